Context: an optimization exercise on an open-source flow, tuned for small area. The choices shown serve that exercise and are no tape-out recipe. Where RTL was checked, it was by simulation tests only, not by an equivalence proof against the original. Runs are listed by start time; runs that overlapped did not see each other's results, and the first one shown may already differ from the original design. The series may have gaps, and a smaller design here may also do less where the tests do not look. For runs 1 to 4, only the layout was checked, not whether the RTL still works. Power figures rest on the tool's default switching activity, not on a simulated workload.

--- design/flow/config.mk ---
export PLATFORM = sky130hd
export DESIGN_NAME = img_proc_top
export DESIGN_NICKNAME = img_proc_top
export VERILOG_FILES = /design/flow/design.v
export SDC_FILE = /design/flow/constraint.sdc
export NUM_CORES = 4
export LEC_CHECK = 0
export CAP_MARGIN = 20
export CORE_MARGIN = 2
export CORE_UTILIZATION = 40
export SLEW_MARGIN = 20
--- design/flow/constraint.sdc ---
create_clock -name core_clock -period 10.0 [get_ports {i_clk}]
set_input_delay 2.0000 -clock core_clock [delete_from_list [all_inputs] [get_ports {i_clk}]]
set_output_delay 2.0000 -clock core_clock [all_outputs]
set_load 0.01 [all_outputs]
--- design/flow/design.v ---
`timescale 1ns / 1ps
module lineBuffer #(
    parameter W = 640
) (
    input  wire         i_clk,
    input  wire         i_rst,
    input  wire [15:0]  i_data,          
    input  wire         i_data_valid,
    output wire [47:0]  o_data,          
    input  wire         i_rd_data
);
    reg [15:0] buffer [W-1:0];
    reg [9:0] write_ptr;  
    reg [9:0] read_ptr;
    always @(posedge i_clk) begin
        if (i_data_valid) begin
            buffer[write_ptr] <= i_data;
        end
    end
    always @(posedge i_clk) begin
        if (i_rst) begin
            read_ptr <= 10'd0;
        end 
        else if (i_rd_data) begin
            read_ptr <= (read_ptr == W - 1) ? 10'd0 : read_ptr + 10'd1;
        end
    end
    always @(posedge i_clk) begin
        if (i_rst) begin
            write_ptr <= 10'd0;
        end 
        else if (i_data_valid) begin
            write_ptr <= (write_ptr == W - 1) ? 10'd0 : write_ptr + 10'd1;
        end
    end
    wire [9:0] rd_ptr1 = (read_ptr >= W - 1) ? read_ptr + 1 - W : read_ptr + 1;
    wire [9:0] rd_ptr2 = (read_ptr >= W - 2) ? read_ptr + 2 - W : read_ptr + 2;
    assign o_data = {buffer[read_ptr], 
                     buffer[rd_ptr1], 
                     buffer[rd_ptr2]};
endmodule
`timescale 1ns / 1ps
module control #(
    parameter W = 640
) (
    input  wire         i_clk,
    input  wire         i_rst,
    input  wire [15:0]  i_pixel,
    input  wire         i_pixel_valid,
    output reg  [143:0] o_pixel,
    output wire         o_pixel_valid
);
    reg [9:0]   pix_write_cnt;     
    reg [9:0]   pix_read_cnt;      
    reg [1:0]   curr_w_buff;       
    reg [1:0]   curr_r_buff;      
    reg         rd_line_buff_en;   
    reg [3:0]   buff_data_valid;  
    reg [3:0]   buff_rd_en;        
    reg [11:0]  total_pix_cnt;    
    localparam IDLE      = 1'b0,
               RD_BUFFER = 1'b1;
    reg rd_state;                  
    assign o_pixel_valid = rd_line_buff_en;
    always @(posedge i_clk) begin
        if (i_rst) begin
            total_pix_cnt <= 12'd0;
        end
        else begin
            if (i_pixel_valid && !rd_line_buff_en) begin
                total_pix_cnt <= total_pix_cnt + 12'd1;
            end
            else if (!i_pixel_valid && rd_line_buff_en) begin
                total_pix_cnt <= total_pix_cnt - 12'd1;
            end
        end
    end
    always @(posedge i_clk) begin
        if (i_rst) begin
            pix_write_cnt <= 10'd0;
        end
        else begin
            if (i_pixel_valid && (pix_write_cnt != W - 1)) begin
                pix_write_cnt <= pix_write_cnt + 10'd1;
            end
            else if (i_pixel_valid && (pix_write_cnt == W - 1)) begin
                pix_write_cnt <= 10'd0;
            end
        end
    end
    always @(posedge i_clk) begin
        if (i_rst) begin
            curr_w_buff <= 2'd0;
        end
        else begin
            if ((pix_write_cnt == W - 1) && i_pixel_valid) begin
                curr_w_buff <= curr_w_buff + 2'd1;
            end
        end
    end
    always @(*) begin
        buff_data_valid = 4'b0000;
        buff_data_valid[curr_w_buff] = i_pixel_valid;
    end
    always @(posedge i_clk) begin
        if (i_rst) begin
            pix_read_cnt <= 10'd0;
        end
        else begin
            if (rd_line_buff_en && (pix_read_cnt != W - 1)) begin
                pix_read_cnt <= pix_read_cnt + 10'd1;
            end
            else if (rd_line_buff_en && (pix_read_cnt == W - 1)) begin
                pix_read_cnt <= 10'd0;
            end
        end
    end
    always @(posedge i_clk) begin
        if (i_rst) begin
            curr_r_buff <= 2'd0;
        end
        else begin
            if ((pix_read_cnt == W - 1) && rd_line_buff_en) begin
                curr_r_buff <= curr_r_buff + 2'd1;
            end
        end
    end
    wire [47:0] buf0_data;
    wire [47:0] buf1_data;
    wire [47:0] buf2_data;
    wire [47:0] buf3_data;
    always @(*) begin
        case (curr_r_buff)
            2'd0: o_pixel = {buf2_data, buf1_data, buf0_data};
            2'd1: o_pixel = {buf3_data, buf2_data, buf1_data};
            2'd2: o_pixel = {buf0_data, buf3_data, buf2_data};
            2'd3: o_pixel = {buf1_data, buf0_data, buf3_data};
        endcase
    end
    always @(posedge i_clk) begin
        if (i_rst) begin
            rd_state       <= IDLE;
            rd_line_buff_en <= 1'b0;
        end
        else begin
            case (rd_state)
                IDLE: begin
                    if (total_pix_cnt >= 3 * W) begin
                        rd_line_buff_en <= 1'b1;
                        rd_state        <= RD_BUFFER;
                    end
                end
                RD_BUFFER: begin
                    if (pix_read_cnt == W - 1) begin
                        rd_state       <= IDLE;
                        rd_line_buff_en <= 1'b0;
                    end
                end
            endcase
        end
    end
    always @(*) begin
        case (curr_r_buff)
            2'd0: begin
                buff_rd_en[0] = rd_line_buff_en;
                buff_rd_en[1] = rd_line_buff_en;
                buff_rd_en[2] = rd_line_buff_en;
                buff_rd_en[3] = 1'b0;
            end
            2'd1: begin
                buff_rd_en[0] = 1'b0;
                buff_rd_en[1] = rd_line_buff_en;
                buff_rd_en[2] = rd_line_buff_en;
                buff_rd_en[3] = rd_line_buff_en;
            end
            2'd2: begin
                buff_rd_en[0] = rd_line_buff_en;
                buff_rd_en[1] = 1'b0;
                buff_rd_en[2] = rd_line_buff_en;
                buff_rd_en[3] = rd_line_buff_en;
            end
            2'd3: begin
                buff_rd_en[0] = rd_line_buff_en;
                buff_rd_en[1] = rd_line_buff_en;
                buff_rd_en[2] = 1'b0;
                buff_rd_en[3] = rd_line_buff_en;
            end
        endcase
    end
    lineBuffer #(.W(W)) buf0 (
        .i_clk       (i_clk),
        .i_rst       (i_rst),
        .i_data      (i_pixel),
        .i_data_valid(buff_data_valid[0]),
        .o_data      (buf0_data),
        .i_rd_data   (buff_rd_en[0])
    );
    lineBuffer #(.W(W)) buf1 (
        .i_clk       (i_clk),
        .i_rst       (i_rst),
        .i_data      (i_pixel),
        .i_data_valid(buff_data_valid[1]),
        .o_data      (buf1_data),
        .i_rd_data   (buff_rd_en[1])
    );
    lineBuffer #(.W(W)) buf2 (
        .i_clk       (i_clk),
        .i_rst       (i_rst),
        .i_data      (i_pixel),
        .i_data_valid(buff_data_valid[2]),
        .o_data      (buf2_data),
        .i_rd_data   (buff_rd_en[2])
    );
    lineBuffer #(.W(W)) buf3 (
        .i_clk       (i_clk),
        .i_rst       (i_rst),
        .i_data      (i_pixel),
        .i_data_valid(buff_data_valid[3]),
        .o_data      (buf3_data),
        .i_rd_data   (buff_rd_en[3])
    );
endmodule
`timescale 1ns / 1ps
module gaussian #
(
    parameter SUM_ALL_KERNAL = 16,
    parameter IMG_W = 640,
    parameter IMG_H = 480
) (
    input               d_clk,
    input               rst,
    input               valid_in,   
    input [143:0]       RGB_data,
    output [17:0]       bram_addr,
    output reg          valid_out,      
    output reg [15:0]   convolved_rgb   
);
    integer i, out_c, in_c;
    reg multValid, sumValid;
    reg [7:0] base_kernel [8:0];
    wire [7:0] kernel [2:0][8:0];
    reg [15:0] mult [2:0][8:0];
    reg [19:0] sum_out [2:0];
    reg [19:0] r_out;
    reg [19:0] g_out;
    reg [19:0] b_out;
    generate
        genvar k, g;
        for (k = 0; k < 3; k = k + 1) begin : init_kernel
            for (g = 0; g < 9; g = g + 1) begin : init_elements
                assign kernel[k][g] = (g == 4) ? 8'd4 :
                                      (g == 1 || g == 3 || g == 5 || g == 7) ? 8'd2 : 8'd1;
            end
        end
    endgenerate
    always @(posedge d_clk) begin : extract_rgb
        for (in_c = 0; in_c < 3; in_c = in_c + 1) begin
            for (i = 0; i < 9; i = i + 1) begin
                case (in_c)
                    0: mult[in_c][i] <= kernel[in_c][i] * RGB_data[143 - (i*16) -:5];  
                    1: mult[in_c][i] <= kernel[in_c][i] * RGB_data[138 - (i*16) -:6];  
                    2: mult[in_c][i] <= kernel[in_c][i] * RGB_data[132 - (i*16) -:5];  
                endcase
            end
        end
        multValid <= rst ? 1'b0 : valid_in;
    end
    always @(*) begin
        for (out_c = 0; out_c < 3; out_c = out_c + 1) begin
            sum_out[out_c] = 0;
            for (i = 0; i < 9; i = i + 1) begin
                sum_out[out_c] = sum_out[out_c] + mult[out_c][i];
            end
        end
    end
    always @(posedge d_clk) begin
            r_out <= sum_out[0];
            g_out <= sum_out[1];
            b_out <= sum_out[2];
            sumValid <= rst ? 1'b0 : multValid;
    end
    wire [4:0] r_norm = (r_out / SUM_ALL_KERNAL) > 31 ? 8'd31 : (r_out / SUM_ALL_KERNAL);
    wire [5:0] g_norm = (g_out / SUM_ALL_KERNAL) > 63 ? 8'd63 : (g_out / SUM_ALL_KERNAL);
    wire [4:0] b_norm = (b_out / SUM_ALL_KERNAL) > 31 ? 8'd31 : (b_out / SUM_ALL_KERNAL);
    always @(posedge d_clk) begin
        convolved_rgb <= {r_norm, g_norm, b_norm};
        valid_out <= rst ? 1'b0 : sumValid;
    end
    reg [18:0] filter_addr_ctr;
    assign bram_addr = filter_addr_ctr[18:1];
    always @(posedge d_clk) begin
        if (rst || filter_addr_ctr == IMG_W * IMG_H - 1) begin
            filter_addr_ctr <= 19'd0;
        end
        else if (valid_out == 1) begin
            filter_addr_ctr <= filter_addr_ctr + 19'd1;
        end
    end
endmodule
`timescale 1ns / 1ps
module sobel #
(
    parameter SUM_ALL_KERNAL = 0,
    parameter IMG_W = 640,
    parameter IMG_H = 480
) (
    input               d_clk,
    input               rst,
    input               valid_in,   
    input [143:0]       RGB_data,
    output [17:0]       bram_addr,
    output reg          valid_out,      
    output reg [15:0]   convolved_rgb   
);
    integer i, out_c, in_c;
    reg multValid, sumValid;
    reg [7:0] base_kernel [8:0];
    wire signed [7:0] kernel [2:0][8:0];
    wire signed [7:0] kernel1 [2:0][8:0];
    reg signed [15:0] mult [2:0][8:0];
    reg signed [15:0] mult1 [2:0][8:0];
    reg signed [19:0] sum_out [2:0];
    reg signed [19:0] sum_out1 [2:0];
    reg signed [19:0] r_out;
    reg signed [19:0] g_out;
    reg signed [19:0] b_out;
    generate
        genvar k, g;
        for (k = 0; k < 3; k = k + 1) begin : init_kernel
            for (g = 0; g < 9; g = g + 1) begin : init_elements
                assign kernel[k][g]  = (g == 0 || g == 6) ? -8'sd1 : (g == 3) ? -8'sd2 :
                                       (g == 2 || g == 8) ? 8'sd1 : (g == 5) ? 8'sd2 : 8'sd0;
                assign kernel1[k][g] = (g == 0 || g == 2) ? 8'sd1 : (g == 1) ? 8'sd2 :
                                       (g == 6 || g == 8) ? -8'sd1 : (g == 7) ? -8'sd2 : 8'sd0;
            end
        end
    endgenerate
    always @(posedge d_clk) begin : extract_rgb
        for (in_c = 0; in_c < 3; in_c = in_c + 1) begin
            for (i = 0; i < 9; i = i + 1) begin
                case (in_c)
                    0: begin mult[in_c][i] <= kernel[in_c][i] * RGB_data[143 - (i*16) -:5];  
                    mult1[in_c][i] <= kernel1[in_c][i] * RGB_data[143 - (i*16) -:5];
                    end
                    1: begin mult[in_c][i] <= kernel[in_c][i] * RGB_data[138 - (i*16) -:6];  
                    mult1[in_c][i] <= kernel1[in_c][i] * RGB_data[138 - (i*16) -:6];
                    end
                    2: begin mult[in_c][i] <= kernel[in_c][i] * RGB_data[132 - (i*16) -:5];  
                    mult1[in_c][i] <= kernel1[in_c][i] * RGB_data[132 - (i*16) -:5];
                    end
                endcase
            end
        end
        multValid <= rst ? 1'b0 : valid_in;
    end
    always @(*) begin
        for (out_c = 0; out_c < 3; out_c = out_c + 1) begin
            sum_out[out_c] = 0;
            sum_out1[out_c] = 0;
            for (i = 0; i < 9; i = i + 1) begin
                sum_out[out_c] = sum_out[out_c] + mult[out_c][i];
                sum_out1[out_c] = sum_out1[out_c] + mult1[out_c][i];
            end
        end
    end
    always @(posedge d_clk) begin
            r_out <= sum_out[0] + sum_out1[0];
            g_out <= sum_out[1] + sum_out1[1];
            b_out <= sum_out[2] + sum_out1[2];
            sumValid <= rst ? 1'b0 : multValid;
    end
    wire [4:0] r_norm = (r_out) > 10000 ? 8'd31 : 8'd0;
    wire [5:0] g_norm = (g_out) > 10000 ? 8'd63 : 8'd0;
    wire [4:0] b_norm = (b_out) > 10000 ? 8'd31 : 8'd0;
    always @(posedge d_clk) begin
        convolved_rgb <= {r_norm, g_norm, b_norm};
        valid_out <= rst ? 1'b0 : sumValid;
    end
    reg [18:0] filter_addr_ctr;
    assign bram_addr = filter_addr_ctr[18:1];
    always @(posedge d_clk) begin
        if (rst || filter_addr_ctr == IMG_W * IMG_H - 1) begin
            filter_addr_ctr <= 19'd0;
        end
        else if (valid_out == 1) begin
            filter_addr_ctr <= filter_addr_ctr + 19'd1;
        end
    end
endmodule
`timescale 1ns / 1ps
module img_proc_top(
    input           i_clk,
    input           someport, 
    input           i_data_valid,
    input [11:0]    pixel_in,
    output          o_data_valid,
    output [17:0]   o_waddr,
    output [11:0]   o_data,
    input [2:0]     filter_sel
);
    localparam IMG_W = 32;
    localparam IMG_H = 24;
    wire [143:0] pixel_data;
    wire pixel_data_valid;
    wire [15:0] data_out;
    wire [15:0] gaussian_out;
    wire [15:0] sobel_out;
    wire [17:0] gaussian_addr;
    wire [17:0] sobel_addr;
    wire gaussian_we;
    wire sobel_we;   
    wire [3:0]  r_out = data_out[14:11];
    wire [3:0]  g_out = data_out[8:5];
    wire [3:0]  b_out = data_out[3:0];
    assign o_data  = {r_out, g_out, b_out};
    wire [3:0] r_in = pixel_in[11:8];
    wire [3:0] g_in = pixel_in[7:4];
    wire [3:0] b_in = pixel_in[3:0];
    wire [15:0] data_in;
    wire [11:0] pixel_out;
    wire [13:0] weighted_sum;   
    assign weighted_sum = (299 * r_in) + (587 * g_in) + (114 * b_in);
    wire [7:0] gray_8bit = weighted_sum / 1000;
    wire [3:0] gray_4bit;
    assign gray_4bit = (gray_8bit > 8'd15) ? 4'd15 : gray_8bit[3:0];
    assign data_in = (filter_sel == 3'd2) ? {1'b0, r_in, 2'b0,g_in, 1'b0, b_in} :
                      (filter_sel == 3'd3) ? {1'b0, gray_4bit, 2'b0, gray_4bit, 1'b0, gray_4bit} :
                                 15'b0;
    control #(
        .W(IMG_W)
    ) u_control(
        .i_clk(i_clk),
        .i_rst(someport),
        .i_pixel(data_in),
        .i_pixel_valid(i_data_valid),
        .o_pixel(pixel_data),
        .o_pixel_valid(pixel_data_valid)
    );
    gaussian #(
        .SUM_ALL_KERNAL(16),
        .IMG_W(IMG_W),
        .IMG_H(IMG_H)
    ) u_gaussian(
        .d_clk(i_clk),
        .rst(someport),
        .valid_in(pixel_data_valid),
        .RGB_data(pixel_data),
        .bram_addr(gaussian_addr),
        .valid_out(gaussian_we),
        .convolved_rgb(gaussian_out)
    );
    sobel #(
        .SUM_ALL_KERNAL(0),
        .IMG_W(IMG_W),
        .IMG_H(IMG_H)
    ) u_sobel(
        .d_clk(i_clk),
        .rst(someport),
        .valid_in(pixel_data_valid),
        .RGB_data(pixel_data),
        .bram_addr(sobel_addr),
        .valid_out(sobel_we),
        .convolved_rgb(sobel_out)
    );
    assign data_out = (filter_sel == 3'd2) ? gaussian_out :
                      (filter_sel == 3'd3) ? sobel_out :
                                 16'b0;
    assign o_waddr = (filter_sel == 3'd2) ? gaussian_addr :
                     (filter_sel == 3'd3) ? sobel_addr :
                                18'b0; 
    assign o_data_valid = (filter_sel == 3'd2) ? gaussian_we :
                          (filter_sel == 3'd3) ? sobel_we :
                                     1'b0; 
endmodule
--- design/flow/run.sh ---
#!/bin/bash
# synth_recipe.tcl (not shown) runs the flow's synth.tcl, then flattens the netlist and writes it again
# the make line also repeats each setting of config.mk as NAME=value (left out here)
make -C /OpenROAD-flow-scripts/flow DESIGN_CONFIG=/design/flow/config.mk WORK_HOME=/design/flow/orfs CLKGATE_MAP_FILE= SYNTH_SCRIPT=/design/flow/synth_recipe.tcl finish
==> flow_summary.json, run 1 <==
{
  "drive_gt1_share_pct": 28.6,
  "dp_hpwl_mm": 245,
  "register_area_um2": 57000,
  "synth_area_um2": 121000,
  "htreeDepth": 4,
  "crit_end": "u_control.buf0.buffer[3][12]$_DFFE_PP_",
  "tightest_slew_ns": 1.18,
  "drt_drc_violations_left": 0,
  "worstPathRequired_ns": 10.73,
  "dp_cells": 11800,
  "synthArstFlopShare_pct": 0,
  "yosysWarningCount": 10,
  "clock_skew_ns": 0.0405,
  "clkLatencyLatePin_ns": 0.92,
  "run_status": "timing/DRC/antenna clean",
  "viasPerCell": 6.20,
  "port_buffers": 48,
  "synth_edf_count": 1536,
  "synth_top_family_by_area": "multiplexers",
  "cp.arrival_ns": 10.07,
  "grt_pass1_vias": 75400,
  "cts_tree": "yes",
  "die_h_um": 555,
  "rsz0062_at_grt": "no",
  "slew_headroom_pct": 18.8,
  "path_max_fanout": 16,
  "fmax_mhz": 107,
  "cts_sinks": 2075,
  "ant_nets": 0,
  "die_w_um": 555,
  "cpMaxStageDelayCell": "fa_1",
  "crit_type": "in2reg",
  "r2r_start": "u_control.buf2.read_ptr[1]$_SDFFE_PP0P_",
  "cap_violations": 0,
  "cts-root-buf": "clkbuf_16",
  "synth_mux_area_share_pct": 28.1,
  "nets": 8894,
  "ctsResizeCount": 0,
  "finalCriticalPeriod_ns": 9.34,
  "initial_core_util_pct": 40.1,
  "max_stage_delay_ns": 0.63,
  "grt_util_all_layers_pct": 23.6,
  "synthSimpleGateAreaFrac_pct": 4.41,
  "vias": 75600,
  "r2r_slack_ns": 2.21,
  "worstRegToRegCells": 21,
  "fp.coreArea_um2": 302000,
  "die_area_um2": 308000,
  "clkTransAtPathRegs_ns": 0.06,
  "mostFrequentLayoutCells": "1536 x edfxtp_1, 1440 x mux4_2, 606 x inv_1, 557 x nor2_1, 519 x dfxtp_1",
  "cts_setup_buffers": 0,
  "cp_top_family": "adder cells",
  "layout_commonest_cell": "edfxtp_1",
  "wl_per_cell_um": 30.0,
  "wl_mm": 366,
  "syn_inst": 7811,
  "grt_max_degree": 147,
  "synth-seq-cells": 2075,
  "first_pass_iters": 7,
  "hold_slack_ns": 0.325,
  "instances_no_fill": 12200,
  "maxSlewViolCount": 0,
  "path_common_cell": "ha_1",
  "ys_seq_area_share_pct": 46.9,
  "hold_buffers": 0,
  "cts_buffers": 231,
  "yosys.area_share.adder_pct": 11.1,
  "hold_viol_final": 0,
  "area_growth_syn_to_layout_pct": 12.8,
  "first_iter_violations": 9369,
  "worstHoldPathType": "reg2reg",
  "regToRegEndpoint": "u_sobel.mult1[19][12]$_DFF_P_",
  "cp-end-kind": "flop",
  "grt_pass1_wl_mm": 529,
  "grt_antenna_before_repair": 10,
  "multi_input_area_um2": 61100,
  "fin_crit_sh_pct": 93.4,
  "cp.depth": 30,
  "synth_cell_type_count": 94,
  "synth_ff_type": "edfxtp_1",
  "syn_area_per_cell_um2": 15.5,
  "grt-ovfl-total": 0,
  "fillers": 26000,
  "boundaryPins": 49,
  "cp-start-kind": "primary input",
  "finalSetupViolCount": 0,
  "synth_xor_area_share_pct": 2.29,
  "startpoint": "pixel_in[1]",
  "gp_congestion": 0.849,
  "fp-row-count": 202,
  "cp_num_buf_inv": 3,
  "clk_path_buf_depth": 4,
  "synth_compound_area_share_pct": 3.93
}
==> worst min path at each step <==
| stage | start | to | slack, ns | depth (start not counted) |
|---|---|---|---|---|
| after floorplan | u_gaussian.b_out[4]$_DFF_P_ | u_gaussian.convolved_rgb[0]$_DFF_P_ | 0.31 | 0 |
| after global placement | u_gaussian.g_out[4]$_DFF_P_ | u_gaussian.convolved_rgb[5]$_DFF_P_ | 0.31 | 0 |
| after detailed placement | u_gaussian.g_out[6]$_DFF_P_ | u_gaussian.convolved_rgb[7]$_DFF_P_ | 0.31 | 0 |
| after CTS | u_gaussian.g_out[6]$_DFF_P_ | u_gaussian.convolved_rgb[7]$_DFF_P_ | 0.33 | 0 |
| after global routing | u_gaussian.g_out[6]$_DFF_P_ | u_gaussian.convolved_rgb[7]$_DFF_P_ | 0.33 | 0 |
| final | u_gaussian.b_out[7]$_DFF_P_ | u_gaussian.convolved_rgb[3]$_DFF_P_ | 0.32 | 0 |
==> Yosys cell counts (41+ instances only) <==
library cell     n  area share, %
edfxtp_1      1536             38
mux4_2        1440             27
inv_1          608            1.9
nor2_1         588            1.8
dfxtp_1        539            8.9
ha_1           517            5.3
fa_1           348            5.7
clkbuf_1       264           0.82
a21oi_1        248            1.0
nand2_1        189           0.58
xnor2_1        172            1.2
buf_1          160           0.49
mux2i_1        156            1.3
xor2_1         144            1.0
nor3_1          98           0.40
a21o_1          95           0.59
o21ai_0         77           0.32
nand3_1         70           0.29
o22ai_1         70           0.36
nor2b_1         43           0.22
o21bai_1        41           0.25
==> metrics by stage <==
step,cell area [µm²],setup slack (ns),utilization [%],TNS (ns)
after floorplan,121000,-2.63,-,-1008.46
after global placement,129000,-0.154,42.7,-34.32
after detailed placement,129000,-0.224,42.7,-64.59
after CTS,137000,0.671,45.2,0
after global routing,137000,0.210,45.3,0
final,137000,0.662,45.3,0
==> area by class of cell <==
class | count | share of cell area [%]
inverters | 613 | 1.69
well taps | 3978 | 3.64
multi-input cells | 4681 | 44.7
repair buffers | 409 | 2.68
diodes | 7 | 0.0128
flip-flops and latches | 2075 | 41.6
clock buffers | 306 | 4.67
clock inverters | 128 | 1.01
==> logic make-up (layout without fill, tap and decap cells) <==
logic type | count (synthesis) | after routing
simple gates | 1179 | 1179
compound gates | 717 | 717
fa+ha+maj | 865 | 865
flops | 2075 | 2075
xor+xnor | 317 | 317
mux | 1603 | 1603
buf+inv | 1055 | 1456
other cells | 0 | 7
==> metal layers <==
metal	up-vias	track usage, %	routed length (µm)
met5	-	0	0
li1	31000	-	-
met2	4508	37.3	171000
met3	749	6.64	42100
met4	0	8.58	15200
met1	39400	31.1	138000
==> registers in the layout (all words and copies together) (netlist names), 19 cells and up, named ones only <==
| register | cells |
|---|---|
| u_sobel.mult | 121 |
| u_sobel.filter_addr_ctr | 19 |
| u_control.buf0.buffer | 384 |
| u_control.buf1.buffer | 384 |
| u_gaussian.filter_addr_ctr | 19 |
| u_control.buf3.buffer | 384 |
| u_control.buf2.buffer | 384 |
| u_sobel.mult1 | 122 |
| u_gaussian.mult | 39 |
Power of run 1 is not shown: the default activity estimate is doubtful for this run.
==> run 2: changes to the inputs <==
==> design/flow/design.v (replaced) <==
`timescale 1ns / 1ps
module img_proc_top(
    input           i_clk,
    input           someport, 
    input           i_data_valid,
    input [11:0]    pixel_in,
    output          o_data_valid,
    output [17:0]   o_waddr,
    output [11:0]   o_data,
    input [2:0]     filter_sel
);
    wire rst   = someport;
    wire mode2 = (filter_sel == 3'd2);
    wire mode3 = (filter_sel == 3'd3);
    wire [3:0] r_in = pixel_in[11:8];
    wire [3:0] g_in = pixel_in[7:4];
    wire [3:0] b_in = pixel_in[3:0];
    wire [13:0] weighted_sum = (299 * r_in) + (587 * g_in) + (114 * b_in);
    wire [3:0] gray = weighted_sum / 1000;
    wire [11:0] pix_st = {mode3 ? gray : r_in, g_in, b_in};
    reg [4:0] wcol;      
    reg [1:0] wring;     
    reg [1:0] nrows;     
    reg [5:0] ph;        
    reg [9:0] ctr;       
    wire row_done = i_data_valid && (wcol == 5'd31);
    wire trigger  = row_done && (nrows == 2'd2);
    wire burst    = (ph >= 6'd5);
    always @(posedge i_clk) begin
        if (rst) begin
            wcol  <= 5'd0;
            wring <= 2'd0;
            nrows <= 2'd0;
            ph    <= 6'd0;
        end else begin
            if (i_data_valid) wcol <= wcol + 5'd1;
            if (row_done) begin
                wring <= wring + 2'd1;
                if (nrows != 2'd2) nrows <= nrows + 2'd1;
            end
            if (trigger) ph <= 6'd1;
            else if (ph == 6'd36) ph <= 6'd0;
            else if (ph != 6'd0) ph <= ph + 6'd1;
        end
    end
    always @(posedge i_clk) begin
        if (rst || ctr == 10'd767) ctr <= 10'd0;
        else if (burst) ctr <= ctr + 10'd1;
    end
    reg [383:0] ring [0:3];
    genvar k;
    generate
        for (k = 0; k < 4; k = k + 1) begin : g_ring
            wire wr  = (wring == k);
            wire en  = wr ? i_data_valid : burst;
            wire [11:0] tail_in = wr ? pix_st : ring[k][11:0];
            always @(posedge i_clk)
                if (en) ring[k] <= {tail_in, ring[k][383:12]};
        end
    endgenerate
    wire [1:0] ro = wring + 2'd1;
    wire [1:0] rm = wring + 2'd2;
    wire [1:0] rn = wring + 2'd3;
    wire [35:0] O = ring[ro][35:0];
    wire [35:0] M = ring[rm][35:0];
    wire [35:0] N = ring[rn][35:0];
    function [3:0] px(input [35:0] row, input integer j, input integer s);
        px = row[j*12 + (2-s)*4 +: 4];
    endfunction
    wire [3:0] gs [0:2];
    genvar s;
    generate
        for (s = 0; s < 3; s = s + 1) begin : g_gauss
            wire [5:0] hn = px(N,0,s) + 2*px(N,1,s) + px(N,2,s);
            wire [5:0] hm = px(M,0,s) + 2*px(M,1,s) + px(M,2,s);
            wire [5:0] ho = px(O,0,s) + 2*px(O,1,s) + px(O,2,s);
            wire [7:0] sum = hn + 2*hm + ho;
            assign gs[s] = sum[7:4];
        end
    endgenerate
    wire [3:0] p0 = px(N,0,0), p1 = px(N,1,0), p2 = px(N,2,0);
    wire [3:0] p3 = px(M,0,0),                 p5 = px(M,2,0);
    wire [3:0] p6 = px(O,0,0), p7 = px(O,1,0), p8 = px(O,2,0);
    wire [6:0] X  = p0 + p8 + p3 + p7 + 2*p6;
    wire [5:0] A  = p1 + p2 + p5;
    wire [5:0] B  = p3 + p6 + p7;
    wire edge_px = (X >= 7'd40) || ((X == 7'd39) && ({1'b0, A} >= {1'b0, B} + 7'd9));
    assign o_data       = mode3 ? {12{edge_px}} : {gs[0], gs[1], gs[2]};
    assign o_data_valid = (mode2 || mode3) && burst;
    assign o_waddr      = {9'd0, ctr[9:1]};
endmodule
==> flow_summary.json, run 2 <==
{
  "run_status": "timing/DRC/antenna clean",
  "hold_viol_final": 0,
  "cap_violations": 0,
  "fillers": 11600,
  "nets": 3182,
  "ys_seq_area_share_pct": 81.6,
  "crit_path_cell_trace": "inv_1 -> ha_2 -> a222oi_1 -> nor2b_1 -> a21oi_1 -> fa_1 -> fa_1 -> fa_1 -> ha_1 -> fa_1 -> xor2_1 -> nor2_1 -> o31ai_1 -> a221o_1 -> a221oi_1 -> nor2_1 -> buf_4 -> a21o_1 -> clkdlybuf4s50_1",
  "seq_power_share_pct": 47.0,
  "fp.coreArea_um2": 142000,
  "port_buffers": 39,
  "ant_nets": 0,
  "first_pass_iters": 12,
  "worstPathRequired_ns": 8.00,
  "cp-end-kind": "primary output",
  "synth_top_area_cell": "edfxtp_1",
  "viasPerCell": 5.02,
  "maxSlewViolCount": 0,
  "p_leak_uw": 0.0189,
  "largest_reg_flops": 1536,
  "grt-ovfl-total": 0,
  "cellPowerDensity_nw_per_um2": 237,
  "cpMaxStageDelayCell": "ha_2",
  "die_h_um": 382,
  "holdCritStartpoint": "ring[2][315]$_DFFE_PP_",
  "timing.final.ws_setup_ns": 0.438,
  "synth.most_common_cell": "edfxtp_1",
  "dp_hpwl_mm": 55.0,
  "diodes": 0,
  "cp-start-kind": "flop",
  "synth-seq-cells": 1561,
  "initial_core_util_pct": 40.3,
  "finalCriticalPeriod_ns": 9.56,
  "wl_mm": 96.4,
  "p_switching_uw": 4020,
  "cts_sinks": 1561,
  "clkLatencyLatePin_ns": 0.78,
  "area_growth_syn_to_layout_pct": 14.0,
  "p_sw_share_pct": 26.1,
  "finalSetupViolCount": 0,
  "synth_cell_type_count": 91,
  "hold_depth": 0,
  "boundaryPins": 49,
  "grt_pass1_vias": 25600,
  "die_area_um2": 146000,
  "p_clk_share_pct": 36.1,
  "synth_area_um2": 57100,
  "regToRegEndpoint": "ring[1][102]$_DFFE_PP_",
  "power_uw": 15400,
  "ir_worst_vdd_v": 0.000281,
  "yosysWarningCount": 2,
  "vias": 24700,
  "rsz0062_at_grt": "no",
  "syn_area_per_cell_um2": 20.8,
  "syn_inst": 2745,
  "die_w_um": 382,
  "worstRegToRegCells": 6,
  "crit_type": "reg2out",
  "grt_pass1_wl_mm": 150,
  "worstHoldPathType": "reg2reg",
  "max_stage_delay_ns": 0.62,
  "hold_end": "ring[2][303]$_DFFE_PP_",
  "fin_area_um2": 65100,
  "cts_tree": "yes",
  "mostFrequentLayoutCells": "1536 x edfxtp_1, 155 x inv_1, 153 x clkbuf_16, 134 x ha_1, 113 x fa_1",
  "drive_gt1_share_pct": 12.0,
  "comb_power_share_pct": 16.9,
  "post_dp_cell_area_um2": 60100,
  "cp.arrival_ns": 7.56,
  "grt_util_all_layers_pct": 13.2,
  "grt_antenna_before_repair": 3,
  "tightest_slew_ns": 1.03,
  "place_ws_ns": -0.113,
  "largestRegisters": "ring: 1536 flops, ctr: 10 flops, ph: 6 flops",
  "fp-row-count": 138,
  "fmax_mhz": 105,
  "path_max_fanout": 25,
  "synthTopCellsByCount": "1536 x edfxtp_1, 155 x inv_1, 140 x ha_1, 113 x fa_1, 108 x a222oi_1",
  "cts_buffers": 152,
  "synthArstFlopShare_pct": 0,
  "fin_crit_sh_pct": 95.6,
  "netlist.area_leader.share_pct": 80.7,
  "path_common_cell": "fa_1",
  "r2r_start": "wring[1]$_SDFFE_PP0P_",
  "synthTopCellsByArea": "edfxtp_1 81%, fa_1 4.0%, ha_1 3.1%",
  "layout_commonest_cell": "edfxtp_1",
  "slew_headroom_pct": 31.4,
  "cts-root-buf": "clkbuf_16",
  "htreeDepth": 4,
  "clkTransAtPathRegs_ns": 0.06,
  "clk_path_buf_depth": 3,
  "r2r_slack_ns": 6.34,
  "gp_congestion": 0.820,
  "grt_max_degree": 185,
  "synth_ff_type": "edfxtp_1",
  "wl_per_cell_um": 19.6,
  "internal_power_uw": 11400,
  "synth_edf_count": 1536,
  "first_iter_violations": 2974,
  "largest_register": "ring",
  "drt_drc_violations_left": 0,
  "clock_skew_ns": 0.0490,
  "setup_tns_ns": 0
}
==> run 2: layer usage <==
metal	up-vias	share of wire [%]	global-route usage, %
li1	11100	-	-
met1	12700	47	19.5
met2	719	45	19.5
met3	185	5.7	2.75
met4	2	2.4	4.62
met5	-	0.0083	0
==> run 2: worst max path at each step <==
stage,endpoint,from
final,o_data[10],wring[0]$_SDFFE_PP0P_
after global routing,o_data[10],wring[0]$_SDFFE_PP0P_
after CTS,o_data[7],wring[0]$_SDFFE_PP0P_
after detailed placement,ring[2][380]$_DFFE_PP_,pixel_in[1]
after global placement,ring[2][380]$_DFFE_PP_,pixel_in[1]
after floorplan,ring[2][380]$_DFFE_PP_,pixel_in[1]
==> run 2: stage by stage <==
step / hold slack, ns / std cells / util [%]
after floorplan: 0.400 / 2753 / -
after global placement: 0.400 / 4645 / 42.4
after detailed placement: 0.405 / 4645 / 42.4
after CTS: 0.390 / 4921 / 45.9
after global routing: 0.393 / 4922 / 45.9
final: 0.390 / 4922 / 45.9
==> run 2: layout make-up <==
class	instances	area [µm²]	area share, %
timing repair buffer	98	953	1.46
sequential	1561	46600	71.6
clock inverter	91	983	1.51
tap	1890	2360	3.63
multi-input combinational	943	9620	14.8
inverter	155	582	0.893
clock buffer	184	4000	6.13
==> run 2: cell families after synthesis <==
logic type      count (synthesis)  share of synthesized area (%)
compound gates                301                           4.42
mux                           137                           2.50
xor+xnor                       53                          0.845
buf+inv                       249                           1.84
fa+ha+maj                     253                           7.02
other cells                     1                        0.00656
flops                        1561                           81.6
simple gates                  190                           1.78
==> run 2: repair_timing <==
action                     CTS  global route
resized for setup            0             6
hold buffers                 0             0
setup endpoints to repair    2             4
setup buffers                1             1
==> run 2: critical path, delay by kind of cell (launching register included) <==
family	cells	cell delay (ns)
AO/OA/AOI/OAI	6	2.11
flip-flops	1	0.39
buffers and inverters	3	1.03
XOR/XNOR	1	0.16
AND/OR/NAND/NOR	3	0.36
adder cells (fa/ha/maj)	6	2.74
==> run 2: power groups by stage <==
stage	Clock [µW]	Sequential, µW	Combinational [µW]
floorplan	0	7380	1960
global placement	0	7390	2480
detailed placement	0	7390	2560
CTS	5780	7250	2580
global route	6020	7260	2870
finish	5570	7250	2600
==> run 3: changes to the inputs <==
--- a/design/flow/design.v
+++ b/design/flow/design.v
@@ -21,3 +21,3 @@
     reg [4:0] wcol;      
-    reg [1:0] wring;     
+    reg [2:0] wq;        
     reg [1:0] nrows;     
@@ -27,3 +27,4 @@
     wire trigger  = row_done && (nrows == 2'd2);
-    wire burst    = (ph >= 6'd5);
+    wire pop      = (ph >= 6'd2) && (ph <= 6'd33);   
+    wire outv     = (ph >= 6'd5);                     
     always @(posedge i_clk) begin
@@ -31,3 +32,3 @@
             wcol  <= 5'd0;
-            wring <= 2'd0;
+            wq    <= 3'b001;
             nrows <= 2'd0;
@@ -37,3 +38,3 @@
             if (row_done) begin
-                wring <= wring + 2'd1;
+                wq <= {wq[1:0], wq[2]};
                 if (nrows != 2'd2) nrows <= nrows + 2'd1;
@@ -47,21 +48,40 @@
         if (rst || ctr == 10'd767) ctr <= 10'd0;
-        else if (burst) ctr <= ctr + 10'd1;
+        else if (outv) ctr <= ctr + 10'd1;
     end
-    reg [383:0] ring [0:3];
-    genvar k;
+    wire [35:0] tap [0:2];
+    genvar k, i;
     generate
-        for (k = 0; k < 4; k = k + 1) begin : g_ring
-            wire wr  = (wring == k);
-            wire en  = wr ? i_data_valid : burst;
-            wire [11:0] tail_in = wr ? pix_st : ring[k][11:0];
+        for (k = 0; k < 3; k = k + 1) begin : g_q
+            reg [383:0] d;
+            reg [31:0]  v;
+            wire is_w = wq[k];
+            wire arr  = is_w && i_data_valid;
+            wire [11:0] in31  = is_w ? pix_st : d[11:0];
+            wire        vin31 = is_w ? i_data_valid : 1'b1;
+            wire [30:0] mv = v[31:1] & ~v[30:0];    
+            for (i = 0; i < 31; i = i + 1) begin : g_s
+                always @(posedge i_clk)
+                    if (pop || mv[i]) d[i*12 +: 12] <= d[(i+1)*12 +: 12];
+            end
             always @(posedge i_clk)
-                if (en) ring[k] <= {tail_in, ring[k][383:12]};
+                if (pop || arr) d[383:372] <= in31;
+            always @(posedge i_clk) begin
+                if (rst) v <= 32'd0;
+                else if (pop) v <= {vin31, v[31:1]};
+                else v <= (v & ~{mv, 1'b0}) | {arr, mv};
+            end
+            assign tap[k] = d[35:0];
         end
     endgenerate
-    wire [1:0] ro = wring + 2'd1;
-    wire [1:0] rm = wring + 2'd2;
-    wire [1:0] rn = wring + 2'd3;
-    wire [35:0] O = ring[ro][35:0];
-    wire [35:0] M = ring[rm][35:0];
-    wire [35:0] N = ring[rn][35:0];
+    wire [35:0] Ot = ({36{wq[0]}} & tap[0]) | ({36{wq[1]}} & tap[1]) | ({36{wq[2]}} & tap[2]);
+    wire [35:0] M  = ({36{wq[2]}} & tap[0]) | ({36{wq[0]}} & tap[1]) | ({36{wq[1]}} & tap[2]);
+    wire [35:0] N  = ({36{wq[1]}} & tap[0]) | ({36{wq[2]}} & tap[1]) | ({36{wq[0]}} & tap[2]);
+    reg [23:0] wrap;
+    always @(posedge i_clk)
+        if (ph == 6'd2) wrap <= Ot[23:0];
+    wire last1 = (ph == 6'd32);
+    wire last2 = (ph == 6'd33);
+    wire [35:0] O = {last2 ? wrap[23:12] : (last1 ? wrap[11:0] : Ot[35:24]),
+                     last2 ? wrap[11:0] : Ot[23:12],
+                     Ot[11:0]};
     function [3:0] px(input [35:0] row, input integer j, input integer s);
@@ -87,4 +107,11 @@
     wire edge_px = (X >= 7'd40) || ((X == 7'd39) && ({1'b0, A} >= {1'b0, B} + 7'd9));
-    assign o_data       = mode3 ? {12{edge_px}} : {gs[0], gs[1], gs[2]};
-    assign o_data_valid = (mode2 || mode3) && burst;
+    wire [11:0] res = mode3 ? {12{edge_px}} : {gs[0], gs[1], gs[2]};
+    reg [11:0] r1, r2, r3;
+    always @(posedge i_clk) begin
+        r1 <= res;
+        r2 <= r1;
+        r3 <= r2;
+    end
+    assign o_data       = r3;
+    assign o_data_valid = (mode2 || mode3) && outv;
     assign o_waddr      = {9'd0, ctr[9:1]};
--- a/design/flow/config.mk
+++ b/design/flow/config.mk
@@ -9,3 +9,3 @@
 export CORE_MARGIN = 2
-export CORE_UTILIZATION = 40
+export CORE_UTILIZATION = 80
 export SLEW_MARGIN = 20
==> flow_summary.json, run 3 <==
{
  "grt-ovfl-total": 3,
  "netlist.area_leader.share_pct": 69.2,
  "die_h_um": 257,
  "cts_setup_buffers": 0,
  "ys_seq_area_share_pct": 75.4,
  "grt_max_degree": 111,
  "fp-row-count": 92,
  "syn_area_per_cell_um2": 16.3,
  "firstError": "[ERROR GRT-0232] Routing congestion too high. Check the congestion heatmap in the GUI.",
  "die_w_um": 257,
  "syn_inst": 3129,
  "synth_top_area_cell": "edfxtp_1",
  "synthArstFlopShare_pct": 0,
  "postGrtWorstEndpoint": "g_q[2].d[380]$_DFFE_PP_/D",
  "hold_buffers": 0,
  "yosysWarningCount": 1,
  "post_dp_cell_area_um2": 52900,
  "synthTopCellsByArea": "edfxtp_1 69%, dfxtp_1 6.2%, fa_1 4.4%",
  "synth_cell_type_count": 94,
  "cts-root-buf": "clkbuf_16",
  "port_buffers": 39,
  "haltStage": "global routing (5_1_grt)",
  "worstEndpointType": "sequential cell input",
  "run_status": "aborted with a tool error",
  "grt_antenna_before_repair": 36,
  "clk_path_buf_depth": 3,
  "cts_sinks": 1334,
  "htreeDepth": 3,
  "synthTopCellsByCount": "1176 x edfxtp_1, 309 x inv_1, 254 x nand2_1, 158 x dfxtp_1, 139 x a21oi_1",
  "synth_area_um2": 51000,
  "grt_util_all_layers_pct": 66.0,
  "ctsResizeCount": 0,
  "dp_hpwl_mm": 72.9,
  "gp_congestion": 0.892,
  "initial_core_util_pct": 80.9,
  "synth_ff_type": "edfxtp_1",
  "synth-seq-cells": 1334,
  "synth.most_common_cell": "edfxtp_1",
  "synth_edf_count": 1176,
  "cts_buffers": 118,
  "boundaryPins": 49
}
## run 3: cells by family after synthesis
| family | count (synthesis) | share of synthesized area, % |
|---|---|---|
| DFF | 1334 | 75.4 |
| and+or+nand+nor | 519 | 4.66 |
| AOI/OAI and AO/OA | 491 | 6.60 |
| buffers and inverters | 433 | 3.53 |
| adders and majority gates | 246 | 7.69 |
| muxes | 56 | 1.24 |
| xor gates and xnor gates | 49 | 0.878 |
| other | 1 | 0.00735 |
## run 3: per-layer routing
metal  GRT usage, %  overflow
met1           66.1         0
met5           33.7         0
met2           85.9         1
met4           57.2         1
met3           49.5         1
## run 3: worst max-delay path by stage
stage / slack [ns] / end / depth (start not counted)
CTS: 0.41 / g_q[2].d[380]$_DFFE_PP_ / 32
floorplan: 0.52 / g_q[1].d[380]$_DFFE_PP_ / 32
detailed placement: -0.15 / g_q[1].d[380]$_DFFE_PP_ / 32
global placement: -0.0006 / g_q[1].d[380]$_DFFE_PP_ / 32
## run 3: through the flow
stage	worst slack [ns]	cells
after floorplan	0.525	3137
after global placement	-0.000598	4025
after detailed placement	-0.152	4025
after CTS	0.408	4250
==> run 4: changes to the inputs <==
--- a/design/flow/config.mk
+++ b/design/flow/config.mk
@@ -9,3 +9,3 @@
 export CORE_MARGIN = 2
-export CORE_UTILIZATION = 80
+export CORE_UTILIZATION = 60
 export SLEW_MARGIN = 20
==> flow_summary.json, run 4 <==
{
  "cp.arrival_ns": 9.84,
  "first_pass_iters": 13,
  "cap_violations": 0,
  "rsz0062_at_grt": "no",
  "largest_register": "g_q.d",
  "die_w_um": 296,
  "maxSlewViolCount": 0,
  "htreeDepth": 4,
  "p_leak_uw": 0.0200,
  "die_h_um": 296,
  "p_clk_share_pct": 32.4,
  "comb_power_share_pct": 23.8,
  "fp-row-count": 106,
  "hold_buffers": 0,
  "fp.coreArea_um2": 84000,
  "fin_crit_sh_pct": 94.2,
  "cp-start-kind": "primary input",
  "finalSetupViolCount": 0,
  "largestRegisters": "g_q.d: 1152 flops, g_q.v: 96 flops, wrap: 24 flops",
  "cts_tree": "yes",
  "synthArstFlopShare_pct": 0,
  "initial_core_util_pct": 60.8,
  "grt_util_all_layers_pct": 21.4,
  "syn_area_per_cell_um2": 16.3,
  "r2r_slack_ns": 3.06,
  "ir_worst_vdd_v": 0.000350,
  "synth_cell_type_count": 94,
  "gp_congestion": 0.856,
  "ant_nets": 0,
  "seq_power_share_pct": 43.7,
  "synth_area_um2": 51000,
  "fmax_mhz": 106,
  "drt_drc_violations_left": 0,
  "dp_hpwl_mm": 61.0,
  "layout_commonest_cell": "edfxtp_1",
  "grt_pass1_wl_mm": 142,
  "yosysWarningCount": 1,
  "synthTopCellsByArea": "edfxtp_1 69%, dfxtp_1 6.2%, fa_1 4.4%",
  "netlist.area_leader.share_pct": 69.2,
  "tightest_slew_ns": 1.11,
  "max_stage_delay_ns": 0.61,
  "synthTopCellsByCount": "1176 x edfxtp_1, 309 x inv_1, 254 x nand2_1, 158 x dfxtp_1, 139 x a21oi_1",
  "vias": 25500,
  "cts-root-buf": "clkbuf_16",
  "nets": 3581,
  "grt_pass1_vias": 25200,
  "first_iter_violations": 2476,
  "clk_path_buf_depth": 3,
  "synth_ff_type": "edfxtp_1",
  "grt-ovfl-total": 0,
  "cts_sinks": 1334,
  "cp-end-kind": "flop",
  "synth_edf_count": 1176,
  "ys_seq_area_share_pct": 75.4,
  "syn_inst": 3129,
  "run_status": "timing/DRC/antenna clean",
  "drive_gt1_share_pct": 11.9,
  "grt_max_degree": 96,
  "path_max_fanout": 6,
  "dp_cells": 4315,
  "worstHoldPathType": "reg2reg",
  "synth-seq-cells": 1334,
  "grt_antenna_before_repair": 0,
  "die_area_um2": 87400,
  "clock_skew_ns": 0.0321,
  "clkLatencyLatePin_ns": 0.73,
  "area_growth_syn_to_layout_pct": 12.9,
  "largest_reg_flops": 1152,
  "crit_type": "in2reg",
  "worstPathRequired_ns": 10.43,
  "finalCriticalPeriod_ns": 9.42,
  "hold_viol_final": 0,
  "wl_per_cell_um": 20.1,
  "fillers": 5564,
  "p_sw_share_pct": 28.7,
  "p_switching_uw": 4260,
  "diodes": 0,
  "slew_headroom_pct": 26.2,
  "viasPerCell": 5.59,
  "mostFrequentLayoutCells": "1176 x edfxtp_1, 309 x inv_1, 254 x nand2_1, 155 x dfxtp_1, 139 x a21oi_1",
  "cellPowerDensity_nw_per_um2": 258,
  "cts_setup_buffers": 0,
  "port_buffers": 39,
  "synth_top_area_cell": "edfxtp_1",
  "hold_slack_ns": 0.325,
  "instances_no_fill": 4559,
  "clkTransAtPathRegs_ns": 0.06,
  "cpMaxStageDelayCell": "clkdlybuf4s50_1",
  "cts_buffers": 132,
  "boundaryPins": 49,
  "internal_power_uw": 10600,
  "synth.most_common_cell": "edfxtp_1",
  "wl_mm": 91.6
}
-- run 4: worst max-delay path: cells and delay by family --
kind / cells / cell delay [ns]
adder cells (fa/ha/maj): 9 / 3.33
multiplexers: 2 / 0.62
AO/OA/AOI/OAI: 7 / 1.31
AND/OR/NAND/NOR: 7 / 1.63
buffers and inverters: 6 / 0.90
-- run 4: stage by stage --
stage | util (%) | TNS [ns] | power [µW] | setup slack [ns] | area, µm²
2_1_floorplan | - | 0 | 9060 | 0.525 | 51100
3_3_place_gp | 63.4 | -0.00252 | 10000 | -0.00252 | 53200
3_5_place_dp | 63.4 | -1.06 | 10100 | -0.200 | 53200
4_1_cts | 68.6 | 0 | 14900 | 0.561 | 57600
5_1_grt | 68.6 | 0 | 15600 | 0.0880 | 57600
6_report | 68.6 | 0 | 14900 | 0.583 | 57600
-- run 4: kinds of logic after synthesis --
logic type	count (synthesis)	share of synthesized area [%]
mux	56	1.24
other cells	1	0.00735
buf+inv	433	3.53
xor+xnor	49	0.878
flops	1334	75.4
simple gates	519	4.66
compound gates	491	6.60
fa+ha+maj	246	7.69
-- run 4: area by class of cell --
class                   instances  area (µm²)  area share [%]
clock inverters                77         860            1.49
well taps                    1134        1420            2.46
repair buffers                169        1370            2.38
clock buffers                 165        3470            6.02
multi-input cells            1370       10800            18.8
flip-flops and latches       1334       38500            66.8
inverters                     310        1160            2.02
-- run 4: what timing repair did --
action / in CTS / in global routing
endpoints found under the hold margin: 0 / 0
endpoints found under the setup margin: 0 / 6
resized for setup: 0 / 1
-- run 4: path summary, 6_finish.rpt --
| check | end | depth (start not counted) | startpoint |
|---|---|---|---|
| setup / recovery | g_q[2].d[380]$_DFFE_PP_ | 31 | pixel_in[1] |
| hold / removal | r3[6]$_DFF_P_ | 0 | r2[6]$_DFF_P_ |
| setup reg to reg | r1[3]$_DFF_P_ | 23 | wq[0]$_SDFFE_PP1P_ |
| hold reg to reg | r3[6]$_DFF_P_ | 0 | r2[6]$_DFF_P_ |
-- run 4: power groups by stage --
stage / registers (µW) / logic (µW) / clock network, µW
2_1_floorplan: 6570 / 2490 / 0
3_3_place_gp: 6610 / 3390 / 0
3_5_place_dp: 6610 / 3480 / 0
4_1_cts: 6500 / 3500 / 4940
5_1_grt: 6520 / 3900 / 5170
6_report: 6500 / 3540 / 4820
-- run 4: metal layers --
metal | track usage (%) | vias to the layer above | wire length [µm]
li1 | - | 12000 | -
met1 | 29.8 | 12600 | 39200
met2 | 35.0 | 782 | 44600
met3 | 4.07 | 129 | 5920
met4 | 6.34 | 0 | 1790
met5 | 0 | - | 0
==> run 5: changes to the inputs <==
--- a/design/flow/design.v
+++ b/design/flow/design.v
@@ -17,4 +17,4 @@
     wire [3:0] b_in = pixel_in[3:0];
-    wire [13:0] weighted_sum = (299 * r_in) + (587 * g_in) + (114 * b_in);
-    wire [3:0] gray = weighted_sum / 1000;
+    wire [14:0] weighted_sum = (613 * r_in) + (1202 * g_in) + (233 * b_in);
+    wire [3:0] gray = weighted_sum[14:11];
     wire [11:0] pix_st = {mode3 ? gray : r_in, g_in, b_in};
@@ -50,4 +50,10 @@
     end
+    wire [31:0] low;
+    genvar k, i;
+    generate
+        for (i = 0; i < 32; i = i + 1) begin : g_low
+            assign low[i] = pop && (ph <= 6'd33 - i);
+        end
+    endgenerate
     wire [35:0] tap [0:2];
-    genvar k, i;
     generate
@@ -55,19 +61,12 @@
             reg [383:0] d;
-            reg [31:0]  v;
             wire is_w = wq[k];
             wire arr  = is_w && i_data_valid;
-            wire [11:0] in31  = is_w ? pix_st : d[11:0];
-            wire        vin31 = is_w ? i_data_valid : 1'b1;
-            wire [30:0] mv = v[31:1] & ~v[30:0];    
+            wire [31:0] en = {32{arr}} | (is_w ? low : {32{pop}});
+            wire [11:0] in31 = is_w ? pix_st : d[11:0];
             for (i = 0; i < 31; i = i + 1) begin : g_s
                 always @(posedge i_clk)
-                    if (pop || mv[i]) d[i*12 +: 12] <= d[(i+1)*12 +: 12];
+                    if (en[i]) d[i*12 +: 12] <= d[(i+1)*12 +: 12];
             end
             always @(posedge i_clk)
-                if (pop || arr) d[383:372] <= in31;
-            always @(posedge i_clk) begin
-                if (rst) v <= 32'd0;
-                else if (pop) v <= {vin31, v[31:1]};
-                else v <= (v & ~{mv, 1'b0}) | {arr, mv};
-            end
+                if (en[31]) d[383:372] <= in31;
             assign tap[k] = d[35:0];
--- a/design/flow/config.mk
+++ b/design/flow/config.mk
@@ -9,3 +9,3 @@
 export CORE_MARGIN = 2
-export CORE_UTILIZATION = 60
+export CORE_UTILIZATION = 40
 export SLEW_MARGIN = 20
==> flow_summary.json, run 5 <==
{
  "run_status": "timing/DRC/antenna clean",
  "grt_pass1_wl_mm": 130,
  "cp_num_buf_inv": 5,
  "slew_headroom_pct": 26.2,
  "drive_gt1_share_pct": 8.33,
  "synthTopCellsByArea": "edfxtp_1 76%, fa_1 4.9%, ha_1 3.6%",
  "synthTopCellsByCount": "1176 x edfxtp_1, 226 x inv_1, 151 x nand2_1, 133 x ha_1, 112 x fa_1",
  "cts_buffers": 116,
  "wl_per_cell_um": 20.8,
  "htreeDepth": 3,
  "largest_reg_flops": 1152,
  "dp_cells": 3948,
  "cp-end-kind": "flop",
  "fp.coreArea_um2": 114000,
  "register_area_um2": 36600,
  "fin_crit_sh_pct": 72.6,
  "cellPowerDensity_nw_per_um2": 227,
  "synth_top_area_cell": "edfxtp_1",
  "vias": 21100,
  "met1_usage_pct": 18.8,
  "grt_max_degree": 95,
  "rsz0062_at_grt": "no",
  "first_pass_iters": 15,
  "fmax_mhz": 138,
  "busiest_layer": "met2",
  "clkTransAtPathRegs_ns": 0.06,
  "max_stage_delay_ns": 0.61,
  "cts_sinks": 1238,
  "ir_worst_vdd_v": 0.000157,
  "first_iter_violations": 2928,
  "crit_path_cell_trace": "clkdlybuf4s50_1 -> ha_1 -> inv_1 -> fa_1 -> inv_1 -> ha_1 -> and3b_1 -> o21a_1 -> nor2_1 -> ha_1 -> ha_1 -> inv_1 -> fa_1 -> fa_1 -> inv_1 -> ha_1 -> a21o_1 -> a221oi_1 -> o21ai_1 -> a21oi_2 -> nor4b_1 -> or3_1",
  "hold_viol_final": 0,
  "die_h_um": 344,
  "fin_area_um2": 51900,
  "drt_drc_violations_left": 0,
  "cts-root-buf": "clkbuf_16",
  "instances_no_fill": 4166,
  "finalSetupViolCount": 0,
  "final_core_util_pct": 45.4,
  "synth.most_common_cell": "edfxtp_1",
  "die_w_um": 344,
  "holdCritStartpoint": "r1[5]$_DFF_P_",
  "fp-row-count": 124,
  "startpoint": "pixel_in[6]",
  "initial_core_util_pct": 40.4,
  "path_common_cell": "ha_1",
  "nets": 2817,
  "setup_tns_ns": 0,
  "grt-ovfl-total": 0,
  "yosysWarningCount": 1,
  "grt_pass1_vias": 21700,
  "met2_usage_pct": 24.4,
  "largest_register": "g_q.d",
  "synthArstFlopShare_pct": 0,
  "die_area_um2": 118000,
  "path_max_fanout": 9,
  "ant_nets": 0,
  "clk_path_buf_depth": 3,
  "cts_tree": "yes",
  "netlist.area_leader.share_pct": 76.5,
  "viasPerCell": 5.07,
  "ctsResizeCount": 0,
  "worstHoldPathType": "reg2reg",
  "cp_top_family": "adder cells",
  "multi_input_area_um2": 8330,
  "wl_mm": 86.6,
  "synth_cell_type_count": 67,
  "ys_seq_area_share_pct": 79.2,
  "boundaryPins": 49,
  "r2r_start": "wq[0]$_SDFFE_PP1P_",
  "maxSlewViolCount": 0,
  "cpMaxStageDelayCell": "clkdlybuf4s50_1",
  "worstPathRequired_ns": 10.45,
  "synth_edf_count": 1176,
  "cts_setup_buffers": 0,
  "area_growth_syn_to_layout_pct": 12.4,
  "layout_commonest_cell": "edfxtp_1",
  "largestRegisters": "g_q.d: 1152 flops, wrap: 24 flops",
  "p_leak_uw": 0.0183,
  "port_buffers": 39,
  "grt_antenna_before_repair": 3,
  "post_dp_cell_area_um2": 48100,
  "cp-start-kind": "primary input",
  "synth_area_um2": 46200,
  "syn_inst": 2476,
  "synth-seq-cells": 1238,
  "grt_util_met3_pct": 4.32,
  "clkLatencyLatePin_ns": 0.71,
  "grt_util_all_layers_pct": 14.7,
  "clock_skew_ns": 0.0740,
  "synth_ff_type": "edfxtp_1",
  "cap_violations": 0,
  "crit_type": "in2reg",
  "hold_buffers": 0,
  "mostFrequentLayoutCells": "1176 x edfxtp_1, 226 x inv_1, 151 x nand2_1, 133 x ha_1, 116 x clkbuf_16",
  "gp_congestion": 0.847,
  "cp.arrival_ns": 7.72,
  "syn_area_per_cell_um2": 18.6,
  "dp_hpwl_mm": 60.5,
  "fillers": 9572,
  "tightest_slew_ns": 1.10,
  "finalCriticalPeriod_ns": 7.26
}
## run 5: path summary, 6_finish.rpt
| kind | to | depth (start not counted) | slack (ns) |
|---|---|---|---|
| worst min-delay path | r2[5]$_DFF_P_ | 0 | 0.32 |
| worst min register to register | r2[5]$_DFF_P_ | 0 | 0.32 |
| worst max register to register | r1[7]$_DFF_P_ | 21 | 3.30 |
| worst max-delay path | g_q[0].d[381]$_DFFE_PP_ | 22 | 2.74 |
## run 5: kinds of logic (layout without fill, tap and decap cells)
kind of cell	Yosys count	in the layout	share of synthesized area, %
buffers and inverters	321	489	2.87
AND/OR/NAND/NOR	312	312	3.12
AO/OA/AOI/OAI	285	285	4.79
other	1	11	0.00812
flip-flops	1238	1238	79.2
multiplexers	33	33	0.781
adder cells (fa/ha/maj)	245	245	8.46
XOR/XNOR	41	41	0.778
## run 5: where the power goes
| part | switching (µW) | internal (µW) | leakage (µW) |
|---|---|---|---|
| sequential | 128 | 6040 | 0.0114 |
| combinational | 771 | 538 | 0.00512 |
| clock | 1850 | 2450 | 0.00183 |
| total | 2750 | 9030 | 0.0183 |
## run 5: worst register-to-register path: stages (launching register included)
cell	delay [ns]
dfxtp_4	0.98
buf_4	0.61
a222oi_1	0.22
fa_1	0.57
inv_1	0.04
ha_1	0.24
fa_1	0.46
fa_1	0.49
inv_1	0.05
fa_1	0.47
inv_1	0.05
fa_1	0.47
inv_1	0.05
fa_1	0.53
inv_1	0.04
ha_1	0.20
nor2_1	0.26
o21ai_0	0.17
o21a_1	0.17
a41oi_2	0.21
xnor2_1	0.16
o21ai_1	0.08
## run 5: cell type report
class	instances	area share, %
inverters	226	1.63
clock inverters	79	1.59
clock buffers	137	5.75
flip-flops and latches	1238	70.5
well taps	1512	3.65
diodes	2	0.00964
repair buffers	47	0.868
multi-input cells	925	16.0
## run 5: per-stage QoR
stage	setup WS, ns	hold WS (ns)	power (µW)
after CTS	2.76	0.324	11900
final	2.74	0.322	11800
after global placement	2.12	0.310	7550
after global routing	2.38	0.329	12300
after detailed placement	2.01	0.312	7600
after floorplan	3.22	0.310	7170
## run 5: layer usage
| metal | up-vias | part of all wire (%) |
|---|---|---|
| met5 | - | 0 |
| met4 | 0 | 2.0 |
| met3 | 117 | 9.5 |
| met2 | 768 | 49 |
| li1 | 9519 | - |
| met1 | 10700 | 40 |
==> run 6: changes to the inputs <==
--- a/design/flow/design.v
+++ b/design/flow/design.v
@@ -17,4 +17,90 @@
     wire [3:0] b_in = pixel_in[3:0];
-    wire [14:0] weighted_sum = (613 * r_in) + (1202 * g_in) + (233 * b_in);
-    wire [3:0] gray = weighted_sum[14:11];
+    wire gy_0 = r_in[1] ^ r_in[0] ^ g_in[2];
+    wire gy_1 = (r_in[1] & r_in[0]) | (r_in[1] & g_in[2]) | (r_in[0] & g_in[2]);
+    wire gy_2 = r_in[2] ^ r_in[1] ^ g_in[3];
+    wire gy_3 = (r_in[2] & r_in[1]) | (r_in[2] & g_in[3]) | (r_in[1] & g_in[3]);
+    wire gy_4 = g_in[2] ^ g_in[0] ^ b_in[2];
+    wire gy_5 = (g_in[2] & g_in[0]) | (g_in[2] & b_in[2]) | (g_in[0] & b_in[2]);
+    wire gy_6 = r_in[3] ^ r_in[2] ^ g_in[3];
+    wire gy_7 = (r_in[3] & r_in[2]) | (r_in[3] & g_in[3]) | (r_in[2] & g_in[3]);
+    wire gy_8 = g_in[1] ^ b_in[3] ^ b_in[2];
+    wire gy_9 = (g_in[1] & b_in[3]) | (g_in[1] & b_in[2]) | (b_in[3] & b_in[2]);
+    wire gy_10 = r_in[3] ^ r_in[0] ^ g_in[2];
+    wire gy_11 = (r_in[3] & r_in[0]) | (r_in[3] & g_in[2]) | (r_in[0] & g_in[2]);
+    wire gy_12 = r_in[3] ^ r_in[1] ^ g_in[2];
+    wire gy_13 = (r_in[3] & r_in[1]) | (r_in[3] & g_in[2]) | (r_in[1] & g_in[2]);
+    wire gy_14 = r_in[2] ^ g_in[3] ^ g_in[0];
+    wire gy_15 = (r_in[2] & g_in[3]) | (r_in[2] & g_in[0]) | (g_in[3] & g_in[0]);
+    wire gy_16 = r_in[3] ^ r_in[0] ^ g_in[1];
+    wire gy_17 = (r_in[3] & r_in[0]) | (r_in[3] & g_in[1]) | (r_in[0] & g_in[1]);
+    wire gy_18 = g_in[0] ^ b_in[2] ^ b_in[0];
+    wire gy_19 = (g_in[0] & b_in[2]) | (g_in[0] & b_in[0]) | (b_in[2] & b_in[0]);
+    wire gy_20 = gy_0 ^ g_in[1] ^ b_in[3];
+    wire gy_21 = (gy_0 & g_in[1]) | (gy_0 & b_in[3]) | (g_in[1] & b_in[3]);
+    wire gy_22 = b_in[1] ^ b_in[0];
+    wire gy_23 = b_in[1] & b_in[0];
+    wire gy_24 = gy_1 ^ gy_2 ^ gy_4;
+    wire gy_25 = (gy_1 & gy_2) | (gy_1 & gy_4) | (gy_2 & gy_4);
+    wire gy_26 = b_in[1] ^ b_in[0];
+    wire gy_27 = b_in[1] & b_in[0];
+    wire gy_28 = gy_3 ^ gy_5 ^ gy_6;
+    wire gy_29 = (gy_3 & gy_5) | (gy_3 & gy_6) | (gy_5 & gy_6);
+    wire gy_30 = gy_8 ^ b_in[1];
+    wire gy_31 = gy_8 & b_in[1];
+    wire gy_32 = gy_7 ^ gy_9 ^ gy_10;
+    wire gy_33 = (gy_7 & gy_9) | (gy_7 & gy_10) | (gy_9 & gy_10);
+    wire gy_34 = b_in[3] ^ b_in[2];
+    wire gy_35 = b_in[3] & b_in[2];
+    wire gy_36 = gy_11 ^ r_in[1] ^ g_in[3];
+    wire gy_37 = (gy_11 & r_in[1]) | (gy_11 & g_in[3]) | (r_in[1] & g_in[3]);
+    wire gy_38 = g_in[0] ^ b_in[3];
+    wire gy_39 = g_in[0] & b_in[3];
+    wire gy_40 = r_in[2] ^ r_in[0] ^ g_in[1];
+    wire gy_41 = (r_in[2] & r_in[0]) | (r_in[2] & g_in[1]) | (r_in[0] & g_in[1]);
+    wire gy_42 = gy_12 ^ b_in[3] ^ b_in[0];
+    wire gy_43 = (gy_12 & b_in[3]) | (gy_12 & b_in[0]) | (b_in[3] & b_in[0]);
+    wire gy_44 = gy_13 ^ gy_14 ^ b_in[1];
+    wire gy_45 = (gy_13 & gy_14) | (gy_13 & b_in[1]) | (gy_14 & b_in[1]);
+    wire gy_46 = gy_15 ^ gy_16 ^ gy_18;
+    wire gy_47 = (gy_15 & gy_16) | (gy_15 & gy_18) | (gy_16 & gy_18);
+    wire gy_48 = gy_17 ^ gy_19 ^ gy_20;
+    wire gy_49 = (gy_17 & gy_19) | (gy_17 & gy_20) | (gy_19 & gy_20);
+    wire gy_50 = gy_21 ^ gy_23 ^ gy_24;
+    wire gy_51 = (gy_21 & gy_23) | (gy_21 & gy_24) | (gy_23 & gy_24);
+    wire gy_52 = gy_25 ^ gy_27 ^ gy_28;
+    wire gy_53 = (gy_25 & gy_27) | (gy_25 & gy_28) | (gy_27 & gy_28);
+    wire gy_54 = gy_29 ^ gy_31 ^ gy_32;
+    wire gy_55 = (gy_29 & gy_31) | (gy_29 & gy_32) | (gy_31 & gy_32);
+    wire gy_56 = gy_33 ^ gy_35 ^ gy_36;
+    wire gy_57 = (gy_33 & gy_35) | (gy_33 & gy_36) | (gy_35 & gy_36);
+    wire gy_58 = gy_37 ^ gy_39 ^ r_in[2];
+    wire gy_59 = (gy_37 & gy_39) | (gy_37 & r_in[2]) | (gy_39 & r_in[2]);
+    wire gy_60 = r_in[1] ^ g_in[0] ^ b_in[1];
+    wire gy_61 = (r_in[1] & g_in[0]) | (r_in[1] & b_in[1]) | (g_in[0] & b_in[1]);
+    wire gy_62 = gy_40 ^ b_in[2];
+    wire gy_63 = gy_40 & b_in[2];
+    wire gy_64 = gy_41 ^ gy_42;
+    wire gy_65 = gy_41 & gy_42;
+    wire gy_66 = gy_43 ^ gy_44;
+    wire gy_67 = gy_43 & gy_44;
+    wire gy_68 = gy_45 ^ gy_46;
+    wire gy_69 = gy_45 & gy_46;
+    wire gy_70 = gy_47 ^ gy_48 ^ gy_22;
+    wire gy_71 = (gy_47 & gy_48) | (gy_47 & gy_22) | (gy_48 & gy_22);
+    wire gy_72 = gy_49 ^ gy_50 ^ gy_26;
+    wire gy_73 = (gy_49 & gy_50) | (gy_49 & gy_26) | (gy_50 & gy_26);
+    wire gy_74 = gy_51 ^ gy_52 ^ gy_30;
+    wire gy_75 = (gy_51 & gy_52) | (gy_51 & gy_30) | (gy_52 & gy_30);
+    wire gy_76 = gy_53 ^ gy_54 ^ gy_34;
+    wire gy_77 = (gy_53 & gy_54) | (gy_53 & gy_34) | (gy_54 & gy_34);
+    wire gy_78 = gy_55 ^ gy_56 ^ gy_38;
+    wire gy_79 = (gy_55 & gy_56) | (gy_55 & gy_38) | (gy_56 & gy_38);
+    wire gy_80 = gy_57 ^ gy_58 ^ g_in[1];
+    wire gy_81 = (gy_57 & gy_58) | (gy_57 & g_in[1]) | (gy_58 & g_in[1]);
+    wire gy_82 = gy_59 ^ r_in[3] ^ g_in[2];
+    wire gy_83 = (gy_59 & r_in[3]) | (gy_59 & g_in[2]) | (r_in[3] & g_in[2]);
+    wire [14:0] gy_a = {1'b0, gy_83, gy_81, gy_79, gy_77, gy_75, gy_73, gy_71, gy_69, gy_67, gy_65, gy_63, gy_61, gy_60, r_in[0]};
+    wire [14:0] gy_b = {1'b0, g_in[3], gy_82, gy_80, gy_78, gy_76, gy_74, gy_72, gy_70, gy_68, gy_66, gy_64, gy_62, 1'b0, b_in[0]};
+    wire [14:0] gy_sum = gy_a + gy_b;
+    wire [3:0] gray = gy_sum[14:11];
     wire [11:0] pix_st = {mode3 ? gray : r_in, g_in, b_in};
@@ -85,24 +171,227 @@
                      Ot[11:0]};
-    function [3:0] px(input [35:0] row, input integer j, input integer s);
-        px = row[j*12 + (2-s)*4 +: 4];
-    endfunction
-    wire [3:0] gs [0:2];
-    genvar s;
-    generate
-        for (s = 0; s < 3; s = s + 1) begin : g_gauss
-            wire [5:0] hn = px(N,0,s) + 2*px(N,1,s) + px(N,2,s);
-            wire [5:0] hm = px(M,0,s) + 2*px(M,1,s) + px(M,2,s);
-            wire [5:0] ho = px(O,0,s) + 2*px(O,1,s) + px(O,2,s);
-            wire [7:0] sum = hn + 2*hm + ho;
-            assign gs[s] = sum[7:4];
-        end
-    endgenerate
-    wire [3:0] p0 = px(N,0,0), p1 = px(N,1,0), p2 = px(N,2,0);
-    wire [3:0] p3 = px(M,0,0),                 p5 = px(M,2,0);
-    wire [3:0] p6 = px(O,0,0), p7 = px(O,1,0), p8 = px(O,2,0);
-    wire [6:0] X  = p0 + p8 + p3 + p7 + 2*p6;
-    wire [5:0] A  = p1 + p2 + p5;
-    wire [5:0] B  = p3 + p6 + p7;
-    wire edge_px = (X >= 7'd40) || ((X == 7'd39) && ({1'b0, A} >= {1'b0, B} + 7'd9));
-    wire [11:0] res = mode3 ? {12{edge_px}} : {gs[0], gs[1], gs[2]};
+    wire ga0_0 = N[9] ^ N[20] ^ N[33];
+    wire ga0_1 = (N[9] & N[20]) | (N[9] & N[33]) | (N[20] & N[33]);
+    wire ga0_2 = N[10] ^ N[21] ^ N[34];
+    wire ga0_3 = (N[10] & N[21]) | (N[10] & N[34]) | (N[21] & N[34]);
+    wire ga0_4 = M[9] ^ M[20] ^ M[33];
+    wire ga0_5 = (M[9] & M[20]) | (M[9] & M[33]) | (M[20] & M[33]);
+    wire ga0_6 = N[11] ^ N[22] ^ N[35];
+    wire ga0_7 = (N[11] & N[22]) | (N[11] & N[35]) | (N[22] & N[35]);
+    wire ga0_8 = M[10] ^ M[21] ^ M[34];
+    wire ga0_9 = (M[10] & M[21]) | (M[10] & M[34]) | (M[21] & M[34]);
+    wire ga0_10 = O[11] ^ O[22] ^ O[35];
+    wire ga0_11 = (O[11] & O[22]) | (O[11] & O[35]) | (O[22] & O[35]);
+    wire ga0_12 = N[23] ^ M[11] ^ M[22];
+    wire ga0_13 = (N[23] & M[11]) | (N[23] & M[22]) | (M[11] & M[22]);
+    wire ga0_14 = ga0_0 ^ M[8] ^ M[32];
+    wire ga0_15 = (ga0_0 & M[8]) | (ga0_0 & M[32]) | (M[8] & M[32]);
+    wire ga0_16 = ga0_1 ^ ga0_2 ^ ga0_4;
+    wire ga0_17 = (ga0_1 & ga0_2) | (ga0_1 & ga0_4) | (ga0_2 & ga0_4);
+    wire ga0_18 = O[10] ^ O[21] ^ O[34];
+    wire ga0_19 = (O[10] & O[21]) | (O[10] & O[34]) | (O[21] & O[34]);
+    wire ga0_20 = ga0_3 ^ ga0_5 ^ ga0_6;
+    wire ga0_21 = (ga0_3 & ga0_5) | (ga0_3 & ga0_6) | (ga0_5 & ga0_6);
+    wire ga0_22 = ga0_8 ^ ga0_10;
+    wire ga0_23 = ga0_8 & ga0_10;
+    wire ga0_24 = ga0_7 ^ ga0_9 ^ ga0_11;
+    wire ga0_25 = (ga0_7 & ga0_9) | (ga0_7 & ga0_11) | (ga0_9 & ga0_11);
+    wire ga0_26 = ga0_12 ^ M[35] ^ O[23];
+    wire ga0_27 = (ga0_12 & M[35]) | (ga0_12 & O[23]) | (M[35] & O[23]);
+    wire ga0_28 = N[8] ^ N[32] ^ O[8];
+    wire ga0_29 = (N[8] & N[32]) | (N[8] & O[8]) | (N[32] & O[8]);
+    wire ga0_30 = ga0_14 ^ O[9] ^ O[20];
+    wire ga0_31 = (ga0_14 & O[9]) | (ga0_14 & O[20]) | (O[9] & O[20]);
+    wire ga0_32 = ga0_15 ^ ga0_16 ^ ga0_18;
+    wire ga0_33 = (ga0_15 & ga0_16) | (ga0_15 & ga0_18) | (ga0_16 & ga0_18);
+    wire ga0_34 = ga0_17 ^ ga0_19 ^ ga0_20;
+    wire ga0_35 = (ga0_17 & ga0_19) | (ga0_17 & ga0_20) | (ga0_19 & ga0_20);
+    wire ga0_36 = ga0_21 ^ ga0_23 ^ ga0_24;
+    wire ga0_37 = (ga0_21 & ga0_23) | (ga0_21 & ga0_24) | (ga0_23 & ga0_24);
+    wire ga0_38 = ga0_25 ^ ga0_27 ^ ga0_13;
+    wire ga0_39 = (ga0_25 & ga0_27) | (ga0_25 & ga0_13) | (ga0_27 & ga0_13);
+    wire ga0_40 = ga0_29 ^ ga0_30 ^ O[33];
+    wire ga0_41 = (ga0_29 & ga0_30) | (ga0_29 & O[33]) | (ga0_30 & O[33]);
+    wire ga0_42 = ga0_31 ^ ga0_32;
+    wire ga0_43 = ga0_31 & ga0_32;
+    wire ga0_44 = ga0_33 ^ ga0_34 ^ ga0_22;
+    wire ga0_45 = (ga0_33 & ga0_34) | (ga0_33 & ga0_22) | (ga0_34 & ga0_22);
+    wire ga0_46 = ga0_35 ^ ga0_36 ^ ga0_26;
+    wire ga0_47 = (ga0_35 & ga0_36) | (ga0_35 & ga0_26) | (ga0_36 & ga0_26);
+    wire ga0_48 = ga0_37 ^ ga0_38 ^ M[23];
+    wire ga0_49 = (ga0_37 & ga0_38) | (ga0_37 & M[23]) | (ga0_38 & M[23]);
+    wire [7:0] ga0_a = {1'b0, ga0_49, ga0_47, ga0_45, ga0_43, ga0_41, ga0_40, ga0_28};
+    wire [7:0] ga0_b = {1'b0, ga0_39, ga0_48, ga0_46, ga0_44, ga0_42, 1'b0, O[32]};
+    wire [7:0] ga0_sum = ga0_a + ga0_b;
+    wire [3:0] gs0 = ga0_sum[7:4];
+    wire ga1_0 = N[5] ^ N[16] ^ N[29];
+    wire ga1_1 = (N[5] & N[16]) | (N[5] & N[29]) | (N[16] & N[29]);
+    wire ga1_2 = N[6] ^ N[17] ^ N[30];
+    wire ga1_3 = (N[6] & N[17]) | (N[6] & N[30]) | (N[17] & N[30]);
+    wire ga1_4 = M[5] ^ M[16] ^ M[29];
+    wire ga1_5 = (M[5] & M[16]) | (M[5] & M[29]) | (M[16] & M[29]);
+    wire ga1_6 = N[7] ^ N[18] ^ N[31];
+    wire ga1_7 = (N[7] & N[18]) | (N[7] & N[31]) | (N[18] & N[31]);
+    wire ga1_8 = M[6] ^ M[17] ^ M[30];
+    wire ga1_9 = (M[6] & M[17]) | (M[6] & M[30]) | (M[17] & M[30]);
+    wire ga1_10 = O[7] ^ O[18] ^ O[31];
+    wire ga1_11 = (O[7] & O[18]) | (O[7] & O[31]) | (O[18] & O[31]);
+    wire ga1_12 = N[19] ^ M[7] ^ M[18];
+    wire ga1_13 = (N[19] & M[7]) | (N[19] & M[18]) | (M[7] & M[18]);
+    wire ga1_14 = ga1_0 ^ M[4] ^ M[28];
+    wire ga1_15 = (ga1_0 & M[4]) | (ga1_0 & M[28]) | (M[4] & M[28]);
+    wire ga1_16 = ga1_1 ^ ga1_2 ^ ga1_4;
+    wire ga1_17 = (ga1_1 & ga1_2) | (ga1_1 & ga1_4) | (ga1_2 & ga1_4);
+    wire ga1_18 = O[6] ^ O[17] ^ O[30];
+    wire ga1_19 = (O[6] & O[17]) | (O[6] & O[30]) | (O[17] & O[30]);
+    wire ga1_20 = ga1_3 ^ ga1_5 ^ ga1_6;
+    wire ga1_21 = (ga1_3 & ga1_5) | (ga1_3 & ga1_6) | (ga1_5 & ga1_6);
+    wire ga1_22 = ga1_8 ^ ga1_10;
+    wire ga1_23 = ga1_8 & ga1_10;
+    wire ga1_24 = ga1_7 ^ ga1_9 ^ ga1_11;
+    wire ga1_25 = (ga1_7 & ga1_9) | (ga1_7 & ga1_11) | (ga1_9 & ga1_11);
+    wire ga1_26 = ga1_12 ^ M[31] ^ O[19];
+    wire ga1_27 = (ga1_12 & M[31]) | (ga1_12 & O[19]) | (M[31] & O[19]);
+    wire ga1_28 = N[4] ^ N[28] ^ O[4];
+    wire ga1_29 = (N[4] & N[28]) | (N[4] & O[4]) | (N[28] & O[4]);
+    wire ga1_30 = ga1_14 ^ O[5] ^ O[16];
+    wire ga1_31 = (ga1_14 & O[5]) | (ga1_14 & O[16]) | (O[5] & O[16]);
+    wire ga1_32 = ga1_15 ^ ga1_16 ^ ga1_18;
+    wire ga1_33 = (ga1_15 & ga1_16) | (ga1_15 & ga1_18) | (ga1_16 & ga1_18);
+    wire ga1_34 = ga1_17 ^ ga1_19 ^ ga1_20;
+    wire ga1_35 = (ga1_17 & ga1_19) | (ga1_17 & ga1_20) | (ga1_19 & ga1_20);
+    wire ga1_36 = ga1_21 ^ ga1_23 ^ ga1_24;
+    wire ga1_37 = (ga1_21 & ga1_23) | (ga1_21 & ga1_24) | (ga1_23 & ga1_24);
+    wire ga1_38 = ga1_25 ^ ga1_27 ^ ga1_13;
+    wire ga1_39 = (ga1_25 & ga1_27) | (ga1_25 & ga1_13) | (ga1_27 & ga1_13);
+    wire ga1_40 = ga1_29 ^ ga1_30 ^ O[29];
+    wire ga1_41 = (ga1_29 & ga1_30) | (ga1_29 & O[29]) | (ga1_30 & O[29]);
+    wire ga1_42 = ga1_31 ^ ga1_32;
+    wire ga1_43 = ga1_31 & ga1_32;
+    wire ga1_44 = ga1_33 ^ ga1_34 ^ ga1_22;
+    wire ga1_45 = (ga1_33 & ga1_34) | (ga1_33 & ga1_22) | (ga1_34 & ga1_22);
+    wire ga1_46 = ga1_35 ^ ga1_36 ^ ga1_26;
+    wire ga1_47 = (ga1_35 & ga1_36) | (ga1_35 & ga1_26) | (ga1_36 & ga1_26);
+    wire ga1_48 = ga1_37 ^ ga1_38 ^ M[19];
+    wire ga1_49 = (ga1_37 & ga1_38) | (ga1_37 & M[19]) | (ga1_38 & M[19]);
+    wire [7:0] ga1_a = {1'b0, ga1_49, ga1_47, ga1_45, ga1_43, ga1_41, ga1_40, ga1_28};
+    wire [7:0] ga1_b = {1'b0, ga1_39, ga1_48, ga1_46, ga1_44, ga1_42, 1'b0, O[28]};
+    wire [7:0] ga1_sum = ga1_a + ga1_b;
+    wire [3:0] gs1 = ga1_sum[7:4];
+    wire ga2_0 = N[1] ^ N[12] ^ N[25];
+    wire ga2_1 = (N[1] & N[12]) | (N[1] & N[25]) | (N[12] & N[25]);
+    wire ga2_2 = N[2] ^ N[13] ^ N[26];
+    wire ga2_3 = (N[2] & N[13]) | (N[2] & N[26]) | (N[13] & N[26]);
+    wire ga2_4 = M[1] ^ M[12] ^ M[25];
+    wire ga2_5 = (M[1] & M[12]) | (M[1] & M[25]) | (M[12] & M[25]);
+    wire ga2_6 = N[3] ^ N[14] ^ N[27];
+    wire ga2_7 = (N[3] & N[14]) | (N[3] & N[27]) | (N[14] & N[27]);
+    wire ga2_8 = M[2] ^ M[13] ^ M[26];
+    wire ga2_9 = (M[2] & M[13]) | (M[2] & M[26]) | (M[13] & M[26]);
+    wire ga2_10 = O[3] ^ O[14] ^ O[27];
+    wire ga2_11 = (O[3] & O[14]) | (O[3] & O[27]) | (O[14] & O[27]);
+    wire ga2_12 = N[15] ^ M[3] ^ M[14];
+    wire ga2_13 = (N[15] & M[3]) | (N[15] & M[14]) | (M[3] & M[14]);
+    wire ga2_14 = ga2_0 ^ M[0] ^ M[24];
+    wire ga2_15 = (ga2_0 & M[0]) | (ga2_0 & M[24]) | (M[0] & M[24]);
+    wire ga2_16 = ga2_1 ^ ga2_2 ^ ga2_4;
+    wire ga2_17 = (ga2_1 & ga2_2) | (ga2_1 & ga2_4) | (ga2_2 & ga2_4);
+    wire ga2_18 = O[2] ^ O[13] ^ O[26];
+    wire ga2_19 = (O[2] & O[13]) | (O[2] & O[26]) | (O[13] & O[26]);
+    wire ga2_20 = ga2_3 ^ ga2_5 ^ ga2_6;
+    wire ga2_21 = (ga2_3 & ga2_5) | (ga2_3 & ga2_6) | (ga2_5 & ga2_6);
+    wire ga2_22 = ga2_8 ^ ga2_10;
+    wire ga2_23 = ga2_8 & ga2_10;
+    wire ga2_24 = ga2_7 ^ ga2_9 ^ ga2_11;
+    wire ga2_25 = (ga2_7 & ga2_9) | (ga2_7 & ga2_11) | (ga2_9 & ga2_11);
+    wire ga2_26 = ga2_12 ^ M[27] ^ O[15];
+    wire ga2_27 = (ga2_12 & M[27]) | (ga2_12 & O[15]) | (M[27] & O[15]);
+    wire ga2_28 = N[0] ^ N[24] ^ O[0];
+    wire ga2_29 = (N[0] & N[24]) | (N[0] & O[0]) | (N[24] & O[0]);
+    wire ga2_30 = ga2_14 ^ O[1] ^ O[12];
+    wire ga2_31 = (ga2_14 & O[1]) | (ga2_14 & O[12]) | (O[1] & O[12]);
+    wire ga2_32 = ga2_15 ^ ga2_16 ^ ga2_18;
+    wire ga2_33 = (ga2_15 & ga2_16) | (ga2_15 & ga2_18) | (ga2_16 & ga2_18);
+    wire ga2_34 = ga2_17 ^ ga2_19 ^ ga2_20;
+    wire ga2_35 = (ga2_17 & ga2_19) | (ga2_17 & ga2_20) | (ga2_19 & ga2_20);
+    wire ga2_36 = ga2_21 ^ ga2_23 ^ ga2_24;
+    wire ga2_37 = (ga2_21 & ga2_23) | (ga2_21 & ga2_24) | (ga2_23 & ga2_24);
+    wire ga2_38 = ga2_25 ^ ga2_27 ^ ga2_13;
+    wire ga2_39 = (ga2_25 & ga2_27) | (ga2_25 & ga2_13) | (ga2_27 & ga2_13);
+    wire ga2_40 = ga2_29 ^ ga2_30 ^ O[25];
+    wire ga2_41 = (ga2_29 & ga2_30) | (ga2_29 & O[25]) | (ga2_30 & O[25]);
+    wire ga2_42 = ga2_31 ^ ga2_32;
+    wire ga2_43 = ga2_31 & ga2_32;
+    wire ga2_44 = ga2_33 ^ ga2_34 ^ ga2_22;
+    wire ga2_45 = (ga2_33 & ga2_34) | (ga2_33 & ga2_22) | (ga2_34 & ga2_22);
+    wire ga2_46 = ga2_35 ^ ga2_36 ^ ga2_26;
+    wire ga2_47 = (ga2_35 & ga2_36) | (ga2_35 & ga2_26) | (ga2_36 & ga2_26);
+    wire ga2_48 = ga2_37 ^ ga2_38 ^ M[15];
+    wire ga2_49 = (ga2_37 & ga2_38) | (ga2_37 & M[15]) | (ga2_38 & M[15]);
+    wire [7:0] ga2_a = {1'b0, ga2_49, ga2_47, ga2_45, ga2_43, ga2_41, ga2_40, ga2_28};
+    wire [7:0] ga2_b = {1'b0, ga2_39, ga2_48, ga2_46, ga2_44, ga2_42, 1'b0, O[24]};
+    wire [7:0] ga2_sum = ga2_a + ga2_b;
+    wire [3:0] gs2 = ga2_sum[7:4];
+    wire sb_0 = N[21] ^ N[33] ^ M[33];
+    wire sb_1 = (N[21] & N[33]) | (N[21] & M[33]) | (N[33] & M[33]);
+    wire sb_2 = N[22] ^ N[34] ^ M[34];
+    wire sb_3 = (N[22] & N[34]) | (N[22] & M[34]) | (N[34] & M[34]);
+    wire sb_4 = N[23] ^ N[35] ^ M[35];
+    wire sb_5 = (N[23] & N[35]) | (N[23] & M[35]) | (N[35] & M[35]);
+    wire sb_6 = N[20] ^ N[32] ^ M[32];
+    wire sb_7 = (N[20] & N[32]) | (N[20] & M[32]) | (N[32] & M[32]);
+    wire sb_8 = sb_0 ^ ~M[9] ^ ~O[9];
+    wire sb_9 = (sb_0 & ~M[9]) | (sb_0 & ~O[9]) | (~M[9] & ~O[9]);
+    wire sb_10 = sb_1 ^ sb_2 ^ ~M[10];
+    wire sb_11 = (sb_1 & sb_2) | (sb_1 & ~M[10]) | (sb_2 & ~M[10]);
+    wire sb_12 = sb_3 ^ sb_4 ^ ~M[11];
+    wire sb_13 = (sb_3 & sb_4) | (sb_3 & ~M[11]) | (sb_4 & ~M[11]);
+    wire sb_14 = ~O[11] ^ ~O[23] ^ 1'b1;
+    wire sb_15 = (~O[11] & ~O[23]) | (~O[11] & 1'b1) | (~O[23] & 1'b1);
+    wire sb_16 = N[9] ^ O[33] ^ M[9];
+    wire sb_17 = (N[9] & O[33]) | (N[9] & M[9]) | (O[33] & M[9]);
+    wire sb_18 = N[10] ^ O[34] ^ M[10];
+    wire sb_19 = (N[10] & O[34]) | (N[10] & M[10]) | (O[34] & M[10]);
+    wire sb_20 = N[11] ^ O[35] ^ M[11];
+    wire sb_21 = (N[11] & O[35]) | (N[11] & M[11]) | (O[35] & M[11]);
+    wire sb_22 = O[23] ^ O[10] ^ 1'b1;
+    wire sb_23 = (O[23] & O[10]) | (O[23] & 1'b1) | (O[10] & 1'b1);
+    wire sb_24 = sb_6 ^ ~M[8] ^ ~O[8];
+    wire sb_25 = (sb_6 & ~M[8]) | (sb_6 & ~O[8]) | (~M[8] & ~O[8]);
+    wire sb_26 = sb_7 ^ sb_8 ^ ~O[21];
+    wire sb_27 = (sb_7 & sb_8) | (sb_7 & ~O[21]) | (sb_8 & ~O[21]);
+    wire sb_28 = sb_9 ^ sb_10 ^ ~O[10];
+    wire sb_29 = (sb_9 & sb_10) | (sb_9 & ~O[10]) | (sb_10 & ~O[10]);
+    wire sb_30 = sb_11 ^ sb_12 ^ sb_14;
+    wire sb_31 = (sb_11 & sb_12) | (sb_11 & sb_14) | (sb_12 & sb_14);
+    wire sb_32 = sb_13 ^ sb_15 ^ sb_5;
+    wire sb_33 = (sb_13 & sb_15) | (sb_13 & sb_5) | (sb_15 & sb_5);
+    wire sb_34 = N[8] ^ O[32] ^ M[8];
+    wire sb_35 = (N[8] & O[32]) | (N[8] & M[8]) | (O[32] & M[8]);
+    wire sb_36 = sb_16 ^ O[21] ^ O[8];
+    wire sb_37 = (sb_16 & O[21]) | (sb_16 & O[8]) | (O[21] & O[8]);
+    wire sb_38 = sb_17 ^ sb_18 ^ O[22];
+    wire sb_39 = (sb_17 & sb_18) | (sb_17 & O[22]) | (sb_18 & O[22]);
+    wire sb_40 = sb_19 ^ sb_20 ^ sb_22;
+    wire sb_41 = (sb_19 & sb_20) | (sb_19 & sb_22) | (sb_20 & sb_22);
+    wire sb_42 = sb_21 ^ sb_23 ^ O[11];
+    wire sb_43 = (sb_21 & sb_23) | (sb_21 & O[11]) | (sb_23 & O[11]);
+    wire sb_44 = sb_25 ^ sb_26 ^ 1'b1;
+    wire sb_45 = (sb_25 & sb_26) | (sb_25 & 1'b1) | (sb_26 & 1'b1);
+    wire sb_46 = sb_27 ^ sb_28 ^ ~O[22];
+    wire sb_47 = (sb_27 & sb_28) | (sb_27 & ~O[22]) | (sb_28 & ~O[22]);
+    wire sb_48 = sb_29 ^ sb_30;
+    wire sb_49 = sb_29 & sb_30;
+    wire sb_50 = sb_31 ^ sb_32;
+    wire sb_51 = sb_31 & sb_32;
+    wire sb_52 = sb_37 ^ sb_38 ^ O[9];
+    wire sb_53 = (sb_37 & sb_38) | (sb_37 & O[9]) | (sb_38 & O[9]);
+    wire sb_54 = sb_39 ^ sb_40;
+    wire sb_55 = sb_39 & sb_40;
+    wire sb_56 = sb_41 ^ sb_42 ^ 1'b1;
+    wire sb_57 = (sb_41 & sb_42) | (sb_41 & 1'b1) | (sb_42 & 1'b1);
+    wire [14:0] sb_a = {1'b0, 1'b1, sb_57, sb_55, sb_53, sb_52, sb_35, sb_34, 1'b1, sb_51, sb_49, sb_47, sb_45, sb_44, sb_24};
+    wire [14:0] sb_b = {1'b0, 1'b0, sb_43, sb_56, sb_54, 1'b0, sb_36, O[20], 1'b0, sb_33, sb_50, sb_48, sb_46, 1'b0, ~O[20]};
+    wire [14:0] sb_sum = sb_a + sb_b;
+    wire edge_px = sb_sum[14];
+    wire [11:0] res = mode3 ? {12{edge_px}} : {gs0, gs1, gs2};
     reg [11:0] r1, r2, r3;
--- a/design/flow/config.mk
+++ b/design/flow/config.mk
@@ -9,3 +9,7 @@
 export CORE_MARGIN = 2
-export CORE_UTILIZATION = 40
+export CORE_UTILIZATION = 45
+export CTS_BUF_LIST = sky130_fd_sc_hd__clkbuf_16
+export CTS_CLUSTER_DIAMETER = 60
+export CTS_CLUSTER_SIZE = 30
+export GPL_TIMING_DRIVEN = 0
 export SLEW_MARGIN = 20
==> flow_summary.json, run 6 <==
{
  "drive_gt1_share_pct": 8.11,
  "die_w_um": 320,
  "rsz0062_at_grt": "no",
  "boundaryPins": 49,
  "cp-start-kind": "flop",
  "largest_reg_flops": 1152,
  "hold_end": "r3[5]$_DFF_P_",
  "finalSetupViolCount": 0,
  "grt_max_degree": 31,
  "synth_area_um2": 44900,
  "dp_hpwl_mm": 65.2,
  "crit_type": "reg2reg",
  "cellPowerDensity_nw_per_um2": 206,
  "synth_top_area_cell": "edfxtp_1",
  "htreeDepth": 3,
  "clk_path_buf_depth": 3,
  "grt_antenna_before_repair": 2,
  "fin_area_um2": 50000,
  "ys_seq_area_share_pct": 81.3,
  "cp-end-kind": "flop",
  "synthTopCellsByArea": "edfxtp_1 79%, fa_1 5.3%, dfxtp_1 2.8%",
  "cts-root-buf": "clkbuf_16",
  "synth-seq-cells": 1238,
  "grt_pass1_vias": 20500,
  "post_dp_cell_area_um2": 47000,
  "synth_ff_type": "edfxtp_1",
  "startpoint": "wq[0]$_SDFFE_PP1P_",
  "grt_pass1_wl_mm": 132,
  "fp-row-count": 115,
  "cts_tree": "yes",
  "clock_skew_ns": 0.0419,
  "synth_xor_area_share_pct": 0.604,
  "max_stage_delay_ns": 0.74,
  "cp.arrival_ns": 7.90,
  "cp_top_family": "buffers and inverters",
  "cpMaxStageDelayCell": "clkbuf_1",
  "die_h_um": 320,
  "p_leak_uw": 0.0177,
  "worstHoldPathType": "reg2reg",
  "slew_headroom_pct": 22.9,
  "synth_edf_count": 1176,
  "first_iter_violations": 2751,
  "syn_inst": 2353,
  "wl_mm": 90.7,
  "synth_compound_area_share_pct": 4.40,
  "fp.coreArea_um2": 98700,
  "power_uw": 10300,
  "fmax_mhz": 135,
  "finalCriticalPeriod_ns": 7.39,
  "grt-ovfl-total": 0,
  "regToRegEndpoint": "r1[8]$_DFF_P_",
  "synthArstFlopShare_pct": 0,
  "netlist.area_leader.share_pct": 78.6,
  "largest_register": "g_q.d",
  "mostFrequentLayoutCells": "1176 x edfxtp_1, 233 x inv_1, 166 x nand2_1, 119 x fa_1, 94 x a222oi_1",
  "r2r_slack_ns": 2.61,
  "fillers": 7903,
  "cap_violations": 0,
  "setup_tns_ns": 0,
  "run_status": "timing/DRC/antenna clean",
  "yosys.area_share.adder_pct": 7.21,
  "cp_num_buf_inv": 6,
  "synthTopCellsByCount": "1176 x edfxtp_1, 228 x inv_1, 166 x nand2_1, 119 x fa_1, 94 x a222oi_1",
  "fin_crit_sh_pct": 73.9,
  "first_pass_iters": 12,
  "viasPerCell": 5.31,
  "synth_top_family_by_area": "adder cells",
  "cts_sinks": 1238,
  "path_common_cell": "clkbuf_1",
  "holdCritStartpoint": "r2[5]$_DFF_P_",
  "synthSimpleGateAreaFrac_pct": 2.74,
  "clkLatencyLatePin_ns": 0.67,
  "clkTransAtPathRegs_ns": 0.08,
  "wl_per_cell_um": 23.6,
  "hold_viol_final": 0,
  "gp_congestion": 0.909,
  "die_area_um2": 102000,
  "path_max_fanout": 10,
  "synth_mux_area_share_pct": 0.894,
  "crit_path_cell_trace": "buf_1 -> clkbuf_1 -> clkbuf_1 -> clkbuf_1 -> a222oi_1 -> fa_1 -> inv_1 -> fa_1 -> fa_1 -> ha_1 -> ha_1 -> a21oi_1 -> o21ai_0 -> a21oi_1 -> nor2b_1 -> o21ai_0 -> clkbuf_1 -> o21ai_0",
  "r2r_start": "wq[0]$_SDFFE_PP1P_",
  "tightest_slew_ns": 1.16,
  "vias": 20400,
  "yosysWarningCount": 1,
  "nets": 2690,
  "ant_nets": 0,
  "hold_depth": 0,
  "synth.most_common_cell": "edfxtp_1",
  "maxSlewViolCount": 0,
  "worstRegToRegCells": 18,
  "syn_area_per_cell_um2": 19.1,
  "drt_drc_violations_left": 0,
  "port_buffers": 39,
  "layout_commonest_cell": "edfxtp_1",
  "ir_worst_vdd_v": 0.000133,
  "synth_cell_type_count": 59,
  "hold_buffers": 0,
  "grt_util_all_layers_pct": 17.8,
  "initial_core_util_pct": 45.5,
  "cts_buffers": 79,
  "largestRegisters": "g_q.d: 1152 flops, wrap: 24 flops",
  "cts_setup_buffers": 0,
  "worstPathRequired_ns": 10.51,
  "area_growth_syn_to_layout_pct": 11.2,
  "ctsResizeCount": 0
}
-- run 6: cell types whose count changed after synthesis, sizes merged, moves of 7 or more --
| cell | previous run | this run |
|---|---|---|
| o21ai | 50 | 63 |
| nor2b | 14 | 4 |
| nand2 | 151 | 166 |
| clkbuf | 40 | 52 |
| buf | 54 | 36 |
| a21oi | 52 | 40 |
| ha | 133 | 67 |
| a222oi | 105 | 94 |
| a22oi | 4 | 15 |
| fa | 112 | 119 |
| nor2 | 71 | 56 |
-- run 6: routing by layer --
layer	part of all wire (%)	vias up	global-route usage [%]
met5	0.026	-	0.189
met4	2.1	2	4.55
met3	11	127	5.29
met2	47	757	28.1
met1	40	10400	24.1
li1	-	9112	-
-- run 6: worst max path at each step --
stage / to / slack [ns] / cells past startpoint
global placement: r1[10]$_DFF_P_ / 2.87 / 18
floorplan: g_q[2].d[383]$_DFFE_PP_ / 4.22 / 15
CTS: r1[8]$_DFF_P_ / 2.81 / 18
global route: r1[8]$_DFF_P_ / 2.42 / 18
detailed placement: g_q[1].d[381]$_DFFE_PP_ / 2.79 / 16
finish: r1[8]$_DFF_P_ / 2.61 / 18
-- run 6: final cells by class --
type                       count  area, µm²  share of cell area, %
sequential                  1238      36600                   73.1
multi-input combinational    807       7170                   14.3
inverter                     228        856                   1.71
buffer                        88        408                  0.816
clock inverter                68        960                   1.92
antenna                        2       5.00                 0.0100
tap                         1287       1610                   3.22
timing repair buffer          44        448                  0.896
clock buffer                  79       1980                   3.96
-- run 6: per-stage QoR --
stage               util [%]  worst slack (ns)  hold WS, ns  std cells
detailed placement      47.6              2.79        0.312       3690
global route            50.6              2.42        0.329       3839
global placement        47.6              2.87        0.309       3687
finish                  50.6              2.61        0.328       3841
floorplan                  -              4.22        0.310       2361
CTS                     50.6              2.81        0.329       3837
-- run 6: logic make-up after synthesis --
kind of cell / count (synthesis)
other cells: 1
buf+inv: 316
simple gates: 281
xor+xnor: 31
fa+ha+maj: 188
compound gates: 261
mux: 37
flops: 1238
-- run 6: where the power goes --
part,internal (µW),switching [µW]
sequential,5880,84.8
clock,1730,1880
combinational,289,420
==> run 7: changes to the inputs <==
--- a/design/flow/config.mk
+++ b/design/flow/config.mk
@@ -10,5 +10,5 @@
 export CORE_UTILIZATION = 45
-export CTS_BUF_LIST = sky130_fd_sc_hd__clkbuf_16
-export CTS_CLUSTER_DIAMETER = 60
-export CTS_CLUSTER_SIZE = 30
+export CTS_BUF_LIST = sky130_fd_sc_hd__clkbuf_8
+export CTS_CLUSTER_DIAMETER = 50
+export CTS_CLUSTER_SIZE = 16
 export GPL_TIMING_DRIVEN = 0
==> flow_summary.json, run 7 <==
{
  "run_status": "timing/DRC/antenna clean",
  "cts_tree": "yes",
  "hold_slack_ns": 0.327,
  "synthTopCellsByArea": "edfxtp_1 79%, fa_1 5.3%, dfxtp_1 2.8%",
  "dp_hpwl_mm": 65.2,
  "cp.arrival_ns": 8.01,
  "worstHoldPathType": "reg2reg",
  "clk_path_buf_depth": 3,
  "fp.coreArea_um2": 98700,
  "synth_top_family_by_area": "adder cells",
  "crit_type": "reg2reg",
  "gp_congestion": 0.909,
  "clkLatencyLatePin_ns": 0.78,
  "cellPowerDensity_nw_per_um2": 193,
  "cp-start-kind": "flop",
  "mostFrequentLayoutCells": "1176 x edfxtp_1, 243 x inv_1, 166 x nand2_1, 119 x fa_1, 108 x clkbuf_8",
  "synth_edf_count": 1176,
  "synth_top_area_cell": "edfxtp_1",
  "vias": 20600,
  "synth.most_common_cell": "edfxtp_1",
  "p_sw_share_pct": 22.8,
  "fin_crit_sh_pct": 73.9,
  "nets": 2716,
  "synth_area_um2": 44900,
  "clkTransAtPathRegs_ns": 0.09,
  "grt_util_all_layers_pct": 17.8,
  "grt_antenna_before_repair": 2,
  "area_growth_syn_to_layout_pct": 9.20,
  "cap_violations": 0,
  "initial_core_util_pct": 45.5,
  "syn_inst": 2353,
  "synth-seq-cells": 1238,
  "first_pass_iters": 10,
  "yosys.area_share.adder_pct": 7.21,
  "layout_commonest_cell": "edfxtp_1",
  "yosysWarningCount": 1,
  "register_area_um2": 36600,
  "wl_mm": 91.5,
  "place_ws_ns": 2.79,
  "grt_pass1_wl_mm": 132,
  "ys_seq_area_share_pct": 81.3,
  "hold_viol_final": 0,
  "synth_mux_area_share_pct": 0.894,
  "p_leak_uw": 0.0173,
  "synth_cell_type_count": 59,
  "synthTopCellsByCount": "1176 x edfxtp_1, 228 x inv_1, 166 x nand2_1, 119 x fa_1, 94 x a222oi_1",
  "largest_register": "g_q.d",
  "setup_tns_ns": 0,
  "wl_per_cell_um": 23.7,
  "synthArstFlopShare_pct": 0,
  "seq_power_share_pct": 63.1,
  "htreeDepth": 3,
  "tightest_slew_ns": 1.20,
  "viasPerCell": 5.34,
  "path_max_fanout": 10,
  "p_switching_uw": 2160,
  "cp-end-kind": "flop",
  "ir_worst_vdd_v": 0.000121,
  "multi_input_area_um2": 7170,
  "ctsResizeCount": 0,
  "die_area_um2": 102000,
  "cts_buffers": 105,
  "syn_area_per_cell_um2": 19.1,
  "p_clk_share_pct": 29.4,
  "maxSlewViolCount": 0,
  "boundaryPins": 49,
  "cts-root-buf": "clkbuf_8",
  "netlist.area_leader.share_pct": 78.6,
  "grt_pass1_vias": 20700,
  "largestRegisters": "g_q.d: 1152 flops, wrap: 24 flops",
  "internal_power_uw": 7300,
  "drive_gt1_share_pct": 8.24,
  "grt-ovfl-total": 0,
  "slew_headroom_pct": 20.1,
  "hold_buffers": 0,
  "first_iter_violations": 2779,
  "port_buffers": 39,
  "fmax_mhz": 135,
  "die_h_um": 320,
  "cts_sinks": 1238,
  "synthSimpleGateAreaFrac_pct": 2.74,
  "synth_ff_type": "edfxtp_1",
  "cts_setup_buffers": 0,
  "finalSetupViolCount": 0,
  "finalCriticalPeriod_ns": 7.39,
  "fp-row-count": 115,
  "fillers": 8021,
  "die_w_um": 320,
  "largest_reg_flops": 1152,
  "worstPathRequired_ns": 10.63,
  "rsz0062_at_grt": "no",
  "grt_max_degree": 18,
  "synth_compound_area_share_pct": 4.40,
  "timing.final.ws_setup_ns": 2.61,
  "ant_nets": 0,
  "comb_power_share_pct": 7.5,
  "drt_drc_violations_left": 0,
  "clock_skew_ns": 0.0537,
  "synth_xor_area_share_pct": 0.604
}
[run 7: changes by cell type in the layout (fill, tap and decap cells not counted), moves of 3 or more]
cell / change
clkbuf_8: +108
clkbuf_16: -79
clkinv_8: -10
inv_1: +10
clkinv_1: +7
inv_6: -7
inv_12: -5
inv_16: -5
clkinv_2: +3
clkinvlp_4: +3
[run 7: final timing paths]
check / startpoint / end / slack (ns) / cells after the start
min: r1[2]$_DFF_P_ / r2[2]$_DFF_P_ / 0.33 / 0
max: wq[0]$_SDFFE_PP1P_ / r1[8]$_DFF_P_ / 2.61 / 18
min reg2reg: r1[2]$_DFF_P_ / r2[2]$_DFF_P_ / 0.33 / 0
max reg2reg: wq[0]$_SDFFE_PP1P_ / r1[8]$_DFF_P_ / 2.61 / 18
[run 7: cell families (layout without fill, tap and decap cells)]
family                     after synthesis  after routing
adders and majority gates              188            188
muxes                                   37             37
other                                    1             12
AOI/OAI and AO/OA                      261            261
and+or+nand+nor                        281            281
DFF                                   1238           1238
xor gates and xnor gates                31             31
buffers and inverters                  316            529
[run 7: cell type report]
class | instances | area share [%]
Sequential cell | 1238 | 74.5
Multi-Input combinational cell | 807 | 14.6
Tap cell | 1287 | 3.28
Clock buffer | 108 | 3.03
Inverter | 228 | 1.74
Clock inverter | 61 | 1.11
Timing Repair Buffer | 44 | 0.913
Buffer | 88 | 0.831
Antenna cell | 3 | 0.0153
[run 7: stage by stage]
step / power (µW) / instance area, µm² / util, % / instances
global placement: 6770 / 47000 / 47.6 / 3687
detailed placement: 6800 / 47000 / 47.6 / 3690
global route: 9840 / 49100 / 49.7 / 3864
CTS: 9580 / 49100 / 49.7 / 3859
finish: 9450 / 49100 / 49.7 / 3864
floorplan: 6510 / 45000 / - / 2361
[run 7: power groups by stage]
stage	clock network, µW	registers (µW)	logic [µW]
floorplan	0	6040	469
global placement	0	6070	691
detailed placement	0	6080	712
CTS	2890	5970	721
global route	3050	5980	805
finish	2780	5960	710
[run 7: per-layer routing]
metal | track usage (%) | up-vias | share of wire (%) | wire, µm
li1 | - | 9116 | - | -
met1 | 24.2 | 10400 | 40 | 37000
met2 | 28.4 | 898 | 47 | 42800
met3 | 5.18 | 165 | 10 | 9570
met4 | 4.55 | 0 | 2.3 | 2080
met5 | 0 | - | 0 | 0
[run 7: worst max-delay path: stages (launching register included)]
cell      delay [ns]
dfxtp_1         0.39
buf_1           0.42
clkbuf_1        0.48
clkbuf_1        0.73
clkbuf_1        0.72
a222oi_1        0.37
fa_1            0.63
inv_1           0.06
fa_1            0.51
fa_1            0.44
ha_1            0.30
ha_1            0.32
a21oi_1         0.13
o21ai_0         0.10
a21oi_1         0.15
nor2b_1         0.07
o21ai_0         0.65
clkbuf_1        0.54
o21ai_0         0.20
==> run 8: changes to the inputs <==
--- a/design/flow/config.mk
+++ b/design/flow/config.mk
@@ -11,4 +11,4 @@
 export CTS_BUF_LIST = sky130_fd_sc_hd__clkbuf_8
-export CTS_CLUSTER_DIAMETER = 50
-export CTS_CLUSTER_SIZE = 16
+export CTS_CLUSTER_DIAMETER = 40
+export CTS_CLUSTER_SIZE = 20
 export GPL_TIMING_DRIVEN = 0
==> flow_summary.json, run 8 <==
{
  "run_status": "timing/DRC/antenna clean",
  "place_ws_ns": 2.79,
  "finalSetupViolCount": 0,
  "nets": 2747,
  "synth.most_common_cell": "edfxtp_1",
  "largest_register": "g_q.d",
  "tightest_slew_ns": 1.10,
  "cellPowerDensity_nw_per_um2": 206,
  "slew_headroom_pct": 26.6,
  "synth_top_area_cell": "edfxtp_1",
  "syn_area_per_cell_um2": 19.1,
  "ctsResizeCount": 0,
  "first_pass_iters": 8,
  "ys_seq_area_share_pct": 81.3,
  "grt_pass1_vias": 21000,
  "synth_cell_type_count": 59,
  "cts_setup_buffers": 0,
  "ir_worst_vdd_v": 0.000111,
  "fp-row-count": 115,
  "grt_max_degree": 21,
  "synth_area_um2": 44900,
  "grt_antenna_before_repair": 2,
  "fillers": 7925,
  "synth_edf_count": 1176,
  "die_w_um": 320,
  "die_h_um": 320,
  "multi_input_area_um2": 7170,
  "viasPerCell": 5.31,
  "grt_pass1_wl_mm": 135,
  "wl_mm": 92.5,
  "first_iter_violations": 2977,
  "grt-ovfl-total": 0,
  "vias": 21000,
  "crit_type": "reg2reg",
  "ant_nets": 0,
  "clkLatencyLatePin_ns": 0.83,
  "grt_util_all_layers_pct": 18.2,
  "dp_hpwl_mm": 65.2,
  "setup_tns_ns": 0,
  "synthTopCellsByArea": "edfxtp_1 79%, fa_1 5.3%, dfxtp_1 2.8%",
  "timing.final.ws_setup_ns": 2.61,
  "fin_crit_sh_pct": 73.9,
  "cts-root-buf": "clkbuf_8",
  "port_buffers": 39,
  "boundaryPins": 49,
  "r2r_start": "wq[0]$_SDFFE_PP1P_",
  "largest_reg_flops": 1152,
  "wl_per_cell_um": 23.5,
  "netlist.area_leader.share_pct": 78.6,
  "path_max_fanout": 10,
  "largestRegisters": "g_q.d: 1152 flops, wrap: 24 flops",
  "rsz0062_at_grt": "no",
  "synth-seq-cells": 1238,
  "cts_sinks": 1238,
  "cts_tree": "yes",
  "gp_congestion": 0.909,
  "r2r_slack_ns": 2.61,
  "drive_gt1_share_pct": 11.3,
  "cap_violations": 0,
  "synthTopCellsByCount": "1176 x edfxtp_1, 228 x inv_1, 166 x nand2_1, 119 x fa_1, 94 x a222oi_1",
  "fmax_mhz": 135,
  "instances_no_fill": 3943,
  "die_area_um2": 102000,
  "worstRegToRegCells": 18,
  "synth_ff_type": "edfxtp_1",
  "fp.coreArea_um2": 98700,
  "worstHoldPathType": "reg2reg",
  "clk_path_buf_depth": 3,
  "cp-start-kind": "flop",
  "cp-end-kind": "flop",
  "worstPathRequired_ns": 10.65,
  "hold_buffers": 0,
  "hold_end": "r3[5]$_DFF_P_",
  "initial_core_util_pct": 45.5,
  "regToRegEndpoint": "r1[8]$_DFF_P_",
  "dp_cells": 3690,
  "clock_skew_ns": 0.0524,
  "area_growth_syn_to_layout_pct": 11.5,
  "register_area_um2": 36600,
  "finalCriticalPeriod_ns": 7.39,
  "hold_depth": 0,
  "startpoint": "wq[0]$_SDFFE_PP1P_",
  "htreeDepth": 4,
  "p_leak_uw": 0.0178,
  "syn_inst": 2353,
  "cts_buffers": 136,
  "synthArstFlopShare_pct": 0,
  "holdCritStartpoint": "r2[5]$_DFF_P_",
  "drt_drc_violations_left": 0,
  "layout_commonest_cell": "edfxtp_1",
  "hold_viol_final": 0,
  "yosysWarningCount": 1,
  "clkTransAtPathRegs_ns": 0.07,
  "mostFrequentLayoutCells": "1176 x edfxtp_1, 234 x inv_1, 166 x nand2_1, 138 x clkbuf_8, 119 x fa_1",
  "maxSlewViolCount": 0,
  "cp.arrival_ns": 8.04
}
-- run 8: changes by cell type in the layout (fill, tap and decap cells not counted), sizes merged --
cell and change:
inv +24, clkinv +9, bufinv +9, clkbuf +30, diode -2, clkinvlp +9
-- run 8: power by group --
group | internal [µW] | leakage (µW) | switching (µW)
combinational | 289 | 0.00486 | 420
sequential | 5880 | 0.0114 | 85.8
clock | 1730 | 0.00156 | 1930
total | 7890 | 0.0178 | 2440
-- run 8: layout make-up --
cell class	count	area share (%)
flip-flops and latches	1238	72.9
multi-input cells	807	14.3
plain buffers	88	0.814
clock buffers	138	3.79
well taps	1287	3.21
inverters	228	1.71
repair buffers	44	0.894
clock inverters	112	2.36
diodes	1	0.00499
-- run 8: worst max-delay path, cell delays in order, from the launching register on --
cell and delay, ns:
dfxtp_1 0.38, buf_1 0.43, clkbuf_1 0.49, clkbuf_1 0.76, clkbuf_1 0.71, a222oi_1 0.38, fa_1 0.63, inv_1 0.06
fa_1 0.46, fa_1 0.49, ha_1 0.30, ha_1 0.32, a21oi_1 0.13, o21ai_0 0.10, a21oi_1 0.15, nor2b_1 0.07
o21ai_0 0.66, clkbuf_1 0.51, o21ai_0 0.19
-- run 8: worst max-delay path by stage --
stage / end / slack (ns)
after CTS: r1[8]$_DFF_P_ / 2.84
after global placement: r1[10]$_DFF_P_ / 2.87
final: r1[8]$_DFF_P_ / 2.61
after floorplan: g_q[2].d[383]$_DFFE_PP_ / 4.22
after detailed placement: g_q[1].d[381]$_DFFE_PP_ / 2.79
after global routing: r1[8]$_DFF_P_ / 2.46
-- run 8: kinds of logic after synthesis --
logic type	Yosys count	share of synthesized area, %
xor+xnor	31	0.604
flops	1238	81.3
fa+ha+maj	188	7.21
buf+inv	316	2.81
compound gates	261	4.40
mux	37	0.894
other cells	1	0.00834
simple gates	281	2.74
-- run 8: per-stage QoR --
stage / hold slack, ns / total power, µW / utilization, % / instance area (µm²)
after floorplan: 0.310 / 6510 / - / 45000
after detailed placement: 0.312 / 6800 / 47.6 / 47000
final: 0.317 / 10300 / 50.8 / 50100
after global placement: 0.309 / 6770 / 47.6 / 47000
after global routing: 0.320 / 10800 / 50.8 / 50100
after CTS: 0.320 / 10500 / 50.8 / 50100
-- run 8: per-layer routing --
layer	part of all wire (%)	routed length, µm	track usage [%]	up-vias
met5	0	0	0	-
met2	47	43600	28.8	890
met1	40	36900	24.2	10600
li1	-	-	-	9250
met4	2.0	1840	5.21	0
met3	11	10100	6.03	166
==> run 9: changes to the inputs <==
--- a/design/flow/config.mk
+++ b/design/flow/config.mk
@@ -9,6 +9,6 @@
 export CORE_MARGIN = 2
-export CORE_UTILIZATION = 45
+export CORE_UTILIZATION = 55
 export CTS_BUF_LIST = sky130_fd_sc_hd__clkbuf_8
 export CTS_CLUSTER_DIAMETER = 40
-export CTS_CLUSTER_SIZE = 20
+export CTS_CLUSTER_SIZE = 18
 export GPL_TIMING_DRIVEN = 0
==> flow_summary.json, run 9 <==
{
  "fp.coreArea_um2": 80700,
  "cts_sinks": 1238,
  "area_growth_syn_to_layout_pct": 10.9,
  "grt_pass1_vias": 21100,
  "worstHoldPathType": "reg2reg",
  "mostFrequentLayoutCells": "1176 x edfxtp_1, 237 x inv_1, 166 x nand2_1, 142 x clkbuf_8, 119 x fa_1",
  "synth.most_common_cell": "edfxtp_1",
  "ys_seq_area_share_pct": 81.3,
  "slew_headroom_pct": 22.7,
  "initial_core_util_pct": 55.7,
  "wl_met2_mm": 43.3,
  "synth_top_area_cell": "edfxtp_1",
  "grt_pass1_wl_mm": 134,
  "wl_mm": 91.8,
  "p_sw_share_pct": 23.0,
  "vias": 21100,
  "worstPathRequired_ns": 10.60,
  "internal_power_uw": 7960,
  "layout_commonest_cell": "edfxtp_1",
  "ctsResizeCount": 0,
  "synth_edf_count": 1176,
  "comb_power_share_pct": 6.9,
  "gp_congestion": 0.928,
  "p_switching_uw": 2370,
  "fillers": 5829,
  "grt_util_all_layers_pct": 22.0,
  "clkLatencyLatePin_ns": 0.79,
  "ant_nets": 0,
  "die_w_um": 290,
  "dp_hpwl_mm": 64.4,
  "met3_length_mm": 8.65,
  "clk_path_buf_depth": 3,
  "synth_cell_type_count": 59,
  "synthTopCellsByCount": "1176 x edfxtp_1, 228 x inv_1, 166 x nand2_1, 119 x fa_1, 94 x a222oi_1",
  "cp.arrival_ns": 7.82,
  "cp-end-kind": "flop",
  "cp-start-kind": "flop",
  "seq_power_share_pct": 57.7,
  "cts_tree": "yes",
  "drt_drc_violations_left": 0,
  "viasPerCell": 5.68,
  "grt_antenna_before_repair": 3,
  "fmax_mhz": 139,
  "clkTransAtPathRegs_ns": 0.09,
  "grt_max_degree": 19,
  "path_max_fanout": 10,
  "die_area_um2": 84000,
  "syn_inst": 2353,
  "hold_buffers": 0,
  "largest_register": "g_q.d",
  "nets": 2744,
  "p_clk_share_pct": 35.4,
  "met1_length_mm": 37.6,
  "routed.top_layer": "met4",
  "power_uw": 10300,
  "rsz0062_at_grt": "no",
  "cap_violations": 0,
  "synth-seq-cells": 1238,
  "largestRegisters": "g_q.d: 1152 flops, wrap: 24 flops",
  "grt-ovfl-total": 0,
  "run_status": "timing/DRC/antenna clean",
  "first_pass_iters": 12,
  "fin_crit_sh_pct": 72.2,
  "synth_ff_type": "edfxtp_1",
  "wl_per_cell_um": 24.7,
  "cts_setup_buffers": 0,
  "synthArstFlopShare_pct": 0,
  "maxSlewViolCount": 0,
  "ir_worst_vdd_v": 0.000125,
  "port_buffers": 39,
  "synth_area_um2": 44900,
  "setup_tns_ns": 0,
  "first_iter_violations": 2851,
  "finalSetupViolCount": 0,
  "crit_type": "reg2reg",
  "fp-row-count": 104,
  "syn_area_per_cell_um2": 19.1,
  "clock_skew_ns": 0.0340,
  "largest_reg_flops": 1152,
  "drive_gt1_share_pct": 11.2,
  "hold_viol_final": 0,
  "cts-root-buf": "clkbuf_8",
  "boundaryPins": 49,
  "yosysWarningCount": 1,
  "tightest_slew_ns": 1.15,
  "hold_slack_ns": 0.322,
  "cts_buffers": 135,
  "cellPowerDensity_nw_per_um2": 207,
  "p_leak_uw": 0.0178,
  "htreeDepth": 4,
  "finalCriticalPeriod_ns": 7.22,
  "die_h_um": 290,
  "synthTopCellsByArea": "edfxtp_1 79%, fa_1 5.3%, dfxtp_1 2.8%",
  "netlist.area_leader.share_pct": 78.6
}
## run 9: cell count changes in the layout (fill, tap and decap cells not counted), moves of 2 or more
cell	previous run	this run
buf_4	22	19
bufinv_16	12	14
clkbuf_8	138	142
clkinv_2	11	15
clkinv_8	7	3
inv_1	234	237
inv_4	5	2
inv_6	24	19
## run 9: path summary, 6_finish.rpt
check / from / end / slack, ns / depth (start not counted)
worst max-delay path: wq[0]$_SDFFE_PP1P_ / r1[3]$_DFF_P_ / 2.78 / 18
worst min-delay path: r2[1]$_DFF_P_ / r3[1]$_DFF_P_ / 0.32 / 0
worst max register to register: wq[0]$_SDFFE_PP1P_ / r1[3]$_DFF_P_ / 2.78 / 18
worst min register to register: r2[1]$_DFF_P_ / r3[1]$_DFF_P_ / 0.32 / 0
## run 9: cell families (layout without fill, tap and decap cells)
logic type      after synthesis  after routing  synth area share, %
compound gates              261            261                 4.40
simple gates                281            281                 2.74
other cells                   1             10              0.00834
xor+xnor                     31             31                0.604
mux                          37             37                0.894
buf+inv                     316            607                 2.81
flops                      1238           1238                 81.3
fa+ha+maj                   188            188                 7.21
## run 9: area by class of cell
type	count	area, µm²	area share, %
diodes	1	2.50	0.00502
inverters	228	856	1.72
clock inverters	107	1140	2.28
plain buffers	88	408	0.818
well taps	1060	1330	2.66
clock buffers	142	1950	3.92
multi-input cells	807	7170	14.4
repair buffers	42	437	0.876
flip-flops and latches	1238	36600	73.3
## run 9: routing by layer
layer / vias to the layer above / track usage (%)
li1: 9223 / -
met1: 10800 / 30.3
met2: 908 / 34.0
met3: 163 / 6.46
met4: 0 / 7.74
met5: - / 0
## run 9: power by group through the flow
stage | logic (µW) | clock network, µW | registers (µW)
floorplan | 469 | 0 | 6040
global placement | 690 | 0 | 6070
detailed placement | 709 | 0 | 6080
CTS | 717 | 3770 | 5970
global route | 800 | 3980 | 5980
finish | 711 | 3650 | 5960
## run 9: critical path, stage by stage, from the launching register on
cell	delay [ns]
dfxtp_1	0.41
buf_1	0.42
clkbuf_1	0.52
clkbuf_1	0.66
clkbuf_1	0.72
a222oi_1	0.36
fa_1	0.62
inv_1	0.05
fa_1	0.50
fa_1	0.42
ha_1	0.29
ha_1	0.31
a21oi_1	0.12
o21ai_0	0.11
a21oi_1	0.15
nor2b_1	0.06
o21ai_0	0.55
clkbuf_1	0.54
o21ai_1	0.21
## run 9: per-stage QoR
| stage | worst slack (ns) | area, µm² | std cells | util (%) |
|---|---|---|---|---|
| after floorplan | 4.22 | 45000 | 2361 | - |
| final | 2.78 | 49800 | 3713 | 61.8 |
| after CTS | 2.87 | 49800 | 3712 | 61.8 |
| after detailed placement | 2.86 | 46800 | 3463 | 57.9 |
| after global routing | 2.41 | 49800 | 3713 | 61.8 |
| after global placement | 2.93 | 46700 | 3460 | 57.9 |
==> run 10: changes to the inputs <==
--- a/design/flow/config.mk
+++ b/design/flow/config.mk
@@ -9,6 +9,4 @@
 export CORE_MARGIN = 2
-export CORE_UTILIZATION = 55
+export CORE_UTILIZATION = 45
 export CTS_BUF_LIST = sky130_fd_sc_hd__clkbuf_8
-export CTS_CLUSTER_DIAMETER = 40
-export CTS_CLUSTER_SIZE = 18
 export GPL_TIMING_DRIVEN = 0
==> flow_summary.json, run 10 <==
{
  "run_status": "timing/DRC/antenna clean",
  "finalSetupViolCount": 0,
  "dp_hpwl_mm": 65.2,
  "r2r_start": "wq[0]$_SDFFE_PP1P_",
  "grt_pass1_wl_mm": 136,
  "timing.final.ws_setup_ns": 2.49,
  "syn_inst": 2353,
  "finalCriticalPeriod_ns": 7.51,
  "wl_per_cell_um": 23.2,
  "clkLatencyLatePin_ns": 0.89,
  "area_growth_syn_to_layout_pct": 12.5,
  "cp-start-kind": "flop",
  "layout_commonest_cell": "edfxtp_1",
  "regToRegEndpoint": "r1[8]$_DFF_P_",
  "internal_power_uw": 8120,
  "rsz0062_at_grt": "no",
  "largest_register": "g_q.d",
  "synthTopCellsByArea": "edfxtp_1 79%, fa_1 5.3%, dfxtp_1 2.8%",
  "cap_violations": 0,
  "path_max_fanout": 10,
  "cellPowerDensity_nw_per_um2": 208,
  "hold_slack_ns": 0.319,
  "grt_max_degree": 17,
  "grt_util_all_layers_pct": 18.3,
  "fmax_mhz": 133,
  "comb_power_share_pct": 6.7,
  "vias": 21300,
  "die_area_um2": 102000,
  "place_ws_ns": 2.79,
  "nets": 2799,
  "cts-root-buf": "clkbuf_8",
  "maxSlewViolCount": 0,
  "final_core_util_pct": 51.2,
  "p_sw_share_pct": 22.9,
  "clkTransAtPathRegs_ns": 0.07,
  "synthArstFlopShare_pct": 0,
  "ctsResizeCount": 0,
  "netlist.area_leader.share_pct": 78.6,
  "grt_antenna_before_repair": 2,
  "wl_mm": 93.3,
  "yosysWarningCount": 1,
  "worstRegToRegCells": 18,
  "drt_drc_violations_left": 0,
  "first_iter_violations": 2930,
  "cts_setup_buffers": 0,
  "dp_cells": 3690,
  "synth-seq-cells": 1238,
  "crit_type": "reg2reg",
  "instances_no_fill": 4030,
  "setup_tns_ns": 0,
  "slew_headroom_pct": 24.1,
  "drive_gt1_share_pct": 11.1,
  "cp-end-kind": "flop",
  "p_clk_share_pct": 36.6,
  "synth_cell_type_count": 59,
  "cp.arrival_ns": 8.18,
  "r2r_slack_ns": 2.49,
  "clk_path_buf_depth": 3,
  "p_leak_uw": 0.0183,
  "hold_end": "r3[5]$_DFF_P_",
  "hold_depth": 0,
  "mostFrequentLayoutCells": "1176 x edfxtp_1, 289 x inv_1, 198 x clkbuf_8, 166 x nand2_1, 119 x fa_1",
  "initial_core_util_pct": 45.5,
  "largest_reg_flops": 1152,
  "synth.most_common_cell": "edfxtp_1",
  "holdCritStartpoint": "r2[5]$_DFF_P_",
  "cts_sinks": 1238,
  "cts_buffers": 188,
  "synthTopCellsByCount": "1176 x edfxtp_1, 228 x inv_1, 166 x nand2_1, 119 x fa_1, 94 x a222oi_1",
  "tightest_slew_ns": 1.14,
  "synth_area_um2": 44900,
  "boundaryPins": 49,
  "ys_seq_area_share_pct": 81.3,
  "grt-ovfl-total": 0,
  "gp_congestion": 0.909,
  "p_switching_uw": 2420,
  "startpoint": "wq[0]$_SDFFE_PP1P_",
  "synth_top_area_cell": "edfxtp_1",
  "synth_edf_count": 1176,
  "fin_crit_sh_pct": 75.1,
  "fp.coreArea_um2": 98700,
  "first_pass_iters": 9,
  "seq_power_share_pct": 56.7,
  "die_w_um": 320,
  "htreeDepth": 4,
  "viasPerCell": 5.29,
  "hold_viol_final": 0,
  "port_buffers": 39,
  "clock_skew_ns": 0.0681,
  "grt_pass1_vias": 21700,
  "fp-row-count": 115,
  "cts_tree": "yes",
  "largestRegisters": "g_q.d: 1152 flops, wrap: 24 flops",
  "synth_ff_type": "edfxtp_1",
  "ir_worst_vdd_v": 0.000118,
  "hold_buffers": 0,
  "worstPathRequired_ns": 10.67,
  "syn_area_per_cell_um2": 19.1,
  "worstHoldPathType": "reg2reg",
  "die_h_um": 320,
  "ant_nets": 0
}
[run 10: cell counts after synthesis]
Identical to the previous run, type by type.
[run 10: routing by layer]
layer	GRT usage, %	wire length [µm]	up-vias
li1	-	-	9368
met5	0	0	-
met2	28.7	43900	935
met1	23.9	37800	10900
met4	5.71	1820	0
met3	6.82	9820	157
[run 10: cells by family (layout without fill, tap and decap cells)]
| logic type | Yosys count | count (layout) | share of synthesized area [%] |
|---|---|---|---|
| compound gates | 261 | 261 | 4.40 |
| xor+xnor | 31 | 31 | 0.604 |
| fa+ha+maj | 188 | 188 | 7.21 |
| buf+inv | 316 | 695 | 2.81 |
| flops | 1238 | 1238 | 81.3 |
| mux | 37 | 37 | 0.894 |
| other cells | 1 | 12 | 0.00834 |
| simple gates | 281 | 281 | 2.74 |
[run 10: stage by stage]
step	instance area [µm²]	total power [µW]
after floorplan	45000	6510
after global placement	47000	6770
after detailed placement	47000	6800
after CTS	50600	10700
after global routing	50600	11000
final	50600	10500
[run 10: cell type report]
type                    count  area [µm²]
fillers                  7909       48100
flip-flops and latches   1238       36600
multi-input cells         807        7170
clock buffers             198        2730
well taps                1287        1610
inverters                 228         856
clock inverters           137         805
repair buffers             44         448
plain buffers              88         408
diodes                      3        7.51
[run 10: worst max path at each step]
stage                                    endpoint  slack, ns  cells after the start
final                               r1[8]$_DFF_P_       2.49                     18
after global routing                r1[8]$_DFF_P_       2.42                     18
after CTS                           r1[8]$_DFF_P_       2.78                     18
after detailed placement  g_q[1].d[381]$_DFFE_PP_       2.79                     16
after global placement             r1[10]$_DFF_P_       2.87                     18
after floorplan           g_q[2].d[383]$_DFFE_PP_       4.22                     15
[run 10: power by group through the flow]
stage / clock network, µW / registers, µW / logic [µW]
floorplan: 0 / 6040 / 469
global placement: 0 / 6070 / 691
detailed placement: 0 / 6080 / 712
CTS: 3990 / 5980 / 720
global route: 4210 / 5990 / 805
finish: 3850 / 5970 / 709
[run 10: worst max-delay path, cell delays in order (launching register included)]
cell	delay (ns)
dfxtp_1	0.39
buf_1	0.46
clkbuf_1	0.49
clkbuf_1	0.78
clkbuf_1	0.73
a222oi_1	0.38
fa_1	0.63
inv_1	0.06
fa_1	0.51
fa_1	0.44
ha_1	0.30
ha_1	0.32
a21oi_1	0.13
o21ai_0	0.10
a21oi_1	0.15
nor2b_1	0.07
o21ai_0	0.62
clkbuf_1	0.55
o21ai_0	0.20
==> run 11: changes to the inputs <==
--- a/design/flow/config.mk
+++ b/design/flow/config.mk
@@ -9,4 +9,6 @@
 export CORE_MARGIN = 2
-export CORE_UTILIZATION = 45
+export CORE_UTILIZATION = 55
 export CTS_BUF_LIST = sky130_fd_sc_hd__clkbuf_8
+export CTS_CLUSTER_DIAMETER = 45
+export CTS_CLUSTER_SIZE = 18
 export GPL_TIMING_DRIVEN = 0
==> flow_summary.json, run 11 <==
{
  "crit_path_cell_trace": "buf_1 -> clkbuf_1 -> clkbuf_1 -> clkbuf_1 -> a222oi_1 -> fa_1 -> inv_1 -> fa_1 -> fa_1 -> ha_1 -> ha_1 -> a21oi_1 -> o21ai_0 -> a21oi_1 -> nor2b_1 -> o21ai_0 -> clkbuf_1 -> o21ai_1",
  "synth_top_area_cell": "edfxtp_1",
  "synth_cell_type_count": 59,
  "port_buffers": 39,
  "die_w_um": 290,
  "first_iter_violations": 2938,
  "fin_crit_sh_pct": 73.5,
  "fin_area_um2": 49400,
  "mostFrequentLayoutCells": "1176 x edfxtp_1, 233 x inv_1, 166 x nand2_1, 119 x fa_1, 115 x clkbuf_8",
  "grt-ovfl-total": 0,
  "die_area_um2": 84000,
  "grt_antenna_before_repair": 4,
  "htreeDepth": 3,
  "synth_compound_area_share_pct": 4.40,
  "clk_path_buf_depth": 3,
  "post_dp_cell_area_um2": 46800,
  "synth-seq-cells": 1238,
  "synth_ff_type": "edfxtp_1",
  "setup_tns_ns": 0,
  "synthTopCellsByCount": "1176 x edfxtp_1, 228 x inv_1, 166 x nand2_1, 119 x fa_1, 94 x a222oi_1",
  "cp_num_buf_inv": 6,
  "dp_hpwl_mm": 64.4,
  "fp-row-count": 104,
  "cts_buffers": 115,
  "synthTopCellsByArea": "edfxtp_1 79%, fa_1 5.3%, dfxtp_1 2.8%",
  "clkLatencyLatePin_ns": 0.76,
  "synthArstFlopShare_pct": 0,
  "synth_area_um2": 44900,
  "path_max_fanout": 10,
  "hold_depth": 0,
  "wl_mm": 91.5,
  "largest_register": "g_q.d",
  "synth.most_common_cell": "edfxtp_1",
  "clock_skew_ns": 0.0582,
  "final_core_util_pct": 61.3,
  "largest_reg_flops": 1152,
  "holdCritStartpoint": "r2[1]$_DFF_P_",
  "gp_congestion": 0.928,
  "worstPathRequired_ns": 10.56,
  "finalSetupViolCount": 0,
  "grt_pass1_vias": 21000,
  "cts-root-buf": "clkbuf_8",
  "rsz0062_at_grt": "no",
  "max_stage_delay_ns": 0.75,
  "synth_edf_count": 1176,
  "tightest_slew_ns": 1.17,
  "grt_pass1_wl_mm": 134,
  "cpMaxStageDelayCell": "clkbuf_1",
  "timing.final.ws_setup_ns": 2.65,
  "syn_area_per_cell_um2": 19.1,
  "syn_inst": 2353,
  "ctsResizeCount": 0,
  "fmax_mhz": 136,
  "cap_violations": 0,
  "fp.coreArea_um2": 80700,
  "wl_per_cell_um": 24.9,
  "yosysWarningCount": 1,
  "drive_gt1_share_pct": 10.0,
  "cts_setup_buffers": 0,
  "place_ws_ns": 2.86,
  "cts_tree": "yes",
  "grt_max_degree": 19,
  "vias": 20900,
  "finalCriticalPeriod_ns": 7.35,
  "cp_top_family": "buffers and inverters",
  "synth_mux_area_share_pct": 0.894,
  "boundaryPins": 49,
  "ant_nets": 0,
  "dp_cells": 3463,
  "cellPowerDensity_nw_per_um2": 203,
  "path_common_cell": "clkbuf_1",
  "cts_sinks": 1238,
  "drt_drc_violations_left": 0,
  "instances_no_fill": 3671,
  "viasPerCell": 5.71,
  "first_pass_iters": 15,
  "ys_seq_area_share_pct": 81.3,
  "cp-start-kind": "flop",
  "synth_xor_area_share_pct": 0.604,
  "worstRegToRegCells": 18,
  "yosys.area_share.adder_pct": 7.21,
  "r2r_slack_ns": 2.65,
  "crit_type": "reg2reg",
  "r2r_start": "wq[0]$_SDFFE_PP1P_",
  "worstHoldPathType": "reg2reg",
  "startpoint": "wq[0]$_SDFFE_PP1P_",
  "largestRegisters": "g_q.d: 1152 flops, wrap: 24 flops",
  "synthSimpleGateAreaFrac_pct": 2.74,
  "die_h_um": 290,
  "synth_top_family_by_area": "adder cells",
  "ir_worst_vdd_v": 0.000160,
  "initial_core_util_pct": 55.7,
  "clkTransAtPathRegs_ns": 0.10,
  "maxSlewViolCount": 0,
  "cp.arrival_ns": 7.92,
  "slew_headroom_pct": 21.0,
  "grt_util_all_layers_pct": 21.8,
  "p_leak_uw": 0.0176,
  "hold_buffers": 0,
  "hold_viol_final": 0,
  "hold_end": "r3[1]$_DFF_P_",
  "run_status": "timing/DRC/antenna clean",
  "regToRegEndpoint": "r1[3]$_DFF_P_",
  "layout_commonest_cell": "edfxtp_1",
  "cp-end-kind": "flop",
  "netlist.area_leader.share_pct": 78.6,
  "area_growth_syn_to_layout_pct": 9.99,
  "nets": 2724
}
## run 11: cell counts after synthesis
Identical to the previous run, type by type.
## run 11: logic make-up (layout without fill, tap and decap cells)
family | Yosys count | count (layout)
buffers and inverters | 316 | 563
xor gates and xnor gates | 31 | 31
DFF | 1238 | 1238
muxes | 37 | 37
other | 1 | 12
AOI/OAI and AO/OA | 261 | 261
adders and majority gates | 188 | 188
and+or+nand+nor | 281 | 281
## run 11: worst max-delay path by stage
stage,end,depth (start not counted),slack [ns]
final,r1[3]$_DFF_P_,18,2.65
after global routing,r1[10]$_DFF_P_,18,2.34
after CTS,r1[3]$_DFF_P_,18,2.84
after detailed placement,g_q[1].d[381]$_DFFE_PP_,16,2.86
after global placement,g_q[1].d[381]$_DFFE_PP_,16,2.93
after floorplan,g_q[2].d[383]$_DFFE_PP_,15,4.22
## run 11: power by group
part           switching [µW]  leakage, µW  internal [µW]
logic                     421      0.00485            290
registers                83.5       0.0114           5880
clock network            1810      0.00133           1540
## run 11: layout make-up
type                            instances  area [µm²]
Multi-Input combinational cell        807        7170
Fill cell                            5814       31200
Clock inverter                         90        1090
Clock buffer                          115        1580
Tap cell                             1060        1330
Sequential cell                      1238       36600
Inverter                              228         856
Buffer                                 88         408
Timing Repair Buffer                   42         437
Antenna cell                            3        7.51
## run 11: worst reg2reg max path, stage by stage (launching register included)
cell	delay (ns)
dfxtp_1	0.42
buf_1	0.42
clkbuf_1	0.51
clkbuf_1	0.68
clkbuf_1	0.76
a222oi_1	0.37
fa_1	0.62
inv_1	0.05
fa_1	0.50
fa_1	0.43
ha_1	0.29
ha_1	0.31
a21oi_1	0.12
o21ai_0	0.10
a21oi_1	0.15
nor2b_1	0.06
o21ai_0	0.58
clkbuf_1	0.56
o21ai_1	0.21
## run 11: stage by stage
| stage | power (µW) | hold WS, ns |
|---|---|---|
| 6_report | 10000 | 0.322 |
| 3_5_place_dp | 6790 | 0.312 |
| 2_1_floorplan | 6510 | 0.310 |
| 3_3_place_gp | 6760 | 0.309 |
| 5_1_grt | 10400 | 0.332 |
| 4_1_cts | 10100 | 0.323 |
## run 11: layer usage
| metal | up-vias | global-route usage [%] | wire, µm |
|---|---|---|---|
| met4 | 0 | 6.29 | 2130 |
| li1 | 9154 | - | - |
| met1 | 10700 | 30.2 | 37100 |
| met2 | 907 | 34.2 | 43100 |
| met5 | - | 0 | 0 |
| met3 | 162 | 6.36 | 9180 |
==> run 12: changes to the inputs <==
--- a/design/flow/config.mk
+++ b/design/flow/config.mk
@@ -9,6 +9,6 @@
 export CORE_MARGIN = 2
-export CORE_UTILIZATION = 55
+export CORE_UTILIZATION = 45
 export CTS_BUF_LIST = sky130_fd_sc_hd__clkbuf_8
-export CTS_CLUSTER_DIAMETER = 45
-export CTS_CLUSTER_SIZE = 18
+export CTS_CLUSTER_DIAMETER = 55
+export CTS_CLUSTER_SIZE = 17
 export GPL_TIMING_DRIVEN = 0
==> flow_summary.json, run 12 <==
{
  "cts-root-buf": "clkbuf_8",
  "cts_setup_buffers": 0,
  "grt-ovfl-total": 0,
  "gp_congestion": 0.909,
  "place_ws_ns": 2.79,
  "synthTopCellsByArea": "edfxtp_1 79%, fa_1 5.3%, dfxtp_1 2.8%",
  "synth-seq-cells": 1238,
  "worstRegToRegCells": 18,
  "area_growth_syn_to_layout_pct": 8.74,
  "nets": 2706,
  "mostFrequentLayoutCells": "1176 x edfxtp_1, 236 x inv_1, 166 x nand2_1, 119 x fa_1, 99 x clkbuf_8",
  "finalCriticalPeriod_ns": 7.41,
  "crit_type": "reg2reg",
  "syn_inst": 2353,
  "worstHoldPathType": "reg2reg",
  "drt_drc_violations_left": 0,
  "regToRegEndpoint": "r1[8]$_DFF_P_",
  "fin_crit_sh_pct": 74.1,
  "vias": 20600,
  "tightest_slew_ns": 1.16,
  "multi_input_area_um2": 7170,
  "hold_buffers": 0,
  "power_uw": 9350,
  "register_area_um2": 36600,
  "clock_skew_ns": 0.0625,
  "netlist.area_leader.share_pct": 78.6,
  "grt_pass1_vias": 20600,
  "finalSetupViolCount": 0,
  "boundaryPins": 49,
  "p_leak_uw": 0.0172,
  "fp.coreArea_um2": 98700,
  "first_iter_violations": 2903,
  "fp-row-count": 115,
  "initial_core_util_pct": 45.5,
  "ctsResizeCount": 0,
  "yosysWarningCount": 1,
  "clk_path_buf_depth": 3,
  "synth.most_common_cell": "edfxtp_1",
  "fillers": 8030,
  "worstPathRequired_ns": 10.62,
  "cts_sinks": 1238,
  "cellPowerDensity_nw_per_um2": 191,
  "clkLatencyLatePin_ns": 0.80,
  "r2r_slack_ns": 2.59,
  "setup_tns_ns": 0,
  "cts_tree": "yes",
  "die_area_um2": 102000,
  "largest_register": "g_q.d",
  "die_w_um": 320,
  "cp-start-kind": "flop",
  "largest_reg_flops": 1152,
  "synthTopCellsByCount": "1176 x edfxtp_1, 228 x inv_1, 166 x nand2_1, 119 x fa_1, 94 x a222oi_1",
  "die_h_um": 320,
  "synth_edf_count": 1176,
  "clkTransAtPathRegs_ns": 0.09,
  "hold_depth": 0,
  "slew_headroom_pct": 23.0,
  "ys_seq_area_share_pct": 81.3,
  "hold_viol_final": 0,
  "synth_top_area_cell": "edfxtp_1",
  "first_pass_iters": 10,
  "path_max_fanout": 10,
  "grt_util_all_layers_pct": 17.9,
  "synth_area_um2": 44900,
  "synthArstFlopShare_pct": 0,
  "htreeDepth": 3,
  "hold_end": "r3[0]$_DFF_P_",
  "run_status": "timing/DRC/antenna clean",
  "wl_per_cell_um": 23.8,
  "grt_antenna_before_repair": 2,
  "holdCritStartpoint": "r2[0]$_DFF_P_",
  "layout_commonest_cell": "edfxtp_1",
  "dp_hpwl_mm": 65.2,
  "synth_cell_type_count": 59,
  "cp.arrival_ns": 8.03,
  "cp-end-kind": "flop",
  "wl_mm": 91.5,
  "ant_nets": 0,
  "ir_worst_vdd_v": 0.000113,
  "cts_buffers": 96,
  "synth_ff_type": "edfxtp_1",
  "grt_pass1_wl_mm": 132,
  "rsz0062_at_grt": "no",
  "timing.final.ws_setup_ns": 2.59,
  "drive_gt1_share_pct": 7.85,
  "cap_violations": 0,
  "fmax_mhz": 135,
  "largestRegisters": "g_q.d: 1152 flops, wrap: 24 flops",
  "grt_max_degree": 18,
  "r2r_start": "wq[0]$_SDFFE_PP1P_",
  "maxSlewViolCount": 0,
  "port_buffers": 39,
  "viasPerCell": 5.36,
  "syn_area_per_cell_um2": 19.1
}
-- run 12: cell counts after synthesis --
No cell type changed its count.
-- run 12: kinds of logic (layout without fill, tap and decap cells) --
| kind of cell | Yosys count | in the layout | share of synthesized area (%) |
|---|---|---|---|
| DFF | 1238 | 1238 | 81.3 |
| xor gates and xnor gates | 31 | 31 | 0.604 |
| buffers and inverters | 316 | 504 | 2.81 |
| and+or+nand+nor | 281 | 281 | 2.74 |
| AOI/OAI and AO/OA | 261 | 261 | 4.40 |
| adders and majority gates | 188 | 188 | 7.21 |
| other | 1 | 12 | 0.00834 |
| muxes | 37 | 37 | 0.894 |
-- run 12: routing by layer --
| metal | track usage, % | up-vias | share of wire (%) |
|---|---|---|---|
| li1 | - | 9076 | - |
| met3 | 5.34 | 144 | 9.9 |
| met4 | 4.61 | 0 | 2.1 |
| met1 | 24.2 | 10500 | 41 |
| met2 | 28.4 | 819 | 47 |
| met5 | 0 | - | 0 |
-- run 12: critical path, cell delays in order (launching register included) --
cell and delay [ns]:
dfxtp_1 0.39, buf_1 0.45, clkbuf_1 0.48, clkbuf_1 0.79, clkbuf_1 0.70, a222oi_1 0.38
fa_1 0.63, inv_1 0.06, fa_1 0.51, fa_1 0.44, ha_1 0.30, ha_1 0.32
a21oi_1 0.13, o21ai_0 0.10, a21oi_1 0.15, nor2b_1 0.07, o21ai_0 0.60, clkbuf_1 0.54
o21ai_0 0.20
-- run 12: metrics by stage --
stage / std cells / hold WS (ns) / util (%) / cell area (µm²)
final: 3839 / 0.333 / 49.5 / 48900
after global routing: 3839 / 0.342 / 49.5 / 48900
after CTS: 3835 / 0.335 / 49.5 / 48900
after detailed placement: 3690 / 0.312 / 47.6 / 47000
after global placement: 3687 / 0.309 / 47.6 / 47000
after floorplan: 2361 / 0.310 / - / 45000
-- run 12: cell type report --
class	count	area share, %
Clock inverter	46	0.952
Clock buffer	99	2.79
Antenna cell	3	0.0154
Sequential cell	1238	74.8
Timing Repair Buffer	43	0.901
Inverter	228	1.75
Tap cell	1287	3.29
Multi-Input combinational cell	807	14.7
Buffer	88	0.835
-- run 12: worst max-delay path by stage --
| stage | slack, ns | cells after the start | startpoint | to |
|---|---|---|---|---|
| after floorplan | 4.22 | 15 | pixel_in[7] | g_q[2].d[383]$_DFFE_PP_ |
| after global placement | 2.87 | 18 | wq[0]$_SDFFE_PP1P_ | r1[10]$_DFF_P_ |
| after detailed placement | 2.79 | 16 | pixel_in[7] | g_q[1].d[381]$_DFFE_PP_ |
| after CTS | 2.82 | 18 | wq[0]$_SDFFE_PP1P_ | r1[8]$_DFF_P_ |
| after global routing | 2.45 | 18 | wq[0]$_SDFFE_PP1P_ | r1[8]$_DFF_P_ |
| final | 2.59 | 18 | wq[0]$_SDFFE_PP1P_ | r1[8]$_DFF_P_ |
-- run 12: where the power goes --
part	internal [µW]	total, µW	switching, µW
registers	5880	5960	85.1
logic	289	709	420
clock network	1080	2680	1600
==> run 13: changes to the inputs <==
--- a/design/flow/config.mk
+++ b/design/flow/config.mk
@@ -10,5 +10,5 @@
 export CORE_UTILIZATION = 45
-export CTS_BUF_LIST = sky130_fd_sc_hd__clkbuf_8
-export CTS_CLUSTER_DIAMETER = 55
-export CTS_CLUSTER_SIZE = 17
+export CTS_BUF_LIST = sky130_fd_sc_hd__clkbuf_4
+export CTS_CLUSTER_DIAMETER = 50
+export CTS_CLUSTER_SIZE = 8
 export GPL_TIMING_DRIVEN = 0
==> flow_summary.json, run 13 <==
{
  "synthTopCellsByArea": "edfxtp_1 79%, fa_1 5.3%, dfxtp_1 2.8%",
  "area_growth_syn_to_layout_pct": 8.89,
  "grt_pass1_wl_mm": 134,
  "clkLatencyLatePin_ns": 1.12,
  "cp-start-kind": "flop",
  "synthArstFlopShare_pct": 0,
  "die_area_um2": 102000,
  "drive_gt1_share_pct": 11.6,
  "largest_register": "g_q.d",
  "hold_viol_final": 0,
  "run_status": "timing/DRC/antenna clean",
  "fmax_mhz": 136,
  "worstHoldPathType": "reg2reg",
  "ant_nets": 0,
  "wl_met2_mm": 43.3,
  "tightest_slew_ns": 1.20,
  "ctsResizeCount": 0,
  "largestRegisters": "g_q.d: 1152 flops, wrap: 24 flops",
  "netlist.area_leader.share_pct": 78.6,
  "wl_mm": 92.6,
  "dp_cells": 3690,
  "rsz0062_at_grt": "no",
  "largest_reg_flops": 1152,
  "die_w_um": 320,
  "slew_headroom_pct": 20.1,
  "fin_area_um2": 48900,
  "port_buffers": 39,
  "synth_edf_count": 1176,
  "maxSlewViolCount": 0,
  "hold_depth": 0,
  "gp_congestion": 0.909,
  "mostFrequentLayoutCells": "1176 x edfxtp_1, 228 x inv_1, 214 x clkbuf_4, 166 x nand2_1, 119 x fa_1",
  "synth_ff_type": "edfxtp_1",
  "clkTransAtPathRegs_ns": 0.10,
  "cts_sinks": 1238,
  "syn_inst": 2353,
  "nets": 2791,
  "grt_pass1_vias": 21400,
  "crit_type": "reg2reg",
  "initial_core_util_pct": 45.5,
  "worstPathRequired_ns": 10.91,
  "cts_setup_buffers": 0,
  "clk_path_buf_depth": 3,
  "path_max_fanout": 10,
  "fin_crit_sh_pct": 73.7,
  "cts-root-buf": "clkbuf_4",
  "cp.arrival_ns": 8.28,
  "dp_hpwl_mm": 65.2,
  "ys_seq_area_share_pct": 81.3,
  "clock_skew_ns": 0.119,
  "routed.top_layer": "met4",
  "synth_area_um2": 44900,
  "yosysWarningCount": 1,
  "grt_antenna_before_repair": 3,
  "fp.coreArea_um2": 98700,
  "worstRegToRegCells": 18,
  "cellPowerDensity_nw_per_um2": 192,
  "cts_tree": "yes",
  "drt_drc_violations_left": 0,
  "grt_util_all_layers_pct": 18.2,
  "cp-end-kind": "flop",
  "cap_violations": 0,
  "die_h_um": 320,
  "boundaryPins": 49,
  "instances_no_fill": 3939,
  "layout_commonest_cell": "edfxtp_1",
  "synthTopCellsByCount": "1176 x edfxtp_1, 228 x inv_1, 166 x nand2_1, 119 x fa_1, 94 x a222oi_1",
  "wl_per_cell_um": 23.5,
  "met3_length_mm": 10.9,
  "synth_cell_type_count": 59,
  "syn_area_per_cell_um2": 19.1,
  "synth.most_common_cell": "edfxtp_1",
  "final_core_util_pct": 49.6,
  "vias": 21100,
  "finalSetupViolCount": 0,
  "fp-row-count": 115,
  "cts_buffers": 180,
  "ir_worst_vdd_v": 0.0000953,
  "first_pass_iters": 13,
  "viasPerCell": 5.35,
  "hold_slack_ns": 0.319,
  "grt-ovfl-total": 0,
  "hold_buffers": 0,
  "htreeDepth": 4,
  "synth_top_area_cell": "edfxtp_1",
  "grt_max_degree": 17,
  "setup_tns_ns": 0,
  "synth-seq-cells": 1238,
  "post_dp_cell_area_um2": 47000,
  "p_leak_uw": 0.0174,
  "finalCriticalPeriod_ns": 7.37,
  "first_iter_violations": 2948,
  "met1_length_mm": 36.5
}
## run 13: cells by family (layout without fill, tap and decap cells)
group,after synthesis,after routing,share of synthesized area [%]
flops,1238,1238,81.3
buf+inv,316,604,2.81
simple gates,281,281,2.74
compound gates,261,261,4.40
fa+ha+maj,188,188,7.21
mux,37,37,0.894
xor+xnor,31,31,0.604
other cells,1,12,0.00834
## run 13: where the power goes
| group | leakage [µW] | total [µW] | switching, µW | internal [µW] |
|---|---|---|---|---|
| Clock | 0.00112 | 2710 | 1620 | 1080 |
| Combinational | 0.00486 | 710 | 421 | 289 |
| Sequential | 0.0114 | 5960 | 85.9 | 5880 |
## run 13: worst paths after layout
kind,startpoint,end,slack [ns]
worst max register to register,wq[0]$_SDFFE_PP1P_,r1[8]$_DFF_P_,2.63
worst min-delay path,r1[10]$_DFF_P_,r2[10]$_DFF_P_,0.32
worst min register to register,r1[10]$_DFF_P_,r2[10]$_DFF_P_,0.32
worst max-delay path,wq[0]$_SDFFE_PP1P_,r1[8]$_DFF_P_,2.63
## run 13: critical path: stages, from the launching register on
cell      delay [ns]
dfxtp_1         0.40
buf_1           0.43
clkbuf_1        0.47
clkbuf_1        0.74
clkbuf_1        0.71
a222oi_1        0.37
fa_1            0.63
inv_1           0.06
fa_1            0.51
fa_1            0.44
ha_1            0.30
ha_1            0.32
a21oi_1         0.13
o21ai_0         0.10
a21oi_1         0.15
nor2b_1         0.07
o21ai_0         0.66
clkbuf_1        0.51
o21ai_0         0.19
## run 13: final cells by class
| cell class | count | area (µm²) |
|---|---|---|
| diodes | 3 | 7.51 |
| plain buffers | 88 | 408 |
| clock buffers | 214 | 1610 |
| clock inverters | 30 | 285 |
| fillers | 8109 | 49800 |
| inverters | 228 | 856 |
| multi-input cells | 807 | 7170 |
| flip-flops and latches | 1238 | 36600 |
| well taps | 1287 | 1610 |
| repair buffers | 44 | 448 |
## run 13: stage by stage
| stage | power [µW] | setup WS, ns |
|---|---|---|
| after floorplan | 6510 | 4.22 |
| after global placement | 6770 | 2.87 |
| final | 9380 | 2.63 |
| after CTS | 9520 | 2.81 |
| after global routing | 9820 | 2.44 |
| after detailed placement | 6800 | 2.79 |
## run 13: routing by layer
| layer | up-vias | GRT usage (%) |
|---|---|---|
| li1 | 9333 | - |
| met1 | 10600 | 23.4 |
| met2 | 951 | 28.2 |
| met3 | 145 | 7.41 |
| met4 | 0 | 5.86 |
| met5 | - | 0 |
==> run 14: changes to the inputs <==
--- a/design/flow/design.v
+++ b/design/flow/design.v
@@ -107,3 +107,2 @@
     reg [4:0] wcol;      
-    reg [2:0] wq;        
     reg [1:0] nrows;     
@@ -112,3 +111,4 @@
     wire row_done = i_data_valid && (wcol == 5'd31);
-    wire trigger  = row_done && (nrows == 2'd2);
+    wire trigger  = row_done && nrows[1];
+    wire primed   = (nrows == 2'd3);
     wire pop      = (ph >= 6'd2) && (ph <= 6'd33);   
@@ -118,3 +118,2 @@
             wcol  <= 5'd0;
-            wq    <= 3'b001;
             nrows <= 2'd0;
@@ -123,6 +122,3 @@
             if (i_data_valid) wcol <= wcol + 5'd1;
-            if (row_done) begin
-                wq <= {wq[1:0], wq[2]};
-                if (nrows != 2'd2) nrows <= nrows + 2'd1;
-            end
+            if (row_done && !primed) nrows <= nrows + 2'd1;
             if (trigger) ph <= 6'd1;
@@ -137,3 +133,3 @@
     wire [31:0] low;
-    genvar k, i;
+    genvar i;
     generate
@@ -143,30 +139,33 @@
     endgenerate
-    wire [35:0] tap [0:2];
+    reg [383:0] qo, qm, qn;
+    wire chain = pop || (i_data_valid && !primed);
+    wire [31:0] en_n = {32{i_data_valid}} | low;
+    always @(posedge i_clk)
+        if (chain) begin
+            qo <= {qm[11:0], qo[383:12]};
+            qm <= {qn[11:0], qm[383:12]};
+        end
     generate
-        for (k = 0; k < 3; k = k + 1) begin : g_q
-            reg [383:0] d;
-            wire is_w = wq[k];
-            wire arr  = is_w && i_data_valid;
-            wire [31:0] en = {32{arr}} | (is_w ? low : {32{pop}});
-            wire [11:0] in31 = is_w ? pix_st : d[11:0];
-            for (i = 0; i < 31; i = i + 1) begin : g_s
-                always @(posedge i_clk)
-                    if (en[i]) d[i*12 +: 12] <= d[(i+1)*12 +: 12];
-            end
+        for (i = 0; i < 31; i = i + 1) begin : g_n
             always @(posedge i_clk)
-                if (en[31]) d[383:372] <= in31;
-            assign tap[k] = d[35:0];
+                if (en_n[i]) qn[i*12 +: 12] <= qn[(i+1)*12 +: 12];
         end
     endgenerate
-    wire [35:0] Ot = ({36{wq[0]}} & tap[0]) | ({36{wq[1]}} & tap[1]) | ({36{wq[2]}} & tap[2]);
-    wire [35:0] M  = ({36{wq[2]}} & tap[0]) | ({36{wq[0]}} & tap[1]) | ({36{wq[1]}} & tap[2]);
-    wire [35:0] N  = ({36{wq[1]}} & tap[0]) | ({36{wq[2]}} & tap[1]) | ({36{wq[0]}} & tap[2]);
+    always @(posedge i_clk)
+        if (en_n[31]) qn[383:372] <= pix_st;
     reg [23:0] wrap;
     always @(posedge i_clk)
-        if (ph == 6'd2) wrap <= Ot[23:0];
+        if (ph == 6'd2) wrap <= qo[23:0];
     wire last1 = (ph == 6'd32);
     wire last2 = (ph == 6'd33);
-    wire [35:0] O = {last2 ? wrap[23:12] : (last1 ? wrap[11:0] : Ot[35:24]),
-                     last2 ? wrap[11:0] : Ot[23:12],
-                     Ot[11:0]};
+    wire last  = last1 || last2;
+    wire [35:0] O = {last2 ? wrap[23:12] : (last1 ? wrap[11:0] : qo[35:24]),
+                     last2 ? wrap[11:0] : qo[23:12],
+                     qo[11:0]};
+    wire [35:0] M = {last ? qo[35:24] : qm[35:24],
+                     last2 ? qo[23:12] : qm[23:12],
+                     qm[11:0]};
+    wire [35:0] N = {last ? qm[35:24] : qn[35:24],
+                     last2 ? qm[23:12] : qn[23:12],
+                     qn[11:0]};
     wire ga0_0 = N[9] ^ N[20] ^ N[33];
--- a/design/flow/config.mk
+++ b/design/flow/config.mk
@@ -10,5 +10,5 @@
 export CORE_UTILIZATION = 45
-export CTS_BUF_LIST = sky130_fd_sc_hd__clkbuf_4
-export CTS_CLUSTER_DIAMETER = 50
-export CTS_CLUSTER_SIZE = 8
+export CTS_BUF_LIST = sky130_fd_sc_hd__clkbuf_8
+export CTS_CLUSTER_DIAMETER = 55
+export CTS_CLUSTER_SIZE = 17
 export GPL_TIMING_DRIVEN = 0
==> flow_summary.json, run 14 <==
{
  "r2r_start": "ph[1]$_SDFFE_PP0P_",
  "clk_path_buf_depth": 3,
  "crit_path_cell_trace": "inv_1 -> ha_1 -> clkbuf_1 -> nand2_2 -> buf_6 -> clkbuf_1 -> buf_2 -> mux2i_1 -> fa_1 -> fa_1 -> fa_1 -> fa_1 -> inv_1 -> ha_1 -> a21oi_1 -> nor2_1 -> a2111oi_0 -> a31oi_2 -> nor2_1 -> a21oi_1",
  "hold_depth": 0,
  "drive_gt1_share_pct": 11.0,
  "clkTransAtPathRegs_ns": 0.09,
  "instances_no_fill": 3524,
  "viasPerCell": 4.85,
  "worstHoldPathType": "reg2reg",
  "fin_crit_sh_pct": 70.2,
  "syn_inst": 2016,
  "synthArstFlopShare_pct": 0,
  "first_iter_violations": 1394,
  "slew_headroom_pct": 26.7,
  "wl_per_cell_um": 17.8,
  "fp.coreArea_um2": 95200,
  "cts_setup_buffers": 0,
  "path_max_fanout": 10,
  "synth_cell_type_count": 57,
  "yosysWarningCount": 1,
  "fillers": 7543,
  "die_w_um": 314,
  "dp_hpwl_mm": 38.4,
  "cp-end-kind": "flop",
  "p_sw_share_pct": 23.3,
  "vias": 17100,
  "run_status": "timing/DRC/antenna clean",
  "mostFrequentLayoutCells": "1176 x edfxtp_1, 191 x inv_1, 120 x fa_1, 109 x clkbuf_8, 67 x ha_1",
  "r2r_slack_ns": 2.98,
  "cp.arrival_ns": 7.60,
  "worstRegToRegCells": 20,
  "grt_util_all_layers_pct": 12.8,
  "synth_area_um2": 43200,
  "initial_core_util_pct": 45.4,
  "grt_antenna_before_repair": 2,
  "synth.most_common_cell": "edfxtp_1",
  "place_ws_ns": 2.93,
  "p_leak_uw": 0.0165,
  "synthTopCellsByArea": "edfxtp_1 82%, fa_1 5.6%, dfxtp_1 2.7%",
  "gp_congestion": 0.811,
  "drt_drc_violations_left": 0,
  "crit_end": "r1[3]$_DFF_P_",
  "fp-row-count": 113,
  "synthTopCellsByCount": "1176 x edfxtp_1, 175 x inv_1, 120 x fa_1, 67 x ha_1, 59 x dfxtp_1",
  "cpMaxStageDelayCell": "clkbuf_1",
  "grt_pass1_vias": 17600,
  "rsz0062_at_grt": "no",
  "ant_nets": 0,
  "multi_input_area_um2": 5880,
  "synth-seq-cells": 1235,
  "p_clk_share_pct": 29.7,
  "grt_max_degree": 63,
  "cp-start-kind": "flop",
  "cts_sinks": 1235,
  "grt-ovfl-total": 0,
  "ir_worst_vdd_v": 0.000101,
  "finalSetupViolCount": 0,
  "finalCriticalPeriod_ns": 7.02,
  "cts_tree": "yes",
  "timing.final.ws_setup_ns": 2.98,
  "netlist.area_leader.share_pct": 81.7,
  "worstPathRequired_ns": 10.58,
  "startpoint": "ph[1]$_SDFFE_PP0P_",
  "boundaryPins": 49,
  "internal_power_uw": 7790,
  "wl_mm": 62.7,
  "synth_ff_type": "edfxtp_1",
  "htreeDepth": 3,
  "cap_violations": 0,
  "cts-root-buf": "clkbuf_8",
  "ys_seq_area_share_pct": 84.4,
  "max_stage_delay_ns": 0.73,
  "layout_commonest_cell": "edfxtp_1",
  "synth_edf_count": 1176,
  "synth_top_area_cell": "edfxtp_1",
  "largestRegisters": "qm: 384 flops, qn: 384 flops, qo: 384 flops",
  "fmax_mhz": 142,
  "ctsResizeCount": 0,
  "path_common_cell": "fa_1",
  "setup_tns_ns": 0,
  "hold_viol_final": 0,
  "clkLatencyLatePin_ns": 0.77,
  "seq_power_share_pct": 60.5,
  "regToRegEndpoint": "r1[3]$_DFF_P_",
  "comb_power_share_pct": 9.9,
  "port_buffers": 38,
  "p_switching_uw": 2370,
  "clock_skew_ns": 0.0725,
  "crit_type": "reg2reg",
  "grt_pass1_wl_mm": 98.8,
  "cts_buffers": 102,
  "area_growth_syn_to_layout_pct": 10.8,
  "syn_area_per_cell_um2": 21.4,
  "cellPowerDensity_nw_per_um2": 212,
  "nets": 2386,
  "die_area_um2": 98600,
  "dp_cells": 3342,
  "hold_buffers": 0,
  "first_pass_iters": 5,
  "tightest_slew_ns": 1.10,
  "maxSlewViolCount": 0,
  "register_area_um2": 36500,
  "die_h_um": 314
}
[run 14: routing by layer]
layer  wire length [µm]  up-vias  track usage (%)  share of wire, %
met3               2440      114             2.21               3.9
met4               1600        0             4.32               2.6
met1              29900     8863             18.8                48
li1                   -     7820                -                 -
met2              28700      297             19.7                46
met5                  0        -                0                 0
[run 14: cells by family (layout without fill, tap and decap cells)]
family / after synthesis / after routing / share of synthesized area (%)
muxes: 72 / 72 / 1.75
AOI/OAI and AO/OA: 121 / 121 / 1.88
xor gates and xnor gates: 29 / 29 / 0.587
adders and majority gates: 188 / 188 / 7.52
and+or+nand+nor: 149 / 149 / 1.73
DFF: 1235 / 1235 / 84.4
buffers and inverters: 221 / 455 / 2.12
other: 1 / 10 / 0.00867
[run 14: layout make-up]
type / instances / area share (%)
Antenna cell: 1 / 0.00522
Inverter: 175 / 1.37
Sequential cell: 1235 / 76.1
Tap cell: 1265 / 3.30
Clock inverter: 72 / 1.63
Multi-Input combinational cell: 568 / 12.3
Buffer: 46 / 0.548
Timing Repair Buffer: 53 / 1.59
Clock buffer: 109 / 3.13
[run 14: how the worst min path moves through the flow]
stage	from	endpoint	slack, ns
after global placement	r1[3]$_DFF_P_	r2[3]$_DFF_P_	0.32
after CTS	r2[1]$_DFF_P_	r3[1]$_DFF_P_	0.33
after detailed placement	r2[0]$_DFF_P_	r3[0]$_DFF_P_	0.31
after global routing	r1[3]$_DFF_P_	r2[3]$_DFF_P_	0.33
after floorplan	r1[0]$_DFF_P_	r2[0]$_DFF_P_	0.31
final	r2[1]$_DFF_P_	r3[1]$_DFF_P_	0.33
[run 14: power by group through the flow]
stage / clock, µW / sequential [µW] / combinational (µW)
3_5_place_dp: 0 / 6260 / 1020
4_1_cts: 3150 / 6150 / 1030
6_report: 3010 / 6140 / 1000
3_3_place_gp: 0 / 6290 / 970
5_1_grt: 3330 / 6170 / 1160
2_1_floorplan: 0 / 6250 / 692
[run 14: stage by stage]
| stage | util, % | total power [µW] | hold slack, ns | area [µm²] |
|---|---|---|---|---|
| finish | 50.4 | 10200 | 0.327 | 47900 |
| global route | 50.4 | 10700 | 0.330 | 47900 |
| CTS | 50.4 | 10300 | 0.327 | 47900 |
| detailed placement | 48.0 | 7270 | 0.312 | 45600 |
| global placement | 47.5 | 7260 | 0.315 | 45200 |
| floorplan | - | 6940 | 0.310 | 43300 |
[run 14: worst max-delay path: cells and delay by family, from the launching register on]
family | cells | cell delay [ns]
muxes | 1 | 0.43
adders and majority gates | 6 | 2.36
buffers and inverters | 6 | 1.97
AOI/OAI and AO/OA | 4 | 1.01
DFF | 1 | 0.49
and+or+nand+nor | 3 | 0.58
==> run 15: changes to the inputs <==
--- a/design/flow/config.mk
+++ b/design/flow/config.mk
@@ -7,3 +7,3 @@
 export LEC_CHECK = 0
-export CAP_MARGIN = 20
+export CAP_MARGIN = 0
 export CORE_MARGIN = 2
@@ -14,2 +14,2 @@
 export GPL_TIMING_DRIVEN = 0
-export SLEW_MARGIN = 20
+export SLEW_MARGIN = 0
==> flow_summary.json, run 15 <==
{
  "crit_path_cell_trace": "inv_1 -> ha_1 -> clkbuf_1 -> nand2_2 -> buf_6 -> clkbuf_1 -> buf_2 -> mux2i_1 -> fa_1 -> fa_1 -> fa_1 -> fa_1 -> inv_1 -> ha_1 -> a21oi_1 -> nor2_1 -> a2111oi_0 -> a31oi_2 -> nand2_2 -> o31ai_1",
  "ys_seq_area_share_pct": 84.4,
  "vias": 17000,
  "regToRegEndpoint": "r1[2]$_DFF_P_",
  "synth_area_um2": 43200,
  "synth_top_area_cell": "edfxtp_1",
  "drive_gt1_share_pct": 10.4,
  "cp-start-kind": "flop",
  "cts_sinks": 1235,
  "grt_pass1_wl_mm": 98.9,
  "fmax_mhz": 144,
  "die_area_um2": 98600,
  "final_core_util_pct": 50.1,
  "grt_max_degree": 85,
  "synthTopCellsByCount": "1176 x edfxtp_1, 175 x inv_1, 120 x fa_1, 67 x ha_1, 59 x dfxtp_1",
  "path_common_cell": "fa_1",
  "power_uw": 10000,
  "die_w_um": 314,
  "cts_tree": "yes",
  "fp.coreArea_um2": 95200,
  "r2r_start": "ph[1]$_SDFFE_PP0P_",
  "tightest_slew_ns": 1.30,
  "drt_drc_violations_left": 0,
  "ctsResizeCount": 0,
  "synth_edf_count": 1176,
  "cp_num_buf_inv": 6,
  "instances_no_fill": 3510,
  "slew_headroom_pct": 12.9,
  "cts_buffers": 101,
  "finalCriticalPeriod_ns": 6.95,
  "wl_met2_mm": 28.8,
  "boundaryPins": 49,
  "synth_ff_type": "edfxtp_1",
  "dp_hpwl_mm": 38.0,
  "rsz0062_at_grt": "no",
  "synthTopCellsByArea": "edfxtp_1 82%, fa_1 5.6%, dfxtp_1 2.7%",
  "cts_setup_buffers": 0,
  "clock_skew_ns": 0.0446,
  "synthArstFlopShare_pct": 0,
  "initial_core_util_pct": 45.4,
  "synth.most_common_cell": "edfxtp_1",
  "hold_viol_final": 0,
  "grt_pass1_vias": 17700,
  "syn_area_per_cell_um2": 21.4,
  "routed.top_layer": "met4",
  "grt_util_all_layers_pct": 12.9,
  "cp.arrival_ns": 7.51,
  "ant_nets": 0,
  "run_status": "timing/DRC/antenna clean",
  "mostFrequentLayoutCells": "1176 x edfxtp_1, 189 x inv_1, 120 x fa_1, 102 x clkbuf_8, 67 x ha_1",
  "wl_mm": 62.7,
  "yosysWarningCount": 1,
  "met3_length_mm": 2.49,
  "die_h_um": 314,
  "nets": 2381,
  "r2r_slack_ns": 3.05,
  "crit_end": "r1[2]$_DFF_P_",
  "first_iter_violations": 1599,
  "fin_crit_sh_pct": 69.5,
  "cts-root-buf": "clkbuf_8",
  "syn_inst": 2016,
  "layout_commonest_cell": "edfxtp_1",
  "startpoint": "ph[1]$_SDFFE_PP0P_",
  "synth_cell_type_count": 57,
  "grt_antenna_before_repair": 3,
  "hold_slack_ns": 0.333,
  "worstHoldPathType": "reg2reg",
  "largestRegisters": "qm: 384 flops, qn: 384 flops, qo: 384 flops",
  "gp_congestion": 0.811,
  "htreeDepth": 3,
  "viasPerCell": 4.83,
  "netlist.area_leader.share_pct": 81.7,
  "clkLatencyLatePin_ns": 0.74,
  "worstRegToRegCells": 20,
  "cp_top_family": "adder cells",
  "cpMaxStageDelayCell": "clkbuf_1",
  "ir_worst_vdd_v": 0.000111,
  "crit_type": "reg2reg",
  "hold_buffers": 0,
  "first_pass_iters": 5,
  "maxSlewViolCount": 0,
  "path_max_fanout": 10,
  "cp.depth": 20,
  "fp-row-count": 113,
  "met1_length_mm": 30.1,
  "synth-seq-cells": 1235,
  "fillers": 7501,
  "cap_violations": 0,
  "grt-ovfl-total": 0,
  "place_ws_ns": 2.98,
  "worstPathRequired_ns": 10.57,
  "clk_path_buf_depth": 3,
  "finalSetupViolCount": 0,
  "port_buffers": 38,
  "cellPowerDensity_nw_per_um2": 210,
  "timing.final.ws_setup_ns": 3.05,
  "wl_per_cell_um": 17.9,
  "cp-end-kind": "flop",
  "dp_cells": 3337,
  "clkTransAtPathRegs_ns": 0.10,
  "max_stage_delay_ns": 0.70,
  "area_growth_syn_to_layout_pct": 10.2,
  "p_leak_uw": 0.0164
}
==> run 15: cell count changes in the layout (fill, tap and decap cells not counted), sizes merged <==
cell / delta
clkinvlp: +1
clkinv: -2
buf: -4
diode: +1
clkbuf: -7
bufinv: -3
==> run 15: through the flow <==
stage	TNS, ns	instance area (µm²)
floorplan	0	43300
global placement	-105.79	45200
detailed placement	0	45500
CTS	0	47600
global route	0	47600
finish	0	47600
==> run 15: routing by layer <==
layer,track usage [%],vias to the layer above
met5,0,-
met4,3.69,0
met3,2.53,99
met2,19.8,283
met1,18.9,8791
li1,-,7795
==> run 15: worst reg2reg max path: stages (launching register included) <==
cell and delay (ns):
dfxtp_1 0.49, inv_1 0.16, ha_1 0.22, clkbuf_1 0.29, nand2_2 0.18, buf_6 0.18, clkbuf_1 0.70, buf_2 0.57
mux2i_1 0.44, fa_1 0.48, fa_1 0.53, fa_1 0.44, fa_1 0.49, inv_1 0.04, ha_1 0.18, a21oi_1 0.12
nor2_1 0.05, a2111oi_0 0.53, a31oi_2 0.19, nand2_2 0.27, o31ai_1 0.22
==> run 15: final cells by class <==
cell class	instances	area (µm²)	share of cell area, %
Inverter	175	657	1.38
Clock buffer	102	1400	2.95
Buffer	46	262	0.549
Multi-Input combinational cell	568	5870	12.3
Clock inverter	68	706	1.48
Sequential cell	1235	36500	76.6
Timing Repair Buffer	49	663	1.39
Tap cell	1265	1580	3.32
Antenna cell	2	5.00	0.0105
==> run 15: power by group <==
part,switching (µW),internal [µW]
logic,589,416
registers,103,6030
clock network,1670,1200
total,2360,7650
==> run 15: cells by family after synthesis <==
group                      share of synthesized area [%]
buffers and inverters                               2.12
xor gates and xnor gates                           0.587
DFF                                                 84.4
AOI/OAI and AO/OA                                   1.88
and+or+nand+nor                                     1.73
adders and majority gates                           7.52
muxes                                               1.75
other                                            0.00867
==> run 15: how the worst min path moves through the flow <==
stage,start,end,slack [ns],depth (start not counted)
2_1_floorplan,r1[0]$_DFF_P_,r2[0]$_DFF_P_,0.31,0
3_3_place_gp,r1[3]$_DFF_P_,r2[3]$_DFF_P_,0.32,0
3_5_place_dp,r2[11]$_DFF_P_,r3[11]$_DFF_P_,0.31,0
4_1_cts,r2[1]$_DFF_P_,r3[1]$_DFF_P_,0.34,0
5_1_grt,r1[3]$_DFF_P_,r2[3]$_DFF_P_,0.34,0
6_report,r1[5]$_DFF_P_,r2[5]$_DFF_P_,0.33,0
==> run 16: changes to the inputs <==
--- a/design/flow/config.mk
+++ b/design/flow/config.mk
@@ -9,6 +9,6 @@
 export CORE_MARGIN = 2
-export CORE_UTILIZATION = 45
-export CTS_BUF_LIST = sky130_fd_sc_hd__clkbuf_8
-export CTS_CLUSTER_DIAMETER = 55
-export CTS_CLUSTER_SIZE = 17
+export CORE_UTILIZATION = 55
+export CTS_BUF_LIST = sky130_fd_sc_hd__clkbuf_4
+export CTS_CLUSTER_DIAMETER = 50
+export CTS_CLUSTER_SIZE = 8
 export GPL_TIMING_DRIVEN = 0
==> flow_summary.json, run 16 <==
{
  "drive_gt1_share_pct": 14.1,
  "run_status": "timing/DRC/antenna clean",
  "fp.coreArea_um2": 77600,
  "die_area_um2": 80900,
  "cap_violations": 0,
  "worstHoldPathType": "reg2reg",
  "finalCriticalPeriod_ns": 6.94,
  "cts_tree": "yes",
  "synthArstFlopShare_pct": 0,
  "synth.most_common_cell": "edfxtp_1",
  "area_growth_syn_to_layout_pct": 9.38,
  "netlist.area_leader.share_pct": 81.7,
  "max_stage_delay_ns": 0.72,
  "drt_drc_violations_left": 0,
  "synth_edf_count": 1176,
  "cp.arrival_ns": 7.79,
  "fmax_mhz": 144,
  "crit_type": "reg2reg",
  "rsz0062_at_grt": "no",
  "crit_path_cell_trace": "inv_1 -> ha_1 -> clkbuf_1 -> nand2_1 -> nand2_1 -> buf_2 -> mux2_2 -> fa_1 -> inv_1 -> fa_1 -> inv_1 -> fa_1 -> ha_1 -> ha_1 -> a21oi_1 -> nor2_1 -> a2111oi_0 -> a31oi_2 -> nor2_1 -> a21oi_1",
  "cts_setup_buffers": 0,
  "fp-row-count": 102,
  "yosysWarningCount": 1,
  "wl_per_cell_um": 19.2,
  "ys_seq_area_share_pct": 84.4,
  "fin_crit_sh_pct": 69.4,
  "nets": 2457,
  "worstPathRequired_ns": 10.86,
  "maxSlewViolCount": 0,
  "largestRegisters": "qm: 384 flops, qn: 384 flops, qo: 384 flops",
  "grt_max_degree": 84,
  "hold_slack_ns": 0.328,
  "syn_inst": 2016,
  "cts_buffers": 176,
  "r2r_slack_ns": 3.06,
  "ant_nets": 0,
  "grt_pass1_wl_mm": 100,
  "mostFrequentLayoutCells": "1176 x edfxtp_1, 224 x clkbuf_4, 175 x inv_1, 120 x fa_1, 67 x ha_1",
  "tightest_slew_ns": 1.35,
  "power_uw": 9930,
  "cp_top_family": "adder cells",
  "synth_cell_type_count": 57,
  "finalSetupViolCount": 0,
  "dp_cells": 3114,
  "ctsResizeCount": 0,
  "cpMaxStageDelayCell": "clkbuf_1",
  "vias": 17500,
  "grt_antenna_before_repair": 3,
  "initial_core_util_pct": 55.7,
  "viasPerCell": 5.19,
  "grt_pass1_vias": 18000,
  "cts-root-buf": "clkbuf_4",
  "gp_congestion": 0.787,
  "clkLatencyLatePin_ns": 1.04,
  "boundaryPins": 49,
  "grt_util_all_layers_pct": 16.3,
  "hold_buffers": 0,
  "synthTopCellsByArea": "edfxtp_1 82%, fa_1 5.6%, dfxtp_1 2.7%",
  "clock_skew_ns": 0.0635,
  "port_buffers": 38,
  "synthTopCellsByCount": "1176 x edfxtp_1, 175 x inv_1, 120 x fa_1, 67 x ha_1, 59 x dfxtp_1",
  "die_h_um": 284,
  "first_pass_iters": 5,
  "synth_ff_type": "edfxtp_1",
  "slew_headroom_pct": 9.82,
  "dp_hpwl_mm": 39.5,
  "syn_area_per_cell_um2": 21.4,
  "cts_sinks": 1235,
  "synth-seq-cells": 1235,
  "wl_mm": 64.5,
  "clk_path_buf_depth": 3,
  "path_max_fanout": 10,
  "p_leak_uw": 0.0165,
  "cp_num_buf_inv": 5,
  "clkTransAtPathRegs_ns": 0.09,
  "die_w_um": 284,
  "cp-end-kind": "flop",
  "first_iter_violations": 1269,
  "instances_no_fill": 3368,
  "cp-start-kind": "flop",
  "layout_commonest_cell": "edfxtp_1",
  "hold_viol_final": 0,
  "htreeDepth": 4,
  "synth_top_area_cell": "edfxtp_1",
  "grt-ovfl-total": 0,
  "ir_worst_vdd_v": 0.000115,
  "synth_area_um2": 43200,
  "cellPowerDensity_nw_per_um2": 210
}
==> run 16: cell counts after synthesis <==
No cell type changed its count.
==> run 16: metal layers <==
| metal | vias up | track usage, % | wire, µm |
|---|---|---|---|
| li1 | 8018 | - | - |
| met1 | 8925 | 23.3 | 29700 |
| met2 | 399 | 24.4 | 29700 |
| met3 | 147 | 3.75 | 3290 |
| met4 | 2 | 7.14 | 1840 |
| met5 | - | 0 | 13 |
==> run 16: cells by family (layout without fill, tap and decap cells) <==
| group | after synthesis | count (layout) | share of synthesized area [%] |
|---|---|---|---|
| fa+ha+maj | 188 | 188 | 7.52 |
| xor+xnor | 29 | 29 | 0.587 |
| mux | 72 | 72 | 1.75 |
| compound gates | 121 | 121 | 1.88 |
| simple gates | 149 | 149 | 1.73 |
| buf+inv | 221 | 518 | 2.12 |
| flops | 1235 | 1235 | 84.4 |
| other cells | 1 | 16 | 0.00867 |
==> run 16: power breakdown <==
part	switching, µW	leakage (µW)	internal [µW]	total [µW]
Clock	1590	0.00118	1190	2790
Combinational	581	0.00392	415	996
Sequential	109	0.0114	6030	6140
Total	2280	0.0165	7640	9930
==> run 16: final cells by class <==
class | count | area (µm²)
Fill cell | 5632 | 30300
Multi-Input combinational cell | 568 | 5870
Timing Repair Buffer | 50 | 703
Antenna cell | 7 | 17.5
Inverter | 175 | 657
Clock inverter | 23 | 308
Clock buffer | 224 | 1680
Sequential cell | 1235 | 36500
Buffer | 46 | 262
Tap cell | 1040 | 1300
==> run 16: path summary, 6_finish.rpt <==
path                            depth (start not counted)            end                from
worst min register to register                          0  r3[4]$_DFF_P_       r2[4]$_DFF_P_
worst max register to register                         20  r1[7]$_DFF_P_  ph[0]$_SDFFE_PP0P_
worst min-delay path                                    0  r3[4]$_DFF_P_       r2[4]$_DFF_P_
worst max-delay path                                   20  r1[7]$_DFF_P_  ph[0]$_SDFFE_PP0P_
==> run 16: metrics by stage <==
stage	area (µm²)	setup TNS (ns)	setup slack [ns]	util, %
3_3_place_gp	45000	-213.62	-0.404	57.9
6_report	47300	0	3.06	61.0
4_1_cts	47300	0	3.07	60.9
5_1_grt	47300	0	2.65	60.9
2_1_floorplan	43300	0	2.24	-
3_5_place_dp	45300	0	3.10	58.4
==> run 17: changes to the inputs <==
--- a/design/flow/config.mk
+++ b/design/flow/config.mk
@@ -9,6 +9,6 @@
 export CORE_MARGIN = 2
-export CORE_UTILIZATION = 55
+export CORE_UTILIZATION = 45
 export CTS_BUF_LIST = sky130_fd_sc_hd__clkbuf_4
-export CTS_CLUSTER_DIAMETER = 50
-export CTS_CLUSTER_SIZE = 8
+export CTS_CLUSTER_DIAMETER = 40
+export CTS_CLUSTER_SIZE = 10
 export GPL_TIMING_DRIVEN = 0
==> flow_summary.json, run 17 <==
{
  "run_status": "timing/DRC/antenna clean",
  "hold_buffers": 0,
  "die_h_um": 314,
  "syn_inst": 2016,
  "fp-row-count": 113,
  "synth_top_area_cell": "edfxtp_1",
  "cellPowerDensity_nw_per_um2": 209,
  "finalSetupViolCount": 0,
  "cap_violations": 0,
  "clkTransAtPathRegs_ns": 0.11,
  "grt_pass1_wl_mm": 100,
  "drt_drc_violations_left": 0,
  "dp_hpwl_mm": 38.0,
  "finalCriticalPeriod_ns": 6.95,
  "fin_area_um2": 47500,
  "grt_pass1_vias": 18100,
  "ir_worst_vdd_v": 0.000106,
  "fillers": 7597,
  "path_common_cell": "fa_1",
  "drive_gt1_share_pct": 13.2,
  "ant_nets": 0,
  "multi_input_area_um2": 5870,
  "met3_length_mm": 3.15,
  "cts_setup_buffers": 0,
  "cp-start-kind": "flop",
  "worstPathRequired_ns": 10.84,
  "wl_per_cell_um": 17.7,
  "met1_length_mm": 30.1,
  "ys_seq_area_share_pct": 84.4,
  "routed.top_layer": "met4",
  "grt_util_all_layers_pct": 13.2,
  "p_leak_uw": 0.0164,
  "synth_area_um2": 43200,
  "fmax_mhz": 144,
  "maxSlewViolCount": 0,
  "cts-root-buf": "clkbuf_4",
  "tightest_slew_ns": 1.33,
  "wl_met2_mm": 29.0,
  "crit_path_cell_trace": "inv_1 -> ha_1 -> clkbuf_1 -> nand2_2 -> buf_6 -> clkbuf_1 -> buf_2 -> mux2i_1 -> fa_1 -> fa_1 -> fa_1 -> fa_1 -> inv_1 -> ha_1 -> a21oi_1 -> nor2_1 -> a2111oi_0 -> a31oi_2 -> nor2_1 -> a21oi_1",
  "synthArstFlopShare_pct": 0,
  "path_max_fanout": 10,
  "boundaryPins": 49,
  "clkLatencyLatePin_ns": 1.05,
  "yosysWarningCount": 1,
  "synth.most_common_cell": "edfxtp_1",
  "port_buffers": 38,
  "power_uw": 9910,
  "worstHoldPathType": "reg2reg",
  "mostFrequentLayoutCells": "1176 x edfxtp_1, 185 x clkbuf_4, 175 x inv_1, 120 x fa_1, 67 x ha_1",
  "die_area_um2": 98600,
  "crit_type": "reg2reg",
  "cpMaxStageDelayCell": "clkbuf_1",
  "syn_area_per_cell_um2": 21.4,
  "rsz0062_at_grt": "no",
  "netlist.area_leader.share_pct": 81.7,
  "cts_buffers": 158,
  "vias": 17300,
  "place_ws_ns": 2.98,
  "gp_congestion": 0.811,
  "wl_mm": 63.4,
  "cts_sinks": 1235,
  "ctsResizeCount": 0,
  "max_stage_delay_ns": 0.68,
  "cts_tree": "yes",
  "first_iter_violations": 1441,
  "clk_path_buf_depth": 3,
  "htreeDepth": 4,
  "register_area_um2": 36500,
  "grt_antenna_before_repair": 3,
  "synthTopCellsByCount": "1176 x edfxtp_1, 175 x inv_1, 120 x fa_1, 67 x ha_1, 59 x dfxtp_1",
  "layout_commonest_cell": "edfxtp_1",
  "synth_edf_count": 1176,
  "die_w_um": 314,
  "synth_ff_type": "edfxtp_1",
  "fp.coreArea_um2": 95200,
  "synth_cell_type_count": 57,
  "post_dp_cell_area_um2": 45500,
  "hold_viol_final": 0,
  "timing.final.ws_setup_ns": 3.05,
  "synthTopCellsByArea": "edfxtp_1 82%, fa_1 5.6%, dfxtp_1 2.7%",
  "first_pass_iters": 5,
  "slew_headroom_pct": 11.3,
  "cp.arrival_ns": 7.80,
  "clock_skew_ns": 0.0620,
  "nets": 2437,
  "synth-seq-cells": 1235,
  "fin_crit_sh_pct": 69.5,
  "largestRegisters": "qm: 384 flops, qn: 384 flops, qo: 384 flops",
  "grt_max_degree": 85,
  "grt-ovfl-total": 0,
  "initial_core_util_pct": 45.4,
  "final_core_util_pct": 49.9,
  "area_growth_syn_to_layout_pct": 9.82,
  "viasPerCell": 4.84,
  "cp-end-kind": "flop"
}
run 17: cell counts after synthesis:
Identical to the previous run, type by type.
run 17: metrics by stage:
stage,std cells,TNS [ns],hold WS (ns)
finish,3580,0,0.328
floorplan,2024,0,0.310
detailed placement,3337,0,0.312
global route,3579,0,0.333
CTS,3575,0,0.326
global placement,3327,-105.79,0.315
run 17: metal layers:
layer	vias to the layer above	global-route usage (%)
li1	7996	-
met1	8884	18.9
met2	354	19.7
met3	93	3.21
met4	0	5.00
met5	-	0
run 17: layout make-up:
| type | instances | share of cell area (%) |
|---|---|---|
| flip-flops and latches | 1235 | 76.9 |
| multi-input cells | 568 | 12.4 |
| well taps | 1265 | 3.33 |
| clock buffers | 185 | 2.92 |
| inverters | 175 | 1.38 |
| repair buffers | 48 | 1.38 |
| clock inverters | 53 | 1.18 |
| plain buffers | 46 | 0.551 |
| diodes | 5 | 0.0263 |
run 17: logic make-up (layout without fill, tap and decap cells):
kind of cell / count (synthesis) / after routing / share of synthesized area (%)
fa+ha+maj: 188 / 188 / 7.52
buf+inv: 221 / 507 / 2.12
compound gates: 121 / 121 / 1.88
xor+xnor: 29 / 29 / 0.587
flops: 1235 / 1235 / 84.4
other cells: 1 / 14 / 0.00867
simple gates: 149 / 149 / 1.73
mux: 72 / 72 / 1.75
run 17: path summary, 6_finish.rpt:
kind	slack, ns	from	end	cells past startpoint
setup reg to reg	3.05	ph[1]$_SDFFE_PP0P_	r1[3]$_DFF_P_	20
hold reg to reg	0.33	r1[5]$_DFF_P_	r2[5]$_DFF_P_	0
setup / recovery	3.05	ph[1]$_SDFFE_PP0P_	r1[3]$_DFF_P_	20
hold / removal	0.33	r1[5]$_DFF_P_	r2[5]$_DFF_P_	0
run 17: critical path: cells and delay by family (launching register included):
kind                       cells  cell delay, ns
adders and majority gates      6            2.33
buffers and inverters          6            1.93
AOI/OAI and AO/OA              4            0.99
and+or+nand+nor                3            0.58
DFF                            1            0.50
muxes                          1            0.43
run 17: where the power goes:
group | internal (µW) | switching [µW] | total, µW
Clock | 1150 | 1620 | 2770
Sequential | 6030 | 104 | 6140
Combinational | 414 | 585 | 999
Total | 7600 | 2310 | 9910
==> run 18: changes to the inputs <==
--- a/design/flow/config.mk
+++ b/design/flow/config.mk
@@ -11,4 +11,4 @@
 export CTS_BUF_LIST = sky130_fd_sc_hd__clkbuf_4
-export CTS_CLUSTER_DIAMETER = 40
-export CTS_CLUSTER_SIZE = 10
+export CTS_CLUSTER_DIAMETER = 50
+export CTS_CLUSTER_SIZE = 8
 export GPL_TIMING_DRIVEN = 0
==> flow_summary.json, run 18 <==
{
  "run_status": "timing/DRC/antenna clean",
  "nets": 2455,
  "fp.coreArea_um2": 95200,
  "grt_pass1_wl_mm": 101,
  "dp_cells": 3337,
  "clock_skew_ns": 0.0967,
  "viasPerCell": 4.87,
  "startpoint": "ph[1]$_SDFFE_PP0P_",
  "layout_commonest_cell": "edfxtp_1",
  "wl_mm": 63.8,
  "p_leak_uw": 0.0164,
  "fin_crit_sh_pct": 69.3,
  "synth_top_area_cell": "edfxtp_1",
  "grt_antenna_before_repair": 3,
  "instances_no_fill": 3591,
  "cpMaxStageDelayCell": "clkbuf_1",
  "vias": 17500,
  "worstPathRequired_ns": 10.87,
  "first_iter_violations": 1268,
  "max_stage_delay_ns": 0.70,
  "grt-ovfl-total": 0,
  "cts_tree": "yes",
  "cts_setup_buffers": 0,
  "final_core_util_pct": 49.9,
  "ctsResizeCount": 0,
  "cts-root-buf": "clkbuf_4",
  "netlist.area_leader.share_pct": 81.7,
  "synth.most_common_cell": "edfxtp_1",
  "synth_edf_count": 1176,
  "synth_ff_type": "edfxtp_1",
  "area_growth_syn_to_layout_pct": 9.79,
  "power_uw": 9880,
  "synthTopCellsByCount": "1176 x edfxtp_1, 175 x inv_1, 120 x fa_1, 67 x ha_1, 59 x dfxtp_1",
  "die_h_um": 314,
  "die_w_um": 314,
  "grt_pass1_vias": 18400,
  "worstHoldPathType": "reg2reg",
  "wl_per_cell_um": 17.8,
  "synthArstFlopShare_pct": 0,
  "largestRegisters": "qm: 384 flops, qn: 384 flops, qo: 384 flops",
  "maxSlewViolCount": 0,
  "r2r_start": "ph[1]$_SDFFE_PP0P_",
  "cp.arrival_ns": 7.80,
  "first_pass_iters": 5,
  "fp-row-count": 113,
  "gp_congestion": 0.811,
  "die_area_um2": 98600,
  "fmax_mhz": 144,
  "rsz0062_at_grt": "no",
  "slew_headroom_pct": 12.9,
  "htreeDepth": 4,
  "post_dp_cell_area_um2": 45500,
  "cp-start-kind": "flop",
  "initial_core_util_pct": 45.4,
  "synthTopCellsByArea": "edfxtp_1 82%, fa_1 5.6%, dfxtp_1 2.7%",
  "synth-seq-cells": 1235,
  "hold_buffers": 0,
  "port_buffers": 38,
  "boundaryPins": 49,
  "path_max_fanout": 10,
  "timing.final.ws_setup_ns": 3.07,
  "place_ws_ns": 2.98,
  "cp-end-kind": "flop",
  "cellPowerDensity_nw_per_um2": 208,
  "clkTransAtPathRegs_ns": 0.09,
  "cp_num_buf_inv": 6,
  "cp_top_family": "adder cells",
  "synth_cell_type_count": 57,
  "ir_worst_vdd_v": 0.0000956,
  "cap_violations": 0,
  "finalCriticalPeriod_ns": 6.93,
  "crit_path_cell_trace": "inv_1 -> ha_1 -> clkbuf_1 -> nand2_2 -> buf_6 -> clkbuf_1 -> buf_2 -> mux2i_1 -> fa_1 -> fa_1 -> fa_1 -> fa_1 -> inv_1 -> ha_1 -> a21oi_1 -> nor2_1 -> a2111oi_0 -> a31oi_2 -> nand2_2 -> o31ai_1",
  "ys_seq_area_share_pct": 84.4,
  "fillers": 7622,
  "syn_area_per_cell_um2": 21.4,
  "finalSetupViolCount": 0,
  "cts_sinks": 1235,
  "holdCritStartpoint": "r2[11]$_DFF_P_",
  "clkLatencyLatePin_ns": 1.07,
  "tightest_slew_ns": 1.30,
  "crit_type": "reg2reg",
  "synth_area_um2": 43200,
  "syn_inst": 2016,
  "yosysWarningCount": 1,
  "clk_path_buf_depth": 3,
  "drt_drc_violations_left": 0,
  "ant_nets": 0,
  "grt_util_all_layers_pct": 13.2,
  "dp_hpwl_mm": 38.0,
  "fin_area_um2": 47500,
  "drive_gt1_share_pct": 14.1,
  "path_common_cell": "fa_1",
  "hold_viol_final": 0,
  "cts_buffers": 176,
  "grt_max_degree": 85,
  "mostFrequentLayoutCells": "1176 x edfxtp_1, 226 x clkbuf_4, 175 x inv_1, 120 x fa_1, 67 x ha_1"
}
-- run 18: changes by cell type in the layout (fill, tap and decap cells not counted), moves of 4 or more --
| cell | change |
|---|---|
| clkbuf_4 | +41 |
| clkinv_1 | -11 |
| bufinv_16 | -7 |
| clkinv_2 | -7 |
| clkinvlp_4 | -4 |
-- run 18: worst paths after layout --
kind | endpoint | slack, ns | cells past startpoint
setup / recovery | r1[2]$_DFF_P_ | 3.07 | 20
hold / removal | r3[11]$_DFF_P_ | 0.32 | 0
setup reg to reg | r1[2]$_DFF_P_ | 3.07 | 20
hold reg to reg | r3[11]$_DFF_P_ | 0.32 | 0
-- run 18: final cells by class --
type / count / area, µm² / share of cell area [%]
Tap cell: 1265 / 1580 / 3.33
Multi-Input combinational cell: 568 / 5870 / 12.4
Antenna cell: 5 / 12.5 / 0.0264
Inverter: 175 / 657 / 1.38
Buffer: 46 / 262 / 0.551
Timing Repair Buffer: 48 / 656 / 1.38
Sequential cell: 1235 / 36500 / 76.9
Clock inverter: 23 / 235 / 0.496
Clock buffer: 226 / 1700 / 3.57
-- run 18: routing by layer --
layer,share of wire (%),track usage (%),vias up
li1,-,-,8021
met1,48,18.9,8977
met2,45,19.8,361
met3,4.7,3.36,120
met4,2.1,5.01,0
met5,0,0,-
-- run 18: cells by family (layout without fill, tap and decap cells) --
family	Yosys count	in the layout	share of synthesized area, %
adder cells (fa/ha/maj)	188	188	7.52
AO/OA/AOI/OAI	121	121	1.88
buffers and inverters	221	518	2.12
flip-flops	1235	1235	84.4
other	1	14	0.00867
XOR/XNOR	29	29	0.587
multiplexers	72	72	1.75
AND/OR/NAND/NOR	149	149	1.73
-- run 18: worst reg2reg max path: cells and delay by family, from the launching register on --
kind | cells | cell delay, ns
mux | 1 | 0.43
buf+inv | 6 | 1.95
fa+ha+maj | 6 | 2.34
flops | 1 | 0.49
simple gates | 3 | 0.50
compound gates | 4 | 1.06
-- run 18: power breakdown --
part / leakage (µW) / internal, µW / switching, µW
Combinational: 0.00390 / 415 / 587
Sequential: 0.0114 / 6030 / 103
Clock: 0.00115 / 1130 / 1620
-- run 18: metrics by stage --
step	TNS (ns)	hold slack, ns
floorplan	0	0.310
finish	0	0.324
CTS	0	0.320
global route	0	0.325
global placement	-105.79	0.315
detailed placement	0	0.312
==> run 19: changes to the inputs <==
--- a/design/flow/design.v
+++ b/design/flow/design.v
@@ -140,9 +140,18 @@
     reg [383:0] qo, qm, qn;
-    wire chain = pop || (i_data_valid && !primed);
+    wire fill  = i_data_valid && !primed;
+    wire chain = pop || fill;
+    wire pop_o = (ph >= 6'd2) && (ph <= 6'd35);
+    wire rot_o = (ph == 6'd2) || (ph == 6'd3);
+    reg [11:0] d1, d2;
+    always @(posedge i_clk) begin
+        d1 <= qm[11:0];
+        d2 <= d1;
+    end
     wire [31:0] en_n = {32{i_data_valid}} | low;
     always @(posedge i_clk)
-        if (chain) begin
-            qo <= {qm[11:0], qo[383:12]};
+        if (pop_o || fill)
+            qo <= {fill ? qm[11:0] : (rot_o ? qo[11:0] : d2), qo[383:12]};
+    always @(posedge i_clk)
+        if (chain)
             qm <= {qn[11:0], qm[383:12]};
-        end
     generate
@@ -155,5 +164,2 @@
         if (en_n[31]) qn[383:372] <= pix_st;
-    reg [23:0] wrap;
-    always @(posedge i_clk)
-        if (ph == 6'd2) wrap <= qo[23:0];
     wire last1 = (ph == 6'd32);
@@ -161,7 +167,5 @@
     wire last  = last1 || last2;
-    wire [35:0] O = {last2 ? wrap[23:12] : (last1 ? wrap[11:0] : qo[35:24]),
-                     last2 ? wrap[11:0] : qo[23:12],
-                     qo[11:0]};
-    wire [35:0] M = {last ? qo[35:24] : qm[35:24],
-                     last2 ? qo[23:12] : qm[23:12],
+    wire [35:0] O = qo[35:0];
+    wire [35:0] M = {last ? qo[59:48] : qm[35:24],
+                     last2 ? qo[47:36] : qm[23:12],
                      qm[11:0]};
==> flow_summary.json, run 19 <==
{
  "hold_buffers": 0,
  "cp-start-kind": "flop",
  "dp_hpwl_mm": 39.5,
  "cts_buffers": 175,
  "viasPerCell": 4.82,
  "synthTopCellsByArea": "edfxtp_1 81%, fa_1 5.6%, dfxtp_1 3.9%",
  "finalCriticalPeriod_ns": 6.72,
  "slew_headroom_pct": 29.0,
  "cp-end-kind": "flop",
  "nets": 2435,
  "syn_area_per_cell_um2": 21.5,
  "synth.most_common_cell": "edfxtp_1",
  "layout_commonest_cell": "edfxtp_1",
  "grt-ovfl-total": 0,
  "fillers": 7595,
  "clock_skew_ns": 0.0578,
  "drive_gt1_share_pct": 16.0,
  "port_buffers": 38,
  "synth_area_um2": 42800,
  "grt_max_degree": 79,
  "synthTopCellsByCount": "1152 x edfxtp_1, 136 x inv_1, 120 x fa_1, 83 x dfxtp_1, 67 x ha_1",
  "seq_power_share_pct": 59.6,
  "fin_crit_sh_pct": 67.2,
  "cellPowerDensity_nw_per_um2": 225,
  "largestRegisters": "qm: 384 flops, qn: 384 flops, qo: 384 flops",
  "wl_mm": 64.5,
  "htreeDepth": 4,
  "multi_input_area_um2": 5850,
  "ctsResizeCount": 0,
  "tightest_slew_ns": 1.07,
  "synth_ff_type": "edfxtp_1",
  "synthArstFlopShare_pct": 0,
  "grt_antenna_before_repair": 4,
  "cts-root-buf": "clkbuf_4",
  "boundaryPins": 49,
  "p_clk_share_pct": 27.3,
  "synth_top_area_cell": "edfxtp_1",
  "area_growth_syn_to_layout_pct": 10.7,
  "clkLatencyLatePin_ns": 1.02,
  "hold_viol_final": 0,
  "first_pass_iters": 5,
  "dp_cells": 3318,
  "rsz0062_at_grt": "no",
  "internal_power_uw": 8080,
  "clk_path_buf_depth": 3,
  "vias": 17400,
  "first_iter_violations": 1428,
  "cts_setup_buffers": 0,
  "gp_congestion": 0.815,
  "cp.arrival_ns": 7.62,
  "comb_power_share_pct": 13.1,
  "yosysWarningCount": 1,
  "instances_no_fill": 3605,
  "synth_edf_count": 1152,
  "grt_util_all_layers_pct": 13.5,
  "wl_per_cell_um": 17.9,
  "maxSlewViolCount": 0,
  "p_switching_uw": 2590,
  "die_w_um": 312,
  "post_dp_cell_area_um2": 45200,
  "p_sw_share_pct": 24.3,
  "fin_area_um2": 47400,
  "p_leak_uw": 0.0170,
  "drt_drc_violations_left": 0,
  "path_max_fanout": 10,
  "crit_type": "reg2reg",
  "ir_worst_vdd_v": 0.000115,
  "fmax_mhz": 149,
  "die_h_um": 312,
  "initial_core_util_pct": 45.3,
  "cap_violations": 0,
  "netlist.area_leader.share_pct": 80.8,
  "grt_pass1_vias": 18100,
  "register_area_um2": 36300,
  "grt_pass1_wl_mm": 101,
  "fp-row-count": 113,
  "die_area_um2": 97600,
  "synth_cell_type_count": 64,
  "fp.coreArea_um2": 94600,
  "finalSetupViolCount": 0,
  "cts_sinks": 1235,
  "cts_tree": "yes",
  "syn_inst": 1988,
  "clkTransAtPathRegs_ns": 0.11,
  "synth-seq-cells": 1235,
  "worstPathRequired_ns": 10.89,
  "ys_seq_area_share_pct": 84.7,
  "ant_nets": 0,
  "worstHoldPathType": "reg2reg",
  "mostFrequentLayoutCells": "1152 x edfxtp_1, 262 x clkbuf_4, 136 x inv_1, 120 x fa_1, 83 x dfxtp_1",
  "run_status": "timing/DRC/antenna clean"
}
[run 19: cell types whose count changed in the layout (fill, tap and decap cells not counted), sizes merged, moves of 8 or more]
cell	delta
nand3	-8
nor3	+9
o21ai	+19
edfxtp	-24
a21o	-22
inv	-42
buf	+11
clkbuf	+32
a21oi	-11
nand2	+36
dfxtp	+24
[run 19: stage by stage]
stage	setup WS [ns]	power, µW	hold slack (ns)	setup TNS, ns	util (%)
after floorplan	2.14	7370	0.310	0	-
after global placement	-1.14	7870	0.311	-625.68	47.4
after detailed placement	3.13	7890	0.312	0	47.8
after CTS	3.23	10900	0.321	0	50.1
after global routing	2.96	11300	0.329	0	50.1
final	3.28	10700	0.321	0	50.1
[run 19: cell families after synthesis]
| family | after synthesis | synth area share, % |
|---|---|---|
| other | 1 | 0.00876 |
| DFF | 1235 | 84.7 |
| xor gates and xnor gates | 23 | 0.470 |
| AOI/OAI and AO/OA | 110 | 1.67 |
| muxes | 66 | 1.66 |
| and+or+nand+nor | 183 | 2.12 |
| buffers and inverters | 182 | 1.79 |
| adders and majority gates | 188 | 7.59 |
[run 19: final timing paths]
check	to	startpoint	cells past startpoint	slack [ns]
hold reg to reg	d2[8]$_DFF_P_	d1[8]$_DFF_P_	0	0.32
setup reg to reg	r1[1]$_DFF_P_	ph[1]$_SDFFE_PP0P_	19	3.28
setup / recovery	r1[1]$_DFF_P_	ph[1]$_SDFFE_PP0P_	19	3.28
hold / removal	d2[8]$_DFF_P_	d1[8]$_DFF_P_	0	0.32
[run 19: metal layers]
layer	global-route usage, %	share of wire (%)
met4	5.35	2.4
met1	19.2	47
met3	3.42	5.0
met5	0	0.025
met2	20.1	46
[run 19: worst max-delay path, stage by stage (launching register included)]
cell and delay (ns):
dfxtp_1 0.52, inv_1 0.23, ha_1 0.23, clkbuf_1 0.22, nand2_2 0.31, buf_2 0.44
mux2i_1 0.34, inv_1 0.11, fa_1 0.54, inv_1 0.05, fa_1 0.46, fa_1 0.52
inv_1 0.05, fa_1 0.45, ha_1 0.31, nand4bb_1 0.10, a21oi_1 0.07, o41ai_1 0.70
a21oi_1 0.50, or2_2 0.49
[run 19: final cells by class]
| class | instances | area share [%] |
|---|---|---|
| inverter | 138 | 1.09 |
| clock inverter | 20 | 0.459 |
| sequential | 1235 | 76.5 |
| timing repair buffer | 57 | 1.60 |
| antenna | 5 | 0.0264 |
| buffer | 44 | 0.525 |
| multi-input combinational | 579 | 12.3 |
| clock buffer | 262 | 4.15 |
| tap | 1265 | 3.34 |
[run 19: power groups by stage]
stage          logic [µW]  registers (µW)  clock network [µW]
2_1_floorplan         927            6440                   0
3_3_place_gp         1350            6520                   0
3_5_place_dp         1420            6470                   0
4_1_cts              1430            6370                3060
5_1_grt              1600            6400                3280
6_report             1400            6360                2910
==> run 20: changes to the inputs <==
--- a/design/flow/config.mk
+++ b/design/flow/config.mk
@@ -9,6 +9,6 @@
 export CORE_MARGIN = 2
-export CORE_UTILIZATION = 45
+export CORE_UTILIZATION = 50
 export CTS_BUF_LIST = sky130_fd_sc_hd__clkbuf_4
-export CTS_CLUSTER_DIAMETER = 50
-export CTS_CLUSTER_SIZE = 8
+export CTS_CLUSTER_DIAMETER = 45
+export CTS_CLUSTER_SIZE = 9
 export GPL_TIMING_DRIVEN = 0
==> flow_summary.json, run 20 <==
{
  "htreeDepth": 4,
  "netlist.area_leader.share_pct": 80.8,
  "cp_num_buf_inv": 6,
  "worstPathRequired_ns": 10.83,
  "grt-ovfl-total": 0,
  "cp_top_family": "adder cells",
  "drive_gt1_share_pct": 14.5,
  "die_w_um": 297,
  "crit_path_cell_trace": "inv_1 -> ha_1 -> clkbuf_1 -> nand2_2 -> buf_2 -> mux2i_1 -> inv_1 -> fa_1 -> inv_1 -> fa_1 -> fa_1 -> inv_1 -> fa_1 -> ha_1 -> nand4bb_1 -> a21oi_1 -> o41ai_1 -> a21oi_1 -> or2_2",
  "fp-row-count": 107,
  "layout_commonest_cell": "edfxtp_1",
  "first_pass_iters": 7,
  "hold_end": "r3[11]$_DFF_P_",
  "die_area_um2": 88000,
  "regToRegEndpoint": "r1[9]$_DFF_P_",
  "power_uw": 10600,
  "clkTransAtPathRegs_ns": 0.10,
  "boundaryPins": 49,
  "cts_tree": "yes",
  "wl_mm": 63.6,
  "path_max_fanout": 10,
  "maxSlewViolCount": 0,
  "first_iter_violations": 1230,
  "grt_pass1_wl_mm": 99.8,
  "ir_worst_vdd_v": 0.000107,
  "worstHoldPathType": "reg2reg",
  "cellPowerDensity_nw_per_um2": 224,
  "mostFrequentLayoutCells": "1152 x edfxtp_1, 212 x clkbuf_4, 136 x inv_1, 120 x fa_1, 83 x dfxtp_1",
  "holdCritStartpoint": "r2[11]$_DFF_P_",
  "cpMaxStageDelayCell": "o41ai_1",
  "cts_sinks": 1235,
  "yosys.area_share.adder_pct": 7.59,
  "hold_depth": 0,
  "fp.coreArea_um2": 85000,
  "gp_congestion": 0.829,
  "area_growth_syn_to_layout_pct": 9.90,
  "fmax_mhz": 148,
  "initial_core_util_pct": 50.4,
  "grt_antenna_before_repair": 4,
  "cp-start-kind": "flop",
  "ys_seq_area_share_pct": 84.7,
  "ctsResizeCount": 0,
  "seq_power_share_pct": 60.2,
  "synth_xor_area_share_pct": 0.470,
  "synthSimpleGateAreaFrac_pct": 2.12,
  "setup_tns_ns": 0,
  "cts_setup_buffers": 0,
  "synthTopCellsByCount": "1152 x edfxtp_1, 136 x inv_1, 120 x fa_1, 83 x dfxtp_1, 67 x ha_1",
  "worstRegToRegCells": 19,
  "port_buffers": 38,
  "cts_buffers": 165,
  "place_ws_ns": 3.08,
  "clock_skew_ns": 0.0718,
  "r2r_slack_ns": 3.23,
  "p_clk_share_pct": 26.8,
  "synth-seq-cells": 1235,
  "p_leak_uw": 0.0168,
  "p_switching_uw": 2550,
  "syn_inst": 1988,
  "cp-end-kind": "flop",
  "synth_edf_count": 1152,
  "finalSetupViolCount": 0,
  "run_status": "timing/DRC/antenna clean",
  "viasPerCell": 5.03,
  "synthArstFlopShare_pct": 0,
  "fin_crit_sh_pct": 67.7,
  "synth_area_um2": 42800,
  "rsz0062_at_grt": "no",
  "cap_violations": 0,
  "finalCriticalPeriod_ns": 6.77,
  "comb_power_share_pct": 13.0,
  "yosysWarningCount": 1,
  "syn_area_per_cell_um2": 21.5,
  "cp.arrival_ns": 7.60,
  "synth.most_common_cell": "edfxtp_1",
  "slew_headroom_pct": 23.4,
  "clkLatencyLatePin_ns": 1.03,
  "max_stage_delay_ns": 0.58,
  "ant_nets": 0,
  "cts-root-buf": "clkbuf_4",
  "timing.final.ws_setup_ns": 3.23,
  "synthTopCellsByArea": "edfxtp_1 81%, fa_1 5.6%, dfxtp_1 3.9%",
  "clk_path_buf_depth": 3,
  "synth_mux_area_share_pct": 1.66,
  "synth_cell_type_count": 64,
  "hold_buffers": 0,
  "crit_type": "reg2reg",
  "synth_top_family_by_area": "adder cells",
  "wl_per_cell_um": 18.4,
  "grt_pass1_vias": 18100,
  "internal_power_uw": 8000,
  "synth_ff_type": "edfxtp_1",
  "synth_compound_area_share_pct": 1.67,
  "p_sw_share_pct": 24.1,
  "synth_top_area_cell": "edfxtp_1",
  "nets": 2423,
  "vias": 17400,
  "r2r_start": "ph[1]$_SDFFE_PP0P_",
  "grt_max_degree": 80,
  "largestRegisters": "qm: 384 flops, qn: 384 flops, qo: 384 flops",
  "cp.depth": 19,
  "tightest_slew_ns": 1.15,
  "grt_util_all_layers_pct": 15.0,
  "drt_drc_violations_left": 0,
  "die_h_um": 297,
  "dp_hpwl_mm": 38.6,
  "hold_viol_final": 0
}
## run 20: cell counts after synthesis
Identical to the previous run, type by type.
## run 20: area by class of cell
cell class,instances,area [µm²]
multi-input cells,579,5850
diodes,6,15.0
plain buffers,44,249
clock buffers,212,1590
repair buffers,55,708
fillers,6444,38000
well taps,1144,1430
clock inverters,38,437
inverters,138,518
flip-flops and latches,1235,36300
## run 20: worst max-delay path by stage
stage / from / to / slack, ns
after floorplan: i_data_valid / qo[0]$_DFFE_PP_ / 2.14
after global placement: i_data_valid / qo[371]$_DFFE_PP_ / -1.10
after detailed placement: pixel_in[6] / qn[380]$_DFFE_PP_ / 3.08
after CTS: ph[1]$_SDFFE_PP0P_ / r1[9]$_DFF_P_ / 3.24
after global routing: ph[1]$_SDFFE_PP0P_ / r1[9]$_DFF_P_ / 2.87
final: ph[1]$_SDFFE_PP0P_ / r1[9]$_DFF_P_ / 3.23
## run 20: power groups by stage
stage          logic, µW  registers [µW]  clock network (µW)
3_3_place_gp        1310            6510                   0
2_1_floorplan        927            6440                   0
4_1_cts             1380            6360                2980
3_5_place_dp        1370            6470                   0
6_report            1370            6350                2830
5_1_grt             1560            6400                3190
## run 20: kinds of logic (layout without fill, tap and decap cells)
group / Yosys count / after routing
adders and majority gates: 188 / 188
xor gates and xnor gates: 23 / 23
muxes: 66 / 66
buffers and inverters: 182 / 487
AOI/OAI and AO/OA: 110 / 110
and+or+nand+nor: 183 / 183
other: 1 / 15
DFF: 1235 / 1235
## run 20: routing by layer
metal,track usage (%),vias to the layer above,part of all wire [%]
met5,0,-,0.020
met1,22.1,8876,48
met2,21.8,392,44
met4,5.83,2,2.5
met3,3.80,141,4.9
li1,-,7952,-
## run 20: stage by stage
step / util, % / hold WS [ns] / cell area (µm²) / instances
after floorplan: - / 0.310 / 42800 / 1996
after global placement: 52.5 / 0.313 / 44700 / 3178
after global routing: 55.3 / 0.324 / 47000 / 3449
after detailed placement: 52.9 / 0.312 / 45000 / 3195
after CTS: 55.3 / 0.320 / 47000 / 3445
final: 55.3 / 0.327 / 47100 / 3451
==> run 21: changes to the inputs <==
--- a/design/flow/config.mk
+++ b/design/flow/config.mk
@@ -9,6 +9,6 @@
 export CORE_MARGIN = 2
-export CORE_UTILIZATION = 50
-export CTS_BUF_LIST = sky130_fd_sc_hd__clkbuf_4
-export CTS_CLUSTER_DIAMETER = 45
-export CTS_CLUSTER_SIZE = 9
+export CORE_UTILIZATION = 45
+export CTS_BUF_LIST = sky130_fd_sc_hd__clkbuf_8
+export CTS_CLUSTER_DIAMETER = 55
+export CTS_CLUSTER_SIZE = 17
 export GPL_TIMING_DRIVEN = 0
==> flow_summary.json, run 21 <==
{
  "startpoint": "ph[1]$_SDFFE_PP0P_",
  "cap_violations": 0,
  "run_status": "timing/DRC/antenna clean",
  "power_uw": 10400,
  "clkLatencyLatePin_ns": 0.75,
  "final_core_util_pct": 49.8,
  "dp_cells": 3318,
  "path_max_fanout": 10,
  "cellPowerDensity_nw_per_um2": 221,
  "syn_inst": 1988,
  "first_pass_iters": 5,
  "r2r_start": "ph[1]$_SDFFE_PP0P_",
  "wl_per_cell_um": 18.0,
  "clk_path_buf_depth": 3,
  "synth_top_area_cell": "edfxtp_1",
  "rsz0062_at_grt": "no",
  "htreeDepth": 3,
  "fmax_mhz": 150,
  "die_w_um": 312,
  "worstHoldPathType": "reg2reg",
  "grt_util_all_layers_pct": 13.0,
  "layout_commonest_cell": "edfxtp_1",
  "synth_edf_count": 1152,
  "fin_crit_sh_pct": 66.6,
  "area_growth_syn_to_layout_pct": 10.1,
  "hold_end": "d2[0]$_DFF_P_",
  "die_h_um": 312,
  "p_leak_uw": 0.0167,
  "fp.coreArea_um2": 94600,
  "synth.most_common_cell": "edfxtp_1",
  "clock_skew_ns": 0.0466,
  "vias": 16900,
  "dp_hpwl_mm": 39.5,
  "synthArstFlopShare_pct": 0,
  "clkTransAtPathRegs_ns": 0.10,
  "drive_gt1_share_pct": 10.5,
  "gp_congestion": 0.815,
  "synth_ff_type": "edfxtp_1",
  "maxSlewViolCount": 0,
  "first_iter_violations": 1489,
  "synth_area_um2": 42800,
  "worstPathRequired_ns": 10.61,
  "ant_nets": 0,
  "nets": 2356,
  "grt_pass1_vias": 17300,
  "port_buffers": 38,
  "drt_drc_violations_left": 0,
  "hold_depth": 0,
  "cts_buffers": 96,
  "cp.arrival_ns": 7.27,
  "instances_no_fill": 3490,
  "r2r_slack_ns": 3.34,
  "finalSetupViolCount": 0,
  "largestRegisters": "qm: 384 flops, qn: 384 flops, qo: 384 flops",
  "mostFrequentLayoutCells": "1152 x edfxtp_1, 164 x inv_1, 120 x fa_1, 99 x clkbuf_8, 83 x dfxtp_1",
  "cts_tree": "yes",
  "die_area_um2": 97600,
  "synth-seq-cells": 1235,
  "cp-end-kind": "flop",
  "synth_cell_type_count": 64,
  "slew_headroom_pct": 28.1,
  "syn_area_per_cell_um2": 21.5,
  "holdCritStartpoint": "d1[0]$_DFF_P_",
  "regToRegEndpoint": "r1[5]$_DFF_P_",
  "grt_pass1_wl_mm": 98.4,
  "post_dp_cell_area_um2": 45200,
  "ctsResizeCount": 0,
  "netlist.area_leader.share_pct": 80.8,
  "grt-ovfl-total": 0,
  "finalCriticalPeriod_ns": 6.66,
  "hold_viol_final": 0,
  "wl_mm": 63.0,
  "viasPerCell": 4.85,
  "boundaryPins": 49,
  "fp-row-count": 113,
  "max_stage_delay_ns": 0.65,
  "crit_type": "reg2reg",
  "hold_buffers": 0,
  "cp-start-kind": "flop",
  "cts_sinks": 1235,
  "initial_core_util_pct": 45.3,
  "ir_worst_vdd_v": 0.000120,
  "worstRegToRegCells": 19,
  "grt_antenna_before_repair": 5,
  "synthTopCellsByArea": "edfxtp_1 81%, fa_1 5.6%, dfxtp_1 3.9%",
  "cpMaxStageDelayCell": "o41ai_1",
  "tightest_slew_ns": 1.08,
  "synthTopCellsByCount": "1152 x edfxtp_1, 136 x inv_1, 120 x fa_1, 83 x dfxtp_1, 67 x ha_1",
  "yosysWarningCount": 1,
  "cts-root-buf": "clkbuf_8",
  "cts_setup_buffers": 0,
  "fin_area_um2": 47100,
  "crit_path_cell_trace": "inv_1 -> ha_1 -> clkbuf_1 -> nand2_2 -> buf_2 -> mux2i_1 -> inv_1 -> fa_1 -> inv_1 -> fa_1 -> fa_1 -> inv_1 -> fa_1 -> ha_1 -> nand4bb_1 -> a21oi_1 -> o41ai_1 -> a21oi_1 -> or2_2",
  "grt_max_degree": 79,
  "ys_seq_area_share_pct": 84.7
}
-- run 21: cell count changes in the layout (fill, tap and decap cells not counted), moves of 2 or more --
cell | before | now
clkinv_1 | 10 | 3
diode_2 | 6 | 3
buf_12 | 0 | 3
clkinv_2 | 5 | 7
inv_8 | 0 | 7
inv_2 | 4 | 1
clkbuf_8 | 0 | 99
clkinvlp_4 | 7 | 9
bufinv_16 | 9 | 3
clkinv_8 | 0 | 7
clkbuf_4 | 212 | 0
inv_1 | 136 | 164
-- run 21: logic make-up after synthesis --
logic type | after synthesis | synth area share [%]
mux | 66 | 1.66
compound gates | 110 | 1.67
fa+ha+maj | 188 | 7.59
xor+xnor | 23 | 0.470
other cells | 1 | 0.00876
buf+inv | 182 | 1.79
simple gates | 183 | 2.12
flops | 1235 | 84.7
-- run 21: how the worst max path moves through the flow --
stage / slack (ns) / to / depth (start not counted)
after floorplan: 2.14 / qo[0]$_DFFE_PP_ / 4
after global placement: -1.14 / qo[221]$_DFFE_PP_ / 5
after detailed placement: 3.13 / qn[380]$_DFFE_PP_ / 15
after CTS: 3.20 / r1[5]$_DFF_P_ / 19
after global routing: 2.92 / r1[5]$_DFF_P_ / 19
final: 3.34 / r1[5]$_DFF_P_ / 19
-- run 21: stage by stage --
step	TNS (ns)	setup WS (ns)	hold WS, ns
2_1_floorplan	0	2.14	0.310
3_3_place_gp	-625.68	-1.14	0.311
3_5_place_dp	0	3.13	0.312
4_1_cts	0	3.20	0.319
5_1_grt	0	2.92	0.331
6_report	0	3.34	0.322
-- run 21: metal layers --
metal / part of all wire [%] / global-route usage [%]
met2: 46 / 19.9
met1: 47 / 19.0
met5: 0.019 / 0
met4: 2.5 / 4.20
met3: 4.0 / 2.53
-- run 21: layout make-up --
| class | instances | area (µm²) |
|---|---|---|
| fill | 7516 | 47400 |
| sequential | 1235 | 36300 |
| multi-input combinational | 579 | 5850 |
| tap | 1265 | 1580 |
| clock buffer | 99 | 1360 |
| timing repair buffer | 57 | 761 |
| clock inverter | 70 | 564 |
| inverter | 138 | 518 |
| buffer | 44 | 249 |
| antenna | 3 | 7.51 |
-- run 21: where the power goes --
| group | internal, µW | total (µW) | switching (µW) |
|---|---|---|---|
| registers | 6200 | 6360 | 161 |
| clock network | 1060 | 2670 | 1610 |
| logic | 584 | 1400 | 812 |
-- run 21: worst max-delay path: cells and delay by family, from the launching register on --
kind,cells,cell delay (ns)
mux,1,0.34
simple gates,3,0.88
compound gates,3,1.20
flops,1,0.53
fa+ha+maj,6,2.49
buf+inv,6,1.12

==> separate check: timing with driven ports <==
In the flow no input, the clock included, has a driving cell. The finished layouts below were timed again as built, in two steps.
Step 1: set_driving_cell puts a clkbuf_16 on i_clk and a buf_2 on each other input, an assumption about the parent block.
Step 2 moves the port delays by t, midway between the first and last clock arrival at a register: inputs arrive t later, outputs are due t later. That takes back most of the time a late clock gives input paths.
Three values: ideal ports, drivers, drivers and shift; two values: the first two.
run	shift t [ns]	setup WS [ns]	worst setup path at the end	latest minus earliest clock arrival (ns)
run 1	0.992	0.662 / 0.733 / -0.259	input to register	0.042 / 0.042
run 2	0.832	0.438 / 0.369 / -0.152	input to register	0.062 / 0.062
run 4	0.776	0.583 / 0.619 / -0.157	input to register	0.033 / 0.032
run 5	0.738	2.736 / 2.775 / 2.037	input to register	0.082 / 0.082
run 6	0.718	2.610 / 2.610 / 2.610	register to register	0.042 / 0.042
run 7	0.815	2.614 / 2.614 / 2.614	register to register	0.060 / 0.059
run 8	0.863	2.611 / 2.611 / 2.611	register to register	0.064 / 0.065
run 9	0.831	2.781 / 2.781 / 2.781	register to register	0.042 / 0.043
run 10	0.912	2.495 / 2.495 / 2.495	register to register	0.074 / 0.074
run 11	0.796	2.647 / 2.647 / 2.647	register to register	0.058 / 0.058
run 12	0.826	2.591 / 2.591 / 2.591	register to register	0.062 / 0.062
run 13	1.121	2.634 / 2.634 / 2.634	register to register	0.131 / 0.132
run 14	0.798	2.981 / 2.981 / 2.981	register to register	0.074 / 0.074
run 15	0.782	3.051 / 3.051 / 3.051	register to register	0.052 / 0.052
run 16	1.067	3.062 / 3.062 / 3.062	register to register	0.064 / 0.063
run 17	1.072	3.049 / 3.049 / 3.049	register to register	0.077 / 0.078
run 18	1.076	3.071 / 3.071 / 3.071	register to register	0.107 / 0.108
run 19	1.054	3.276 / 3.276 / 3.161	input to register	0.058 / 0.059
run 20	1.046	3.231 / 3.231 / 3.122	input to register	0.084 / 0.085
run 21	0.789	3.340 / 3.340 / 3.104	input to register	0.053 / 0.053
Met with ideal ports but missed after step 2: setup timing in run 1, run 2 and run 4. The setup slack of run 1, which loses most, moves by +0.071 ns with the drivers and by -0.921 ns with both steps.
